This design comes from an exercise in tuning for a short achievable clock period and few clock cycles on the open sky130 flow, not from production work.
At most, simulation tests tie the RTL to the original design; equivalence was not proved.
Runs are listed by start time; runs that overlapped did not see each other's results, and the first one shown may already differ from the original design.
Some runs may be left out. An edit can pass the tests and still lose a function that they never use.
For runs 5 and 8, only the layout was checked, not whether the RTL still works.
No activity file was given, so power comes from the tool's default toggle rates.

$ cat config.mk
export PLATFORM = sky130hd
export DESIGN_NAME = projectCPU2021
export DESIGN_NICKNAME = projectCPU2021
export VERILOG_FILES = /design/flow/design.v
export SDC_FILE = /design/flow/constraint.sdc
export NUM_CORES = 4
export LEC_CHECK = 0
export CAP_MARGIN = 20
export CORE_MARGIN = 2
export CORE_UTILIZATION = 40
export SLEW_MARGIN = 20
$ cat constraint.sdc
create_clock -name core_clock -period 4.5 [get_ports {clk}]
set_input_delay 0.9000 -clock core_clock [delete_from_list [all_inputs] [get_ports {clk}]]
set_output_delay 0.9000 -clock core_clock [all_outputs]
set_load 0.01 [all_outputs]
$ cat design.v
module projectCPU2021(
  clk,
  rst,
  wrEn,
  data_fromRAM,
  addr_toRAM,
  data_toRAM,
  PC,
  W
);
input clk, rst;
input wire [15:0] data_fromRAM;
output reg [15:0] data_toRAM;
output reg wrEn;
output reg [12:0] addr_toRAM;
output reg [12:0] PC;  
output reg [15:0] W;  
reg [3:0] counter, counterNext;
reg [15:0] num, numNext;
reg [2:0]  opcode, opcodeNext;
reg [12:0] operand, operandNext;
reg [12:0] PCnext;
reg [2:0]  state, stateNext;
reg [15:0] Wnext;
always @(posedge clk) begin
    counter <= counterNext;
    num     <= numNext;
    opcode  <= opcodeNext;
    operand <= operandNext;
    PC      <= PCnext;
    state   <= stateNext;
    W       <= Wnext;
end
always @* begin
    addr_toRAM  = 0;
    counterNext = counter;
    data_toRAM  = 0;
    numNext     = num;
    opcodeNext  = opcode;
    operandNext = operand;
    PCnext      = PC;
    stateNext   = state;
    Wnext       = W;
    wrEn        = 0;
    if(rst) begin
        addr_toRAM  = 0;
        counterNext = 0;
        data_toRAM  = 0;
        numNext     = 0;
        opcodeNext  = 0;
        operandNext = 0;
        PCnext      = 0;
        stateNext   = 0;
        Wnext       = 0;    
        wrEn        = 0;    
    end
    else
    case(state)
        0: begin                                  
            counterNext = 0;
            data_toRAM  = 0;                      
            numNext     = 0;                      
            opcodeNext  = opcode;                 
            operandNext = operand;                
            addr_toRAM  = PC;                     
            PCnext      = PC;                     
            Wnext       = W;                      
            wrEn        = 0;                      
            stateNext   = 1;                      
        end
        1: begin                                  
           counterNext = 0;
            data_toRAM  = 0;                      
            numNext     = 0;                      
            addr_toRAM  = data_fromRAM[12:0];     
            opcodeNext  = data_fromRAM[15:13];    
            operandNext = data_fromRAM[12:0];     
            PCnext      = PC;                     
            Wnext       = W;                      
            wrEn        = 0;                      
            if(data_fromRAM[12:0] == 0) begin     
                stateNext = 5;                    
            end
            else begin                            
                if(data_fromRAM[15:13] == 3'b110)
                    stateNext = 4;                
                else if(data_fromRAM[15:13] == 3'b100 || data_fromRAM[15:13] == 3'b111)
                    stateNext = 3;                
                else
                    stateNext = 2;                
            end
        end
        2: begin                                  
            addr_toRAM = 0;                       
            data_toRAM = 0;                       
            counterNext = 0;
            numNext     = data_fromRAM;           
            opcodeNext  = opcode;                 
            operandNext = operand;                
            wrEn        = 0;                      
            if(opcode == 3'b000) begin            
                Wnext  = W + data_fromRAM;
                PCnext = PC + 1;                  
            end
            else if(opcode == 3'b001) begin       
                Wnext  = ~(W & data_fromRAM);
                PCnext = PC + 1;                  
            end
            else if(opcode == 3'b010) begin       
                if(data_fromRAM < 16) begin
                    Wnext  = W >> data_fromRAM;
                    PCnext = PC + 1;              
                end
                else if(data_fromRAM < 32) begin
                    Wnext  = W << data_fromRAM[3:0];
                    PCnext = PC + 1;              
                end
                else 
                    stateNext = 7;
            end
            else if(opcode == 3'b011) begin       
                Wnext  = W >= data_fromRAM;
                PCnext = PC + 1;                  
            end
            else if(opcode == 3'b101) begin       
                Wnext = data_fromRAM;
                PCnext      = PC + 1;             
            end
            if(~(opcode == 3'b010 && data_fromRAM >= 32))
                stateNext = 0;                    
        end
        3: begin                                  
            addr_toRAM = 0;                       
            counterNext = 0;
            data_toRAM = 0;                       
            numNext     = data_fromRAM;           
            opcodeNext  = opcode;                 
            operandNext = operand;                
            Wnext       = W;                      
            wrEn        = 0;                      
            if(opcode == 3'b100)                  
                PCnext = (data_fromRAM == 0) ? (PC + 2) : (PC + 1);
            else if(opcode == 3'b111)             
                PCnext = data_fromRAM[12:0];
            stateNext = 0;                        
        end
        4: begin                                  
            counterNext = 0;
            numNext = 0;                          
            opcodeNext  = opcode;                 
            operandNext = operand;                
            PCnext      = PC + 1;                 
            Wnext       = W;                      
            if(opcode == 3'b110 && operand == 0)
                addr_toRAM = num;
            else                                  
                addr_toRAM = operand;             
            data_toRAM = W;                       
            wrEn       = 1;                       
            stateNext = 0;                        
        end
        5: begin
            counterNext = 0;
            data_toRAM  = 0;                      
            numNext     = 0;                      
            addr_toRAM  = 2;                      
            opcodeNext  = opcode;                 
            operandNext = operand;                
            PCnext      = PC;                     
            Wnext       = W;                      
            wrEn        = 0;                      
            stateNext = 6;
        end
        6: begin
            counterNext = 0;
            data_toRAM  = 0;                      
            addr_toRAM = data_fromRAM;            
            numNext = data_fromRAM;               
            opcodeNext  = opcode;                 
            operandNext = operand;                
            PCnext      = PC;                     
            Wnext       = W;                      
            wrEn        = 0;                      
            if(opcode == 3'b110)
                stateNext = 4;                    
            else if(opcode == 3'b100 || opcode == 3'b111)
                stateNext = 3;                    
            else
                stateNext = 2;                    
        end
        7: begin
            if(counter < num[3:0]) begin
                counterNext = counter + 1;
                if(opcode == 3'b010) begin
                    if(num < 48)
                        Wnext = {W[0], W[15:1]};
                    else
                        Wnext = {W[14:0], W[15]};
                end
                stateNext = 7;
            end
            else begin
                stateNext = 0;
                PCnext    = PC + 1;
            end
        end
    endcase
end
endmodule
$ cat run.sh
#!/bin/bash
# synth_recipe.tcl (not shown) runs the flow's synth.tcl, then flattens the netlist and writes it again
# the make line also repeats each setting of config.mk as NAME=value (left out here)
make -C /OpenROAD-flow-scripts/flow DESIGN_CONFIG=/design/flow/config.mk WORK_HOME=/design/flow/orfs CLKGATE_MAP_FILE= SYNTH_SCRIPT=/design/flow/synth_recipe.tcl finish
==> metrics.yaml, run 1 <==
finish:
  fin_nets: 1093
  diodes: 0
  drive_gt1_frac: 0.105
  area_growth_pct: 15.2
  layout_commonest_cell: "nand2_1"
  final-instance-count-excl-fill: 1268
  layout_common_cells: "115 x nand2_1, 86 x a21oi_1, 75 x nor2_1"
synthesis:
  postSynth.asyncResetShare: 0
  syn_area_um2: 7460
  synth_edf_count: 0
  synthCells: 1018
  synthFlopType: "dfxtp_1"
  yosysSeqAreaShare: 0.182
  ys_ff_latch: 68
  synth_area_per_cell_um2: 7.33
  yosys.cell_types.count: 78
  ys_warn_count: 1
global_route:
  overflow: 0
  grt.total_usage: 0.283
  grt_max_degree: 48
  antenna_found_initial: 0
  grt_pass1_vias: 7574
  grt_pass1_wl_mm: 44.1
clock_tree:
  cts_tree: "done"
  post_cts_resized: 0
  postCtsHoldBufs: 0
  cts_setup_buffers: 0
  clk_path_buf_depth: 2
  cts_buffers: 9
  root_buffer: "clkbuf_16"
  clock_sinks: 68
  clk_latency_ns: 0.35
  htreeDepth: 3
  clkSlewWorstSetupHoldPaths_ns: 0.06
power_and_ir_drop:
  p_leak_nw: 3.14
  peakVddDrop_mv: 0.156
  power_per_cell_area_nw_per_um2: 252
  p_total_mw: 2.16
sta:
  hold_viol: 0
  finalCriticalPeriod_ns: 3.92
  rsz0062_at_grt: "false"
  period_share: 0.871
  clock_skew_ns: 0.00709
  setup_viol: 0
  slew_viol_final: 0
  finalSetupTns_ns: 0
  tightestPinTransition_ns: 0.927
  slew_headroom: 0.382
  fmax_mhz: 255
route:
  wl_per_cell_um: 22.2
  vias: 8291
  drc: 0
  drtIter0Drc: 1151
  dr.pass1.iters: 6
  ant_nets: 0
  avgViaCountPerCell: 6.54
  wirelength_mm: 28.1
floorplan:
  coreArea_um2: 18100
  ios: 77
  die_h_um: 141
  dieArea_um2: 19800
  start_util: 0.411
  fp-row-count: 49
  dieWidth_um: 141
worst_hold_path:
  worstHoldPathType: "flop to flop"
  hold_start: "operand[4]$_SDFFE_PP0N_"
worst_setup_path:
  rr_startpoint: "W[1]$_SDFFE_PP0P_"
  required_ns: 3.60
  crit_path_start_kind: "flop"
  crit_path_max_fanout: 8
  criticalPathCategory: "flop to output port"
  arrival_ns: 3.02
  setup.worst_path.end_class: "output port"
  worstSetupStartpoint: "operand[2]$_SDFFE_PP0N_"
run_status:
  run_status: "finished clean"
run:
  drv_cap: 0
placement:
  port_buffers: 76
  globalplace.congestion: 0.985
  dpl.hpwl_mm: 20.2
  placedCellCount: 1253
## per-stage QoR
stage	cell area [um^2]	hold slack [ns]	worst slack (ns)	utilization
6_report	8600	0.467	0.580	0.474
5_1_grt	8600	0.488	0.430	0.474
4_1_cts	8600	0.467	0.572	0.474
3_5_place_dp	8300	0.460	0.583	0.458
3_3_place_gp	8300	0.449	0.632	0.458
2_1_floorplan	7460	0.434	0.652	-
## path summary, 6_finish.rpt
path,to,slack [ns],cells past startpoint
setup reg to reg,W[12]$_SDFFE_PP0P_,1.34,9
hold reg to reg,operand[4]$_SDFFE_PP0N_,0.47,2
setup / recovery,addr_toRAM[12],0.58,7
hold / removal,operand[4]$_SDFFE_PP0N_,0.47,2
## synthesized netlist by cell type (6+ instances only)
cell / count / area [um^2]
xor2_1: 7 / 61.3
clkbuf_1: 73 / 274
o221a_2: 13 / 146
inv_1: 36 / 135
nor4_1: 12 / 75.1
a211oi_1: 11 / 82.6
buf_4: 7 / 52.6
a31oi_1: 18 / 113
o22ai_1: 9 / 56.3
nor3_1: 24 / 120
o211ai_1: 12 / 90.1
nand4_1: 16 / 100
and2_1: 23 / 144
and3_1: 8 / 50.1
buf_2: 19 / 95.1
nand3_1: 23 / 115
mux2i_1: 39 / 390
nand2b_1: 9 / 56.3
a22o_1: 14 / 123
nor2_1: 75 / 282
ha_1: 39 / 488
a22oi_1: 16 / 120
nor2b_1: 9 / 56.3
mux2_2: 11 / 124
xnor2_1: 13 / 114
dfxtp_1: 68 / 1360
o21ai_0: 64 / 320
or2_2: 6 / 37.5
or3_1: 10 / 62.6
o31ai_1: 10 / 75.1
mux4_2: 14 / 315
a21oi_1: 86 / 430
nand2_1: 115 / 432
## routing by layer
| layer | up-vias | global-route usage | part of all wire |
|---|---|---|---|
| li1 | 3802 | - | - |
| met1 | 3948 | 0.417 | 0.45 |
| met2 | 486 | 0.410 | 0.42 |
| met3 | 55 | 0.0754 | 0.11 |
| met4 | 0 | 0.0726 | 0.021 |
| met5 | - | 0 | 0 |
## where the power goes
part,switching [mW],internal (mW)
logic,0.428,0.290
registers,0.0779,0.634
clock network,0.292,0.441
## state kept, by name, summed over array words and instances (netlist names)
register,cells
operand,13
PC,13
opcode,3
W,16
counter,4
state,3
num,16
## kinds of logic (layout without fill, tap and decap cells)
| logic type | after synthesis | after routing | share of synthesized area |
|---|---|---|---|
| and+or+nand+nor | 350 | 350 | 0.231 |
| AOI/OAI and AO/OA | 332 | 332 | 0.303 |
| xor gates and xnor gates | 20 | 20 | 0.0235 |
| DFF | 68 | 68 | 0.182 |
| buffers and inverters | 144 | 165 | 0.0813 |
| muxes | 64 | 64 | 0.111 |
| adders and majority gates | 40 | 40 | 0.0681 |
## area by class of cell
| cell class | count | area (um^2) |
|---|---|---|
| clock buffer | 11 | 243 |
| clock inverter | 4 | 50.0 |
| fill | 1856 | 9550 |
| inverter | 39 | 146 |
| multi-input combinational | 806 | 5500 |
| sequential | 68 | 1360 |
| tap | 229 | 287 |
| timing repair buffer | 111 | 1010 |
## critical path, stage by stage (launching register included)
cell	delay, ns
dfxtp_1	0.33
or4_1	0.53
nor4_2	0.55
buf_4	0.27
a21oi_1	0.08
o221a_2	0.29
nor2_1	0.09
clkdlybuf4s50_1	0.54
Testbench counts, summed over its fixed seeds: cycles 168,084.
==> inputs of run 2 (changes only) <==
==> design.v (replaced) <==
module projectCPU2021(
  clk,
  rst,
  wrEn,
  data_fromRAM,
  addr_toRAM,
  data_toRAM,
  PC,
  W
);
input clk, rst;
input wire [15:0] data_fromRAM;
output wire [15:0] data_toRAM;
output wire wrEn;
output wire [12:0] addr_toRAM;
output reg [12:0] PC;
output reg [15:0] W;
localparam OP_ADD = 3'b000, OP_NAND = 3'b001, OP_SRRL = 3'b010, OP_GE = 3'b011,
           OP_SZ = 3'b100, OP_CP2W = 3'b101, OP_CPFW = 3'b110, OP_JMP = 3'b111;
reg        ph;         
reg [12:0] addr_q;
reg        wr_q;
reg        cur_f, cur_j, cur_o, cur_r2;
reg        in_i, in_t, in_o, in_s;
reg        d_valid;
reg [2:0]  d_op;
reg [12:0] d_ea;
reg        e_valid;
reg [2:0]  e_op;
reg [12:0] fpc;        
reg [12:0] fa_q;       
reg [12:0] shadow;     
reg        fwd_q;      
reg        shfwd_q;    
assign addr_toRAM = addr_q;
assign wrEn       = wr_q & ~rst;
assign data_toRAM = W;
wire [15:0] din = data_fromRAM;
wire [15:0] iw     = fwd_q ? W : din;
wire [2:0]  i_op   = iw[15:13];
wire [12:0] sh_eff = shfwd_q ? W[12:0] : shadow;
wire        i_ind  = (iw[12:0] == 13'd0);
wire [12:0] i_ea   = i_ind ? sh_eff : iw[12:0];
wire        exec   = in_o & e_valid;
wire        zero   = (din == 16'd0);
wire        skip   = exec & (e_op == OP_SZ) & zero;
wire [3:0]  k      = din[3:0];
wire        s_r    = (din[15:4] == 12'd0);
wire        s_l    = (din[15:4] == 12'd1);
wire        s_rr   = (din[15:4] == 12'd2);
wire [31:0] rr2    = {W, W} >> k;
wire [31:0] rl2    = {W, W} << k;
wire [15:0] shr    = W >> k;
wire [15:0] shl    = W << k;
wire [15:0] srrl   = s_r ? shr : s_l ? shl : s_rr ? rr2[15:0] : rl2[31:16];
reg [15:0] alu;
always @* begin
    case (e_op)
        OP_ADD:  alu = W + din;
        OP_NAND: alu = ~(W & din);
        OP_SRRL: alu = srrl;
        OP_GE:   alu = {15'd0, W >= din};
        default: alu = din;
    endcase
end
wire        wen_w  = exec & (e_op != OP_SZ);
always @(posedge clk) begin
    if (rst) begin
        ph      <= 1'b1;
        addr_q  <= 13'd2;
        wr_q    <= 1'b0;
        cur_f   <= 1'b0;
        cur_j   <= 1'b0;
        cur_o   <= 1'b0;
        cur_r2  <= 1'b1;
        in_i    <= 1'b0;
        in_t    <= 1'b0;
        in_o    <= 1'b0;
        in_s    <= 1'b0;
        d_valid <= 1'b0;
        d_op    <= 3'd0;
        d_ea    <= 13'd0;
        e_valid <= 1'b0;
        e_op    <= 3'd0;
        fpc     <= 13'd0;
        fa_q    <= 13'd0;
        shadow  <= 13'd0;
        fwd_q   <= 1'b0;
        shfwd_q <= 1'b0;
        PC      <= 13'd0;
        W       <= 16'd0;
    end else begin
        ph    <= ~ph;
        in_i  <= cur_f;
        in_t  <= cur_j;
        in_o  <= cur_o;
        in_s  <= cur_r2;
        cur_f  <= 1'b0;
        cur_j  <= 1'b0;
        cur_o  <= 1'b0;
        cur_r2 <= 1'b0;
        wr_q    <= 1'b0;
        fwd_q   <= 1'b0;
        shfwd_q <= 1'b0;
        if (in_s)
            shadow <= din[12:0];
        if (shfwd_q)
            shadow <= W[12:0];
        if (wen_w)
            W <= alu;
        if (ph) begin
            e_valid <= d_valid & (d_op != OP_CPFW) & (d_op != OP_JMP);
            e_op    <= d_op;
            if (in_i) begin
                d_valid <= 1'b1;
                d_op    <= i_op;
                d_ea    <= i_ea;
                PC      <= fa_q;
                if (i_op == OP_JMP) begin
                    addr_q <= i_ea;
                    cur_j  <= 1'b1;
                end else begin
                    addr_q <= fpc;
                    fa_q   <= fpc;
                    fpc    <= fpc + 13'd1;
                    cur_f  <= 1'b1;
                end
            end else if (in_t) begin
                d_valid <= 1'b0;
                addr_q  <= d_valid ? din[12:0] : fpc;
                fa_q    <= d_valid ? din[12:0] : fpc;
                fpc     <= (d_valid ? din[12:0] : fpc) + 13'd1;
                cur_f   <= 1'b1;
            end else begin
                d_valid <= 1'b0;
                addr_q  <= fpc;
                fa_q    <= fpc;
                fpc     <= fpc + 13'd1;
                cur_f   <= 1'b1;
            end
        end else begin
            if (skip)
                d_valid <= 1'b0;
            if (d_valid & ~skip & (d_op != OP_JMP)) begin
                addr_q  <= d_ea;
                wr_q    <= (d_op == OP_CPFW);
                cur_o   <= (d_op != OP_CPFW);
                fwd_q   <= (d_op == OP_CPFW) & cur_f & (d_ea == fa_q);
                shfwd_q <= (d_op == OP_CPFW) & (d_ea == 13'd2);
            end
        end
    end
end
endmodule
==> run 2 against run 1 <==
Still clean on timing, DRC and antenna; flip-flop and latch count up 46; first-iteration DRC count up 22%; cell area up 30%; sequential power up 53%; sequential share of layout area up 4.5 points; setup slack better by 0.32 ns.
==> metrics.yaml, run 2 <==
run_status:
  run_status: "finished clean"
clock_tree:
  clkSlewWorstSetupHoldPaths_ns: 0.07
  post_cts_resized: 0
  clk_latency_ns: 0.43
  cts_setup_buffers: 0
  root_buffer: "clkbuf_16"
  postCtsHoldBufs: 0
  clock_sinks: 114
  clk_path_buf_depth: 2
  htreeDepth: 4
  cts_tree: "done"
  cts_buffers: 17
global_route:
  grt_pass1_vias: 9253
  overflow: 0
  grt_max_degree: 54
  grt.total_usage: 0.292
  antenna_found_initial: 0
  grt_pass1_wl_mm: 57.7
route:
  drc: 0
  vias: 10100
  wirelength_mm: 38.2
  ant_nets: 0
  dr.pass1.iters: 6
  wl_per_cell_um: 23.9
  avgViaCountPerCell: 6.33
  drtIter0Drc: 1409
power_and_ir_drop:
  p_int_mw: 2.00
  power_per_cell_area_nw_per_um2: 260
  clkPwrFrac: 0.478
  peakVddDrop_mv: 0.278
  pwr-share-comb: 0.146
  swShare: 0.314
  seq_power_share: 0.375
  p_switching_mw: 0.914
  p_leak_nw: 4.11
synthesis:
  yosys.cell_types.count: 85
  ys_warn_count: 1
  syn_area_um2: 9660
  yosysSeqAreaShare: 0.236
  yosys.area.top_type_share: 0.236
  yosysTopAreaCell: "dfxtp_1"
  synthTopCellsByArea: "dfxtp_1 24%, mux2i_1 6.4%, mux4_2 6.1%"
  synthFlopType: "dfxtp_1"
  synthCells: 1242
  ys_ff_latch: 114
  synth_most_common_cell: "nor2_1"
  synthTopCellsByCount: "142 x nor2_1, 135 x nand2_1, 114 x dfxtp_1"
  synth_edf_count: 0
  postSynth.asyncResetShare: 0
  synth_area_per_cell_um2: 7.78
finish:
  layout_commonest_cell: "nor2_1"
  final-instance-count-excl-fill: 1597
  largest_reg_flops: 16
  layout_common_cells: "141 x nor2_1, 135 x nand2_1, 114 x dfxtp_1"
  drive_gt1_frac: 0.129
  max_flop_register: "W"
  fin_nets: 1318
  area_growth_pct: 16.1
sta:
  slew_viol_final: 0
  fmax_mhz: 278
  finalSetupTns_ns: 0
  finalCriticalPeriod_ns: 3.60
  setup_viol: 0
  tightestPinTransition_ns: 1.00
  clock_skew_ns: 0.0118
  slew_headroom: 0.328
  hold_viol: 0
  period_share: 0.800
  rsz0062_at_grt: "false"
floorplan:
  dieArea_um2: 25400
  start_util: 0.409
  coreArea_um2: 23600
  dieWidth_um: 159
  ios: 77
  fp-row-count: 56
  die_h_um: 159
placement:
  dpl.hpwl_mm: 27.6
  placedCellCount: 1564
  globalplace.congestion: 0.992
  port_buffers: 76
worst_setup_path:
  crit_path_start_kind: "input pin"
  criticalPathCategory: "input pin to flop"
  setup.worst_path.end_class: "flop"
  required_ns: 4.88
  crit_path_max_fanout: 5
  arrival_ns: 3.98
worst_hold_path:
  worstHoldPathType: "flop to flop"
run:
  drv_cap: 0
## run 2: kinds of logic (layout without fill, tap and decap cells)
logic type / Yosys count / count (layout) / synth area share
xor gates and xnor gates: 36 / 36 / 0.0326
DFF: 114 / 114 / 0.236
buffers and inverters: 172 / 207 / 0.0816
muxes: 110 / 110 / 0.151
and+or+nand+nor: 417 / 417 / 0.201
adders and majority gates: 36 / 36 / 0.0474
other: 0 / 1 / 0
AOI/OAI and AO/OA: 357 / 357 / 0.251
## run 2: per-stage QoR
stage	setup slack (ns)	total power [mW]	hold WS [ns]	util	instance area (um^2)
after global routing	0.851	3.00	0.462	0.475	11200
final	0.900	2.91	0.443	0.475	11200
after global placement	0.604	1.53	0.417	0.450	10600
after CTS	1.01	2.91	0.442	0.475	11200
after floorplan	1.16	1.37	0.414	-	9660
after detailed placement	0.584	1.53	0.426	0.450	10600
## run 2: cell type report
cell class / instances / area [um^2]
fillers: 2358 / 12400
multi-input cells: 956 / 6600
flip-flops and latches: 114 / 2280
repair buffers: 132 / 1180
clock buffers: 17 / 425
well taps: 319 / 399
clock inverters: 15 / 163
inverters: 43 / 161
diodes: 1 / 2.50
## run 2: power groups by stage
| stage | Sequential (mW) | Clock [mW] | Combinational [mW] |
|---|---|---|---|
| 2_1_floorplan | 1.10 | 0 | 0.276 |
| 3_5_place_dp | 1.11 | 0 | 0.416 |
| 4_1_cts | 1.09 | 1.40 | 0.418 |
| 6_report | 1.09 | 1.39 | 0.427 |
| 5_1_grt | 1.10 | 1.44 | 0.457 |
| 3_3_place_gp | 1.11 | 0 | 0.415 |
## run 2: critical path, stage by stage
cell	delay, ns
clkdlybuf4s50_1	0.54
nor3_1	0.82
and4_1	0.37
mux4_2	0.58
o221a_1	0.23
a2111oi_0	0.37
or3_1	0.16
## run 2: routing by layer
metal	global-route usage	wire length, um	vias to the layer above
met4	0.105	1250	0
met1	0.405	16800	4874
li1	-	-	4594
met3	0.0417	3050	95
met5	0	0	-
met2	0.463	17100	543
## run 2: path summary, 6_finish.rpt
kind | startpoint | depth (start not counted) | slack (ns) | to
min | cur_j$_SDFF_PP0_ | 1 | 0.44 | in_t$_SDFF_PP0_
max reg2reg | W[4]$_SDFFE_PP0P_ | 8 | 1.20 | W[12]$_SDFFE_PP0P_
max | data_fromRAM[13] | 7 | 0.90 | W[4]$_SDFFE_PP0P_
min reg2reg | cur_j$_SDFF_PP0_ | 1 | 0.44 | in_t$_SDFF_PP0_
Testbench counts for the RTL of run 2, summed over its fixed seeds: cycles 108,348.
==> inputs of run 3 (changes only) <==
--- a/config.mk
+++ b/config.mk
@@ -6,6 +6,8 @@
 export NUM_CORES = 4
 export LEC_CHECK = 0
+export ABC_CLOCK_PERIOD_IN_PS = 2000
 export CAP_MARGIN = 20
 export CORE_MARGIN = 2
 export CORE_UTILIZATION = 40
+export SETUP_SLACK_MARGIN = 2.5
 export SLEW_MARGIN = 20
==> run 3 against run 2 <==
Synthesized cell count unchanged; via count up 11%; sequential share of layout area down 3.6 points; first-iteration DRC count up 32%; power up 5.6%; register-to-register slack better by 0.75 ns; utilization up 12 points; largest power group unchanged; die area unchanged; highest routed layer unchanged; setup slack better by 1.0 ns; sequential power about the same; critical path type unchanged; cell area up 25%.
==> metrics.yaml, run 3 <==
finish:
  fin_nets: 1473
  largest_reg_flops: 16
  final-instance-count-excl-fill: 1751
  area_growth_pct: 45.1
  max_flop_register: "W"
  layout_commonest_cell: "buf_4"
  diodes: 0
  drive_gt1_frac: 0.376
  finish.utilization: 0.594
  layout_common_cells: "142 x buf_4, 132 x nor2_1, 124 x nand2_1"
  fin_area_um2: 14000
sta:
  hold_viol: 0
  finalSetupTns_ns: 0
  slew_viol_final: 0
  setup_viol: 0
  tightestPinTransition_ns: 1.04
  clock_skew_ns: 0.0154
  fmax_mhz: 385
  period_share: 0.577
  rsz0062_at_grt: "true"
  slew_headroom: 0.303
  finalCriticalPeriod_ns: 2.60
route:
  wirelength_mm: 44.2
  vias: 11200
  dr.pass1.iters: 8
  wl_per_cell_um: 25.3
  ant_nets: 0
  avgViaCountPerCell: 6.41
  drc: 0
  drtIter0Drc: 1861
worst_setup_path:
  slowest_stage: "fa_2"
  arrival_ns: 2.91
  criticalPathCategory: "input pin to flop"
  crit_path_max_fanout: 5
  required_ns: 4.81
  crit_chain: "buf_16 -> ha_4 -> fa_2 -> nor2b_4 -> o21ai_4 -> a311oi_2 -> a221oi_2 -> o31ai_1 -> xnor2_1 -> o211ai_1"
  setup.worst_path.end_class: "flop"
  crit_path_start_kind: "input pin"
  critical-path-max-stage-delay_ns: 0.35
synthesis:
  yosysTopAreaCell: "dfxtp_1"
  yosysSeqAreaShare: 0.236
  synth_edf_count: 0
  synth_most_common_cell: "nor2_1"
  synthFlopType: "dfxtp_1"
  synth_area_per_cell_um2: 7.78
  ys_warn_count: 1
  syn_area_um2: 9660
  synthTopCellsByCount: "142 x nor2_1, 135 x nand2_1, 114 x dfxtp_1"
  synthCells: 1242
  yosys.cell_types.count: 85
  yosys.area.top_type_share: 0.236
  postSynth.asyncResetShare: 0
  synthTopCellsByArea: "dfxtp_1 24%, mux2i_1 6.4%, mux4_2 6.1%"
  ys_ff_latch: 114
clock_tree:
  postCtsHoldBufs: 0
  clk_path_buf_depth: 2
  cts_buffers: 17
  cts_tree: "done"
  clk_latency_ns: 0.43
  clock_sinks: 114
  root_buffer: "clkbuf_16"
  clkSlewWorstSetupHoldPaths_ns: 0.07
  htreeDepth: 4
power_and_ir_drop:
  power_per_cell_area_nw_per_um2: 219
  p_total_mw: 3.08
  peakVddDrop_mv: 0.242
  p_leak_nw: 5.45
floorplan:
  dieWidth_um: 159
  die_h_um: 159
  start_util: 0.409
  fp-row-count: 56
  coreArea_um2: 23600
  dieArea_um2: 25400
  ios: 77
global_route:
  grt_pass1_vias: 10400
  antenna_found_initial: 0
  use_met1: 0.447
  met3_usage: 0.0714
  overflow: 0
  busiest_layer: "met2"
  met2_usage: 0.496
  grt_pass1_wl_mm: 64.6
  grt.total_usage: 0.329
  grt_max_degree: 74
placement:
  place_area_um2: 10900
  placedCellCount: 1557
  globalplace.congestion: 1.01
  port_buffers: 76
  dpl.hpwl_mm: 27.6
run:
  drv_cap: 0
worst_hold_path:
  worstHoldPathType: "flop to flop"
run_status:
  run_status: "finished clean"
run 3: cell counts after synthesis:
Identical to the previous run, type by type.
run 3: power by group:
part | switching [mW] | internal [mW]
clock | 0.596 | 0.833
sequential | 0.0529 | 1.04
combinational | 0.311 | 0.245
run 3: cell families (layout without fill, tap and decap cells):
| logic type | after synthesis | count (layout) | share of synthesized area |
|---|---|---|---|
| multiplexers | 110 | 110 | 0.151 |
| AND/OR/NAND/NOR | 417 | 418 | 0.201 |
| flip-flops | 114 | 114 | 0.236 |
| buffers and inverters | 172 | 361 | 0.0816 |
| adder cells (fa/ha/maj) | 36 | 36 | 0.0474 |
| AO/OA/AOI/OAI | 357 | 357 | 0.251 |
| XOR/XNOR | 36 | 36 | 0.0326 |
run 3: worst max-delay path, delay by kind of cell:
kind / cells / cell delay (ns)
xor gates and xnor gates: 1 / 0.24
and+or+nand+nor: 1 / 0.15
adders and majority gates: 2 / 0.52
AOI/OAI and AO/OA: 5 / 0.97
buffers and inverters: 1 / 0.13
run 3: metal layers:
metal | vias up | share of wire
met5 | - | 0
met4 | 0 | 0.060
met3 | 195 | 0.11
met2 | 808 | 0.43
met1 | 5293 | 0.40
li1 | 4932 | -
run 3: what timing repair did:
action	CTS	global route
resized for setup	429	143
pin swaps	81	71
cloned	4	0
buffers inserted	121	37
setup endpoints to repair	135	91
run 3: area by class of cell:
cell class                 instances  area [um^2]
sequential                       114         2350
clock inverter                    15          173
inverter                          43          193
tap                              319          399
clock buffer                      17          425
timing repair buffer             286         2820
fill                            2044         9590
multi-input combinational        957         7650
run 3: worst paths after layout:
check	cells past startpoint	to	slack [ns]	start
worst max-delay path	10	W[14]$_SDFFE_PP0P_	1.90	data_fromRAM[0]
worst max register to register	10	W[14]$_SDFFE_PP0P_	1.95	W[0]$_SDFFE_PP0P_
worst min-delay path	1	in_t$_SDFF_PP0_	0.43	cur_j$_SDFF_PP0_
worst min register to register	1	in_t$_SDFF_PP0_	0.43	cur_j$_SDFF_PP0_
run 3: per-stage QoR:
step                      setup WS (ns)  hold WS (ns)
after global placement            0.546         0.418
final                              1.90         0.430
after floorplan                    1.55         0.414
after detailed placement          0.526         0.420
after global routing               1.85         0.446
after CTS                          1.91         0.429
==> inputs of run 4 (changes only) <==
--- a/design.v
+++ b/design.v
@@ -18,7 +18,30 @@
 localparam OP_ADD = 3'b000, OP_NAND = 3'b001, OP_SRRL = 3'b010, OP_GE = 3'b011,
            OP_SZ = 3'b100, OP_CP2W = 3'b101, OP_CPFW = 3'b110, OP_JMP = 3'b111;
+function [15:0] pfx_carry;
+    input [15:0] g_in, p_in;
+    input        cin;
+    reg   [15:0] g, p, gn, pn;
+    integer i, d;
+    begin
+        g = g_in;
+        p = p_in;
+        g[0] = g[0] | (p[0] & cin);
+        for (d = 1; d < 16; d = d * 2) begin
+            gn = g;
+            pn = p;
+            for (i = d; i < 16; i = i + 1) begin
+                gn[i] = g[i] | (p[i] & g[i-d]);
+                pn[i] = p[i] & p[i-d];
+            end
+            g = gn;
+            p = pn;
+        end
+        pfx_carry = g;
+    end
+endfunction
 reg        ph;         
 reg [12:0] addr_q;
 reg        wr_q;
+reg        pt_q;       
 reg        cur_f, cur_j, cur_o, cur_r2;
 reg        in_i, in_t, in_o, in_s;
@@ -33,5 +56,5 @@
 reg        fwd_q;      
 reg        shfwd_q;    
-assign addr_toRAM = addr_q;
+assign addr_toRAM = pt_q ? data_fromRAM[12:0] : addr_q;
 assign wrEn       = wr_q & ~rst;
 assign data_toRAM = W;
@@ -54,15 +77,20 @@
 wire [15:0] shl    = W << k;
 wire [15:0] srrl   = s_r ? shr : s_l ? shl : s_rr ? rr2[15:0] : rl2[31:16];
+wire [15:0] add_c  = pfx_carry(W & din, W ^ din, 1'b0);
+wire [15:0] sum    = (W ^ din) ^ {add_c[14:0], 1'b0};
+wire [15:0] ge_c   = pfx_carry(W & ~din, W | ~din, 1'b1);
+wire        ge     = ge_c[15];
 reg [15:0] alu;
 always @* begin
     case (e_op)
-        OP_ADD:  alu = W + din;
+        OP_ADD:  alu = sum;
         OP_NAND: alu = ~(W & din);
         OP_SRRL: alu = srrl;
-        OP_GE:   alu = {15'd0, W >= din};
+        OP_GE:   alu = {15'd0, ge};
         default: alu = din;
     endcase
 end
 wire        wen_w  = exec & (e_op != OP_SZ);
+wire [12:0] tgt    = pt_q ? din[12:0] : addr_q;
 always @(posedge clk) begin
     if (rst) begin
@@ -70,4 +98,5 @@
         addr_q  <= 13'd2;
         wr_q    <= 1'b0;
+        pt_q    <= 1'b0;
         cur_f   <= 1'b0;
         cur_j   <= 1'b0;
@@ -101,4 +130,5 @@
         cur_r2 <= 1'b0;
         wr_q    <= 1'b0;
+        pt_q    <= 1'b0;
         fwd_q   <= 1'b0;
         shfwd_q <= 1'b0;
@@ -112,5 +142,10 @@
             e_valid <= d_valid & (d_op != OP_CPFW) & (d_op != OP_JMP);
             e_op    <= d_op;
-            if (in_i) begin
+            if (in_t) begin
+                ph      <= 1'b1;
+                d_valid <= 1'b0;
+                fa_q    <= tgt;
+                fpc     <= tgt + 13'd1;
+            end else if (in_i) begin
                 d_valid <= 1'b1;
                 d_op    <= i_op;
@@ -126,10 +161,4 @@
                     cur_f  <= 1'b1;
                 end
-            end else if (in_t) begin
-                d_valid <= 1'b0;
-                addr_q  <= d_valid ? din[12:0] : fpc;
-                fa_q    <= d_valid ? din[12:0] : fpc;
-                fpc     <= (d_valid ? din[12:0] : fpc) + 13'd1;
-                cur_f   <= 1'b1;
             end else begin
                 d_valid <= 1'b0;
@@ -142,5 +171,9 @@
             if (skip)
                 d_valid <= 1'b0;
-            if (d_valid & ~skip & (d_op != OP_JMP)) begin
+            if (cur_j) begin
+                addr_q <= fpc;
+                cur_f  <= 1'b1;
+                pt_q   <= d_valid & ~skip;
+            end else if (d_valid & ~skip & (d_op != OP_JMP)) begin
                 addr_q  <= d_ea;
                 wr_q    <= (d_op == OP_CPFW);
==> run 4 against run 3 <==
Via count shrank 2.2%; flip-flop and latch count up 1; sequential power about the same; critical endpoint is now d_ea[4]$_SDFFE_PP0P_; utilization grew 0.75 points.
==> metrics.yaml, run 4 <==
sta:
  tightestPinTransition_ns: 0.939
  slew_headroom: 0.373
  fmax_mhz: 341
  clock_skew_ns: 0.0113
  hold_viol: 0
  slew_viol_final: 0
  period_share: 0.651
  setup_viol: 0
  fin_ws_ns: 1.57
  finalCriticalPeriod_ns: 2.93
  rsz0062_at_grt: "true"
  finalSetupTns_ns: 0
clock_tree:
  cts_buffers: 17
  clk_latency_ns: 0.42
  clk_path_buf_depth: 2
  postCtsHoldBufs: 0
  htreeDepth: 4
  cts_tree: "done"
  clkSlewWorstSetupHoldPaths_ns: 0.05
  root_buffer: "clkbuf_16"
  clock_sinks: 115
global_route:
  grt_max_degree: 52
  grt_pass1_wl_mm: 64.0
  grt.total_usage: 0.324
  overflow: 0
  grt_pass1_vias: 10100
  antenna_found_initial: 1
power_and_ir_drop:
  peakVddDrop_mv: 0.284
  p_int_mw: 2.16
  swShare: 0.284
  seq_power_share: 0.364
  p_leak_nw: 5.67
  clkPwrFrac: 0.431
  power_per_cell_area_nw_per_um2: 206
  pwr-share-comb: 0.206
  p_switching_mw: 0.854
  p_total_mw: 3.01
finish:
  final-seq-area_um2: 2370
  nFillCells: 2092
  finish.utilization: 0.601
  multi_input_area_um2: 7870
  fin_nets: 1450
  drive_gt1_frac: 0.396
  largest_reg_flops: 16
  max_flop_register: "W"
  area_growth_pct: 47.5
  final-instance-count-excl-fill: 1715
  layout_common_cells: "138 x buf_4, 103 x nand2_1, 97 x nor2_1"
  diodes: 0
  layout_commonest_cell: "buf_4"
worst_hold_path:
  hold_start: "cur_o$_SDFF_PP0_"
  hold_depth: 1
  hold_end: "in_o$_SDFF_PP0_"
  worstHoldPathType: "flop to flop"
synthesis:
  yosys.area.top_type_share: 0.232
  synthTopCellsByArea: "dfxtp_1 23%, mux4_2 10%, mux2i_1 6.7%"
  synthFlopType: "dfxtp_1"
  synthTopCellsByCount: "115 x dfxtp_1, 107 x nand2_1, 103 x nor2_1"
  synth_area_per_cell_um2: 8.43
  yosysTopAreaCell: "dfxtp_1"
  yosys.cell_types.count: 81
  synth_most_common_cell: "dfxtp_1"
  ys_ff_latch: 115
  synth_edf_count: 0
  yosysSeqAreaShare: 0.232
  syn_area_um2: 9910
  ys_warn_count: 1
  postSynth.asyncResetShare: 0
  synthCells: 1176
route:
  ant_nets: 0
  drtIter0Drc: 1477
  wirelength_mm: 43.2
  dr.pass1.iters: 7
  vias: 11000
  avgViaCountPerCell: 6.40
  wl_per_cell_um: 25.2
  drc: 0
worst_setup_path:
  rrSetupSlack_ns: 1.83
  crit_buf_inv: 2
  crit_path_max_fanout: 4
  critical_path.top_delay_family: "simple AND/OR/NAND/NOR gates"
  slowest_stage: "or4b_4"
  cp.depth: 9
  setup.worst_path.end_class: "flop"
  rr_startpoint: "e_op[1]$_SDFFE_PP0P_"
  worstRegToRegCells: 8
  reg2reg_to: "addr_q[1]$_SDFFE_PP1P_"
  crit_path_start_kind: "input pin"
  required_ns: 4.84
  critical-path-max-stage-delay_ns: 0.61
  arrival_ns: 3.27
  criticalPathCategory: "input pin to flop"
  crit_chain: "buf_8 -> or4_4 -> or4b_4 -> nand2_4 -> buf_12 -> mux2i_4 -> nor2_1 -> or3_1 -> a21oi_1"
floorplan:
  start_util: 0.408
  dieArea_um2: 26100
  ios: 77
  fp-row-count: 57
  dieWidth_um: 161
  coreArea_um2: 24300
  die_h_um: 161
run_status:
  run_status: "finished clean"
placement:
  dpl.hpwl_mm: 27.0
  dp_slack_ns: 0.533
  port_buffers: 76
  placedCellCount: 1506
  globalplace.congestion: 1.01
run:
  drv_cap: 0
run 4: cell type report:
type / count / share of cell area
Multi-Input combinational cell: 885 / 0.538
Timing Repair Buffer: 302 / 0.217
Sequential cell: 115 / 0.162
Clock buffer: 25 / 0.0346
Tap cell: 324 / 0.0277
Inverter: 60 / 0.0175
Clock inverter: 4 / 0.00334
run 4: cells by family (layout without fill, tap and decap cells):
kind of cell | Yosys count | after routing | synth area share
xor gates and xnor gates | 32 | 32 | 0.0283
AOI/OAI and AO/OA | 310 | 310 | 0.222
buffers and inverters | 176 | 391 | 0.0752
adders and majority gates | 51 | 51 | 0.0651
DFF | 115 | 115 | 0.232
muxes | 136 | 136 | 0.199
and+or+nand+nor | 356 | 356 | 0.178
run 4: power groups by stage:
stage                     clock, mW  combinational [mW]  sequential [mW]
after floorplan                   0               0.338             1.11
after global placement            0               0.458             1.12
after detailed placement          0               0.461             1.12
after CTS                      1.30               0.560             1.09
after global routing           1.35               0.656             1.10
final                          1.30               0.619             1.10
run 4: worst max path at each step:
stage                startpoint                      end
2_1_floorplan   data_fromRAM[6]   addr_q[0]$_SDFFE_PP0P_
3_3_place_gp   data_fromRAM[10]        W[6]$_SDFFE_PP0P_
3_5_place_dp   data_fromRAM[10]        W[6]$_SDFFE_PP0P_
4_1_cts         data_fromRAM[7]   addr_q[5]$_SDFFE_PP0P_
5_1_grt        data_fromRAM[10]  addr_q[11]$_SDFFE_PP0P_
6_report       data_fromRAM[10]     d_ea[4]$_SDFFE_PP0P_
run 4: timing repair:
| item | in CTS | in global routing |
|---|---|---|
| gates resized for setup | 480 | 114 |
| cloned | 7 | 0 |
| pin swaps | 70 | 66 |
| buffers inserted | 139 | 34 |
| endpoints found under the setup margin | 152 | 126 |
run 4: stage by stage:
step / hold slack, ns / area [um^2]
4_1_cts: 0.438 / 13900
3_3_place_gp: 0.422 / 11200
2_1_floorplan: 0.414 / 10500
5_1_grt: 0.461 / 14600
3_5_place_dp: 0.434 / 11200
6_report: 0.435 / 14600
run 4: layer usage:
metal / track usage / part of all wire / vias to the layer above
li1: - / - / 4782
met1: 0.455 / 0.42 / 5392
met2: 0.477 / 0.43 / 662
met3: 0.0827 / 0.11 / 138
met4: 0.123 / 0.044 / 2
met5: 0 / 0.00028 / -
Testbench counts for the RTL of run 4, summed over its fixed seeds: cycles 103,348.
==> inputs of run 5 (changes only) <==
--- a/design.v
+++ b/design.v
@@ -40,13 +40,23 @@
     end
 endfunction
+function [12:0] inc13;
+    input [12:0] x;
+    reg   [12:0] c;
+    integer i;
+    begin
+        c[0] = 1'b1;
+        for (i = 1; i < 13; i = i + 1)
+            c[i] = &(x | ~((13'd1 << i) - 13'd1));
+        inc13 = x ^ c;
+    end
+endfunction
 reg        ph;         
 reg [12:0] addr_q;
 reg        wr_q;
-reg        pt_q;       
 reg        cur_f, cur_j, cur_o, cur_r2;
 reg        in_i, in_t, in_o, in_s;
 reg        d_valid;
-reg [2:0]  d_op;
-reg [12:0] d_ea;
+reg [15:0] d_w;
+reg        jfix;       
 reg        e_valid;
 reg [2:0]  e_op;
@@ -55,14 +65,13 @@
 reg [12:0] shadow;     
 reg        fwd_q;      
-reg        shfwd_q;    
-assign addr_toRAM = pt_q ? data_fromRAM[12:0] : addr_q;
+assign addr_toRAM = addr_q;
 assign wrEn       = wr_q & ~rst;
 assign data_toRAM = W;
 wire [15:0] din = data_fromRAM;
 wire [15:0] iw     = fwd_q ? W : din;
-wire [2:0]  i_op   = iw[15:13];
-wire [12:0] sh_eff = shfwd_q ? W[12:0] : shadow;
-wire        i_ind  = (iw[12:0] == 13'd0);
-wire [12:0] i_ea   = i_ind ? sh_eff : iw[12:0];
+wire        i_jmp  = (iw[15:13] == OP_JMP);
+wire [2:0]  d_op   = d_w[15:13];
+wire        d_ind  = (d_w[12:0] == 13'd0);
+wire [12:0] d_ea   = d_ind ? shadow : d_w[12:0];
 wire        exec   = in_o & e_valid;
 wire        zero   = (din == 16'd0);
@@ -77,6 +86,6 @@
 wire [15:0] shl    = W << k;
 wire [15:0] srrl   = s_r ? shr : s_l ? shl : s_rr ? rr2[15:0] : rl2[31:16];
-wire [15:0] add_c  = pfx_carry(W & din, W ^ din, 1'b0);
-wire [15:0] sum    = (W ^ din) ^ {add_c[14:0], 1'b0};
+wire [15:0] add_c  = pfx_carry(W & din, W | din, 1'b0);
+wire [15:0] sum    = W ^ (din ^ {add_c[14:0], 1'b0});
 wire [15:0] ge_c   = pfx_carry(W & ~din, W | ~din, 1'b1);
 wire        ge     = ge_c[15];
@@ -92,5 +101,5 @@
 end
 wire        wen_w  = exec & (e_op != OP_SZ);
-wire [12:0] tgt    = pt_q ? din[12:0] : addr_q;
+wire [12:0] tgt    = d_valid ? din[12:0] : fpc;
 always @(posedge clk) begin
     if (rst) begin
@@ -98,5 +107,4 @@
         addr_q  <= 13'd2;
         wr_q    <= 1'b0;
-        pt_q    <= 1'b0;
         cur_f   <= 1'b0;
         cur_j   <= 1'b0;
@@ -108,6 +116,6 @@
         in_s    <= 1'b0;
         d_valid <= 1'b0;
-        d_op    <= 3'd0;
-        d_ea    <= 13'd0;
+        d_w     <= 16'd0;
+        jfix    <= 1'b0;
         e_valid <= 1'b0;
         e_op    <= 3'd0;
@@ -116,5 +124,4 @@
         shadow  <= 13'd0;
         fwd_q   <= 1'b0;
-        shfwd_q <= 1'b0;
         PC      <= 13'd0;
         W       <= 16'd0;
@@ -130,10 +137,8 @@
         cur_r2 <= 1'b0;
         wr_q    <= 1'b0;
-        pt_q    <= 1'b0;
         fwd_q   <= 1'b0;
-        shfwd_q <= 1'b0;
         if (in_s)
             shadow <= din[12:0];
-        if (shfwd_q)
+        if (wr_q && addr_q == 13'd2)
             shadow <= W[12:0];
         if (wen_w)
@@ -142,28 +147,29 @@
             e_valid <= d_valid & (d_op != OP_CPFW) & (d_op != OP_JMP);
             e_op    <= d_op;
-            if (in_t) begin
-                ph      <= 1'b1;
-                d_valid <= 1'b0;
-                fa_q    <= tgt;
-                fpc     <= tgt + 13'd1;
-            end else if (in_i) begin
+            jfix    <= 1'b0;
+            if (in_i) begin
                 d_valid <= 1'b1;
-                d_op    <= i_op;
-                d_ea    <= i_ea;
+                d_w     <= iw;
                 PC      <= fa_q;
-                if (i_op == OP_JMP) begin
-                    addr_q <= i_ea;
+                if (i_jmp) begin
+                    addr_q <= iw[12:0];
                     cur_j  <= 1'b1;
                 end else begin
                     addr_q <= fpc;
                     fa_q   <= fpc;
-                    fpc    <= fpc + 13'd1;
+                    fpc    <= inc13(fpc);
                     cur_f  <= 1'b1;
                 end
+            end else if (in_t) begin
+                d_valid <= 1'b0;
+                addr_q  <= tgt;
+                fa_q    <= tgt;
+                fpc     <= inc13(tgt);
+                cur_f   <= 1'b1;
             end else begin
                 d_valid <= 1'b0;
                 addr_q  <= fpc;
                 fa_q    <= fpc;
-                fpc     <= fpc + 13'd1;
+                fpc     <= inc13(fpc);
                 cur_f   <= 1'b1;
             end
@@ -172,7 +178,10 @@
                 d_valid <= 1'b0;
             if (cur_j) begin
-                addr_q <= fpc;
-                cur_f  <= 1'b1;
-                pt_q   <= d_valid & ~skip;
+                if (d_valid & ~skip & d_ind & ~jfix) begin
+                    addr_q <= shadow;
+                    cur_j  <= 1'b1;
+                    jfix   <= 1'b1;
+                    ph     <= 1'b0;
+                end
             end else if (d_valid & ~skip & (d_op != OP_JMP)) begin
                 addr_q  <= d_ea;
@@ -180,5 +189,4 @@
                 cur_o   <= (d_op != OP_CPFW);
                 fwd_q   <= (d_op == OP_CPFW) & cur_f & (d_ea == fa_q);
-                shfwd_q <= (d_op == OP_CPFW) & (d_ea == 13'd2);
             end
         end
==> run 5 against run 4 <==
Utilization is 4.8 points lower; still clean; largest power group unchanged; maximum frequency down 15%; worst hold slack got worse by 0.0013 ns; critical path type unchanged; sequential share of layout area is 1.7 points higher; wire length down 7.7%; power decreased by 0.14%.
==> metrics.yaml, run 5 <==
placement:
  dpl.hpwl_mm: 24.6
  port_buffers: 76
  globalplace.congestion: 0.937
route:
  ant_nets: 0
  drc: 0
  wirelength_mm: 39.8
  wl_per_cell_um: 23.8
  drtIter0Drc: 1147
  avgViaCountPerCell: 6.35
  dr.pass1.iters: 6
  vias: 10600
finish:
  drive_gt1_frac: 0.316
  layout_common_cells: "127 x nand2_1, 125 x nor2_1, 101 x buf_4"
  area_growth_pct: 35.3
  nFillCells: 2173
  fin_nets: 1370
  reg_top3: "W (16), d_w (16)"
  layout_commonest_cell: "nand2_1"
  diodes: 0
synthesis:
  synthFlopType: "dfxtp_1"
  synthTopCellsByCount: "133 x nor2_1, 132 x nand2_1, 114 x dfxtp_1"
  synth_area_per_cell_um2: 7.89
  synthTopCellsByArea: "dfxtp_1 24%, mux4_2 8.0%, mux2i_1 7.2%"
  yosysSeqAreaShare: 0.237
  ys_ff_latch: 114
  ys_warn_count: 1
  syn_area_um2: 9620
  synthCells: 1220
  synth_most_common_cell: "nor2_1"
  postSynth.asyncResetShare: 0
  yosysTopAreaCell: "dfxtp_1"
  yosys.cell_types.count: 88
  yosys.area.top_type_share: 0.237
  synth_edf_count: 0
worst_setup_path:
  criticalPathCategory: "input pin to flop"
  required_ns: 4.84
  crit_path_frequent_cell: "maj3_2"
  reg2reg_to: "W[12]$_SDFFE_PP0P_"
  setup.worst_path.end_class: "flop"
  crit_path_start_kind: "input pin"
  crit_path_max_fanout: 3
  rrSetupSlack_ns: 1.19
  arrival_ns: 3.80
  crit_chain: "buf_8 -> ha_4 -> inv_2 -> fa_2 -> inv_2 -> maj3_2 -> a221oi_4 -> nor3_4 -> o41ai_2 -> a31oi_1 -> maj3_2 -> maj3_2 -> mux2i_1 -> o31ai_1"
  critical-path-max-stage-delay_ns: 0.37
  worstRegToRegCells: 13
  slowest_stage: "a221oi_4"
  rr_startpoint: "W[0]$_SDFFE_PP0P_"
floorplan:
  dieWidth_um: 159
  dieArea_um2: 25300
  die_h_um: 159
  start_util: 0.409
  fp-row-count: 56
  ios: 77
  coreArea_um2: 23500
global_route:
  grt_max_degree: 45
  overflow: 0
  grt_pass1_vias: 9781
  antenna_found_initial: 0
  grt.total_usage: 0.303
  grt_pass1_wl_mm: 60.0
power_and_ir_drop:
  power_per_cell_area_nw_per_um2: 231
  peakVddDrop_mv: 0.267
  p_leak_nw: 4.95
  p_total_mw: 3.01
sta:
  rsz0062_at_grt: "true"
  finalSetupTns_ns: 0
  setup_viol: 0
  slew_headroom: 0.293
  tightestPinTransition_ns: 1.06
  hold_viol: 0
  fmax_mhz: 290
  slew_viol_final: 0
  clock_skew_ns: 0.00974
  hold_slack_ns: 0.434
  period_share: 0.767
  finalCriticalPeriod_ns: 3.45
worst_hold_path:
  worstHoldPathType: "flop to flop"
  hold_start: "cur_o$_SDFF_PP0_"
  hold_end: "in_o$_SDFF_PP0_"
  hold_depth: 1
clock_tree:
  cts_tree: "done"
  htreeDepth: 4
  clk_latency_ns: 0.43
  clk_path_buf_depth: 2
  clkSlewWorstSetupHoldPaths_ns: 0.06
  cts_buffers: 17
  clock_sinks: 114
  root_buffer: "clkbuf_16"
run_status:
  run_status: "finished clean"
run:
  drv_cap: 0
-- run 5: changes by cell type in the layout (fill, tap and decap cells not counted), moves of 15 or more --
cell | before | now
o21ai_1 | 10 | 25
a211oi_1 | 62 | 33
nand2_1 | 103 | 127
ha_1 | 38 | 5
a21oi_1 | 56 | 78
inv_1 | 51 | 27
mux2i_1 | 53 | 68
nor2b_1 | 25 | 10
o21ai_0 | 22 | 73
buf_6 | 79 | 32
nor2_1 | 97 | 125
buf_4 | 138 | 101
-- run 5: what timing repair did --
| item | CTS | global route |
|---|---|---|
| pin swaps | 39 | 55 |
| cloned | 10 | 1 |
| buffers inserted | 66 | 32 |
| resized for setup | 271 | 88 |
| endpoints found under the hold margin | 0 | 0 |
| setup endpoints to repair | 152 | 94 |
| hold buffers | 0 | 0 |
-- run 5: worst max path at each step --
stage / slack [ns] / endpoint / startpoint / cells past startpoint
floorplan: 0.91 / W[12]$_SDFFE_PP0P_ / data_fromRAM[1] / 13
global placement: 0.37 / W[10]$_SDFFE_PP0P_ / data_fromRAM[11] / 10
detailed placement: 0.32 / W[14]$_SDFFE_PP0P_ / data_fromRAM[11] / 11
CTS: 1.02 / W[12]$_SDFFE_PP0P_ / data_fromRAM[0] / 14
global route: 0.91 / W[12]$_SDFFE_PP0P_ / data_fromRAM[0] / 14
finish: 1.05 / W[12]$_SDFFE_PP0P_ / data_fromRAM[0] / 14
-- run 5: cells by family (layout without fill, tap and decap cells) --
logic type               Yosys count  count (layout)  synth area share
AND/OR/NAND/NOR                  388             389             0.182
AO/OA/AOI/OAI                    366             367             0.246
buffers and inverters            171             302            0.0960
multiplexers                     122             122             0.178
adder cells (fa/ha/maj)           24              24            0.0293
XOR/XNOR                          35              35            0.0319
flip-flops                       114             114             0.237
-- run 5: where the power goes --
group,switching [mW],total [mW],internal (mW)
Sequential,0.0503,1.09,1.04
Clock,0.542,1.36,0.822
Combinational,0.317,0.554,0.236
-- run 5: worst max-delay path, delay by kind of cell --
kind | cells | cell delay [ns]
and+or+nand+nor | 1 | 0.08
AOI/OAI and AO/OA | 4 | 1.06
adders and majority gates | 5 | 1.41
buffers and inverters | 3 | 0.21
muxes | 1 | 0.13
-- run 5: layout make-up --
| class | instances | area [um^2] | share of cell area |
|---|---|---|---|
| Tap cell | 319 | 399 | 0.0307 |
| Sequential cell | 114 | 2330 | 0.179 |
| Inverter | 36 | 153 | 0.0117 |
| Multi-Input combinational cell | 937 | 7070 | 0.543 |
| Timing Repair Buffer | 234 | 2480 | 0.190 |
| Clock inverter | 14 | 155 | 0.0119 |
| Clock buffer | 18 | 429 | 0.0330 |
-- run 5: metal layers --
layer	part of all wire	vias up	track usage
met1	0.40	5027	0.398
met2	0.45	697	0.478
met4	0.056	0	0.157
met5	0	-	0
met3	0.097	163	0.0537
li1	-	4731	-
-- run 5: per-stage QoR --
stage	instance area, um^2	utilization	setup WS [ns]	cells
3_5_place_dp	10700	0.454	0.321	1531
3_3_place_gp	10700	0.453	0.367	1529
4_1_cts	12500	0.531	1.02	1639
6_report	13000	0.553	1.05	1672
2_1_floorplan	10100	-	0.912	1220
5_1_grt	13000	0.553	0.905	1672
==> inputs of run 6 (changes only) <==
==> design.v (replaced) <==
module projectCPU2021(
  clk,
  rst,
  wrEn,
  data_fromRAM,
  addr_toRAM,
  data_toRAM,
  PC,
  W
);
input clk, rst;
input wire [15:0] data_fromRAM;
output wire [15:0] data_toRAM;
output wire wrEn;
output wire [12:0] addr_toRAM;
output reg [12:0] PC;
output reg [15:0] W;
localparam NB = 4;
localparam OP_ADD = 3'b000, OP_NAND = 3'b001, OP_SRRL = 3'b010, OP_GE = 3'b011,
           OP_SZ = 3'b100, OP_CP2W = 3'b101, OP_CPFW = 3'b110, OP_JMP = 3'b111;
reg        ph;         
reg [12:0] addr_q;
reg        wr_q;
reg        skrec_q;    
reg [15:0] Wa;         
reg [15:0] Wd;         
reg        cur_f, cur_j, cur_o, cur_r2;
reg        in_i, in_t, in_o, in_s;
reg        d_valid;
reg [15:0] d_w;
reg        jfix;       
reg        e_valid;
reg [2:0]  e_op;
reg [12:0] fpc;        
reg [12:0] fa_q;       
reg [12:0] shadow;     
reg        fwd_q;      
reg        bv  [0:NB-1];
reg [12:0] bpc [0:NB-1];
reg [12:0] btg [0:NB-1];
reg [1:0]  bptr;
reg        bh_q;       
reg [12:0] bt_q;
reg [1:0]  bi_q;
reg [12:0] d_pc;       
reg [12:0] d_pc1, d_pc2;   
reg        d_pred;     
reg [12:0] d_ptgt;
reg [1:0]  d_bi;
reg        e_pred;
reg [12:0] e_ptgt;
reg [1:0]  e_bi;
reg        jm_q;       
reg [12:0] jt_q;       
reg [1:0]  jb_q;
assign addr_toRAM = addr_q;
assign wrEn       = wr_q & ~rst;
assign data_toRAM = Wd;
wire [15:0] din = data_fromRAM;
wire [15:0] iw     = fwd_q ? Wa : din;
wire        i_jmp  = (iw[15:13] == OP_JMP);
wire [2:0]  d_op   = d_w[15:13];
wire        d_ind;
cpu_zero13 u_dind (.x(d_w[12:0]), .z(d_ind));
wire [12:0] d_ea   = d_ind ? shadow : d_w[12:0];
wire        d_hits_fa = d_ind ? (shadow == fa_q) : (d_w[12:0] == fa_q);
reg        bhit;
reg [12:0] btgt;
reg [1:0]  bidx;
integer    b;
always @* begin
    bhit = 1'b0;
    btgt = 13'd0;
    bidx = 2'd0;
    for (b = 0; b < NB; b = b + 1)
        if (bv[b] && bpc[b] == fa_q) begin
            bhit = 1'b1;
            btgt = btgt | btg[b];
            bidx = bidx | b[1:0];
        end
end
wire [12:0] bt1, jt1;
cpu_inc13  u_incb (.x(bt_q), .y(bt1));
cpu_inc13  u_incj (.x(jt_q), .y(jt1));
wire        exec   = in_o & e_valid;
wire        zero;
cpu_zero16 u_zero (.x(din), .z(zero));
wire        skip   = exec & (e_op == OP_SZ) & zero;
wire        wen_w  = exec & (e_op != OP_SZ) & (e_op != OP_JMP);
wire [15:0] w_next;
cpu_alu    u_alu  (.op(e_op), .wen(wen_w), .rst(rst), .w(Wa), .d(din), .y(w_next));
wire        jmiss  = exec & e_pred & (din[12:0] != e_ptgt);
wire        d_live = d_valid;
wire [12:0] tgt    = d_live ? din[12:0] : fpc;
wire [12:0] din1;
cpu_inc13  u_incdi (.x(din[12:0]), .y(din1));
wire [12:0] fpc1;
cpu_inc13  u_incf (.x(fpc), .y(fpc1));
always @(posedge clk) begin
    W  <= w_next;      
    Wa <= w_next;
    Wd <= w_next;
    if (rst) begin
        ph      <= 1'b1;
        addr_q  <= 13'd2;
        wr_q    <= 1'b0;
        skrec_q <= 1'b0;
        cur_f   <= 1'b0;
        cur_j   <= 1'b0;
        cur_o   <= 1'b0;
        cur_r2  <= 1'b1;
        in_i    <= 1'b0;
        in_t    <= 1'b0;
        in_o    <= 1'b0;
        in_s    <= 1'b0;
        d_valid <= 1'b0;
        d_w     <= 16'd0;
        jfix    <= 1'b0;
        e_valid <= 1'b0;
        e_op    <= 3'd0;
        fpc     <= 13'd0;
        fa_q    <= 13'd0;
        shadow  <= 13'd0;
        fwd_q   <= 1'b0;
        d_pc    <= 13'd0;
        d_pc1   <= 13'd0;
        d_pc2   <= 13'd0;
        d_pred  <= 1'b0;
        d_ptgt  <= 13'd0;
        d_bi    <= 2'd0;
        e_pred  <= 1'b0;
        e_ptgt  <= 13'd0;
        e_bi    <= 2'd0;
        for (b = 0; b < NB; b = b + 1) begin
            bv[b]  <= 1'b0;
            bpc[b] <= 13'd0;
            btg[b] <= 13'd0;
        end
        bptr    <= 2'd0;
        bh_q    <= 1'b0;
        bt_q    <= 13'd0;
        bi_q    <= 2'd0;
        jm_q    <= 1'b0;
        jt_q    <= 13'd0;
        jb_q    <= 2'd0;
        PC      <= 13'd0;
    end else begin
        ph    <= ~ph;
        in_i  <= cur_f;
        in_t  <= cur_j;
        in_o  <= cur_o;
        in_s  <= cur_r2;
        cur_f  <= 1'b0;
        cur_j  <= 1'b0;
        cur_o  <= 1'b0;
        cur_r2 <= 1'b0;
        wr_q    <= 1'b0;
        fwd_q   <= 1'b0;
        skrec_q <= ~ph & d_valid & d_pred & skip;
        jm_q    <= jmiss;
        jt_q    <= din[12:0];
        jb_q    <= e_bi;
        bh_q    <= bhit & cur_f;
        bt_q    <= btgt;
        bi_q    <= bidx;
        if (in_s)
            shadow <= din[12:0];
        if (wr_q && addr_q == 13'd2)
            shadow <= Wa[12:0];
        if (ph) begin
            e_valid <= d_live & ~jm_q & (d_op != OP_CPFW) & ((d_op != OP_JMP) | d_pred);
            e_op    <= d_op;
            e_pred  <= d_live & ~jm_q & d_pred;
            e_ptgt  <= d_ptgt;
            e_bi    <= d_bi;
            jfix    <= 1'b0;
            if (jm_q) begin
                bv[jb_q]  <= 1'b1;
                btg[jb_q] <= jt_q;
                d_valid <= 1'b0;
                d_pred  <= 1'b0;
                addr_q  <= jt_q;
                fa_q    <= jt_q;
                fpc     <= jt1;
                cur_f   <= 1'b1;
            end else if (skrec_q) begin
                d_valid <= 1'b0;
                d_pred  <= 1'b0;
                addr_q  <= d_pc1;
                fa_q    <= d_pc1;
                fpc     <= d_pc2;
                cur_f   <= 1'b1;
            end else if (in_i) begin
                d_valid <= 1'b1;
                d_w     <= iw;
                d_pc    <= fa_q;
                d_pc1   <= fpc;
                d_pc2   <= fpc1;
                d_pred  <= i_jmp & bh_q;
                d_ptgt  <= bt_q;
                d_bi    <= bi_q;
                PC      <= fa_q;
                if (i_jmp & bh_q) begin
                    addr_q <= bt_q;
                    fa_q   <= bt_q;
                    fpc    <= bt1;
                    cur_f  <= 1'b1;
                end else if (i_jmp) begin
                    addr_q <= iw[12:0];
                    cur_j  <= 1'b1;
                end else begin
                    addr_q <= fpc;
                    fa_q   <= fpc;
                    fpc    <= fpc1;
                    cur_f  <= 1'b1;
                end
            end else if (in_t) begin
                d_valid <= 1'b0;
                d_pred  <= 1'b0;
                if (d_live) begin
                    bv[bptr]  <= 1'b1;
                    bpc[bptr] <= d_pc;
                    btg[bptr] <= din[12:0];
                    bptr      <= bptr + 2'd1;
                end
                addr_q  <= tgt;
                fa_q    <= tgt;
                fpc     <= d_live ? din1 : fpc1;
                cur_f   <= 1'b1;
            end else begin
                d_valid <= 1'b0;
                d_pred  <= 1'b0;
                addr_q  <= fpc;
                fa_q    <= fpc;
                fpc     <= fpc1;
                cur_f   <= 1'b1;
            end
        end else begin
            if (skip)
                d_valid <= 1'b0;
            if (cur_j) begin
                if (d_live & d_ind & ~jfix) begin
                    addr_q <= shadow;
                    cur_j  <= 1'b1;
                    jfix   <= 1'b1;
                    ph     <= 1'b0;
                end
            end else if (d_live & ((d_op != OP_JMP) | d_pred)) begin
                addr_q  <= d_ea;
                wr_q    <= (d_op == OP_CPFW) & ~skip & ~jmiss;
                cur_o   <= (d_op != OP_CPFW);
                fwd_q   <= (d_op == OP_CPFW) & ~skip & ~jmiss & cur_f & d_hits_fa;
            end
        end
    end
end
endmodule
module cpu_inc13(x, y);
input  [12:0] x;
output [12:0] y;
assign y = x + 13'd1;
endmodule
module cpu_zero16(x, z);
input  [15:0] x;
output        z;
assign z = (x == 16'd0);
endmodule
module cpu_zero13(x, z);
input  [12:0] x;
output        z;
assign z = (x == 13'd0);
endmodule
module cpu_alu(op, wen, rst, w, d, y);
input  [2:0]  op;
input         wen, rst;
input  [15:0] w, d;
output [15:0] y;
wire s_add, s_nand, s_srrl, s_ge, s_cp, s_hold;
alu_sel u_sel (.op(op), .wen(wen), .rst(rst), .s_add(s_add), .s_nand(s_nand),
               .s_srrl(s_srrl), .s_ge(s_ge), .s_cp(s_cp), .s_hold(s_hold));
wire [15:0] sum, nandv, srrl;
wire        ge;
alu_add  u_add  (.a(w), .b(d), .s(sum));
alu_ge   u_ge   (.a(w), .b(d), .ge(ge));
alu_srrl u_srrl (.w(w), .d(d), .y(srrl));
alu_nand u_nand (.a(w), .b(d), .y(nandv));
alu_out  u_out  (.s_add(s_add), .s_nand(s_nand), .s_srrl(s_srrl), .s_ge(s_ge),
                 .s_cp(s_cp), .s_hold(s_hold), .sum(sum), .nandv(nandv),
                 .srrl(srrl), .ge(ge), .d(d), .w(w), .y(y));
endmodule
module alu_sel(op, wen, rst, s_add, s_nand, s_srrl, s_ge, s_cp, s_hold);
input  [2:0] op;
input        wen, rst;
output       s_add, s_nand, s_srrl, s_ge, s_cp, s_hold;
wire   en = wen & ~rst;
assign s_add  = en & (op == 3'b000);
assign s_nand = en & (op == 3'b001);
assign s_srrl = en & (op == 3'b010);
assign s_ge   = en & (op == 3'b011);
assign s_cp   = en & (op == 3'b101);
assign s_hold = ~wen & ~rst;
endmodule
module alu_out(s_add, s_nand, s_srrl, s_ge, s_cp, s_hold, sum, nandv, srrl, ge, d, w, y);
input         s_add, s_nand, s_srrl, s_ge, s_cp, s_hold;
input  [15:0] sum, nandv, srrl, d, w;
input         ge;
output [15:0] y;
assign y = ({16{s_add}} & sum) | ({16{s_nand}} & nandv) | ({16{s_srrl}} & srrl) |
           {15'd0, s_ge & ge} | ({16{s_cp}} & d) | ({16{s_hold}} & w);
endmodule
module alu_nand(a, b, y);
input  [15:0] a, b;
output [15:0] y;
assign y = ~(a & b);
endmodule
module alu_add(a, b, s);
input  [15:0] a, b;
output [15:0] s;
wire [15:0] gn0, pn0, x;
wire [15:0] g1, p1, gn2, pn2, g3, p3, gn4, pn4;
ks_pg  u0 (.a(a), .b(b), .gn(gn0), .pn(pn0), .x(x));
ks_oai #(.D(1)) u1 (.gn(gn0), .pn(pn0), .g(g1), .p(p1));
ks_aoi #(.D(2)) u2 (.g(g1), .p(p1), .gn(gn2), .pn(pn2));
ks_oai #(.D(4)) u3 (.gn(gn2), .pn(pn2), .g(g3), .p(p3));
ks_aoi #(.D(8)) u4 (.g(g3), .p(p3), .gn(gn4), .pn(pn4));
ks_sum u5 (.x(x), .cn(gn4), .s(s));
endmodule
module alu_ge(a, b, ge);
input  [15:0] a, b;
output        ge;
wire [15:0] gn0, pn0;
wire [15:0] g1, p1, gn2, pn2, g3, p3, gn4, pn4;
ge_pg  u0 (.a(a), .b(b), .gn(gn0), .pn(pn0));
ks_oai #(.D(1)) u1 (.gn(gn0), .pn(pn0), .g(g1), .p(p1));
ks_aoi #(.D(2)) u2 (.g(g1), .p(p1), .gn(gn2), .pn(pn2));
ks_oai #(.D(4)) u3 (.gn(gn2), .pn(pn2), .g(g3), .p(p3));
ks_aoi #(.D(8)) u4 (.g(g3), .p(p3), .gn(gn4), .pn(pn4));
assign ge = ~gn4[15];
endmodule
module ks_pg(a, b, gn, pn, x);
input  [15:0] a, b;
output [15:0] gn, pn, x;
assign gn = ~(a & b);
assign pn = ~(a | b);
assign x  = a ^ b;
endmodule
module ge_pg(a, b, gn, pn);
input  [15:0] a, b;
output [15:0] gn, pn;
assign pn = ~(a | ~b);
assign gn = {~(a[15:1] & ~b[15:1]), ~(a[0] | ~b[0])};
endmodule
module ks_oai(gn, pn, g, p);
parameter D = 1;
input  [15:0] gn, pn;
output [15:0] g, p;
genvar i;
generate
    for (i = 0; i < 16; i = i + 1) begin : lv
        if (i < D) begin : lo
            assign g[i] = ~gn[i];
            assign p[i] = ~pn[i];
        end else begin : hi
            assign g[i] = ~(gn[i] & (pn[i] | gn[i-D]));
            assign p[i] = ~(pn[i] | pn[i-D]);
        end
    end
endgenerate
endmodule
module ks_aoi(g, p, gn, pn);
parameter D = 2;
input  [15:0] g, p;
output [15:0] gn, pn;
genvar i;
generate
    for (i = 0; i < 16; i = i + 1) begin : lv
        if (i < D) begin : lo
            assign gn[i] = ~g[i];
            assign pn[i] = ~p[i];
        end else begin : hi
            assign gn[i] = ~(g[i] | (p[i] & g[i-D]));
            assign pn[i] = ~(p[i] & p[i-D]);
        end
    end
endgenerate
endmodule
module ks_sum(x, cn, s);
input  [15:0] x, cn;
output [15:0] s;
assign s = {~(x[15:1] ^ cn[14:0]), x[0]};
endmodule
module alu_srrl(w, d, y);
input  [15:0] w, d;
output [15:0] y;
wire [15:0] oh;
wire        m_shr, m_wr, m_shl, m_wl;
srrl_dec   u_dec (.d(d), .oh(oh), .m_shr(m_shr), .m_wr(m_wr), .m_shl(m_shl), .m_wl(m_wl));
wire [15:0] shr, wr, shl, wl;
srrl_terms u_t   (.w(w), .oh(oh), .shr(shr), .wr(wr), .shl(shl), .wl(wl));
srrl_out   u_o   (.shr(shr), .wr(wr), .shl(shl), .wl(wl),
                  .m_shr(m_shr), .m_wr(m_wr), .m_shl(m_shl), .m_wl(m_wl), .y(y));
endmodule
module srrl_dec(d, oh, m_shr, m_wr, m_shl, m_wl);
input  [15:0] d;
output [15:0] oh;
output        m_shr, m_wr, m_shl, m_wl;
wire   hz  = (d[15:6] == 10'd0);
wire   s_r = hz & ~d[5] & ~d[4];
wire   s_l = hz & ~d[5] &  d[4];
wire   s_rr = hz & d[5] & ~d[4];
assign m_shr = s_r | s_rr;
assign m_wr  = s_rr;
assign m_shl = ~(s_r | s_rr);
assign m_wl  = ~(s_r | s_rr | s_l);
genvar i;
generate
    for (i = 0; i < 16; i = i + 1) begin : o
        assign oh[i] = (d[3:0] == i);
    end
endgenerate
endmodule
module srrl_terms(w, oh, shr, wr, shl, wl);
input  [15:0] w, oh;
output reg [15:0] shr, wr, shl, wl;
integer i, j;
always @* begin
    shr = 16'd0; wr = 16'd0; shl = 16'd0; wl = 16'd0;
    for (i = 0; i < 16; i = i + 1)
        for (j = 0; j < 16; j = j + 1) begin
            if (i + j <= 15) shr[i] = shr[i] | (oh[j] & w[i+j]);
            else             wr[i]  = wr[i]  | (oh[j] & w[i+j-16]);
            if (j <= i)      shl[i] = shl[i] | (oh[j] & w[i-j]);
            else             wl[i]  = wl[i]  | (oh[j] & w[i-j+16]);
        end
end
endmodule
module srrl_out(shr, wr, shl, wl, m_shr, m_wr, m_shl, m_wl, y);
input  [15:0] shr, wr, shl, wl;
input         m_shr, m_wr, m_shl, m_wl;
output [15:0] y;
assign y = ({16{m_shr}} & shr) | ({16{m_wr}} & wr) | ({16{m_shl}} & shl) | ({16{m_wl}} & wl);
endmodule
--- a/config.mk
+++ b/config.mk
@@ -12,2 +12,4 @@
 export SETUP_SLACK_MARGIN = 2.5
 export SLEW_MARGIN = 20
+export SYNTH_HIERARCHICAL = 1
+export SYNTH_MINIMUM_KEEP_SIZE = 0
==> run 6 against run 5 <==
Via count rose by 110%; critical path type unchanged; cell area rose by 120%; synthesized area rose by 120%; worst hold slack improved by 0.013 ns; clock power rose by 110%; cell count rose by 110%; clock skew rose by 0.015 ns; global-route usage rose by 5.3 points; die area rose by 110%; flip-flop and latch count rose by 201; maximum frequency rose by 40%.
==> metrics.yaml, run 6 <==
run_status:
  run_status: "finished clean"
global_route:
  overflow: 0
  grt_max_degree: 71
  grt_pass1_wl_mm: 143
  grt_pass1_vias: 21700
  antenna_found_initial: 0
  grt.total_usage: 0.356
run:
  drv_cap: 0
synthesis:
  syn_area_um2: 20700
  ys_warn_count: 8
  synthCells: 2519
  synth_area_per_cell_um2: 8.23
worst_setup_path:
  setup.worst_path.end_class: "flop"
  rrSetupSlack_ns: 2.11
  critical-path-max-stage-delay_ns: 0.32
  required_ns: 4.93
  rr_startpoint: "Wd[10]$_DFF_P_"
  slowest_stage: "a22oi_2"
  criticalPathCategory: "input pin to flop"
  crit_path_max_fanout: 6
  crit_chain: "buf_12 -> buf_8 -> nand2b_4 -> buf_6 -> nor2_4 -> buf_8 -> buf_6 -> buf_6 -> a22oi_2 -> and3_1 -> nand4_1 -> a22oi_2 -> nand2_1 -> a22oi_2 -> nand2_1"
  worstSetupStartpoint: "data_fromRAM[3]"
  crit_path_start_kind: "input pin"
  arrival_ns: 2.90
finish:
  layout_commonest_cell: "nand2_1"
  reg_top3: "bpc (52), btg (52)"
  final-instance-count-excl-fill: 3503
  drive_gt1_frac: 0.339
  fin_nets: 2849
  finish.utilization: 0.558
  diodes: 0
  layout_common_cells: "431 x nand2_1, 232 x buf_4, 150 x nor2_1"
  area_growth_pct: 38.1
clock_tree:
  root_buffer: "clkbuf_16"
  clkSlewWorstSetupHoldPaths_ns: 0.06
  htreeDepth: 2
  clk_path_buf_depth: 3
  cts_tree: "done"
  clock_sinks: 315
  clk_latency_ns: 0.56
  cts_buffers: 36
power_and_ir_drop:
  p_leak_nw: 10.9
  swShare: 0.280
  pwr-share-comb: 0.158
  clkPwrFrac: 0.405
  seq_power_share: 0.437
  peakVddDrop_mv: 0.235
  power_per_cell_area_nw_per_um2: 251
  p_total_mw: 7.19
  p_int_mw: 5.17
  p_switching_mw: 2.01
sta:
  fmax_mhz: 406
  hold_viol: 0
  slew_viol_final: 0
  clock_skew_ns: 0.0243
  period_share: 0.548
  fin_ws_ns: 2.04
  setup_viol: 0
  finalSetupTns_ns: 0
  tightestPinTransition_ns: 0.881
  slew_headroom: 0.412
  rsz0062_at_grt: "true"
  finalCriticalPeriod_ns: 2.46
placement:
  dpl.hpwl_mm: 58.0
  dp_slack_ns: 0.711
  port_buffers: 76
  globalplace.congestion: 0.970
  placedCellCount: 3164
route:
  drtIter0Drc: 2950
  wirelength_mm: 99.3
  ant_nets: 0
  dr.pass1.iters: 9
  vias: 22600
  drc: 0
  wl_per_cell_um: 28.3
  avgViaCountPerCell: 6.45
floorplan:
  fp-row-count: 83
  dieWidth_um: 232
  dieArea_um2: 53700
  coreArea_um2: 51300
  die_h_um: 232
  start_util: 0.404
  ios: 77
worst_hold_path:
  hold_start: "bi_q[1]$_SDFF_PP0_"
  worstHoldPathType: "flop to flop"
[run 6: timing repair]
| action | in CTS | in global routing |
|---|---|---|
| resized for setup | 777 | 226 |
| endpoints found under the setup margin | 425 | 243 |
| hold endpoints to repair | 0 | 0 |
| pin swaps | 141 | 104 |
| hold buffers | 0 | 0 |
| buffers inserted | 204 | 43 |
| cloned | 21 | 6 |
[run 6: cell type report]
cell class	count	area (um^2)
Multi-Input combinational cell	1884	13700
Tap cell	680	851
Clock buffer	51	1010
Inverter	102	400
Clock inverter	14	116
Timing Repair Buffer	457	4960
Sequential cell	315	7600
Fill cell	4513	22700
[run 6: routing by layer]
metal	vias up	part of all wire	track usage	routed length [um]
met4	0	0.097	0.288	9680
met1	10900	0.36	0.423	35700
met3	545	0.10	0.0778	10400
met2	1584	0.44	0.554	43600
li1	9630	-	-	-
met5	-	0	0	0
[run 6: path summary, 6_finish.rpt]
| check | to | cells after the start |
|---|---|---|
| setup / recovery | Wd[5]$_DFF_P_ | 15 |
| hold / removal | d_bi[1]$_SDFFE_PP0P_ | 2 |
| setup reg to reg | Wd[14]$_DFF_P_ | 10 |
| hold reg to reg | d_bi[1]$_SDFFE_PP0P_ | 2 |
[run 6: through the flow]
| stage | cell area, um^2 | hold WS (ns) |
|---|---|---|
| global placement | 22500 | 0.420 |
| CTS | 27200 | 0.448 |
| finish | 28600 | 0.447 |
| detailed placement | 22500 | 0.434 |
| global route | 28600 | 0.460 |
| floorplan | 21300 | 0.414 |
[run 6: critical path: cells and delay by family]
kind,cells,cell delay [ns]
AND/OR/NAND/NOR,6,0.65
AO/OA/AOI/OAI,3,0.58
buffers and inverters,6,0.75
[run 6: power by group through the flow]
| stage | clock, mW | combinational, mW | sequential [mW] |
|---|---|---|---|
| after floorplan | 0 | 0.510 | 3.15 |
| after global placement | 0 | 0.753 | 3.21 |
| after detailed placement | 0 | 0.761 | 3.21 |
| after CTS | 2.92 | 0.988 | 3.13 |
| after global routing | 3.03 | 1.18 | 3.15 |
| final | 2.91 | 1.14 | 3.14 |
Testbench counts for the RTL of run 6, summed over its fixed seeds: cycles 105,416.
==> inputs of run 7 (changes only) <==
--- a/design.v
+++ b/design.v
@@ -23,6 +23,6 @@
 reg        wr_q;
 reg        skrec_q;    
-reg [15:0] Wa;         
-reg [15:0] Wd;         
+reg [15:0] Wn;         
+wire [15:0] Wa = ~Wn;
 reg        cur_f, cur_j, cur_o, cur_r2;
 reg        in_i, in_t, in_o, in_s;
@@ -30,4 +30,6 @@
 reg [15:0] d_w;
 reg        jfix;       
+reg        d_ind;      
+reg [12:0] d_ea;       
 reg        e_valid;
 reg [2:0]  e_op;
@@ -56,13 +58,14 @@
 assign addr_toRAM = addr_q;
 assign wrEn       = wr_q & ~rst;
-assign data_toRAM = Wd;
+assign data_toRAM = W;
 wire [15:0] din = data_fromRAM;
 wire [15:0] iw     = fwd_q ? Wa : din;
 wire        i_jmp  = (iw[15:13] == OP_JMP);
 wire [2:0]  d_op   = d_w[15:13];
-wire        d_ind;
-cpu_zero13 u_dind (.x(d_w[12:0]), .z(d_ind));
-wire [12:0] d_ea   = d_ind ? shadow : d_w[12:0];
-wire        d_hits_fa = d_ind ? (shadow == fa_q) : (d_w[12:0] == fa_q);
+wire        d_hits_fa = (d_ea == fa_q);
+wire        i_ind;
+cpu_zero13 u_iind (.x(iw[12:0]), .z(i_ind));
+wire [12:0] sh_now = (wr_q && addr_q == 13'd2) ? Wa[12:0] : shadow;
+wire [12:0] i_ea   = i_ind ? sh_now : iw[12:0];
 reg        bhit;
 reg [12:0] btgt;
@@ -99,6 +102,5 @@
 always @(posedge clk) begin
     W  <= w_next;      
-    Wa <= w_next;
-    Wd <= w_next;
+    Wn <= ~w_next;
     if (rst) begin
         ph      <= 1'b1;
@@ -117,4 +119,6 @@
         d_w     <= 16'd0;
         jfix    <= 1'b0;
+        d_ind   <= 1'b0;
+        d_ea    <= 13'd0;
         e_valid <= 1'b0;
         e_op    <= 3'd0;
@@ -194,4 +198,6 @@
                 d_valid <= 1'b1;
                 d_w     <= iw;
+                d_ind   <= i_ind;
+                d_ea    <= i_ea;
                 d_pc    <= fa_q;
                 d_pc1   <= fpc;
@@ -241,5 +247,5 @@
             if (cur_j) begin
                 if (d_live & d_ind & ~jfix) begin
-                    addr_q <= shadow;
+                    addr_q <= d_ea;
                     cur_j  <= 1'b1;
                     jfix   <= 1'b1;
@@ -306,6 +312,19 @@
 input         ge;
 output [15:0] y;
-assign y = ({16{s_add}} & sum) | ({16{s_nand}} & nandv) | ({16{s_srrl}} & srrl) |
-           {15'd0, s_ge & ge} | ({16{s_cp}} & d) | ({16{s_hold}} & w);
+wire [15:0] t1, t2, t3;
+alu_aoi22 u1 (.a({16{s_add}}),  .b(sum),   .c({16{s_nand}}), .d(nandv),           .y(t1));
+alu_aoi22 u2 (.a({16{s_srrl}}), .b(srrl),  .c({16{s_cp}}),   .d(d),               .y(t2));
+alu_aoi22 u3 (.a({16{s_hold}}), .b(w),     .c({16{s_ge}}),   .d({15'd0, ge}),     .y(t3));
+alu_nand3 u4 (.a(t1), .b(t2), .c(t3), .y(y));
+endmodule
+module alu_aoi22(a, b, c, d, y);
+input  [15:0] a, b, c, d;
+output [15:0] y;
+assign y = ~((a & b) | (c & d));
+endmodule
+module alu_nand3(a, b, c, y);
+input  [15:0] a, b, c;
+output [15:0] y;
+assign y = ~(a & b & c);
 endmodule
 module alu_nand(a, b, y);
@@ -393,50 +412,53 @@
 input  [15:0] w, d;
 output [15:0] y;
-wire [15:0] oh;
-wire        m_shr, m_wr, m_shl, m_wl;
-srrl_dec   u_dec (.d(d), .oh(oh), .m_shr(m_shr), .m_wr(m_wr), .m_shl(m_shl), .m_wl(m_wl));
-wire [15:0] shr, wr, shl, wl;
-srrl_terms u_t   (.w(w), .oh(oh), .shr(shr), .wr(wr), .shl(shl), .wl(wl));
-srrl_out   u_o   (.shr(shr), .wr(wr), .shl(shl), .wl(wl),
-                  .m_shr(m_shr), .m_wr(m_wr), .m_shl(m_shl), .m_wl(m_wl), .y(y));
+wire [3:0]  s0, s1;
+wire [15:0] er, el;
+srrl_ctl  u_c  (.d(d), .s0(s0), .s1(s1), .er(er), .el(el));
+wire [15:0] r1, l1, r2, l2;
+srrl_st1  u_r1 (.w(w), .s(s0), .r(r1), .l(l1));
+srrl_st2  u_r2 (.r1(r1), .l1(l1), .s(s1), .r(r2), .l(l2));
+srrl_fin  u_f  (.r(r2), .l(l2), .er(er), .el(el), .y(y));
 endmodule
-module srrl_dec(d, oh, m_shr, m_wr, m_shl, m_wl);
+module srrl_ctl(d, s0, s1, er, el);
 input  [15:0] d;
-output [15:0] oh;
-output        m_shr, m_wr, m_shl, m_wl;
-wire   hz  = (d[15:6] == 10'd0);
-wire   s_r = hz & ~d[5] & ~d[4];
-wire   s_l = hz & ~d[5] &  d[4];
-wire   s_rr = hz & d[5] & ~d[4];
-assign m_shr = s_r | s_rr;
-assign m_wr  = s_rr;
-assign m_shl = ~(s_r | s_rr);
-assign m_wl  = ~(s_r | s_rr | s_l);
+output [3:0]  s0, s1;
+output [15:0] er, el;
+wire   hz   = (d[15:6] == 10'd0);
+wire   s_r  = hz & ~d[5] & ~d[4];
+wire   s_l  = hz & ~d[5] &  d[4];
+wire   s_rr = hz &  d[5] & ~d[4];
+wire   s_rl = ~(s_r | s_l | s_rr);
+wire [3:0] k = d[3:0];
+assign s0 = {k[1:0] == 2'd3, k[1:0] == 2'd2, k[1:0] == 2'd1, k[1:0] == 2'd0};
+assign s1 = {k[3:2] == 2'd3, k[3:2] == 2'd2, k[3:2] == 2'd1, k[3:2] == 2'd0};
 genvar i;
 generate
-    for (i = 0; i < 16; i = i + 1) begin : o
-        assign oh[i] = (d[3:0] == i);
+    for (i = 0; i < 16; i = i + 1) begin : m
+        assign er[i] = s_rr | (s_r & ({1'b0, k} <= 5'd15 - i));
+        assign el[i] = s_rl | (s_l & ({1'b0, k} <= i));
     end
 endgenerate
 endmodule
-module srrl_terms(w, oh, shr, wr, shl, wl);
-input  [15:0] w, oh;
-output reg [15:0] shr, wr, shl, wl;
-integer i, j;
-always @* begin
-    shr = 16'd0; wr = 16'd0; shl = 16'd0; wl = 16'd0;
-    for (i = 0; i < 16; i = i + 1)
-        for (j = 0; j < 16; j = j + 1) begin
-            if (i + j <= 15) shr[i] = shr[i] | (oh[j] & w[i+j]);
-            else             wr[i]  = wr[i]  | (oh[j] & w[i+j-16]);
-            if (j <= i)      shl[i] = shl[i] | (oh[j] & w[i-j]);
-            else             wl[i]  = wl[i]  | (oh[j] & w[i-j+16]);
-        end
-end
+module srrl_st1(w, s, r, l);
+input  [15:0] w;
+input  [3:0]  s;
+output [15:0] r, l;
+wire [15:0] r0 = w, r_1 = {w[0], w[15:1]}, r_2 = {w[1:0], w[15:2]}, r_3 = {w[2:0], w[15:3]};
+wire [15:0] l0 = w, l_1 = {w[14:0], w[15]}, l_2 = {w[13:0], w[15:14]}, l_3 = {w[12:0], w[15:13]};
+assign r = ({16{s[0]}} & r0) | ({16{s[1]}} & r_1) | ({16{s[2]}} & r_2) | ({16{s[3]}} & r_3);
+assign l = ({16{s[0]}} & l0) | ({16{s[1]}} & l_1) | ({16{s[2]}} & l_2) | ({16{s[3]}} & l_3);
+endmodule
+module srrl_st2(r1, l1, s, r, l);
+input  [15:0] r1, l1;
+input  [3:0]  s;
+output [15:0] r, l;
+wire [15:0] r_4 = {r1[3:0], r1[15:4]}, r_8 = {r1[7:0], r1[15:8]}, r_12 = {r1[11:0], r1[15:12]};
+wire [15:0] l_4 = {l1[11:0], l1[15:12]}, l_8 = {l1[7:0], l1[15:8]}, l_12 = {l1[3:0], l1[15:4]};
+assign r = ({16{s[0]}} & r1) | ({16{s[1]}} & r_4) | ({16{s[2]}} & r_8) | ({16{s[3]}} & r_12);
+assign l = ({16{s[0]}} & l1) | ({16{s[1]}} & l_4) | ({16{s[2]}} & l_8) | ({16{s[3]}} & l_12);
 endmodule
-module srrl_out(shr, wr, shl, wl, m_shr, m_wr, m_shl, m_wl, y);
-input  [15:0] shr, wr, shl, wl;
-input         m_shr, m_wr, m_shl, m_wl;
+module srrl_fin(r, l, er, el, y);
+input  [15:0] r, l, er, el;
 output [15:0] y;
-assign y = ({16{m_shr}} & shr) | ({16{m_wr}} & wr) | ({16{m_shl}} & shl) | ({16{m_wl}} & wl);
+assign y = (r & er) | (l & el);
 endmodule
--- a/config.mk
+++ b/config.mk
@@ -9,5 +9,6 @@
 export CAP_MARGIN = 20
 export CORE_MARGIN = 2
-export CORE_UTILIZATION = 40
+export CORE_UTILIZATION = 55
+export PLACE_DENSITY = 0.7
 export SETUP_SLACK_MARGIN = 2.5
 export SLEW_MARGIN = 20
==> run 7 against run 6 <==
Still clean on timing, DRC and antenna; non-clock buffer count is 91 lower; die area is 29% lower; sequential share of layout area increased by 3.0 points.
==> metrics.yaml, run 7 <==
run_status:
  run_status: "finished clean"
finish:
  fin_nets: 2684
  layout_common_cells: "285 x nand2_1, 217 x nor2_1, 198 x buf_4"
  area_growth_pct: 33.3
  drive_gt1_frac: 0.356
  reg_top3: "bpc (52), btg (52)"
  layout_commonest_cell: "nand2_1"
route:
  wirelength_mm: 86.2
  avgViaCountPerCell: 6.69
  wl_met3_mm: 12.1
  top_layer: "met4"
  dr.pass1.iters: 12
  ant_nets: 0
  vias: 20900
  drc: 0
  drtIter0Drc: 3252
  dr_wl_met2_mm: 35.2
  wl_per_cell_um: 27.6
  met1_length_mm: 32.2
sta:
  fmax_mhz: 425
  finalCriticalPeriod_ns: 2.35
  slew_headroom: 0.450
  finalSetupTns_ns: 0
  period_share: 0.523
  tightestPinTransition_ns: 0.823
  slew_viol_final: 0
  setup_viol: 0
  hold_viol: 0
  clock_skew_ns: 0.0302
  fin_ws_ns: 2.15
  rsz0062_at_grt: "true"
global_route:
  grt.total_usage: 0.429
  grt_pass1_vias: 19800
  grt_max_degree: 51
  overflow: 0
  grt_pass1_wl_mm: 124
  antenna_found_initial: 2
worst_hold_path:
  worstHoldPathType: "flop to flop"
worst_setup_path:
  crit_chain: "buf_12 -> buf_12 -> buf_16 -> nand2_8 -> inv_12 -> nand2_2 -> nand4_1 -> buf_4 -> a22oi_2 -> nand2_1 -> a22o_1 -> a22oi_2 -> nand3_1"
  critical_path.top_delay_family: "compound AO/OA/AOI/OAI gates"
  setup.worst_path.end_class: "flop"
  crit_path_max_fanout: 6
  required_ns: 4.89
  arrival_ns: 2.74
  criticalPathCategory: "input pin to flop"
  rrSetupSlack_ns: 2.26
  crit_buf_inv: 5
  crit_path_start_kind: "input pin"
  slowest_stage: "a22o_1"
  critical-path-max-stage-delay_ns: 0.27
power_and_ir_drop:
  p_leak_nw: 10.4
  peakVddDrop_mv: 0.283
  power_per_cell_area_nw_per_um2: 278
placement:
  globalplace.congestion: 0.961
  dp_slack_ns: 0.843
  dpl.hpwl_mm: 48.8
  port_buffers: 76
clock_tree:
  cts_buffers: 37
  postCtsHoldBufs: 0
  cts_tree: "done"
  clock_sinks: 332
  clk_latency_ns: 0.55
  htreeDepth: 2
  clk_path_buf_depth: 3
  root_buffer: "clkbuf_16"
  clkSlewWorstSetupHoldPaths_ns: 0.06
floorplan:
  coreArea_um2: 36300
  dieWidth_um: 195
  fp-row-count: 70
  dieArea_um2: 38100
  ios: 77
  start_util: 0.553
  die_h_um: 195
synthesis:
  synth_area_per_cell_um2: 8.50
  syn_area_um2: 20100
  ys_warn_count: 7
  synthCells: 2366
run:
  drv_cap: 0
==> run 7: per-layer routing <==
metal,vias up,GRT usage
met1,9829,0.567
met4,0,0.246
met3,519,0.123
met5,-,0
li1,8842,-
met2,1742,0.627
==> run 7: cell type report <==
type	count	area (um^2)
antenna	1	2.50
timing repair buffer	366	3800
inverter	167	708
sequential	332	7910
fill	2546	9540
multi-input combinational	1725	12600
tap	468	586
clock inverter	18	171
clock buffer	49	981
timing repair inverter	2	25.0
==> run 7: worst min-delay path: stages (launching register included) <==
cell and delay [ns]:
dfxtp_1 0.29, nand2_1 0.05, a21oi_1 0.05
==> run 7: path summary, 6_finish.rpt <==
| kind | startpoint | to | depth (start not counted) |
|---|---|---|---|
| worst min-delay path | bi_q[0]$_SDFF_PP0_ | d_bi[0]$_SDFFE_PP0P_ | 2 |
| worst max register to register | fwd_q$_SDFF_PP0_ | d_ea[8]$_SDFFE_PP0P_ | 9 |
| worst max-delay path | data_fromRAM[0] | W[13]$_DFF_P_ | 13 |
| worst min register to register | bi_q[0]$_SDFF_PP0_ | d_bi[0]$_SDFFE_PP0P_ | 2 |
==> run 7: repair_timing <==
action                                  CTS  global route
hold endpoints to repair                  0             0
endpoints found under the setup margin  449           290
cloned                                   30            10
pin swaps                               136           112
setup buffers                           162            44
gates resized for setup                 740           157
==> run 7: where the power goes <==
part | internal [mW] | switching [mW]
clock network | 1.66 | 1.29
registers | 3.18 | 0.163
logic | 0.506 | 0.642
total | 5.35 | 2.09
==> run 7: per-stage QoR <==
step	power, mW	utilization	hold slack (ns)	area, um^2	cells
finish	7.45	0.738	0.434	26800	3128
floorplan	3.88	-	0.414	20600	2380
CTS	7.27	0.709	0.437	25800	3073
detailed placement	4.15	0.587	0.424	21400	2814
global route	7.61	0.738	0.463	26800	3128
global placement	4.14	0.587	0.416	21300	2814
Testbench counts for the RTL of run 7, summed over its fixed seeds: cycles 105,416.
==> inputs of run 8 (changes only) <==
--- a/design.v
+++ b/design.v
@@ -22,4 +22,5 @@
 reg [12:0] addr_q;
 reg        wr_q;
+reg        w2_q;       
 reg        skrec_q;    
 reg [15:0] Wn;         
@@ -61,11 +62,16 @@
 wire [15:0] din = data_fromRAM;
 wire [15:0] iw     = fwd_q ? Wa : din;
-wire        i_jmp  = (iw[15:13] == OP_JMP);
+wire        i_jmp  = fwd_q ? (Wa[15:13] == OP_JMP) : (din[15:13] == OP_JMP);
 wire [2:0]  d_op   = d_w[15:13];
 wire        d_hits_fa = (d_ea == fa_q);
-wire        i_ind;
-cpu_zero13 u_iind (.x(iw[12:0]), .z(i_ind));
-wire [12:0] sh_now = (wr_q && addr_q == 13'd2) ? Wa[12:0] : shadow;
-wire [12:0] i_ea   = i_ind ? sh_now : iw[12:0];
+wire        z_din, z_w;
+cpu_zero13 u_zdin (.x(din[12:0]), .z(z_din));
+cpu_zero13 u_zw   (.x(Wa[12:0]), .z(z_w));
+wire        i_ind  = fwd_q ? z_w : z_din;
+wire [12:0] sh_now = w2_q ? Wa[12:0] : shadow;
+wire [12:0] ea_din, ea_w, i_ea;
+cpu_mux13  u_eadin (.s(z_din), .a(sh_now), .b(din[12:0]), .y(ea_din));
+cpu_mux13  u_eaw   (.s(z_w), .a(sh_now), .b(Wa[12:0]), .y(ea_w));
+cpu_mux13  u_ea    (.s(fwd_q), .a(ea_w), .b(ea_din), .y(i_ea));
 reg        bhit;
 reg [12:0] btgt;
@@ -107,4 +113,5 @@
         addr_q  <= 13'd2;
         wr_q    <= 1'b0;
+        w2_q    <= 1'b0;
         skrec_q <= 1'b0;
         cur_f   <= 1'b0;
@@ -160,4 +167,5 @@
         cur_r2 <= 1'b0;
         wr_q    <= 1'b0;
+        w2_q    <= 1'b0;
         fwd_q   <= 1'b0;
         skrec_q <= ~ph & d_valid & d_pred & skip;
@@ -170,5 +178,5 @@
         if (in_s)
             shadow <= din[12:0];
-        if (wr_q && addr_q == 13'd2)
+        if (w2_q)
             shadow <= Wa[12:0];
         if (ph) begin
@@ -255,4 +263,5 @@
                 addr_q  <= d_ea;
                 wr_q    <= (d_op == OP_CPFW) & ~skip & ~jmiss;
+                w2_q    <= (d_op == OP_CPFW) & ~skip & ~jmiss & (d_ea == 13'd2);
                 cur_o   <= (d_op != OP_CPFW);
                 fwd_q   <= (d_op == OP_CPFW) & ~skip & ~jmiss & cur_f & d_hits_fa;
@@ -412,16 +421,36 @@
 input  [15:0] w, d;
 output [15:0] y;
-wire [3:0]  s0, s1;
+wire [3:0]  s0r, s1r, s0l, s1l;
 wire [15:0] er, el;
-srrl_ctl  u_c  (.d(d), .s0(s0), .s1(s1), .er(er), .el(el));
+srrl_ctl_r u_cr (.d(d), .s0(s0r), .s1(s1r), .er(er));
+srrl_ctl_l u_cl (.d(d), .s0(s0l), .s1(s1l), .el(el));
 wire [15:0] r1, l1, r2, l2;
-srrl_st1  u_r1 (.w(w), .s(s0), .r(r1), .l(l1));
-srrl_st2  u_r2 (.r1(r1), .l1(l1), .s(s1), .r(r2), .l(l2));
+srrl_st1r u_r1 (.w(w), .s(s0r), .r(r1));
+srrl_st1l u_l1 (.w(w), .s(s0l), .l(l1));
+srrl_st2r u_r2 (.r1(r1), .s(s1r), .r(r2));
+srrl_st2l u_l2 (.l1(l1), .s(s1l), .l(l2));
 srrl_fin  u_f  (.r(r2), .l(l2), .er(er), .el(el), .y(y));
 endmodule
-module srrl_ctl(d, s0, s1, er, el);
+module srrl_ctl_r(d, s0, s1, er);
 input  [15:0] d;
 output [3:0]  s0, s1;
-output [15:0] er, el;
+output [15:0] er;
+wire   hz   = (d[15:6] == 10'd0);
+wire   s_r  = hz & ~d[5] & ~d[4];
+wire   s_rr = hz &  d[5] & ~d[4];
+wire [3:0] k = d[3:0];
+assign s0 = {k[1:0] == 2'd3, k[1:0] == 2'd2, k[1:0] == 2'd1, k[1:0] == 2'd0};
+assign s1 = {k[3:2] == 2'd3, k[3:2] == 2'd2, k[3:2] == 2'd1, k[3:2] == 2'd0};
+genvar i;
+generate
+    for (i = 0; i < 16; i = i + 1) begin : m
+        assign er[i] = s_rr | (s_r & ({1'b0, k} <= 5'd15 - i));
+    end
+endgenerate
+endmodule
+module srrl_ctl_l(d, s0, s1, el);
+input  [15:0] d;
+output [3:0]  s0, s1;
+output [15:0] el;
 wire   hz   = (d[15:6] == 10'd0);
 wire   s_r  = hz & ~d[5] & ~d[4];
@@ -435,26 +464,35 @@
 generate
     for (i = 0; i < 16; i = i + 1) begin : m
-        assign er[i] = s_rr | (s_r & ({1'b0, k} <= 5'd15 - i));
         assign el[i] = s_rl | (s_l & ({1'b0, k} <= i));
     end
 endgenerate
 endmodule
-module srrl_st1(w, s, r, l);
+module srrl_st1r(w, s, r);
 input  [15:0] w;
 input  [3:0]  s;
-output [15:0] r, l;
-wire [15:0] r0 = w, r_1 = {w[0], w[15:1]}, r_2 = {w[1:0], w[15:2]}, r_3 = {w[2:0], w[15:3]};
-wire [15:0] l0 = w, l_1 = {w[14:0], w[15]}, l_2 = {w[13:0], w[15:14]}, l_3 = {w[12:0], w[15:13]};
-assign r = ({16{s[0]}} & r0) | ({16{s[1]}} & r_1) | ({16{s[2]}} & r_2) | ({16{s[3]}} & r_3);
-assign l = ({16{s[0]}} & l0) | ({16{s[1]}} & l_1) | ({16{s[2]}} & l_2) | ({16{s[3]}} & l_3);
+output [15:0] r;
+assign r = ({16{s[0]}} & w) | ({16{s[1]}} & {w[0], w[15:1]}) |
+           ({16{s[2]}} & {w[1:0], w[15:2]}) | ({16{s[3]}} & {w[2:0], w[15:3]});
 endmodule
-module srrl_st2(r1, l1, s, r, l);
-input  [15:0] r1, l1;
+module srrl_st1l(w, s, l);
+input  [15:0] w;
 input  [3:0]  s;
-output [15:0] r, l;
-wire [15:0] r_4 = {r1[3:0], r1[15:4]}, r_8 = {r1[7:0], r1[15:8]}, r_12 = {r1[11:0], r1[15:12]};
-wire [15:0] l_4 = {l1[11:0], l1[15:12]}, l_8 = {l1[7:0], l1[15:8]}, l_12 = {l1[3:0], l1[15:4]};
-assign r = ({16{s[0]}} & r1) | ({16{s[1]}} & r_4) | ({16{s[2]}} & r_8) | ({16{s[3]}} & r_12);
-assign l = ({16{s[0]}} & l1) | ({16{s[1]}} & l_4) | ({16{s[2]}} & l_8) | ({16{s[3]}} & l_12);
+output [15:0] l;
+assign l = ({16{s[0]}} & w) | ({16{s[1]}} & {w[14:0], w[15]}) |
+           ({16{s[2]}} & {w[13:0], w[15:14]}) | ({16{s[3]}} & {w[12:0], w[15:13]});
+endmodule
+module srrl_st2r(r1, s, r);
+input  [15:0] r1;
+input  [3:0]  s;
+output [15:0] r;
+assign r = ({16{s[0]}} & r1) | ({16{s[1]}} & {r1[3:0], r1[15:4]}) |
+           ({16{s[2]}} & {r1[7:0], r1[15:8]}) | ({16{s[3]}} & {r1[11:0], r1[15:12]});
+endmodule
+module srrl_st2l(l1, s, l);
+input  [15:0] l1;
+input  [3:0]  s;
+output [15:0] l;
+assign l = ({16{s[0]}} & l1) | ({16{s[1]}} & {l1[11:0], l1[15:12]}) |
+           ({16{s[2]}} & {l1[7:0], l1[15:8]}) | ({16{s[3]}} & {l1[3:0], l1[15:4]});
 endmodule
 module srrl_fin(r, l, er, el, y);
@@ -463,2 +501,8 @@
 assign y = (r & er) | (l & el);
 endmodule
+module cpu_mux13(s, a, b, y);
+input         s;
+input  [12:0] a, b;
+output [12:0] y;
+assign y = s ? a : b;
+endmodule
==> run 8 against run 7 <==
Clock skew down 0.0027 ns; clock power increased by 12%; sequential share of layout area decreased by 0.40 points; highest routed layer unchanged.
==> metrics.yaml, run 8 <==
run_status:
  run_status: "finished clean"
worst_hold_path:
  worstHoldPathType: "flop to flop"
  hold_start: "bi_q[1]$_SDFF_PP0_"
  hold_depth: 2
  hold_end: "d_bi[1]$_SDFFE_PP0P_"
finish:
  layout_commonest_cell: "nand2_1"
  drive_gt1_frac: 0.342
  fin_area_um2: 27200
  reg_top3: "bpc (52), btg (52)"
  final-instance-count-excl-fill: 3208
  fin_nets: 2721
  layout_common_cells: "336 x nand2_1, 160 x buf_4, 145 x dfxtp_1"
  area_growth_pct: 30.4
clock_tree:
  htreeDepth: 2
  cts_tree: "done"
  root_buffer: "clkbuf_16"
  clkSlewWorstSetupHoldPaths_ns: 0.06
  clk_latency_ns: 0.56
  cts_buffers: 37
  clock_sinks: 333
  postCtsHoldBufs: 0
  clk_path_buf_depth: 3
worst_setup_path:
  slowest_stage: "dfxtp_1"
  critical-path-max-stage-delay_ns: 0.40
  worstRegToRegCells: 10
  worstSetupStartpoint: "Wn[15]$_DFF_P_"
  rrSetupSlack_ns: 2.10
  reg2reg_to: "Wn[0]$_DFF_P_"
  crit_path_frequent_cell: "inv_1"
  criticalPathCategory: "flop to flop"
  required_ns: 4.98
  crit_path_start_kind: "flop"
  rr_startpoint: "Wn[15]$_DFF_P_"
  arrival_ns: 2.87
  setup.worst_path.end_class: "flop"
  crit_chain: "inv_1 -> nor2b_1 -> o21ai_1 -> a21oi_1 -> o21ai_1 -> a21oi_2 -> inv_1 -> a22oi_2 -> nand3_2 -> inv_1"
  crit_path_max_fanout: 13
route:
  ant_nets: 0
  avgViaCountPerCell: 6.63
  vias: 21300
  dr.pass1.iters: 7
  drc: 0
  wl_per_cell_um: 26.4
  drtIter0Drc: 2487
  wirelength_mm: 84.7
power_and_ir_drop:
  peakVddDrop_mv: 0.257
  power_per_cell_area_nw_per_um2: 279
  p_leak_nw: 10.4
global_route:
  overflow: 0
  grt_pass1_wl_mm: 123
  grt_pass1_vias: 20200
  antenna_found_initial: 0
  grt_max_degree: 65
  grt.total_usage: 0.411
floorplan:
  die_h_um: 199
  dieWidth_um: 199
  coreArea_um2: 37500
  dieArea_um2: 39400
  fp-row-count: 71
  start_util: 0.556
  ios: 77
sta:
  fmax_mhz: 417
  finalCriticalPeriod_ns: 2.40
  period_share: 0.532
  slew_viol_final: 0
  rsz0062_at_grt: "true"
  finalSetupTns_ns: 0
  setup_viol: 0
  tightestPinTransition_ns: 1.00
  clock_skew_ns: 0.0275
  hold_viol: 0
  slew_headroom: 0.327
synthesis:
  syn_area_um2: 20800
  synthCells: 2463
  synth_area_per_cell_um2: 8.46
  ys_warn_count: 7
placement:
  placedCellCount: 2952
  place_area_um2: 22200
  port_buffers: 76
  dpl.hpwl_mm: 50.3
  globalplace.congestion: 0.986
run:
  drv_cap: 0
-- run 8: power breakdown --
part | switching, mW | total [mW] | internal [mW]
sequential | 0.110 | 3.28 | 3.17
combinational | 0.575 | 0.983 | 0.409
clock | 1.32 | 3.31 | 1.99
-- run 8: what timing repair did --
item                                    CTS  global route
cloned                                   14             6
buffers inserted                        141            27
pin swaps                                93            83
hold endpoints to repair                  0             0
gates resized for setup                 676           186
endpoints found under the setup margin  442           248
-- run 8: worst max path at each step --
stage | to | slack (ns) | cells after the start
finish | Wn[0]$_DFF_P_ | 2.10 | 10
global route | Wn[7]$_DFF_P_ | 2.15 | 10
CTS | W[7]$_DFF_P_ | 2.22 | 10
detailed placement | Wn[15]$_DFF_P_ | 0.67 | 11
global placement | Wn[15]$_DFF_P_ | 0.72 | 11
floorplan | W[0]$_DFF_P_ | 1.92 | 6
-- run 8: cell type report --
type / count / area, um^2
multi-input combinational: 1813 / 13300
fill: 2743 / 10300
sequential: 333 / 7910
timing repair buffer: 326 / 3380
clock buffer: 52 / 1090
inverter: 157 / 652
tap: 511 / 639
clock inverter: 15 / 228
antenna: 1 / 2.50
-- run 8: worst max-delay path, delay by kind of cell, from the launching register on --
| kind | cells | cell delay, ns |
|---|---|---|
| simple gates | 2 | 0.40 |
| buf+inv | 3 | 0.50 |
| flops | 1 | 0.40 |
| compound gates | 5 | 1.01 |
-- run 8: metrics by stage --
step / hold slack (ns) / setup slack (ns) / utilization / power, mW
floorplan: 0.414 / 1.92 / - / 3.79
global placement: 0.423 / 0.718 / 0.591 / 4.04
detailed placement: 0.429 / 0.666 / 0.591 / 4.05
CTS: 0.437 / 2.22 / 0.696 / 7.46
global route: 0.459 / 2.15 / 0.725 / 7.72
finish: 0.435 / 2.10 / 0.725 / 7.58
-- run 8: per-layer routing --
layer,vias to the layer above,share of wire,GRT usage
met3,456,0.12,0.0951
li1,9131,-,-
met5,-,0,0
met1,10100,0.37,0.521
met4,0,0.078,0.270
met2,1552,0.43,0.629
==> inputs of run 9 (changes only) <==
--- a/design.v
+++ b/design.v
@@ -62,16 +62,11 @@
 wire [15:0] din = data_fromRAM;
 wire [15:0] iw     = fwd_q ? Wa : din;
-wire        i_jmp  = fwd_q ? (Wa[15:13] == OP_JMP) : (din[15:13] == OP_JMP);
+wire        i_jmp  = (iw[15:13] == OP_JMP);
 wire [2:0]  d_op   = d_w[15:13];
 wire        d_hits_fa = (d_ea == fa_q);
-wire        z_din, z_w;
-cpu_zero13 u_zdin (.x(din[12:0]), .z(z_din));
-cpu_zero13 u_zw   (.x(Wa[12:0]), .z(z_w));
-wire        i_ind  = fwd_q ? z_w : z_din;
+wire        i_ind;
+cpu_zero13 u_iind (.x(iw[12:0]), .z(i_ind));
 wire [12:0] sh_now = w2_q ? Wa[12:0] : shadow;
-wire [12:0] ea_din, ea_w, i_ea;
-cpu_mux13  u_eadin (.s(z_din), .a(sh_now), .b(din[12:0]), .y(ea_din));
-cpu_mux13  u_eaw   (.s(z_w), .a(sh_now), .b(Wa[12:0]), .y(ea_w));
-cpu_mux13  u_ea    (.s(fwd_q), .a(ea_w), .b(ea_din), .y(i_ea));
+wire [12:0] i_ea   = i_ind ? sh_now : iw[12:0];
 reg        bhit;
 reg [12:0] btgt;
@@ -99,5 +94,7 @@
 wire [15:0] w_next;
 cpu_alu    u_alu  (.op(e_op), .wen(wen_w), .rst(rst), .w(Wa), .d(din), .y(w_next));
-wire        jmiss  = exec & e_pred & (din[12:0] != e_ptgt);
+wire        tne;
+cpu_ne13   u_tne  (.a(din[12:0]), .b(e_ptgt), .ne(tne));
+wire        jmiss  = exec & e_pred & tne;
 wire        d_live = d_valid;
 wire [12:0] tgt    = d_live ? din[12:0] : fpc;
@@ -276,14 +273,4 @@
 assign y = x + 13'd1;
 endmodule
-module cpu_zero16(x, z);
-input  [15:0] x;
-output        z;
-assign z = (x == 16'd0);
-endmodule
-module cpu_zero13(x, z);
-input  [12:0] x;
-output        z;
-assign z = (x == 13'd0);
-endmodule
 module cpu_alu(op, wen, rst, w, d, y);
 input  [2:0]  op;
@@ -421,37 +408,18 @@
 input  [15:0] w, d;
 output [15:0] y;
-wire [3:0]  s0r, s1r, s0l, s1l;
+wire [3:0]  s0, s1;
 wire [15:0] er, el;
-srrl_ctl_r u_cr (.d(d), .s0(s0r), .s1(s1r), .er(er));
-srrl_ctl_l u_cl (.d(d), .s0(s0l), .s1(s1l), .el(el));
+srrl_ctl  u_c  (.d(d), .s0(s0), .s1(s1), .er(er), .el(el));
 wire [15:0] r1, l1, r2, l2;
-srrl_st1r u_r1 (.w(w), .s(s0r), .r(r1));
-srrl_st1l u_l1 (.w(w), .s(s0l), .l(l1));
-srrl_st2r u_r2 (.r1(r1), .s(s1r), .r(r2));
-srrl_st2l u_l2 (.l1(l1), .s(s1l), .l(l2));
+srrl_st1  u_r1 (.w(w), .s(s0), .r(r1), .l(l1));
+srrl_st2  u_r2 (.r1(r1), .l1(l1), .s(s1), .r(r2), .l(l2));
 srrl_fin  u_f  (.r(r2), .l(l2), .er(er), .el(el), .y(y));
 endmodule
-module srrl_ctl_r(d, s0, s1, er);
+module srrl_ctl(d, s0, s1, er, el);
 input  [15:0] d;
 output [3:0]  s0, s1;
-output [15:0] er;
-wire   hz   = (d[15:6] == 10'd0);
-wire   s_r  = hz & ~d[5] & ~d[4];
-wire   s_rr = hz &  d[5] & ~d[4];
-wire [3:0] k = d[3:0];
-assign s0 = {k[1:0] == 2'd3, k[1:0] == 2'd2, k[1:0] == 2'd1, k[1:0] == 2'd0};
-assign s1 = {k[3:2] == 2'd3, k[3:2] == 2'd2, k[3:2] == 2'd1, k[3:2] == 2'd0};
-genvar i;
-generate
-    for (i = 0; i < 16; i = i + 1) begin : m
-        assign er[i] = s_rr | (s_r & ({1'b0, k} <= 5'd15 - i));
-    end
-endgenerate
-endmodule
-module srrl_ctl_l(d, s0, s1, el);
-input  [15:0] d;
-output [3:0]  s0, s1;
-output [15:0] el;
-wire   hz   = (d[15:6] == 10'd0);
+output [15:0] er, el;
+wire   hz;
+cpu_zero16 u_hz (.x({6'd0, d[15:6]}), .z(hz));
 wire   s_r  = hz & ~d[5] & ~d[4];
 wire   s_l  = hz & ~d[5] &  d[4];
@@ -464,35 +432,26 @@
 generate
     for (i = 0; i < 16; i = i + 1) begin : m
+        assign er[i] = s_rr | (s_r & ({1'b0, k} <= 5'd15 - i));
         assign el[i] = s_rl | (s_l & ({1'b0, k} <= i));
     end
 endgenerate
 endmodule
-module srrl_st1r(w, s, r);
-input  [15:0] w;
-input  [3:0]  s;
-output [15:0] r;
-assign r = ({16{s[0]}} & w) | ({16{s[1]}} & {w[0], w[15:1]}) |
-           ({16{s[2]}} & {w[1:0], w[15:2]}) | ({16{s[3]}} & {w[2:0], w[15:3]});
-endmodule
-module srrl_st1l(w, s, l);
+module srrl_st1(w, s, r, l);
 input  [15:0] w;
 input  [3:0]  s;
-output [15:0] l;
-assign l = ({16{s[0]}} & w) | ({16{s[1]}} & {w[14:0], w[15]}) |
-           ({16{s[2]}} & {w[13:0], w[15:14]}) | ({16{s[3]}} & {w[12:0], w[15:13]});
-endmodule
-module srrl_st2r(r1, s, r);
-input  [15:0] r1;
-input  [3:0]  s;
-output [15:0] r;
-assign r = ({16{s[0]}} & r1) | ({16{s[1]}} & {r1[3:0], r1[15:4]}) |
-           ({16{s[2]}} & {r1[7:0], r1[15:8]}) | ({16{s[3]}} & {r1[11:0], r1[15:12]});
+output [15:0] r, l;
+wire [15:0] r0 = w, r_1 = {w[0], w[15:1]}, r_2 = {w[1:0], w[15:2]}, r_3 = {w[2:0], w[15:3]};
+wire [15:0] l0 = w, l_1 = {w[14:0], w[15]}, l_2 = {w[13:0], w[15:14]}, l_3 = {w[12:0], w[15:13]};
+assign r = ({16{s[0]}} & r0) | ({16{s[1]}} & r_1) | ({16{s[2]}} & r_2) | ({16{s[3]}} & r_3);
+assign l = ({16{s[0]}} & l0) | ({16{s[1]}} & l_1) | ({16{s[2]}} & l_2) | ({16{s[3]}} & l_3);
 endmodule
-module srrl_st2l(l1, s, l);
-input  [15:0] l1;
+module srrl_st2(r1, l1, s, r, l);
+input  [15:0] r1, l1;
 input  [3:0]  s;
-output [15:0] l;
-assign l = ({16{s[0]}} & l1) | ({16{s[1]}} & {l1[11:0], l1[15:12]}) |
-           ({16{s[2]}} & {l1[7:0], l1[15:8]}) | ({16{s[3]}} & {l1[3:0], l1[15:4]});
+output [15:0] r, l;
+wire [15:0] r_4 = {r1[3:0], r1[15:4]}, r_8 = {r1[7:0], r1[15:8]}, r_12 = {r1[11:0], r1[15:12]};
+wire [15:0] l_4 = {l1[11:0], l1[15:12]}, l_8 = {l1[7:0], l1[15:8]}, l_12 = {l1[3:0], l1[15:4]};
+assign r = ({16{s[0]}} & r1) | ({16{s[1]}} & r_4) | ({16{s[2]}} & r_8) | ({16{s[3]}} & r_12);
+assign l = ({16{s[0]}} & l1) | ({16{s[1]}} & l_4) | ({16{s[2]}} & l_8) | ({16{s[3]}} & l_12);
 endmodule
 module srrl_fin(r, l, er, el, y);
@@ -501,8 +460,38 @@
 assign y = (r & er) | (l & el);
 endmodule
-module cpu_mux13(s, a, b, y);
-input         s;
+module g_nor2v(a, b, y);
+parameter N = 1;
+input  [N-1:0] a, b;
+output [N-1:0] y;
+assign y = ~(a | b);
+endmodule
+module g_nand2v(a, b, y);
+parameter N = 1;
+input  [N-1:0] a, b;
+output [N-1:0] y;
+assign y = ~(a & b);
+endmodule
+module cpu_zero16(x, z);
+input  [15:0] x;
+output        z;
+wire [7:0] l1;
+wire [3:0] l2;
+wire [1:0] l3;
+g_nor2v  #(.N(8)) u1 (.a(x[15:8]), .b(x[7:0]), .y(l1));
+g_nand2v #(.N(4)) u2 (.a(l1[7:4]), .b(l1[3:0]), .y(l2));
+g_nor2v  #(.N(2)) u3 (.a(l2[3:2]), .b(l2[1:0]), .y(l3));
+assign z = l3[1] & l3[0];
+endmodule
+module cpu_zero13(x, z);
+input  [12:0] x;
+output        z;
+cpu_zero16 u (.x({3'd0, x}), .z(z));
+endmodule
+module cpu_ne13(a, b, ne);
 input  [12:0] a, b;
-output [12:0] y;
-assign y = s ? a : b;
+output        ne;
+wire [12:0] x = a ^ b;
+wire        z;
+cpu_zero16 u (.x({3'd0, x}), .z(z));
+assign ne = ~z;
 endmodule
==> run 9 against run 8 <==
Global-route usage down 2.0 points; flip-flop and latch count unchanged; synthesized cell count down 1.6%; via count down 5.8%; die area down 2.9%; critical path depth up 3; sequential power about the same; register-to-register slack better by 0.15 ns; largest cell class unchanged; highest routed layer unchanged.
==> metrics.yaml, run 9 <==
finish:
  area_growth_pct: 27.7
  reg_top3: "bpc (52), btg (52)"
  final-instance-count-excl-fill: 3126
  layout_common_cells: "342 x nand2_1, 202 x nor2_1, 148 x buf_4"
  layout_commonest_cell: "nand2_1"
  fin_nets: 2681
  drive_gt1_frac: 0.299
worst_setup_path:
  crit_path_start_kind: "input pin"
  rrSetupSlack_ns: 2.25
  required_ns: 4.94
  crit_path_max_fanout: 17
  rr_startpoint: "Wn[7]$_DFF_P_"
  arrival_ns: 2.77
  reg2reg_to: "Wn[7]$_DFF_P_"
  setup.worst_path.end_class: "flop"
  criticalPathCategory: "input pin to flop"
  worstRegToRegCells: 10
synthesis:
  syn_area_um2: 20200
  synthCells: 2423
  synth_area_per_cell_um2: 8.34
  ys_warn_count: 7
clock_tree:
  cts_buffers: 39
  clk_path_buf_depth: 3
  root_buffer: "clkbuf_16"
  clock_sinks: 333
  cts_tree: "done"
  htreeDepth: 2
  clk_latency_ns: 0.58
  clkSlewWorstSetupHoldPaths_ns: 0.06
route:
  wl_per_cell_um: 24.7
  dr.pass1.iters: 8
  met1_length_mm: 30.1
  vias: 20000
  top_layer: "met4"
  drtIter0Drc: 2455
  drc: 0
  wl_met3_mm: 8.50
  avgViaCountPerCell: 6.40
  wirelength_mm: 77.2
  dr_wl_met2_mm: 33.9
  ant_nets: 0
global_route:
  grt_pass1_wl_mm: 114
  antenna_found_initial: 2
  grt_pass1_vias: 18700
  grt.total_usage: 0.392
  grt_max_degree: 84
  overflow: 0
floorplan:
  die_h_um: 196
  dieWidth_um: 196
  fp-row-count: 70
  coreArea_um2: 36400
  ios: 77
  dieArea_um2: 38300
  start_util: 0.555
power_and_ir_drop:
  peakVddDrop_mv: 0.357
  power_per_cell_area_nw_per_um2: 289
  p_leak_nw: 10.1
sta:
  period_share: 0.517
  hold_slack_ns: 0.433
  fmax_mhz: 430
  rsz0062_at_grt: "true"
  setup_viol: 0
  clock_skew_ns: 0.0177
  finalCriticalPeriod_ns: 2.33
  hold_viol: 0
  slew_viol_final: 0
  tightestPinTransition_ns: 0.975
  finalSetupTns_ns: 0
  slew_headroom: 0.349
run:
  drv_cap: 0
placement:
  placedCellCount: 2885
  port_buffers: 76
  globalplace.congestion: 0.994
  dpl.hpwl_mm: 49.1
worst_hold_path:
  hold_end: "d_bi[1]$_SDFFE_PP0P_"
  worstHoldPathType: "flop to flop"
  hold_depth: 2
  hold_start: "bi_q[1]$_SDFF_PP0_"
run_status:
  run_status: "finished clean"
## run 9: final cells by class
type / count / area (um^2)
antenna: 2 / 5.00
multi-input combinational: 1797 / 12300
fill: 2799 / 10600
tap: 468 / 586
sequential: 333 / 7890
clock inverter: 16 / 203
timing repair buffer: 306 / 3070
inverter: 150 / 641
timing repair inverter: 1 / 7.51
clock buffer: 53 / 1080
## run 9: routing by layer
metal	global-route usage	vias to the layer above
met1	0.529	9550
li1	-	8854
met2	0.595	1305
met4	0.212	0
met3	0.0756	304
met5	0	-
## run 9: worst max path at each step
| stage | from | to | slack, ns | depth (start not counted) |
|---|---|---|---|---|
| after floorplan | data_fromRAM[1] | W[10]$_DFF_P_ | 2.11 | 11 |
| after global placement | data_fromRAM[1] | Wn[9]$_DFF_P_ | 0.69 | 10 |
| after detailed placement | data_fromRAM[4] | fwd_q$_SDFF_PP0_ | 0.71 | 12 |
| after CTS | data_fromRAM[1] | W[7]$_DFF_P_ | 2.32 | 12 |
| after global routing | data_fromRAM[1] | Wn[3]$_DFF_P_ | 2.13 | 13 |
| final | data_fromRAM[1] | W[3]$_DFF_P_ | 2.17 | 13 |
## run 9: power by group
part           total, mW  switching (mW)  internal [mW]
logic              0.931           0.538          0.392
registers           3.30           0.124           3.18
clock network       3.22            1.35           1.87
## run 9: timing repair
item	4_1_cts	5_1_grt
gates cloned	9	2
hold buffers	0	0
resized for setup	663	123
buffers inserted	138	21
pin swaps	74	67
setup endpoints to repair	441	306
hold endpoints to repair	0	0
## run 9: per-stage QoR
step                worst slack [ns]  instance area [um^2]  utilization  power [mW]
floorplan                       2.11                 20700            -        3.79
global placement               0.687                 21500        0.591        4.04
detailed placement             0.710                 21500        0.591        4.05
CTS                             2.32                 25100        0.690        7.36
global route                    2.13                 25800        0.709        7.62
finish                          2.17                 25800        0.709        7.46
## run 9: critical path, stage by stage
cell and delay, ns:
buf_12 0.13, buf_6 0.13, nand2_4 0.06, clkinvlp_4 0.09
buf_12 0.16, nand2_2 0.09, nand4_1 0.18, buf_4 0.21
a22oi_2 0.19, nand2_1 0.09, a22o_1 0.24, a22oi_2 0.18
nand3_2 0.11
Testbench counts for the RTL of run 9, summed over its fixed seeds: cycles 105,416.
==> inputs of run 10 (changes only) <==
--- a/design.v
+++ b/design.v
@@ -281,13 +281,21 @@
 alu_sel u_sel (.op(op), .wen(wen), .rst(rst), .s_add(s_add), .s_nand(s_nand),
                .s_srrl(s_srrl), .s_ge(s_ge), .s_cp(s_cp), .s_hold(s_hold));
-wire [15:0] sum, nandv, srrl;
+wire [15:0] sum, nandv, sr_r, sr_l, sr_er, sr_el, ers, els;
 wire        ge;
 alu_add  u_add  (.a(w), .b(d), .s(sum));
 alu_ge   u_ge   (.a(w), .b(d), .ge(ge));
-alu_srrl u_srrl (.w(w), .d(d), .y(srrl));
+alu_srrl u_srrl (.w(w), .d(d), .r(sr_r), .l(sr_l), .er(sr_er), .el(sr_el));
 alu_nand u_nand (.a(w), .b(d), .y(nandv));
-alu_out  u_out  (.s_add(s_add), .s_nand(s_nand), .s_srrl(s_srrl), .s_ge(s_ge),
+alu_and2v u_ers (.a(sr_er), .b({16{s_srrl}}), .y(ers));
+alu_and2v u_els (.a(sr_el), .b({16{s_srrl}}), .y(els));
+alu_out  u_out  (.s_add(s_add), .s_nand(s_nand), .s_ge(s_ge),
                  .s_cp(s_cp), .s_hold(s_hold), .sum(sum), .nandv(nandv),
-                 .srrl(srrl), .ge(ge), .d(d), .w(w), .y(y));
+                 .ers(ers), .r(sr_r), .els(els), .l(sr_l),
+                 .ge(ge), .d(d), .w(w), .y(y));
+endmodule
+module alu_and2v(a, b, y);
+input  [15:0] a, b;
+output [15:0] y;
+assign y = a & b;
 endmodule
 module alu_sel(op, wen, rst, s_add, s_nand, s_srrl, s_ge, s_cp, s_hold);
@@ -303,15 +311,21 @@
 assign s_hold = ~wen & ~rst;
 endmodule
-module alu_out(s_add, s_nand, s_srrl, s_ge, s_cp, s_hold, sum, nandv, srrl, ge, d, w, y);
-input         s_add, s_nand, s_srrl, s_ge, s_cp, s_hold;
-input  [15:0] sum, nandv, srrl, d, w;
+module alu_out(s_add, s_nand, s_ge, s_cp, s_hold, sum, nandv, ers, r, els, l, ge, d, w, y);
+input         s_add, s_nand, s_ge, s_cp, s_hold;
+input  [15:0] sum, nandv, ers, r, els, l, d, w;
 input         ge;
 output [15:0] y;
 wire [15:0] t1, t2, t3;
-alu_aoi22 u1 (.a({16{s_add}}),  .b(sum),   .c({16{s_nand}}), .d(nandv),           .y(t1));
-alu_aoi22 u2 (.a({16{s_srrl}}), .b(srrl),  .c({16{s_cp}}),   .d(d),               .y(t2));
-alu_aoi22 u3 (.a({16{s_hold}}), .b(w),     .c({16{s_ge}}),   .d({15'd0, ge}),     .y(t3));
+alu_aoi22 u1 (.a({16{s_add}}),  .b(sum),   .c({16{s_nand}}), .d(nandv), .y(t1));
+alu_aoi22 u2 (.a(ers),          .b(r),     .c(els),          .d(l),     .y(t2));
+alu_t3    u3 (.s_hold(s_hold), .w(w), .s_cp(s_cp), .d(d), .s_ge(s_ge), .ge(ge), .y(t3));
 alu_nand3 u4 (.a(t1), .b(t2), .c(t3), .y(y));
 endmodule
+module alu_t3(s_hold, w, s_cp, d, s_ge, ge, y);
+input         s_hold, s_cp, s_ge, ge;
+input  [15:0] w, d;
+output [15:0] y;
+assign y = ~(({16{s_hold}} & w) | ({16{s_cp}} & d) | {15'd0, s_ge & ge});
+endmodule
 module alu_aoi22(a, b, c, d, y);
 input  [15:0] a, b, c, d;
@@ -405,14 +419,12 @@
 assign s = {~(x[15:1] ^ cn[14:0]), x[0]};
 endmodule
-module alu_srrl(w, d, y);
+module alu_srrl(w, d, r, l, er, el);
 input  [15:0] w, d;
-output [15:0] y;
+output [15:0] r, l, er, el;
 wire [3:0]  s0, s1;
-wire [15:0] er, el;
 srrl_ctl  u_c  (.d(d), .s0(s0), .s1(s1), .er(er), .el(el));
-wire [15:0] r1, l1, r2, l2;
+wire [15:0] r1, l1;
 srrl_st1  u_r1 (.w(w), .s(s0), .r(r1), .l(l1));
-srrl_st2  u_r2 (.r1(r1), .l1(l1), .s(s1), .r(r2), .l(l2));
-srrl_fin  u_f  (.r(r2), .l(l2), .er(er), .el(el), .y(y));
+srrl_st2  u_r2 (.r1(r1), .l1(l1), .s(s1), .r(r), .l(l));
 endmodule
 module srrl_ctl(d, s0, s1, er, el);
@@ -455,9 +467,4 @@
 assign l = ({16{s[0]}} & l1) | ({16{s[1]}} & l_4) | ({16{s[2]}} & l_8) | ({16{s[3]}} & l_12);
 endmodule
-module srrl_fin(r, l, er, el, y);
-input  [15:0] r, l, er, el;
-output [15:0] y;
-assign y = (r & er) | (l & el);
-endmodule
 module g_nor2v(a, b, y);
 parameter N = 1;
==> run 10 against run 9 <==
Largest cell class unchanged; synthesized area decreased by 0.14%; cell count increased by 0.45%; sequential power about the same; critical endpoint is now W[0]$_DFF_P_; still clean.
==> metrics.yaml, run 10 <==
finish:
  layout_commonest_cell: "nand2_1"
  layout_common_cells: "337 x nand2_1, 205 x nor2_1, 153 x buf_4"
  drive_gt1_frac: 0.299
  fin_nets: 2696
  diodes: 0
  final-instance-count-excl-fill: 3140
  area_growth_pct: 28.2
  reg_top3: "bpc (52), btg (52)"
  finish.utilization: 0.712
sta:
  slew_viol_final: 0
  slew_headroom: 0.401
  fin_ws_ns: 2.09
  hold_slack_ns: 0.439
  clock_skew_ns: 0.0276
  hold_viol: 0
  rsz0062_at_grt: "true"
  finalSetupTns_ns: 0
  setup_viol: 0
  fmax_mhz: 415
  period_share: 0.536
  finalCriticalPeriod_ns: 2.41
  tightestPinTransition_ns: 0.897
floorplan:
  coreArea_um2: 36300
  ios: 77
  start_util: 0.555
  fp-row-count: 70
  die_h_um: 196
  dieWidth_um: 196
  dieArea_um2: 38300
power_and_ir_drop:
  p_switching_mw: 1.97
  p_leak_nw: 10.2
  peakVddDrop_mv: 0.316
  power_per_cell_area_nw_per_um2: 289
  seq_power_share: 0.441
  clkPwrFrac: 0.436
  p_int_mw: 5.50
  swShare: 0.264
  pwr-share-comb: 0.122
clock_tree:
  clkSlewWorstSetupHoldPaths_ns: 0.06
  clk_path_buf_depth: 3
  root_buffer: "clkbuf_16"
  clock_sinks: 333
  htreeDepth: 2
  cts_tree: "done"
  clk_latency_ns: 0.56
  cts_buffers: 37
global_route:
  antenna_found_initial: 0
  grt.total_usage: 0.384
  grt_max_degree: 74
  grt_pass1_vias: 18600
  overflow: 0
  grt_pass1_wl_mm: 113
worst_setup_path:
  rr_startpoint: "Wn[13]$_DFF_P_"
  worstSetupStartpoint: "Wn[13]$_DFF_P_"
  criticalPathCategory: "flop to flop"
  required_ns: 4.88
  crit_path_start_kind: "flop"
  arrival_ns: 2.79
  setup.worst_path.end_class: "flop"
  crit_path_max_fanout: 7
route:
  vias: 20300
  dr.pass1.iters: 8
  avgViaCountPerCell: 6.46
  wirelength_mm: 77.6
  drc: 0
  drtIter0Drc: 2814
  ant_nets: 0
  wl_per_cell_um: 24.7
synthesis:
  synth_area_per_cell_um2: 8.23
  syn_area_um2: 20200
  ys_warn_count: 7
  synthCells: 2454
placement:
  globalplace.congestion: 0.989
  placedCellCount: 2898
  dpl.hpwl_mm: 50.0
  port_buffers: 76
  dp_slack_ns: 0.633
worst_hold_path:
  hold_start: "cur_r2$_DFF_P_"
  worstHoldPathType: "flop to flop"
run_status:
  run_status: "finished clean"
run:
  drv_cap: 0
==> run 10: repair_timing <==
item                       CTS  global route
setup buffers              117            45
pin swaps                   76            98
resized for setup          607           211
cloned                       7             5
hold buffers                 0             0
setup endpoints to repair  438           231
==> run 10: worst paths after layout <==
path | endpoint | slack (ns) | depth (start not counted)
setup reg to reg | W[0]$_DFF_P_ | 2.09 | 9
setup / recovery | W[0]$_DFF_P_ | 2.09 | 9
hold reg to reg | in_s$_SDFF_PP0_ | 0.44 | 1
hold / removal | in_s$_SDFF_PP0_ | 0.44 | 1
==> run 10: power by group through the flow <==
stage / Combinational, mW / Clock (mW) / Sequential [mW]
after floorplan: 0.479 / 0 / 3.30
after global placement: 0.665 / 0 / 3.36
after detailed placement: 0.675 / 0 / 3.37
after CTS: 0.791 / 3.26 / 3.30
after global routing: 0.961 / 3.39 / 3.30
final: 0.915 / 3.26 / 3.30
==> run 10: cell type report <==
cell class	count	area [um^2]
inverters	162	697
repair buffers	307	3030
multi-input cells	1802	12400
well taps	468	586
fillers	2773	10500
clock buffers	42	986
clock inverters	26	315
flip-flops and latches	333	7920
==> run 10: critical path, cell delays in order, from the launching register on <==
cell,delay (ns)
dfxtp_2,0.40
clkinvlp_4,0.23
nor2b_2,0.22
o21ai_1,0.07
a21oi_1,0.15
o21ai_1,0.12
a21oi_2,0.14
inv_1,0.06
a222oi_1,0.65
nand3_1,0.20
==> run 10: stage by stage <==
stage	area (um^2)	power, mW
floorplan	20600	3.78
global placement	21400	4.03
detailed placement	21400	4.04
CTS	24700	7.35
global route	25900	7.65
finish	25900	7.48
==> run 10: metal layers <==
metal  vias up  global-route usage  part of all wire
li1       8924                   -                 -
met1      9700               0.535              0.40
met2      1412               0.562              0.43
met3       261               0.109              0.13
met4         2               0.150             0.044
met5         -              0.0192            0.0012
Testbench counts for the RTL of run 10, summed over its fixed seeds: cycles 105,416.
==> inputs of run 11 (changes only) <==
--- a/design.v
+++ b/design.v
@@ -286,8 +286,8 @@
 alu_ge   u_ge   (.a(w), .b(d), .ge(ge));
 alu_srrl u_srrl (.w(w), .d(d), .r(sr_r), .l(sr_l), .er(sr_er), .el(sr_el));
-alu_nand u_nand (.a(w), .b(d), .y(nandv));
+alu_nand u_nand (.a(w), .b(d), .cp(s_cp), .y(nandv));
 alu_and2v u_ers (.a(sr_er), .b({16{s_srrl}}), .y(ers));
 alu_and2v u_els (.a(sr_el), .b({16{s_srrl}}), .y(els));
-alu_out  u_out  (.s_add(s_add), .s_nand(s_nand), .s_ge(s_ge),
+alu_out  u_out  (.s_add(s_add), .s_nand(s_nand | s_cp), .s_ge(s_ge),
                  .s_cp(s_cp), .s_hold(s_hold), .sum(sum), .nandv(nandv),
                  .ers(ers), .r(sr_r), .els(els), .l(sr_l),
@@ -319,12 +319,12 @@
 alu_aoi22 u1 (.a({16{s_add}}),  .b(sum),   .c({16{s_nand}}), .d(nandv), .y(t1));
 alu_aoi22 u2 (.a(ers),          .b(r),     .c(els),          .d(l),     .y(t2));
-alu_t3    u3 (.s_hold(s_hold), .w(w), .s_cp(s_cp), .d(d), .s_ge(s_ge), .ge(ge), .y(t3));
+alu_t3    u3 (.s_hold(s_hold), .w(w), .s_ge(s_ge), .ge(ge), .y(t3));
 alu_nand3 u4 (.a(t1), .b(t2), .c(t3), .y(y));
 endmodule
-module alu_t3(s_hold, w, s_cp, d, s_ge, ge, y);
-input         s_hold, s_cp, s_ge, ge;
-input  [15:0] w, d;
+module alu_t3(s_hold, w, s_ge, ge, y);
+input         s_hold, s_ge, ge;
+input  [15:0] w;
 output [15:0] y;
-assign y = ~(({16{s_hold}} & w) | ({16{s_cp}} & d) | {15'd0, s_ge & ge});
+assign y = ~(({16{s_hold}} & w) | {15'd0, s_ge & ge});
 endmodule
 module alu_aoi22(a, b, c, d, y);
@@ -338,8 +338,9 @@
 assign y = ~(a & b & c);
 endmodule
-module alu_nand(a, b, y);
+module alu_nand(a, b, cp, y);
 input  [15:0] a, b;
+input         cp;
 output [15:0] y;
-assign y = ~(a & b);
+assign y = cp ? b : ~(a & b);
 endmodule
 module alu_add(a, b, s);
==> run 11 against run 10 <==
Die area increased by 0.93%; utilization increased by 2.7 points; clock skew decreased by 0.011 ns; maximum frequency increased by 4.4%; cell area increased by 4.2%; cell count increased by 2.2%; critical path depth increased by 3.
==> metrics.yaml, run 11 <==
run_status:
  run_status: "finished clean"
worst_setup_path:
  arrival_ns: 2.72
  criticalPathCategory: "input pin to flop"
  crit_path_max_fanout: 3
  setup.worst_path.end_class: "flop"
  crit_path_start_kind: "input pin"
  required_ns: 4.91
sta:
  rsz0062_at_grt: "true"
  fmax_mhz: 433
  hold_slack_ns: 0.426
  slew_viol_final: 0
  tightestPinTransition_ns: 0.964
  slew_headroom: 0.356
  setup_viol: 0
  finalCriticalPeriod_ns: 2.31
  hold_viol: 0
  clock_skew_ns: 0.0164
  period_share: 0.514
  finalSetupTns_ns: 0
  fin_ws_ns: 2.19
floorplan:
  dieWidth_um: 197
  fp-row-count: 70
  die_h_um: 197
  dieArea_um2: 38600
  ios: 77
  start_util: 0.558
  coreArea_um2: 36500
route:
  dr.pass1.iters: 6
  drtIter0Drc: 3240
  drc: 0
  ant_nets: 0
  wirelength_mm: 80.9
  wl_per_cell_um: 25.2
  avgViaCountPerCell: 6.47
  vias: 20700
global_route:
  grt_pass1_vias: 19200
  overflow: 0
  antenna_found_initial: 1
  grt_max_degree: 84
  grt_pass1_wl_mm: 117
  grt.total_usage: 0.399
clock_tree:
  clk_path_buf_depth: 3
  htreeDepth: 2
  clk_latency_ns: 0.56
  root_buffer: "clkbuf_16"
  cts_tree: "done"
  cts_buffers: 39
  clkSlewWorstSetupHoldPaths_ns: 0.06
  clock_sinks: 333
finish:
  layout_commonest_cell: "nand2_1"
  area_growth_pct: 32.4
  layout_common_cells: "343 x nand2_1, 198 x nor2_1, 171 x buf_4"
  finish.utilization: 0.739
  fin_nets: 2763
  diodes: 0
  reg_top3: "bpc (52), btg (52)"
  drive_gt1_frac: 0.331
run:
  drv_cap: 0
placement:
  port_buffers: 76
  dpl.hpwl_mm: 49.3
  globalplace.congestion: 0.973
  dp_slack_ns: 0.830
power_and_ir_drop:
  peakVddDrop_mv: 0.314
  p_leak_nw: 10.7
  power_per_cell_area_nw_per_um2: 280
synthesis:
  synthCells: 2471
  synth_area_per_cell_um2: 8.25
  ys_warn_count: 7
  syn_area_um2: 20400
worst_hold_path:
  worstHoldPathType: "flop to flop"
-- run 11: power by group --
group / internal (mW) / switching [mW]
sequential: 3.18 / 0.117
clock: 1.93 / 1.32
combinational: 0.446 / 0.572
total: 5.55 / 2.01
-- run 11: path summary, 6_finish.rpt --
kind                    start         endpoint  slack [ns]  cells past startpoint
max          data_fromRAM[10]    W[12]$_DFF_P_        2.19                     12
min          cur_o$_SDFF_PP0_  in_o$_SDFF_PP0_        0.43                      1
max reg2reg     Wn[4]$_DFF_P_    W[12]$_DFF_P_        2.21                     10
min reg2reg  cur_o$_SDFF_PP0_  in_o$_SDFF_PP0_        0.43                      1
-- run 11: per-stage QoR --
step | cell area, um^2 | instances | total power [mW]
floorplan | 20800 | 2480 | 3.78
finish | 27000 | 3208 | 7.56
detailed placement | 21600 | 2912 | 4.03
CTS | 25600 | 3158 | 7.43
global placement | 21600 | 2912 | 4.02
global route | 27000 | 3208 | 7.74
-- run 11: final cells by class --
type	count	area, um^2
clock buffers	55	1090
clock inverters	16	204
fillers	2610	9540
inverters	162	693
multi-input cells	1815	12800
flip-flops and latches	333	7880
well taps	468	586
repair buffers	359	3710
-- run 11: per-layer routing --
layer	global-route usage	wire length, um	vias up
met4	0.134	3320	0
met1	0.555	31800	9901
met5	0	0	-
met2	0.591	34500	1525
li1	-	-	9039
met3	0.120	11200	278
-- run 11: timing repair --
| item | 4_1_cts | 5_1_grt |
|---|---|---|
| pin swaps | 131 | 124 |
| resized for setup | 694 | 194 |
| hold buffers | 0 | 0 |
| endpoints found under the setup margin | 382 | 275 |
| cloned | 11 | 6 |
| setup buffers | 164 | 44 |
| hold endpoints to repair | 0 | 0 |
-- run 11: worst max-delay path, stage by stage --
cell     delay, ns
buf_6         0.11
buf_12        0.14
buf_12        0.11
inv_1         0.04
ha_2          0.20
nor2_4        0.14
nand2_1       0.13
o21ai_2       0.20
a21oi_4       0.05
xnor2_2       0.13
a22oi_2       0.39
nand3_1       0.16
Testbench counts for the RTL of run 11, summed over its fixed seeds: cycles 105,416.
==> inputs of run 12 (changes only) <==
--- a/design.v
+++ b/design.v
@@ -23,4 +23,5 @@
 reg        wr_q;
 reg        w2_q;       
+reg        kill_q;     
 reg        skrec_q;    
 reg [15:0] Wn;         
@@ -58,8 +59,10 @@
 reg [1:0]  jb_q;
 assign addr_toRAM = addr_q;
-assign wrEn       = wr_q & ~rst;
+assign wrEn       = wr_q & ~kill_q & ~rst;
 assign data_toRAM = W;
 wire [15:0] din = data_fromRAM;
-wire [15:0] iw     = fwd_q ? Wa : din;
+wire        fwd    = fwd_q & ~kill_q;
+wire        w2     = w2_q & ~kill_q;
+wire [15:0] iw     = fwd ? Wa : din;
 wire        i_jmp  = (iw[15:13] == OP_JMP);
 wire [2:0]  d_op   = d_w[15:13];
@@ -67,5 +70,5 @@
 wire        i_ind;
 cpu_zero13 u_iind (.x(iw[12:0]), .z(i_ind));
-wire [12:0] sh_now = w2_q ? Wa[12:0] : shadow;
+wire [12:0] sh_now = w2 ? Wa[12:0] : shadow;
 wire [12:0] i_ea   = i_ind ? sh_now : iw[12:0];
 reg        bhit;
@@ -111,4 +114,5 @@
         wr_q    <= 1'b0;
         w2_q    <= 1'b0;
+        kill_q  <= 1'b0;
         skrec_q <= 1'b0;
         cur_f   <= 1'b0;
@@ -165,4 +169,5 @@
         wr_q    <= 1'b0;
         w2_q    <= 1'b0;
+        kill_q  <= skip | jmiss;
         fwd_q   <= 1'b0;
         skrec_q <= ~ph & d_valid & d_pred & skip;
@@ -175,5 +180,5 @@
         if (in_s)
             shadow <= din[12:0];
-        if (w2_q)
+        if (w2)
             shadow <= Wa[12:0];
         if (ph) begin
@@ -259,8 +264,8 @@
             end else if (d_live & ((d_op != OP_JMP) | d_pred)) begin
                 addr_q  <= d_ea;
-                wr_q    <= (d_op == OP_CPFW) & ~skip & ~jmiss;
-                w2_q    <= (d_op == OP_CPFW) & ~skip & ~jmiss & (d_ea == 13'd2);
+                wr_q    <= (d_op == OP_CPFW);
+                w2_q    <= (d_op == OP_CPFW) & (d_ea == 13'd2);
                 cur_o   <= (d_op != OP_CPFW);
-                fwd_q   <= (d_op == OP_CPFW) & ~skip & ~jmiss & cur_f & d_hits_fa;
+                fwd_q   <= (d_op == OP_CPFW) & cur_f & d_hits_fa;
             end
         end
==> run 12 against run 11 <==
Largest cell class unchanged; largest power group unchanged; sequential share of layout area fell by 0.39 points; non-clock buffer count rose by 10; cell count fell by 0.22%; still clean on timing, DRC and antenna; highest routed layer is now met5; critical path depth rose by 1; clock-buffer cell count rose by 4; register-to-register slack got worse by 0.07 ns; setup slack got worse by 0.051 ns; first-iteration DRC count fell by 16%; critical endpoint is now d_ea[8]$_SDFFE_PP0P_; clock skew rose by 0.014 ns; synthesized cell count fell by 1.3%; via count rose by 1.1%; wire length rose by 0.44%.
==> metrics.yaml, run 12 <==
finish:
  final-seq-area_um2: 7900
  nFillCells: 2505
  diodes: 0
  final-instance-count-excl-fill: 3201
  multi_input_area_um2: 13300
  reg_top3: "bpc (52), btg (52)"
  fin_area_um2: 27400
  area_growth_pct: 35.0
  finish.utilization: 0.751
  fin_nets: 2757
  layout_common_cells: "306 x nand2_1, 184 x buf_4, 158 x dfxtp_1"
  drive_gt1_frac: 0.370
  layout_commonest_cell: "nand2_1"
clock_tree:
  clk_path_buf_depth: 3
  clock_sinks: 334
  clkSlewWorstSetupHoldPaths_ns: 0.06
  cts_tree: "done"
  cts_buffers: 38
  clk_latency_ns: 0.59
  root_buffer: "clkbuf_16"
  htreeDepth: 2
power_and_ir_drop:
  peakVddDrop_mv: 0.371
  clkPwrFrac: 0.430
  power_per_cell_area_nw_per_um2: 275
  p_int_mw: 5.46
  pwr-share-comb: 0.126
  p_switching_mw: 2.08
  p_total_mw: 7.54
  seq_power_share: 0.445
  swShare: 0.276
  p_leak_nw: 11.0
run_status:
  run_status: "finished clean"
synthesis:
  synth_area_per_cell_um2: 8.32
  ys_warn_count: 7
  synthCells: 2440
  syn_area_um2: 20300
placement:
  dpl.hpwl_mm: 48.1
  place_area_um2: 21700
  port_buffers: 76
  placedCellCount: 2884
  globalplace.congestion: 1.02
  dp_slack_ns: 0.790
sta:
  tightestPinTransition_ns: 0.750
  slew_viol_final: 0
  clock_skew_ns: 0.0308
  finalSetupTns_ns: 0
  slew_headroom: 0.500
  period_share: 0.525
  fin_ws_ns: 2.14
  hold_slack_ns: 0.441
  fmax_mhz: 423
  rsz0062_at_grt: "true"
  finalCriticalPeriod_ns: 2.36
  hold_viol: 0
  setup_viol: 0
worst_setup_path:
  setup.worst_path.end_class: "flop"
  required_ns: 5.02
  slowest_stage: "dfxtp_4"
  arrival_ns: 2.88
  crit_path_start_kind: "flop"
  critical-path-max-stage-delay_ns: 0.35
  criticalPathCategory: "flop to flop"
  crit_chain: "nor2b_4 -> buf_12 -> mux2i_4 -> inv_1 -> nor2_2 -> nand2_1 -> nor2_1 -> and2_4 -> buf_12 -> buf_12 -> o211ai_1 -> o211ai_1 -> o211a_1"
  crit_path_max_fanout: 5
  crit_path_frequent_cell: "buf_12"
worst_hold_path:
  worstHoldPathType: "flop to flop"
route:
  avgViaCountPerCell: 6.55
  wl_per_cell_um: 25.4
  vias: 21000
  drtIter0Drc: 2716
  dr.pass1.iters: 7
  ant_nets: 0
  wirelength_mm: 81.2
  drc: 0
floorplan:
  coreArea_um2: 36500
  start_util: 0.556
  dieWidth_um: 196
  dieArea_um2: 38500
  die_h_um: 196
  fp-row-count: 70
  ios: 77
global_route:
  grt.total_usage: 0.397
  overflow: 0
  antenna_found_initial: 2
  grt_max_degree: 51
  grt_pass1_vias: 19500
  grt_pass1_wl_mm: 117
run:
  drv_cap: 0
==> run 12: final cells by class <==
class | count | share of cell area
tap | 468 | 0.0214
clock inverter | 10 | 0.00552
multi-input combinational | 1803 | 0.486
timing repair buffer | 369 | 0.133
sequential | 334 | 0.288
clock buffer | 59 | 0.0410
inverter | 158 | 0.0246
==> run 12: worst paths after layout <==
path	from	end	slack [ns]	cells past startpoint
setup / recovery	fwd_q$_SDFF_PP0_	d_ea[8]$_SDFFE_PP0P_	2.14	13
hold reg to reg	cur_r2$_DFF_P_	in_s$_SDFF_PP0_	0.44	1
setup reg to reg	fwd_q$_SDFF_PP0_	d_ea[8]$_SDFFE_PP0P_	2.14	13
hold / removal	cur_r2$_DFF_P_	in_s$_SDFF_PP0_	0.44	1
==> run 12: worst max-delay path: cells and delay by family, from the launching register on <==
family / cells / cell delay [ns]
AO/OA/AOI/OAI: 3 / 0.44
buffers and inverters: 4 / 0.47
flip-flops: 1 / 0.35
multiplexers: 1 / 0.24
AND/OR/NAND/NOR: 5 / 0.80
==> run 12: per-layer routing <==
metal / routed length (um) / GRT usage / vias to the layer above
met5: 13 / 0 / -
met4: 4790 / 0.181 / 2
met2: 35000 / 0.597 / 1518
met3: 10700 / 0.101 / 375
met1: 30700 / 0.540 / 10000
li1: - / - / 9058
==> run 12: power groups by stage <==
stage / Sequential, mW / Combinational [mW] / Clock (mW)
finish: 3.35 / 0.948 / 3.24
global placement: 3.40 / 0.699 / 0
CTS: 3.34 / 0.848 / 3.23
detailed placement: 3.40 / 0.706 / 0
floorplan: 3.33 / 0.514 / 0
global route: 3.36 / 0.991 / 3.34
==> run 12: what timing repair did <==
item | 4_1_cts | 5_1_grt
cloned | 24 | 7
resized for setup | 679 | 293
pin swaps | 109 | 149
endpoints found under the setup margin | 447 | 337
hold buffers | 0 | 0
endpoints found under the hold margin | 0 | 0
setup buffers | 161 | 56
Testbench counts for the RTL of run 12, summed over its fixed seeds: cycles 105,416.

==> static timing again, ports no longer ideal <==
The results above use ideal ports. As a check the final layouts listed here were re-extracted and re-timed, cells and wires unchanged. Step 1, drivers: a clkbuf_16 drives clk and a buf_2 each remaining input, both assumed. Step 2, shift: input delay + t, output delay - t, t = (earliest + latest rising clock arrival at the registers) / 2. This alone moves slack from input paths to output paths. a / b / c = ideal / step 1 / step 2; a / b = the first two.
| run | t, ns | setup slack, ns | worst setup path at the end | latest minus earliest clock arrival (ns) |
|---|---|---|---|---|
| run 1 | 0.386 | 0.580 / 0.539 / 0.493 | input to register | 0.007 / 0.007 |
| run 2 | 0.473 | 0.900 / 0.925 / 0.452 | input to register | 0.012 / 0.012 |
| run 3 | 0.470 | 1.903 / 1.888 / 1.418 | input to register | 0.016 / 0.016 |
| run 4 | 0.464 | 1.570 / 1.579 / 1.115 | input to register | 0.013 / 0.012 |
| run 5 | 0.466 | 1.048 / 1.053 / 0.587 | input to register | 0.010 / 0.010 |
| run 6 | 0.613 | 2.036 / 2.004 / 1.391 | input to register | 0.028 / 0.028 |
| run 7 | 0.593 | 2.146 / 2.128 / 1.538 | input to register | 0.030 / 0.030 |
| run 8 | 0.604 | 2.104 / 2.104 / 1.559 | input to register | 0.028 / 0.028 |
| run 9 | 0.627 | 2.173 / 2.181 / 1.553 | input to register | 0.021 / 0.021 |
| run 10 | 0.595 | 2.088 / 2.088 / 1.531 | input to register | 0.028 / 0.028 |
| run 11 | 0.606 | 2.189 / 2.203 / 1.597 | input to register | 0.022 / 0.022 |
| run 12 | 0.631 | 2.138 / 2.117 / 1.502 | input to register | 0.034 / 0.035 |
After both steps every run listed still meets setup and hold. For run 6, which loses most, drivers alone change the setup slack by -0.032 ns; drivers and shift together by -0.645 ns.
